Background: an optimization exercise with open tools, aiming at small area. Do not read the settings as production practice.
RTL that was checked went through simulation tests only; none was proved equivalent to the original.
The runs stand in the order in which they began. Some may have run side by side, so a run need not build on the results above it, and the first need not be the original design.
The series may have gaps, and a smaller design here may also do less where the tests do not look.
Function not checked in run 11: the RTL went through the layout flow alone.
Power figures rest on the tool's default switching activity, not on a simulated workload.

===== flow/design.v =====
module Segway(clk,RST_n,LED,INERT_SS_n,INERT_MOSI,
              INERT_SCLK,INERT_MISO,A2D_SS_n,A2D_MOSI,A2D_SCLK,
			  A2D_MISO,PWM_rev_rght,PWM_frwrd_rght,PWM_rev_lft,
			  PWM_frwrd_lft,piezo_n,piezo,INT,RX);
  input clk,RST_n;
  input INERT_MISO;						 
  input A2D_MISO;						 
  input INT;							 
  input RX;								 
  output [7:0] LED;						 
  output A2D_SS_n, INERT_SS_n;			 
  output A2D_MOSI, INERT_MOSI;			 
  output A2D_SCLK, INERT_SCLK;			 
  output PWM_rev_rght, PWM_frwrd_rght;   
  output PWM_rev_lft, PWM_frwrd_lft;	 
  output piezo_n,piezo;					 
  localparam fast_sim = 1;				 
  localparam BATT_LOW_THRESH = 12'h800;  
  wire rst_n;                            
  wire [11:0] lft_ld, rght_ld, batt;
  wire vld;								 
  wire [15:0] ptch;						 
  wire pwr_up;
  wire [11:0] ld_cell_diff;
  wire en_steer;
  wire rider_off;
  wire lft_rev, rght_rev;
  wire [10:0] lft_spd, rght_spd;
  wire ovr_spd;
  wire batt_low;
  assign LED = 8'h00;				 
  assign batt_low = batt < BATT_LOW_THRESH;  
  Auth_blk Auth_block(.clk(clk), .rst_n(rst_n), .rider_off(rider_off), .pwr_up(pwr_up), .RX(RX));
  inert_intf Inertial_Interface(.clk(clk), .rst_n(rst_n), .vld(vld), .ptch(ptch), .SS_n(INERT_SS_n), 
								.SCLK(INERT_SCLK), .MOSI(INERT_MOSI), .MISO(INERT_MISO), .INT(INT));
  balance_cntrl  #(.fast_sim(fast_sim)) balance_control(.clk(clk), .rst_n(rst_n), .vld(vld), .ptch(ptch), .ld_cell_diff(ld_cell_diff),
							   .lft_spd(lft_spd), .lft_rev(lft_rev), .rght_spd(rght_spd), .rght_rev(rght_rev),
							   .rider_off(rider_off), .en_steer(en_steer), .pwr_up(pwr_up), .ovr_spd(ovr_spd));
  steer_en  #(.fast_sim(fast_sim)) steer_enable(.clk(clk), .rst_n(rst_n), .lft_ld(lft_ld), .rght_ld(rght_ld), .ld_cell_diff(ld_cell_diff),
						.en_steer(en_steer), .rider_off(rider_off));
  mtr_drv motor_drive(.clk(clk), .rst_n(rst_n), .PWM_rev_lft(PWM_rev_lft), .PWM_rev_rght(PWM_rev_rght), .PWM_frwrd_rght(PWM_frwrd_rght),
					  .PWM_frwrd_lft(PWM_frwrd_lft), .lft_spd(lft_spd), .lft_rev(lft_rev), .rght_spd(rght_spd), .rght_rev(rght_rev));
  A2D_Intf A2D_interface(.clk(clk), .rst_n(rst_n), .nxt(vld), .lft_ld(lft_ld), .rght_ld(rght_ld),
						.batt(batt), .SS_n_A2D(A2D_SS_n), . SCLK_A2D(A2D_SCLK), .MOSI_A2D(A2D_MOSI),
						.MISO_A2D(A2D_MISO));
  piezo #(.fast_sim(fast_sim)) pepperoni_piezo(.clk(clk), .rst_n(rst_n), .piezo(piezo), .piezo_n(piezo_n), .batt_low(batt_low), 
						.ovr_spd(ovr_spd), .norm_mode(en_steer));
  rst_synch iRST(.clk(clk),.RST_n(RST_n),.rst_n(rst_n));
endmodule
module Auth_blk(clk, rst_n, rider_off, pwr_up, RX);
	input clk, rst_n;
	input logic RX, rider_off;
	output logic pwr_up;
	logic [7:0] rx_data;
	logic clr_rx_rdy, rx_rdy;
	localparam go = 8'h67; 				 
	localparam stop = 8'h73; 			 
	UART_rcv receiver(.clk(clk), .rst_n(rst_n), .RX(RX), .clr_rdy(clr_rx_rdy), .rdy(rx_rdy), .rx_data(rx_data));
	typedef enum reg [1:0] {OFF, PWR1, PWR2} state_t;
	state_t state, nxt_state;
	always_ff @(posedge clk, negedge rst_n) begin
		if(!rst_n) state <= OFF;
		else state <= nxt_state;
	end
	always_comb begin
		nxt_state = OFF;
		pwr_up = 0; clr_rx_rdy = 0; 									 
		case (state)
			OFF: begin 										 
				if ((rx_data == go) && (rx_rdy)) begin
					clr_rx_rdy = 1;								 
					nxt_state =  PWR1;																					
				end
			end
			PWR1: begin
				pwr_up = 1; 											 
				if((rx_data == stop) && (rx_rdy)) begin			 
						clr_rx_rdy = 1;	
						nxt_state = PWR2;						 
				end
				else nxt_state = PWR1;								 
			end
			default: begin
				pwr_up = 1;									 
				if ((rx_data == go) && (rx_rdy)) begin
					clr_rx_rdy = 1;
					nxt_state = PWR1;
				end
				else if (rider_off) nxt_state = OFF;
				else nxt_state = PWR2;
			end
		endcase
	end
endmodule
module UART_rcv(clk,rst_n,RX,rdy,rx_data,clr_rdy);
input clk,rst_n;			 
input RX;					 
input clr_rdy;			 
output rdy;				 
output [7:0] rx_data;		 
typedef enum reg {IDLE, RX_STATE} state_t;
state_t state, nxt_state;
reg [8:0] shift_reg;		 
reg [3:0] bit_cnt;			 
reg [11:0] baud_cnt;			 
reg rdy;					 
reg rx_ff1, rx_ff2;			 
logic start, set_rdy, receiving;		 
wire shift;
always_ff @(posedge clk or negedge rst_n)
  if (!rst_n)
    state <= IDLE;
  else
    state <= nxt_state;
always_ff @(posedge clk or negedge rst_n)
  if (!rst_n)
    bit_cnt <= 4'b0000;
  else if (start)
    bit_cnt <= 4'b0000;
  else if (shift)
    bit_cnt <= bit_cnt+1;
always_ff @(posedge clk or negedge rst_n)
  if (!rst_n)
    baud_cnt <= 1302;			 
  else if (start)
    baud_cnt <= 1302;			 
  else if (shift)
    baud_cnt <= 2604;			 
  else if (receiving)
    baud_cnt <= baud_cnt-1;		 
always_ff @(posedge clk)
  if (shift)
    shift_reg <= {rx_ff2,shift_reg[8:1]};    
always @(posedge clk or negedge rst_n)
  if (!rst_n)
    rdy <= 1'b0;
  else if (start || clr_rdy)
    rdy <= 1'b0;			 
  else if (set_rdy)
    rdy <= 1'b1;
always_ff @(posedge clk or negedge rst_n)
  if (!rst_n)
    begin
      rx_ff1 <= 1'b1;			 
      rx_ff2 <= 1'b1;
    end
  else
    begin
      rx_ff1 <= RX;
      rx_ff2 <= rx_ff1;
    end
always_comb
  begin
    start         = 0;
    set_rdy    = 0;
    receiving     = 0;
    nxt_state     = IDLE;	 
    case (state)
      IDLE : begin
        if (!rx_ff2)		 
          begin
            nxt_state = RX_STATE;
            start = 1;
          end
        else nxt_state = IDLE;
      end
      default : begin		 
        if (bit_cnt==4'b1010)
          begin
            set_rdy = 1;
            nxt_state = IDLE;
          end
        else
          nxt_state = RX_STATE;
        receiving = 1;
      end
    endcase
  end
assign shift = ~|baud_cnt; 						 
assign rx_data = shift_reg[7:0];				 
endmodule
module SPI_mstr16(done, rd_data, SS_n, SCLK, MOSI, MISO, wrt, clk, rst_n, cmd);
	input clk, rst_n; 							 
	input wrt;								 
	input MISO;								 
	input [15:0] cmd; 							 
	output logic [15:0] rd_data;						 
	output logic SS_n; 							 
	output logic SCLK;						   	 
	output logic MOSI,  done;						 
	logic rst_cnt;								 
	logic init;									 
	logic set_done;								 
	reg [4:0] sclk_div;							 
	logic smpl; 				 				 
	logic shft; 								 
	reg MISO_smpl;								 
	reg [15:0] shft_reg; 							 
	reg [4:0] shft_cnt; 							 
	assign SCLK = sclk_div[4]; 						 
	assign rd_data = shft_reg;						 
	assign MOSI = shft_reg[15]; 						 
	always @(posedge clk) begin
		if (rst_cnt) sclk_div <= 5'b10111;
		else sclk_div <= sclk_div  + 1;
	end
	always @(posedge clk) begin
		if (rst_cnt)  shft_cnt <= 0;				
		else if (shft) shft_cnt <= shft_cnt  + 1;
	end
	always @(posedge clk) begin
		if (smpl) MISO_smpl <= MISO;
	end
	always @(posedge clk) begin
		if (init) shft_reg <= cmd; 				 
		else if (shft) shft_reg <= {shft_reg[14:0], MISO_smpl};  
	end
	always @(posedge clk, negedge rst_n) begin
		if (!rst_n) done <= 0;										
		else if (init) done <= 0;						 
		else if (set_done) done <= 1; 							
	end
	always @(posedge clk, negedge rst_n) begin
		if (!rst_n) SS_n <= 1;										
		else if (init) SS_n <= 0;						 
		else if (set_done) SS_n <= 1; 							
	end
	typedef enum reg[1:0] {IDLE, SAMPLE_WAIT, SHIFT_WAIT, FINAL} state_t;
	state_t state, nxt_state;
	always_ff @(posedge clk, negedge rst_n) begin
		if (!rst_n) state <= IDLE;
		else state <= nxt_state;
	end
	always_comb begin
		nxt_state = IDLE;
		rst_cnt = 0; 
		set_done = 0;								 
		init = 0;
		smpl = 0;
		shft = 0;
		case (state)
			IDLE: begin
				rst_cnt = 1; 						 
				if (wrt) begin
					init = 1;					 
					nxt_state = SAMPLE_WAIT;
				end
			end
			SAMPLE_WAIT: begin 						 
				if (&sclk_div[3:0]) begin 				 
					smpl = 1;					 
					if (&shft_cnt[3:0]) begin 			 
						nxt_state = FINAL;															
					end
					else nxt_state = SHIFT_WAIT;			 
				end 
				else nxt_state = SAMPLE_WAIT;				 
			end
			SHIFT_WAIT: begin						 
				if(&sclk_div) begin					 
					shft = 1;					 
					nxt_state = SAMPLE_WAIT;
				end
				 else begin
					nxt_state = SHIFT_WAIT;
				end
			end 
			FINAL: begin
				if (&sclk_div) begin 					 
					nxt_state = IDLE;
					rst_cnt = 1;					 
					set_done = 1;					 
					shft = 1;
				end
				else begin
					nxt_state = FINAL;
				end
			end
		default: nxt_state = IDLE;
		endcase
	end
endmodule
module inertial_integrator(clk,rst_n,vld,ptch_rt,AZ,ptch);
	localparam PTCH_RT_OFFSET = 16'h03C2;
	localparam AZ_OFFSET = 16'hFE80;
	localparam FUDGE_FACTOR = $signed(12'h147);			 
	input clk,rst_n;
	input vld;											 
	input signed [15:0] ptch_rt; 						 
	input signed [15:0] AZ;								 
	output signed [15:0]ptch;							 
	logic signed [26:0]ptch_int;						 
	logic signed [26:0]fusion_ptch_offset;
	logic signed [15:0]ptch_rt_comp,AZ_comp;
	logic signed [25:0]ptch_acc_product;
	logic signed [15:0]ptch_acc;
  assign AZ_comp = AZ - AZ_OFFSET;		
  assign ptch_acc_product = AZ_comp * FUDGE_FACTOR; 						 
  assign ptch_acc = {{3{ptch_acc_product[25]}},ptch_acc_product[25:13]};  	 
  assign ptch = ptch_int[26:11];									 
  assign fusion_ptch_offset = (ptch_acc > ptch) ? 1024 : -1024;		 
  assign ptch_rt_comp = ptch_rt - PTCH_RT_OFFSET;					 
  always_ff @(posedge clk,negedge rst_n) begin
    if (!rst_n)
      ptch_int <= 0;
    else if (vld)
      ptch_int <= ptch_int - {{11{ptch_rt_comp[15]}},ptch_rt_comp} + fusion_ptch_offset;
  end
endmodule
module inert_intf(clk, rst_n,  vld, ptch, SS_n, SCLK, MOSI, MISO, INT);
	input clk, rst_n; 							 
	input  INT;									 
	output logic vld;							 
	output [15:0] ptch;							 
	input MISO;
	output SS_n, SCLK, MOSI; 
	logic [15:0] cmd;
	logic [15:0] rd_data;
	logic wrt, done;
	logic C_P_L, C_P_H, C_AZ_L, C_AZ_H; 		 
	logic [7:0] pitch_L, pitch_H, AZL, AZH; 		 
	logic INT_meta1, INT_meta2;					 
	logic [15:0] timer;
	SPI_mstr16 spi(.wrt(wrt), .cmd(cmd), .MISO(MISO), .clk(clk), .rst_n(rst_n),
			.done(done), .rd_data(rd_data), .SS_n(SS_n), .SCLK(SCLK), .MOSI(MOSI));
	inertial_integrator intgr(.clk(clk),.rst_n(rst_n), .vld(vld),
			.ptch_rt({pitch_H, pitch_L}), .AZ({AZH, AZL}), .ptch(ptch));
	always_ff @(posedge clk, negedge rst_n) begin
		if (!rst_n) pitch_L<=0;
		else if (C_P_L) pitch_L <= rd_data [7:0];
	end	
	always_ff @(posedge clk, negedge rst_n) begin
    	if (!rst_n) pitch_H<=0;
		else if (C_P_H) pitch_H <= rd_data [7:0];
	end	
	always_ff @(posedge clk, negedge rst_n) begin
		if (!rst_n) AZL<=0;
		else if (C_AZ_L) AZL <= rd_data [7:0];
	end	
	always_ff @(posedge clk, negedge rst_n) begin
		if (!rst_n) AZH<=0;
		else if (C_AZ_H) AZH <= rd_data [7:0];
	end
	always_ff @(posedge clk, negedge rst_n) begin
		if (!rst_n) begin
			INT_meta1 <= 0;
			INT_meta2 <= 0;
		end 
		else begin
			INT_meta1 <= INT;
			INT_meta2 <= INT_meta1;
		end 
	end
	always_ff @(posedge clk, negedge rst_n) begin
		if (!rst_n) timer <= 0;
		else timer <= timer + 1;
	end
	typedef enum logic [3:0] {INIT1, INIT2, INIT3, INIT4,
							WAIT, READ1, READ2, READ3, READ4, ASRT_VLD} state_t;
	state_t state, nxt_state;
	always_ff @(posedge clk, negedge rst_n) begin
		if (!rst_n) state <= INIT1;
		else state <= nxt_state;
	end
	always_comb begin
		nxt_state = INIT1;			
		cmd = 0;
		wrt = 0;
		C_P_H = 0;
		C_P_L = 0;
		C_AZ_H = 0;
		C_AZ_L = 0;
		vld = 0;
		case (state)
		  INIT1: begin
			cmd = 16'h0D02;
			if (&timer) begin
				nxt_state = INIT2;
				wrt = 1;
			end 
			else nxt_state = INIT1;
		  end
		  INIT2: begin
			cmd = 16'h1053;
			if (done) begin
				nxt_state = INIT3;
				wrt = 1;
			end 
			else nxt_state = INIT2;
		  end
		  INIT3: begin
			cmd = 16'h1150;
			if (done) begin
				nxt_state = INIT4;
				wrt = 1;
			end 
			else nxt_state = INIT3;
		  end
		  INIT4: begin
			cmd = 16'h1460;
			if (done) begin
				nxt_state = WAIT;
				wrt = 1;
			end 
			else nxt_state = INIT4;
		  end
		  WAIT: begin
                        cmd = 16'hA200;
			if (INT_meta2) begin
				nxt_state = READ1;
				wrt = 1;
			end 
			else nxt_state = WAIT;
		  end
		  READ1: begin
			cmd = 16'hA300;
			if (done) begin
				nxt_state = READ2;
				wrt = 1;
				C_P_L = 1;						 
			end
			else nxt_state = READ1;
		  end
		  READ2: begin
			cmd = 16'hAC00;
			if (done) begin
				nxt_state = READ3;
				wrt = 1;
				C_P_H = 1;
			end
			else nxt_state = READ2;
		  end
		  READ3: begin
			cmd = 16'hAD00;
			if (done) begin
				nxt_state = READ4;
				wrt = 1;
				C_AZ_L = 1;
			end 
			else nxt_state = READ3;
		  end
		  READ4: begin
			if (done) begin
				nxt_state = ASRT_VLD;
				wrt = 1;
				C_AZ_H = 1;
			end 
			else nxt_state = READ4;
		  end
		  default: begin
                     vld = 1;
                     nxt_state = WAIT;
                  end
		endcase
	end
endmodule
module balance_cntrl(clk,rst_n,vld,ptch,ld_cell_diff,lft_spd,lft_rev,
                     rght_spd,rght_rev,rider_off, en_steer, pwr_up, ovr_spd);
	parameter fast_sim = 0; 					 
  localparam most_neg10b = 10'h200; 			 
  localparam most_pos10b = 10'h1FF; 			 
  localparam most_neg7b  =  7'h40;			 
  localparam most_pos7b  =  7'h3F;			 
  localparam most_pos11b_unsigned = 11'h7FF; 		 
  localparam warningSpeed = 11'h600;			 
  input clk,rst_n;
  input vld;						 
  input signed [15:0] ptch;			 
  input signed [11:0] ld_cell_diff;	 
  input rider_off;					 
  input en_steer;
  input pwr_up;						 
  output reg [10:0] lft_spd;			 
  output lft_rev;					 
  output reg [10:0] rght_spd;			 
  output rght_rev;					 
  output ovr_spd;					 
  reg signed [17:0] integrator;
  reg [9:0] ptch_err_sat_Stored1;  
  reg [9:0] prev_ptch_err ;
  wire signed [9:0]  ptch_err_sat;
  wire signed [15:0] PID_cntrl;
  wire signed [15:0] lft_torque;
  wire signed [15:0] steerEN_lft_torque;
  wire signed [15:0] rght_torque;
  wire signed [15:0] steerEN_rght_torque;
  wire signed [15:0] lft_torque_SignMult;
  wire signed [15:0] rght_torque_SignMult;
  wire signed [15:0] lft_torque_plusMinus_MinDuty;
  wire signed [15:0] rght_torque_plusMinus_MinDuty;
  wire signed [15:0] lft_shaped_int;
  logic signed [15:0] lft_shaped;
  wire signed [15:0] rght_shaped_int;
  logic signed [15:0] rght_shaped;
  wire [15:0] abs_lft_torque;
  wire [15:0] abs_rght_torque;
  wire [15:0] abs_lft_shaped;
  wire [15:0] abs_rght_shaped;
  logic signed [14:0] ptch_P_term;
  wire signed [17:0] nxt_integrator ; 
  wire neg_overflow;
  wire pos_overflow;
  wire overflow;
  logic signed [12:0] ptch_D_term;
  wire signed [9:0] ptch_D_diff;  
  wire signed [6:0] ptch_D_diff_sat;
  localparam P_COEFF = 5'h0E;
  localparam D_COEFF = 6'h14;			 
  localparam LOW_TORQUE_BAND = 8'h46;	 
  localparam GAIN_MULTIPLIER = 6'h0F;	 
  localparam MIN_DUTY = 15'h03D4;		 
  assign ptch_err_sat = (ptch[15]) ?  
						(&ptch[15:9] ? ptch[9:0] 	 : most_neg10b) :  
						(|ptch[15:9] ? most_pos10b   : ptch[9:0]);  
  always_ff @(posedge clk, negedge rst_n) begin
    if(!rst_n) ptch_P_term <= 0;
    else ptch_P_term <= ($signed(P_COEFF)) * (ptch_err_sat);
  end
  assign nxt_integrator = integrator + {{8{ptch_err_sat[9]}}, ptch_err_sat};
  assign neg_overflow = (integrator[17] & ptch_err_sat[9])   ?   (~nxt_integrator[17]): 1'b0;  
  assign pos_overflow = (!integrator[17] & !ptch_err_sat[9]) ?   nxt_integrator[17]   : 1'b0;  
  assign overflow = (neg_overflow | pos_overflow);
  always @(posedge clk, negedge rst_n) begin
	if(!rst_n) 
		integrator <= 0;
	else if (~pwr_up)
		integrator <= 0;
	else if (rider_off) 
		integrator <= 0;
	else if ((!overflow) & vld)  
		integrator <= nxt_integrator;
  end
  always @(posedge clk, negedge rst_n) begin
	if (!rst_n) begin
		ptch_err_sat_Stored1 <= 0;
		prev_ptch_err <= 0;
	end
	else if (vld) begin
		ptch_err_sat_Stored1 <= ptch_err_sat;
		prev_ptch_err <= ptch_err_sat_Stored1;
	end
  end
  assign ptch_D_diff = ptch_err_sat - prev_ptch_err;
  assign ptch_D_diff_sat = (ptch_D_diff[9]) ?  
						   (&ptch_D_diff[9:6] ? ptch_D_diff[6:0] : most_neg7b) :  
						   (|ptch_D_diff[9:6] ? most_pos7b : ptch_D_diff[6:0]);  
  always_ff @(posedge clk, negedge rst_n) begin
    if(!rst_n) ptch_D_term <= 0;
    else ptch_D_term <= ($signed(D_COEFF)) * ptch_D_diff_sat;  
  end
	assign PID_cntrl = $signed({ptch_P_term[14], ptch_P_term} + {{3{ptch_D_term[12]}}, ptch_D_term} + (fast_sim ? integrator[17:2] : {{4{integrator[17]}}, integrator[17:6]} )); 
	assign steerEN_lft_torque = PID_cntrl[15] ? (PID_cntrl+ {{7{ld_cell_diff[11]}}, ld_cell_diff[11:3]}) : (PID_cntrl - {{7{ld_cell_diff[11]}}, ld_cell_diff[11:3]});
	assign steerEN_rght_torque = PID_cntrl[15] ? ( PID_cntrl - {{7{ld_cell_diff[11]}}, ld_cell_diff[11:3]}) : (PID_cntrl + {{7{ld_cell_diff[11]}}, ld_cell_diff[11:3]}) ;
	assign lft_torque = (en_steer) ? steerEN_lft_torque : PID_cntrl;
	assign rght_torque = (en_steer) ? steerEN_rght_torque : PID_cntrl;
  wire [10:0] lft_spd_test;
  wire [10:0] rght_spd_test;
  assign lft_torque_plusMinus_MinDuty = (lft_torque[15]) ? (lft_torque - MIN_DUTY) : (lft_torque + MIN_DUTY);  
  assign lft_torque_SignMult = ($signed(GAIN_MULTIPLIER)) * lft_torque;
  assign abs_lft_torque = lft_torque[15] ? -lft_torque : lft_torque;  
  assign lft_shaped_int  = (abs_lft_torque >= LOW_TORQUE_BAND) ? lft_torque_plusMinus_MinDuty : lft_torque_SignMult;
  assign lft_rev = lft_shaped[15];  
  assign abs_lft_shaped = lft_shaped[15] ? -lft_shaped : lft_shaped;
  assign lft_spd = pwr_up ? ((|abs_lft_shaped[15:11]) ? most_pos11b_unsigned : abs_lft_shaped[10:0]) : 11'h000;  
  always_ff @(posedge clk, negedge rst_n) begin
     if(!rst_n) lft_shaped <=0;
     else lft_shaped <= lft_shaped_int;
  end
  assign rght_torque_plusMinus_MinDuty = (rght_torque[15]) ? (rght_torque - MIN_DUTY) : (rght_torque + MIN_DUTY);  
  assign rght_torque_SignMult = ($signed(GAIN_MULTIPLIER)) * rght_torque;
  assign abs_rght_torque = rght_torque[15] ? -rght_torque : rght_torque;  
  assign rght_shaped_int = (abs_rght_torque >= LOW_TORQUE_BAND) ? rght_torque_plusMinus_MinDuty : rght_torque_SignMult;
  assign rght_rev = rght_shaped[15];  
  assign abs_rght_shaped = rght_shaped[15] ? -rght_shaped : rght_shaped;
  assign rght_spd = pwr_up ? ((|abs_rght_shaped[15:11]) ? most_pos11b_unsigned : abs_rght_shaped[10:0]) : 11'h000;  
  always_ff @(posedge clk, negedge rst_n) begin
     if(!rst_n) rght_shaped <=0;
     else rght_shaped <= rght_shaped_int;
  end
  assign ovr_spd = ((lft_spd > warningSpeed) || ( rght_spd > warningSpeed));
endmodule 
module steer_en(clk,rst_n,lft_ld,rght_ld,ld_cell_diff,en_steer,rider_off);
  localparam MIN_RIDER_WEIGHT = 12'h200;	 
  parameter fast_sim = 0; 					 
  input clk;								 
  input rst_n;								 
  input signed [11:0]lft_ld,rght_ld;
  output signed [11:0]ld_cell_diff;
  output logic en_steer;					 
  output wire rider_off;					 
  logic [25:0] waitTimer;					 
  logic tmr_full;							 
  logic clr_tmr;							 
  logic [11:0] ld_cell_diff_abs;
  logic signed [11:0] ld_cell_sum;
  logic sum_gt_min;							 
  logic diff_gt_fourth;						 
  logic diff_gt_15_16;						 
  assign ld_cell_diff = lft_ld - rght_ld;
  assign ld_cell_sum = lft_ld + rght_ld;
  assign sum_gt_min = ld_cell_sum >=  MIN_RIDER_WEIGHT;
  assign ld_cell_diff_abs = !ld_cell_diff[11] ? ld_cell_diff : -ld_cell_diff;
  assign diff_gt_fourth = ld_cell_diff_abs > {{2{ld_cell_sum[11]}},ld_cell_sum[11:2]};
  assign diff_gt_15_16 = ld_cell_diff_abs > (($signed(15))*({{4{ld_cell_sum[11]}},ld_cell_sum[11:4]}));  
  always_ff @(posedge clk,negedge rst_n) begin
    if (!rst_n) waitTimer <= 0;
	else if (clr_tmr) waitTimer <= 0;
	else waitTimer <= waitTimer + 1;
  end
  assign tmr_full = fast_sim ? (&waitTimer[14:0]) : (&waitTimer);
  typedef enum reg[1:0] {IDLE, WAIT, STEER_EN} state_t;  
  state_t state, nxt_state;		 
  always_ff @(posedge clk, negedge rst_n) begin
	if(!rst_n)
		state <= IDLE;
	else
		state <= nxt_state;
  end
  assign rider_off = (!sum_gt_min);
  always_comb  begin
	nxt_state = IDLE;  
	clr_tmr = 0;	 
	en_steer = 0;	 
	case (state)
		IDLE: begin
			if (sum_gt_min) begin                
				nxt_state = WAIT;
				clr_tmr = 1;
			end
		end
		WAIT: begin
			if (~sum_gt_min) nxt_state = IDLE;   
			else if (diff_gt_fourth) begin
				nxt_state = WAIT;				 
				clr_tmr = 1;					 
			end
			else if ( tmr_full) begin
				nxt_state = STEER_EN;
				en_steer = 1;
			end
			else nxt_state = WAIT; 				 
		end
		default: begin
			if (~sum_gt_min) nxt_state = IDLE;
			else if (diff_gt_15_16) begin 		 
				nxt_state = WAIT;
				clr_tmr = 1;
			end
			else begin							 
				nxt_state = STEER_EN;
				en_steer = 1;
			end
		end
	endcase
	end
endmodule
module PWM11 (PWM_sig, clk, rst_n, duty);
	input clk, rst_n; 		 
	input [10:0] duty; 		 
	output logic PWM_sig; 	 
	logic [10:0] count;	     
	always_ff @(posedge clk, negedge rst_n) begin
		if (!rst_n)
			count <= 11'h000;
		else 
			count <= count + 1;
	end
	always_ff @(posedge clk, negedge rst_n) begin
		if (!rst_n) 				 
			PWM_sig <= 1'b0;
		else if (count >= duty) 	 
			PWM_sig <= 1'b0;
		else if (count == 11'h0000)
			PWM_sig <= 1'b1;
	end
endmodule
module mtr_drv (PWM_rev_lft, PWM_frwrd_lft, PWM_rev_rght, PWM_frwrd_rght,
				clk, rst_n, lft_spd, lft_rev, rght_spd, rght_rev);
	output logic PWM_rev_lft, PWM_frwrd_lft, PWM_rev_rght, PWM_frwrd_rght;
	input clk, rst_n;
	input logic lft_rev, rght_rev;
	input [10:0] rght_spd, lft_spd;  
	wire lftMotor, rghtMotor;
	PWM11 lftPWM(.PWM_sig(lftMotor), .clk(clk), .rst_n(rst_n), .duty(lft_spd));
	assign PWM_rev_lft = lftMotor & lft_rev;
	assign PWM_frwrd_lft = lftMotor & ~lft_rev;
	PWM11 rghtPWM(.PWM_sig(rghtMotor), .clk(clk), .rst_n(rst_n), .duty(rght_spd));
	assign PWM_rev_rght = rghtMotor & rght_rev;
	assign PWM_frwrd_rght = rghtMotor & ~rght_rev;
endmodule
module A2D_Intf(clk,rst_n, nxt, lft_ld, rght_ld, batt, SS_n_A2D, SCLK_A2D, MOSI_A2D, MISO_A2D);
	localparam CHAN0 = 3'b000;
	localparam CHAN4 = 3'b100;
	localparam CHAN5 = 3'b101;
	input clk, rst_n; 				 
	output logic [11:0] lft_ld;    	 
	output logic [11:0] rght_ld;     
	output logic [11:0] batt;    	 
	input nxt;						 
	input logic MISO_A2D; 				 
	output logic SS_n_A2D;				 
	output logic SCLK_A2D;				 
	output logic MOSI_A2D;				 
	logic [15:0] rd_data;			 
	logic [15:0] cmd;				 
	logic wrt;						 
	logic done;						 
	logic en_0, en_4, en_5; 		 
	logic [2:0] channel ;			 
	logic [1:0] round_robin_cnt ;	 
	logic update;					 
	assign cmd = {2'b00, channel[2:0], 11'h000}; 		 
	assign en_0 = (update) && (channel == 3'b000);		 
	assign en_4 = (update) && (channel == 3'b100);
	assign en_5 = (update) && (channel == 3'b101);
	SPI_mstr16 SPI_Interface(.clk(clk), .rst_n(rst_n), .rd_data(rd_data), .SS_n(SS_n_A2D), .SCLK(SCLK_A2D), 
							 .MOSI(MOSI_A2D), .MISO(MISO_A2D), .wrt(wrt), .cmd(cmd), .done(done));
		always_comb begin
			case (round_robin_cnt) 
				2'b00 : channel = CHAN0;
				2'b01 : channel = CHAN4;
				2'b10 : channel = CHAN5;
				default : channel = CHAN0;
			endcase
		end
	 always_ff @(posedge clk, negedge rst_n) begin
		 if (!rst_n) round_robin_cnt <= 0;
		 else if(update) begin
		 	if(round_robin_cnt == 2'b10) round_robin_cnt <= 2'b00;
		   	else round_robin_cnt <= round_robin_cnt + 1;
		 end
		end
		always_ff @(posedge clk, negedge rst_n) begin
			if (!rst_n) lft_ld <= 0;
			else if (en_0) lft_ld <= rd_data[11:0];	
		end
		always_ff @(posedge clk, negedge rst_n) begin
			if (!rst_n) rght_ld <= 0;
			else if (en_4) rght_ld <= rd_data[11:0];	
		end
		always_ff @(posedge clk, negedge rst_n) begin
			if (!rst_n) batt <= 0;
			else if (en_5) batt <= rd_data[11:0];	
		end
	typedef enum reg [1:0]{IDLE,SPI_1,WAIT,SPI_2} state_t;
	state_t state,nxt_state;
	always_ff @(posedge clk,negedge rst_n) begin
		if (!rst_n) state <= IDLE;
		else state <= nxt_state;
	end
	always_comb begin
		nxt_state = IDLE;
		wrt = 0;							 
		update = 0;							 
		case(state)
			IDLE: begin				 		 
				if (nxt) begin
					wrt = 1;
					nxt_state = SPI_1;
				end
			end
			SPI_1: begin					 
				if (done) nxt_state = WAIT;
				else nxt_state = SPI_1;
			end
			WAIT: begin						 
				wrt = 1;
				nxt_state = SPI_2;
			end
			default: begin					 
				if (done) begin
					update = 1;
				end
				else nxt_state = SPI_2;
			end
		endcase
	end
endmodule
module piezo(clk, rst_n, norm_mode, ovr_spd, batt_low, piezo, piezo_n);
	input clk,rst_n;
	input norm_mode,ovr_spd,batt_low;
	output piezo,piezo_n;
	parameter fast_sim = 0;	 
	localparam SH = fast_sim ? 8 : 0;
	reg [25:0]timer;
	wire norm_mode_wave,ovr_spd_wave,batt_low_wave;
	wire norm_tone_dur,warn_tone1_dur,warn_tone2_dur; 
	always_ff @(posedge clk,negedge rst_n)
	  if (!rst_n) timer <= 0;
	  else timer <= timer + 1;
	assign norm_mode_wave = timer[16-SH];	 
	assign ovr_spd_wave = timer[14-SH];	 
	assign batt_low_wave = timer[15-SH];	 
	assign norm_tone_dur = &timer[25-SH:24-SH];	 
	assign warn_tone1_dur = timer[24-SH];	 
	assign warn_tone2_dur = timer[23-SH];	 
	assign piezo = (ovr_spd & batt_low) ? (ovr_spd_wave & warn_tone2_dur):
		       ovr_spd	 ? (ovr_spd_wave & warn_tone1_dur)  :
		       batt_low	 ? (batt_low_wave & norm_tone_dur) :
		       norm_mode ? (norm_mode_wave & norm_tone_dur):
		       0;
	assign piezo_n = ~piezo;
endmodule
module rst_synch(RST_n, clk, rst_n);
	input RST_n, clk;
	output  rst_n;
	reg reg1, rst_n;
	always @(negedge clk, negedge RST_n) begin
		if (!RST_n) begin
			reg1 <= 0;
			rst_n <= 0;
		end
		else begin
			reg1 <= 1'b1;  
			rst_n <= reg1;
		end
	end
endmodule

===== flow/run.sh =====
#!/bin/bash
# synth_recipe.tcl (not shown) runs the flow's synth.tcl, then flattens the netlist and writes it again
# the make line also repeats each setting of config.mk as NAME=value (left out here)
make -C /OpenROAD-flow-scripts/flow DESIGN_CONFIG=/design/flow/config.mk WORK_HOME=/design/flow/orfs CLKGATE_MAP_FILE= SYNTH_SCRIPT=/design/flow/synth_recipe.tcl finish

===== flow/config.mk =====
export PLATFORM = sky130hd
export DESIGN_NAME = Segway
export DESIGN_NICKNAME = Segway
export VERILOG_FILES = /design/flow/design.v
export SDC_FILE = /design/flow/constraint.sdc
export NUM_CORES = 4
export LEC_CHECK = 0
export CAP_MARGIN = 20
export CORE_MARGIN = 2
export CORE_UTILIZATION = 40
export PLACE_DENSITY = 0.6
export SLEW_MARGIN = 20

===== flow/constraint.sdc =====
create_clock -name core_clock -period 20.0 [get_ports {clk}]
set_input_delay 4.0000 -clock core_clock [delete_from_list [all_inputs] [get_ports {clk}]]
set_output_delay 4.0000 -clock core_clock [all_outputs]
set_load 0.01 [all_outputs]

==> results of run 1 <==
-- cell type report --
cell class / count / area [um2] / area share, %
clock inverter: 23 / 349 / 0.976
multi-input combinational: 2735 / 21900 / 61.4
timing repair buffer: 36 / 325 / 0.910
tap: 1070 / 1340 / 3.74
sequential: 356 / 8910 / 24.9
inverter: 449 / 1690 / 4.71
clock buffer: 56 / 1210 / 3.37
-- final timing paths --
kind                                     startpoint                                   end  slack (ps)  depth (start not counted)
max in group core_clock    A2D_interface.rght_ld[0]                                 piezo        6920                         31
min reg2reg                               iRST.reg1                            iRST.rst_n         290                          0
max reg2reg                A2D_interface.rght_ld[0]        balance_control.lft_shaped[15]        7780                         52
min in group asynchronous                iRST.rst_n  A2D_interface.SPI_Interface.state[1]       10500                          1
min                                       iRST.reg1                            iRST.rst_n         290                          0
max                                           RST_n                             iRST.reg1        6390                          1
-- power breakdown --
group	internal [uW]	leakage, uW	total (uW)	switching (uW)
clock	510	0.000748	848	337
sequential	744	0.00453	758	14.1
combinational	17.1	0.0130	44.8	27.7
total	1270	0.0182	1650	379
-- cell families (layout without fill, tap and decap cells) --
group / after synthesis / in the layout
simple gates: 946 / 946
compound gates: 711 / 711
fa+ha+maj: 581 / 581
buf+inv: 533 / 564
flops: 356 / 356
other cells: 2 / 9
mux: 138 / 138
xor+xnor: 350 / 350
-- metrics by stage --
stage | total power [uW] | instance area (um2) | std cells | hold slack, ps | util (%)
floorplan | 805 | 32900 | 3624 | 292 | -
CTS | 1680 | 35800 | 4725 | 299 | 43.8
global placement | 816 | 34200 | 4646 | 303 | 41.8
global route | 1720 | 35800 | 4725 | 308 | 43.8
detailed placement | 818 | 34200 | 4646 | 302 | 41.8
finish | 1650 | 35800 | 4725 | 294 | 43.8
-- metal layers --
layer	vias to the layer above	track usage [%]
met4	0	4.57
met2	283	28.5
met1	11400	20.4
li1	12400	-
met3	93	1.97
met5	-	0
-- cells in the final DEF, fill, tap and decap left out, types with 11 or more instances in the layout --
| cell type | n |
|---|---|
| xor2_1 | 138 |
| o21ai_1 | 12 |
| a31oi_1 | 26 |
| fa_1 | 129 |
| clkdlybuf4s50_1 | 17 |
| nand2_1 | 299 |
| ha_1 | 451 |
| dfxtp_1 | 31 |
| and2_1 | 21 |
| mux2_2 | 61 |
| clkbuf_16 | 44 |
| or2_2 | 11 |
| buf_4 | 18 |
| nand2b_1 | 46 |
| o21bai_1 | 27 |
| dfrtp_1 | 284 |
| nand3_1 | 89 |
| nor2b_1 | 50 |
| nor2_1 | 217 |
| nor4_1 | 15 |
| a21o_1 | 56 |
| nor3_1 | 59 |
| o21ai_0 | 187 |
| edfxtp_1 | 30 |
| and3_1 | 35 |
| mux2i_1 | 69 |
| a21oi_1 | 205 |
| xnor2_1 | 209 |
| o31ai_1 | 25 |
| nand4_1 | 34 |
| or3_1 | 23 |
| inv_1 | 443 |
| o21a_1 | 25 |
| a211oi_1 | 18 |
==> reports/summary.txt, run 1 <==
IO buf count: 17
top cell type's share of synthesized area: 21.6%
FF+latch count, synth: 356
Pwr Density: 46.2 mW/mm2
count of pins over their slew limit: 0
total setup buffers inserted after CTS: 0
mux cell area share after synthesis: 4.48%
CP delay by family, top: buffers and inverters
Worst VDD drop: 0.0559 mV
syn avg cell area: 9.09 um2
critical-path maximum fanout: 2
largest net degree at the start of global routing: 167
H-tree depth: 2
post-DR vias/cell: 5.11
simple-gate area share of the yosys netlist: 13.8%
run status: no timing/DRC/antenna violations
Post-CTS Hold Buffers: 0
post_cts resized: 0
worst slack, placed: 5780 ps
Critical Path AT: 4490 ps
max layer used: met4
setup violators final: 0
vias in the first global route: 24,100
number of synthesized flops with an enable pin: 30
first-pass GRT wire length: 115,000 um
grt ovf: 0
Final Hold Fails: 0
WL met2: 32,500 um
largest family of logic cells by synthesized area: adder cells
# rows: 105
Leak: 0.0182 uW
layout overhead on the synthesized area: 8.77%
Buf/Inv on CP: 1
CTS tree: built
nets: 4,207
distinct cell type count after synthesis: 104
CTS Buf Count: 43
compound-cell area share of the yosys netlist: 13.7%
clock skew: 19.0 ps
WL/cell: 14.2 um
cells along the critical path: clkdlybuf4s50_1
relative slew slack: 27.8%
post-detail-place hpwl: 52,300 um
yosys warns: 13
register area share after synthesis: 27.1%
Gate Count Post-Synth: 3,617
Die ar.: 0.0845 mm2
DRC: 0
number of I/O pins: 26
critical path launch point type: input port
initial core utilization: 40.2%
maximum root-to-sink buffer count: 3
post-synthesis adder-cell area fraction: 25.0%
initial antenna violation count: 0
Sink Count: 356
synth top area cells: dfrtp_1 (22%), ha_1 (17%), fa_1 (7.9%), xnor2_1 (5.6%), inv_1 (5.1%)
ANT cells: 0
Yosys top cell by area: dfrtp_1
Setup CP Type: input port to async pin
actual slew at the worst max-slew pin: 1070 ps
TNS Setup: 0 ps
Fillers: 8,126
Synth Flop Type: dfrtp_1
Final ANT Viol Nets: 0
Critical Path Max Stage Delay: 490 ps
layout cell share with drive strength beyond 1: 5.96%
Mapped Area: 0.0329 mm2
Regs by FF count: Inertial_Interface.intgr.ptch_int x27, balance_control.integrator x18, pepperoni_piezo.timer x18
CP endpoint kind: async pin
Die W: 291 um
Metal-1 WL: 31,000 um
Clock transition at path regs: 50 ps
largest register by flop count: Inertial_Interface.intgr.ptch_int
Root Buffer: clkbuf_16
slowest CP cell: clkdlybuf4s50_1
RSZ-0062 raised after global routing: false
Largest register FFs: 27
Iter 0 DRT Violations: 965
most frequent cells after synthesis: ha_1 (451), inv_1 (443), nand2_1 (300)
DRT Pass-1 Iters: 5
XOR/XNOR share of the synthesized area: 9.41%
top-count cell post-synth: ha_1
All-Layer GR Usage: 16.0%
Critical Path RT: 10,880 ps
Max Cap Viol: 0
Final WS setup: 6390 ps
WL met3: 1800 um
core area: 0.0817 mm2
via count: 24,200
Post-synth ARST share: 82.9%
worst hold path class: flop to flop
Die Y: 291 um
worst-skew pair later-pin latency: 600 ps
final weighted congestion in routability-driven placement: 0.887
overall routed net length: 66,900 um
==> run 2, diff against run 1 <==
==> flow/design.v (replaced) <==
module Segway(clk,RST_n,LED,INERT_SS_n,INERT_MOSI,
              INERT_SCLK,INERT_MISO,A2D_SS_n,A2D_MOSI,A2D_SCLK,
              A2D_MISO,PWM_rev_rght,PWM_frwrd_rght,PWM_rev_lft,
              PWM_frwrd_lft,piezo_n,piezo,INT,RX);
  input clk,RST_n;
  input INERT_MISO;                      
  input A2D_MISO;                        
  input INT;                             
  input RX;                              
  output [7:0] LED;
  output A2D_SS_n, INERT_SS_n;
  output A2D_MOSI, INERT_MOSI;
  output A2D_SCLK, INERT_SCLK;
  output PWM_rev_rght, PWM_frwrd_rght;
  output PWM_rev_lft, PWM_frwrd_lft;
  output piezo_n,piezo;
  wire rst_n;
  wire [11:0] lft_ld, rght_ld;
  wire batt_low;
  wire vld, upd;
  wire [15:0] ptch;
  wire pwr_up;
  wire [11:0] ld_cell_diff;
  wire en_steer, rider_off;
  wire lft_rev, rght_rev;
  wire [10:0] lft_spd, rght_spd;
  wire ovr_spd;
  assign LED = 8'h00;
  reg [17:0] tmr;
  always @(posedge clk, negedge rst_n)
    if (!rst_n) tmr <= 18'h00000;
    else tmr <= tmr + 1'b1;
  Auth_blk Auth_block(.clk(clk), .rst_n(rst_n), .rider_off(rider_off), .pwr_up(pwr_up), .RX(RX));
  inert_intf Inertial_Interface(.clk(clk), .rst_n(rst_n), .tmr_full(&tmr[15:0]), .vld(vld), .upd(upd),
                                .ptch(ptch), .SS_n(INERT_SS_n), .SCLK(INERT_SCLK), .MOSI(INERT_MOSI),
                                .MISO(INERT_MISO), .INT(INT));
  balance_cntrl balance_control(.clk(clk), .rst_n(rst_n), .vld(vld), .upd(upd), .ptch(ptch),
                                .ld_cell_diff(ld_cell_diff), .lft_spd(lft_spd), .lft_rev(lft_rev),
                                .rght_spd(rght_spd), .rght_rev(rght_rev), .rider_off(rider_off),
                                .en_steer(en_steer), .pwr_up(pwr_up), .ovr_spd(ovr_spd));
  steer_en steer_enable(.clk(clk), .rst_n(rst_n), .lft_ld(lft_ld), .rght_ld(rght_ld),
                        .ld_cell_diff(ld_cell_diff), .en_steer(en_steer), .rider_off(rider_off));
  mtr_drv motor_drive(.clk(clk), .rst_n(rst_n), .cnt(tmr[10:0]),
                      .PWM_rev_lft(PWM_rev_lft), .PWM_frwrd_lft(PWM_frwrd_lft),
                      .PWM_rev_rght(PWM_rev_rght), .PWM_frwrd_rght(PWM_frwrd_rght),
                      .lft_spd(lft_spd), .lft_rev(lft_rev), .rght_spd(rght_spd), .rght_rev(rght_rev));
  A2D_Intf A2D_interface(.clk(clk), .rst_n(rst_n), .nxt(vld), .lft_ld(lft_ld), .rght_ld(rght_ld),
                         .batt_low(batt_low), .SS_n_A2D(A2D_SS_n), .SCLK_A2D(A2D_SCLK),
                         .MOSI_A2D(A2D_MOSI), .MISO_A2D(A2D_MISO));
  piezo pepperoni_piezo(.tmr(tmr), .norm_mode(en_steer), .ovr_spd(ovr_spd), .batt_low(batt_low),
                        .piezo(piezo), .piezo_n(piezo_n));
  rst_synch iRST(.clk(clk), .RST_n(RST_n), .rst_n(rst_n));
endmodule
module Auth_blk(clk, rst_n, rider_off, pwr_up, RX);
	input clk, rst_n;
	input RX, rider_off;
	output pwr_up;
	localparam [1:0] OFF = 2'd0, PWR1 = 2'd1, PWR2 = 2'd2;
	reg [1:0] state, nxt_state;
	reg clr_rx_rdy;
	wire rx_rdy, is_g, is_s;
	UART_rcv receiver(.clk(clk), .rst_n(rst_n), .RX(RX), .clr_rdy(clr_rx_rdy), .rdy(rx_rdy),
	                  .is_g(is_g), .is_s(is_s));
	wire go = rx_rdy & is_g;
	wire stop = rx_rdy & is_s;
	assign pwr_up = (state != OFF);
	always @(posedge clk, negedge rst_n)
		if (!rst_n) state <= OFF;
		else state <= nxt_state;
	always @* begin
		nxt_state = OFF;
		clr_rx_rdy = 1'b0;
		case (state)
			OFF: if (go) begin clr_rx_rdy = 1'b1; nxt_state = PWR1; end
			PWR1: if (stop) begin clr_rx_rdy = 1'b1; nxt_state = PWR2; end
			      else nxt_state = PWR1;
			default: if (go) begin clr_rx_rdy = 1'b1; nxt_state = PWR1; end
			         else if (rider_off) nxt_state = OFF;
			         else nxt_state = PWR2;
		endcase
	end
endmodule
module UART_rcv(clk, rst_n, RX, rdy, is_g, is_s, clr_rdy);
	input clk, rst_n;
	input RX;
	input clr_rdy;
	output reg rdy;
	output reg is_g, is_s;
	localparam [7:0] G = 8'h67, S = 8'h73;
	reg state;                   
	reg [3:0] bit_cnt;
	reg [11:0] baud_cnt;
	reg rx_ff1, rx_ff2;
	wire shift = ~|baud_cnt;
	wire start = ~state & ~rx_ff2;
	wire set_rdy = state & (bit_cnt == 4'd10);
	always @(posedge clk, negedge rst_n)
		if (!rst_n) state <= 1'b0;
		else if (start) state <= 1'b1;
		else if (set_rdy) state <= 1'b0;
	always @(posedge clk, negedge rst_n)
		if (!rst_n) bit_cnt <= 4'd0;
		else if (start) bit_cnt <= 4'd0;
		else if (shift) bit_cnt <= bit_cnt + 1'b1;
	always @(posedge clk, negedge rst_n)
		if (!rst_n) baud_cnt <= 12'd1302;
		else if (start) baud_cnt <= 12'd1302;
		else if (shift) baud_cnt <= 12'd2604;
		else if (state) baud_cnt <= baud_cnt - 1'b1;
	wire [2:0] bi = bit_cnt[2:0] - 3'd1;
	wire data_bit = shift & (bit_cnt >= 4'd1) & (bit_cnt <= 4'd8);
	always @(posedge clk)
		if (start) begin
			is_g <= 1'b1;
			is_s <= 1'b1;
		end else if (data_bit) begin
			is_g <= is_g & (rx_ff2 == G[bi]);
			is_s <= is_s & (rx_ff2 == S[bi]);
		end
	always @(posedge clk, negedge rst_n)
		if (!rst_n) rdy <= 1'b0;
		else if (start | clr_rdy) rdy <= 1'b0;
		else if (set_rdy) rdy <= 1'b1;
	always @(posedge clk, negedge rst_n)
		if (!rst_n) begin
			rx_ff1 <= 1'b1;
			rx_ff2 <= 1'b1;
		end else begin
			rx_ff1 <= RX;
			rx_ff2 <= rx_ff1;
		end
endmodule
module SPI_mstr16(clk, rst_n, wrt, SS_n, SCLK, done, smpl, k);
	input clk, rst_n;
	input wrt;
	output SS_n, SCLK;
	output reg done;
	output smpl;
	output [3:0] k;
	localparam [9:0] IDLE_D = 10'b11111_10111;
	reg busy;
	reg [9:0] d;
	wire last = (d == 10'b01111_11111);
	assign smpl = busy & (d[9] ? (d[4:0] == 5'b11111)
	                           : ((d[4:0] == 5'b01111) & (|d[8:5])));
	assign k = d[9] ? 4'h0 : d[8:5];
	assign SCLK = d[4];
	assign SS_n = ~busy;
	always @(posedge clk)
		if (busy & ~last) d <= d + 1'b1;
		else d <= IDLE_D;
	always @(posedge clk, negedge rst_n)
		if (!rst_n) busy <= 1'b0;
		else if (busy) busy <= ~last;
		else busy <= wrt;
	always @(posedge clk, negedge rst_n)
		if (!rst_n) done <= 1'b0;
		else if (~busy & wrt) done <= 1'b0;
		else if (busy & last) done <= 1'b1;
endmodule
module inertial_integrator(clk, rst_n, upd, ptch_rt, AZ, ptch);
	input clk, rst_n;
	input upd;
	input signed [15:0] ptch_rt;
	input signed [15:0] AZ;
	output signed [15:0] ptch;
	reg signed [26:0] ptch_int;
	wire signed [15:0] AZ_comp = AZ + 16'sh0180;                  
	wire signed [25:0] prod = AZ_comp * $signed(11'sh147);
	wire signed [12:0] ptch_acc = prod[25:13];
	wire fus = ptch_acc > ptch;
	wire signed [15:0] ptch_rt_comp = ptch_rt - 16'sh03C2;
	assign ptch = ptch_int[26:11];
	always @(posedge clk, negedge rst_n)
		if (!rst_n) ptch_int <= 27'sd0;
		else if (upd) ptch_int <= ptch_int - {{11{ptch_rt_comp[15]}}, ptch_rt_comp} +
		                          (fus ? 27'sd1024 : -27'sd1024);
endmodule
module inert_intf(clk, rst_n, tmr_full, vld, upd, ptch, SS_n, SCLK, MOSI, MISO, INT);
	input clk, rst_n;
	input tmr_full;              
	input INT;
	input MISO;
	output vld;                  
	output upd;                  
	output [15:0] ptch;
	output SS_n, SCLK, MOSI;
	localparam [3:0] INIT1 = 4'd0, INIT2 = 4'd1, INIT3 = 4'd2, INIT4 = 4'd3,
	                 WAIT  = 4'd4, READ1 = 4'd5, READ2 = 4'd6, READ3 = 4'd7,
	                 READ4 = 4'd8, ASRT_VLD = 4'd9, VLD2 = 4'd10;
	reg [3:0] state, nxt_state;
	reg wrt;
	reg INT_meta1, INT_meta2;
	reg [3:0] ic;                
	reg [31:0] chain;
	reg [15:0] cmd;
	wire done, smpl;
	wire [3:0] k;
	SPI_mstr16 spi(.clk(clk), .rst_n(rst_n), .wrt(wrt), .SS_n(SS_n), .SCLK(SCLK),
	               .done(done), .smpl(smpl), .k(k));
	inertial_integrator intgr(.clk(clk), .rst_n(rst_n), .upd(upd),
	                          .ptch_rt({chain[23:16], chain[31:24]}),
	                          .AZ({chain[7:0], chain[15:8]}), .ptch(ptch));
	always @(posedge clk, negedge rst_n)
		if (!rst_n) begin
			INT_meta1 <= 1'b0;
			INT_meta2 <= 1'b0;
		end else begin
			INT_meta1 <= INT;
			INT_meta2 <= INT_meta1;
		end
	always @(posedge clk)
		if (smpl & k[3]) chain <= {chain[30:0], MISO};
	always @(posedge clk)
		if (SS_n & wrt) ic <= state;
	always @* begin
		case (ic)
			INIT1: cmd = 16'h0D02;
			INIT2: cmd = 16'h1053;
			INIT3: cmd = 16'h1150;
			INIT4: cmd = 16'h1460;
			WAIT, VLD2: cmd = 16'hA200;
			READ1: cmd = 16'hA300;
			READ2: cmd = 16'hAC00;
			READ3: cmd = 16'hAD00;
			default: cmd = 16'h0000;
		endcase
	end
	assign MOSI = cmd[~k];
	always @(posedge clk, negedge rst_n)
		if (!rst_n) state <= INIT1;
		else state <= nxt_state;
	assign vld = (state == ASRT_VLD);
	assign upd = (state == VLD2);
	always @* begin
		nxt_state = state;
		wrt = 1'b0;
		case (state)
			INIT1: if (tmr_full) begin nxt_state = INIT2; wrt = 1'b1; end
			INIT2: if (done) begin nxt_state = INIT3; wrt = 1'b1; end
			INIT3: if (done) begin nxt_state = INIT4; wrt = 1'b1; end
			INIT4: if (done) begin nxt_state = WAIT; wrt = 1'b1; end
			WAIT, VLD2: begin
				nxt_state = WAIT;
				if (INT_meta2) begin nxt_state = READ1; wrt = 1'b1; end
			end
			READ1: if (done) begin nxt_state = READ2; wrt = 1'b1; end
			READ2: if (done) begin nxt_state = READ3; wrt = 1'b1; end
			READ3: if (done) begin nxt_state = READ4; wrt = 1'b1; end
			READ4: if (done) begin nxt_state = ASRT_VLD; wrt = 1'b1; end
			ASRT_VLD: nxt_state = VLD2;
			default: nxt_state = WAIT;
		endcase
	end
endmodule
module balance_cntrl(clk, rst_n, vld, upd, ptch, ld_cell_diff, lft_spd, lft_rev,
                     rght_spd, rght_rev, rider_off, en_steer, pwr_up, ovr_spd);
	input clk, rst_n;
	input vld;                        
	input upd;                        
	input [15:0] ptch;
	input [11:0] ld_cell_diff;
	input rider_off, en_steer, pwr_up;
	output [10:0] lft_spd, rght_spd;
	output lft_rev, rght_rev;
	output ovr_spd;
	reg signed [17:0] integrator;
	reg [9:0] err1, err2;             
	reg [10:0] lft_mag, rght_mag;
	reg lft_sgn, rght_sgn;
	wire [9:0] err = ptch[15] ? (&ptch[14:9] ? ptch[9:0] : 10'h200)
	                          : (|ptch[14:9] ? 10'h1FF : ptch[9:0]);
	wire [17:0] nxt_integrator = integrator + {{8{err[9]}}, err};
	wire overflow = (integrator[17] == err[9]) & (nxt_integrator[17] != err[9]);
	always @(posedge clk, negedge rst_n)
		if (!rst_n) integrator <= 18'h00000;
		else if (~pwr_up | rider_off) integrator <= 18'h00000;
		else if (vld & ~overflow) integrator <= nxt_integrator;
	always @(posedge clk, negedge rst_n)
		if (!rst_n) begin
			err1 <= 10'h000;
			err2 <= 10'h000;
		end else if (upd) begin
			err1 <= err;
			err2 <= err1;
		end
	wire [9:0] d_diff = err - err2;
	wire [6:0] d_sat = d_diff[9] ? (&d_diff[8:6] ? d_diff[6:0] : 7'h40)
	                             : (|d_diff[8:6] ? 7'h3F : d_diff[6:0]);
	wire [15:0] P = {{6{err[9]}}, err} * 16'd14;
	wire [15:0] D = {{9{d_sat[6]}}, d_sat} * 16'd20;
	wire [15:0] PID = P + D + integrator[17:2];
	wire [15:0] ldd = {{7{ld_cell_diff[11]}}, ld_cell_diff[11:3]};
	wire [15:0] stv = en_steer ? (PID[15] ? ldd : -ldd) : 16'h0000;
	wire [15:0] lft_torque = PID + stv;
	wire [15:0] rght_torque = PID - stv;
	wire [10:0] lft_mag_n, rght_mag_n;
	wire lft_sgn_n, rght_sgn_n;
	shape shl(.t(lft_torque), .mag(lft_mag_n), .sgn(lft_sgn_n));
	shape shr(.t(rght_torque), .mag(rght_mag_n), .sgn(rght_sgn_n));
	always @(posedge clk, negedge rst_n)
		if (!rst_n) begin
			lft_mag <= 11'h000;
			lft_sgn <= 1'b0;
			rght_mag <= 11'h000;
			rght_sgn <= 1'b0;
		end else begin
			lft_mag <= lft_mag_n;
			lft_sgn <= lft_sgn_n;
			rght_mag <= rght_mag_n;
			rght_sgn <= rght_sgn_n;
		end
	assign lft_rev = lft_sgn;
	assign rght_rev = rght_sgn;
	assign lft_spd = pwr_up ? lft_mag : 11'h000;
	assign rght_spd = pwr_up ? rght_mag : 11'h000;
	assign ovr_spd = (lft_spd[10] & lft_spd[9] & |lft_spd[8:0]) |
	                 (rght_spd[10] & rght_spd[9] & |rght_spd[8:0]);
endmodule
module shape(t, mag, sgn);
	input [15:0] t;
	output [10:0] mag;
	output sgn;
	wire neg = t[15];
	wire [14:0] u = t[14:0] ^ {15{neg}};      
	wire sml = neg ? (u < 15'd69) : (u < 15'd70);
	wire big = neg ? (u >= 15'd1067) : (u >= 15'd1068);
	wire wrap = (u >= 15'd31788);              
	wire [6:0] a7 = u[6:0] + neg;              
	wire [10:0] m_small = {a7, 4'b0000} - {4'b0000, a7};
	wire [10:0] m_band = u[10:0] + 11'd980 + neg;
	assign mag = sml ? m_small : (big ? 11'h7FF : m_band);
	assign sgn = neg ^ (~sml & wrap);
endmodule
module steer_en(clk, rst_n, lft_ld, rght_ld, ld_cell_diff, en_steer, rider_off);
	input clk, rst_n;
	input [11:0] lft_ld, rght_ld;
	output [11:0] ld_cell_diff;
	output reg en_steer;
	output rider_off;
	localparam [1:0] IDLE = 2'd0, WAIT = 2'd1, STEER_EN = 2'd2;
	reg [1:0] state, nxt_state;
	reg [14:0] waitTimer;        
	reg clr_tmr;
	wire [11:0] sum = lft_ld + rght_ld;
	assign ld_cell_diff = lft_ld - rght_ld;
	wire [11:0] diff_abs = ld_cell_diff[11] ? -ld_cell_diff : ld_cell_diff;
	wire sum_gt_min = sum[11] | sum[10] | sum[9];
	assign rider_off = ~sum_gt_min;
	wire diff_gt_fourth = ~sum[11] & (diff_abs > {3'b000, sum[10:2]});
	wire [10:0] sum15 = {sum[10:4], 4'b0000} - {4'b0000, sum[10:4]};
	wire diff_gt_15_16 = ~sum[11] & (diff_abs > {1'b0, sum15});
	wire tmr_full = &waitTimer;
	always @(posedge clk)
		if (clr_tmr) waitTimer <= 15'h0000;
		else waitTimer <= waitTimer + 1'b1;
	always @(posedge clk, negedge rst_n)
		if (!rst_n) state <= IDLE;
		else state <= nxt_state;
	always @* begin
		nxt_state = IDLE;
		clr_tmr = 1'b0;
		en_steer = 1'b0;
		case (state)
			IDLE: if (sum_gt_min) begin nxt_state = WAIT; clr_tmr = 1'b1; end
			WAIT: begin
				if (~sum_gt_min) nxt_state = IDLE;
				else if (diff_gt_fourth) begin nxt_state = WAIT; clr_tmr = 1'b1; end
				else if (tmr_full) begin nxt_state = STEER_EN; en_steer = 1'b1; end
				else nxt_state = WAIT;
			end
			default: begin
				if (~sum_gt_min) nxt_state = IDLE;
				else if (diff_gt_15_16) begin nxt_state = WAIT; clr_tmr = 1'b1; end
				else begin nxt_state = STEER_EN; en_steer = 1'b1; end
			end
		endcase
	end
endmodule
module PWM11(PWM_sig, clk, rst_n, cnt, duty);
	input clk, rst_n;
	input [10:0] cnt;
	input [10:0] duty;
	output reg PWM_sig;
	always @(posedge clk, negedge rst_n)
		if (!rst_n)
			PWM_sig <= 1'b0;
		else if (cnt >= duty)
			PWM_sig <= 1'b0;
		else if (cnt == 11'h000)
			PWM_sig <= 1'b1;
endmodule
module mtr_drv(PWM_rev_lft, PWM_frwrd_lft, PWM_rev_rght, PWM_frwrd_rght,
               clk, rst_n, cnt, lft_spd, lft_rev, rght_spd, rght_rev);
	output PWM_rev_lft, PWM_frwrd_lft, PWM_rev_rght, PWM_frwrd_rght;
	input clk, rst_n;
	input [10:0] cnt;
	input lft_rev, rght_rev;
	input [10:0] lft_spd, rght_spd;
	wire lftMotor, rghtMotor;
	PWM11 lftPWM(.PWM_sig(lftMotor), .clk(clk), .rst_n(rst_n), .cnt(cnt), .duty(lft_spd));
	PWM11 rghtPWM(.PWM_sig(rghtMotor), .clk(clk), .rst_n(rst_n), .cnt(cnt), .duty(rght_spd));
	assign PWM_rev_lft    = lftMotor & lft_rev;
	assign PWM_frwrd_lft  = lftMotor & ~lft_rev;
	assign PWM_rev_rght   = rghtMotor & rght_rev;
	assign PWM_frwrd_rght = rghtMotor & ~rght_rev;
endmodule
module A2D_Intf(clk, rst_n, nxt, lft_ld, rght_ld, batt_low, SS_n_A2D, SCLK_A2D, MOSI_A2D, MISO_A2D);
	input clk, rst_n;
	input nxt;
	output reg [11:0] lft_ld, rght_ld;
	output batt_low;
	input MISO_A2D;
	output SS_n_A2D, SCLK_A2D, MOSI_A2D;
	localparam [1:0] IDLE = 2'd0, SPI_1 = 2'd1, WAIT = 2'd2, SPI_2 = 2'd3;
	reg [1:0] state, nxt_state;
	reg [1:0] rr;
	reg wrt, update;
	reg [11:0] rx;
	reg batt11;
	wire done, smpl;
	wire [3:0] k;
	SPI_mstr16 spi(.clk(clk), .rst_n(rst_n), .wrt(wrt), .SS_n(SS_n_A2D), .SCLK(SCLK_A2D),
	               .done(done), .smpl(smpl), .k(k));
	assign MOSI_A2D = ((k == 4'd2) & (rr != 2'd0)) | ((k == 4'd4) & (rr == 2'd2));
	always @(posedge clk)
		if (smpl) rx <= {rx[10:0], MISO_A2D};
	always @(posedge clk, negedge rst_n)
		if (!rst_n) rr <= 2'd0;
		else if (update) rr <= rr[1] ? 2'd0 : rr + 1'b1;
	always @(posedge clk, negedge rst_n)
		if (!rst_n) lft_ld <= 12'h000;
		else if (update & (rr == 2'd0)) lft_ld <= rx;
	always @(posedge clk, negedge rst_n)
		if (!rst_n) rght_ld <= 12'h000;
		else if (update & (rr == 2'd1)) rght_ld <= rx;
	always @(posedge clk, negedge rst_n)
		if (!rst_n) batt11 <= 1'b0;
		else if (update & (rr == 2'd2)) batt11 <= rx[11];
	assign batt_low = ~batt11;
	always @(posedge clk, negedge rst_n)
		if (!rst_n) state <= IDLE;
		else state <= nxt_state;
	always @* begin
		nxt_state = IDLE;
		wrt = 1'b0;
		update = 1'b0;
		case (state)
			IDLE: if (nxt) begin wrt = 1'b1; nxt_state = SPI_1; end
			SPI_1: nxt_state = done ? WAIT : SPI_1;
			WAIT: begin wrt = 1'b1; nxt_state = SPI_2; end
			default: if (done) update = 1'b1; else nxt_state = SPI_2;
		endcase
	end
endmodule
module piezo(tmr, norm_mode, ovr_spd, batt_low, piezo, piezo_n);
	input [17:0] tmr;
	input norm_mode, ovr_spd, batt_low;
	output piezo, piezo_n;
	wire norm_tone_dur = tmr[17] & tmr[16];
	assign piezo = ovr_spd ? (tmr[6] & (batt_low ? tmr[15] : tmr[16])) :
	               batt_low ? (tmr[7] & norm_tone_dur) :
	               norm_mode & tmr[8] & norm_tone_dur;
	assign piezo_n = ~piezo;
endmodule
module rst_synch(RST_n, clk, rst_n);
	input RST_n, clk;
	output rst_n;
	reg reg1, rst_n;
	always @(negedge clk, negedge RST_n) begin
		if (!RST_n) begin
			reg1 <= 0;
			rst_n <= 0;
		end
		else begin
			reg1 <= 1'b1;
			rst_n <= reg1;
		end
	end
endmodule
==> reports/summary.txt, run 2 <==
most frequent cells in the layout: ha_1 (325), inv_1 (317), nor2_1 (242), nand2_1 (220), xnor2_1 (207)
Die ar.: 0.0665 mm2
actual slew at the worst max-slew pin: 1040 ps
Largest register FFs: 32
number of I/O pins: 26
Net Sw Frac: 22.5%
initial core utilization: 40.2%
CTS Buf Count: 34
Peak Freq: 67.5 MHz
Worst Hold Path Cells: 0
Clock transition at path regs: 50 ps
sequential share of power: 45.6%
CP endpoint kind: flop
Max Cap Viol: 0
relative slew slack: 30.5%
TNS Setup: 0 ps
WL/cell: 15.8 um
worst-skew pair later-pin latency: 550 ps
Post-synth ARST share: 64.7%
Hold Startpoint: iRST.reg1
post-DR vias/cell: 5.39
clock share of power: 50.4%
Yosys top cell by area: dfrtp_1
Worst R2R Start: Inertial_Interface.intgr.ptch_int[23]
# rows: 93
register area share after synthesis: 26.2%
Critical Path RT: 20,420 ps
RSZ-0062 raised after global routing: false
most common cell after layout, fill and taps aside: ha_1
RR Endpoint: balance_control.rght_mag[9]
cells on worst reg2reg path: 58
Worst R2R Setup Slack: 5190 ps
Regs by FF count: Inertial_Interface.chain x32, Inertial_Interface.intgr.ptch_int x27
Post-CTS Hold Buffers: 0
Critical Path Max Stage Delay: 770 ps
count of pins over their slew limit: 0
All-Layer GR Usage: 18.0%
core area: 0.0641 mm2
top-count cell post-synth: ha_1
Mapped Area: 0.0258 mm2
Fillers: 6,191
first-pass GRT wire length: 101,000 um
fin crit period: 14,810 ps
synth top area cells: dfrtp_1 (16%), ha_1 (16%), xnor2_1 (7.0%), fa_1 (6.5%), edfxtp_1 (5.6%)
Iter 0 DRT Violations: 1,476
largest net degree at the start of global routing: 173
syn avg cell area: 8.72 um2
critical-path maximum fanout: 13
maximum root-to-sink buffer count: 3
Sink Count: 269
slowest CP cell: o31ai_1
grt ovf: 0
vias in the first global route: 20,400
most frequent cell on the critical path: ha_1
Root Buffer: clkbuf_16
internal power: 993 uW
Final Hold Fails: 0
final weighted congestion in routability-driven placement: 0.935
overall routed net length: 60,500 um
largest register by flop count: Inertial_Interface.chain
setup violators final: 0
yosys warns: 11
layout overhead on the synthesized area: 8.71%
fin crit share: 74.1%
hold worst-path end: iRST.rst_n
Gate Count Post-Synth: 2,954
DRT Pass-1 Iters: 5
DRC: 0
H-tree depth: 2
number of synthesized flops with an enable pin: 48
Leak: 0.0125 uW
worst hold path class: flop to flop
nets: 3,358
Die W: 258 um
Die Y: 258 um
switching power: 288 uW
Finished Cell Area: 0.0280 mm2
critical path launch point type: flop
Worst VDD drop: 0.0455 mV
combinational share of power: 4.0%
post-detail-place hpwl: 47,600 um
initial antenna violation count: 0
CTS tree: built
FF+latch count, synth: 269
IO buf count: 17
clock skew: 13.4 ps
Pwr Density: 45.7 mW/mm2
Critical Path AT: 15,230 ps
Setup CP Type: flop to flop
layout cell share with drive strength beyond 1: 5.80%
via count: 20,600
top cell type's share of synthesized area: 16.0%
Synth Flop Type: dfrtp_1
run status: no timing/DRC/antenna violations
dpl cell area: 0.0268 mm2
most frequent cells after synthesis: ha_1 (325), inv_1 (317), nor2_1 (244)
post_cts resized: 0
distinct cell type count after synthesis: 104
total setup buffers inserted after CTS: 0
Final ANT Viol Nets: 0
-- run 2: cell count changes after synthesis, sizes merged, moves of 18 or more --
| cell | change |
|---|---|
| nor2 | +24 |
| nand2 | -81 |
| dfrtp | -119 |
| mux2i | -38 |
| mux2 | -37 |
| fa | -45 |
| ha | -126 |
| xor2 | -60 |
| a21oi | -31 |
| edfxtp | +18 |
| inv | -128 |
| o21ai | -27 |
| nand3 | -25 |
-- run 2: final cells by class --
type	count	area, um2	area share, %
multi-input cells	2283	17500	62.5
flip-flops and latches	269	6750	24.1
inverters	321	1200	4.30
well taps	855	1070	3.82
clock buffers	49	987	3.52
repair buffers	34	315	1.13
clock inverters	12	195	0.697
diodes	1	2.50	0.00893
-- run 2: worst max path at each step --
stage / end / cells after the start / from
4_1_cts: balance_control.rght_mag[9] / 58 / Inertial_Interface.intgr.ptch_int[23]
2_1_floorplan: A2D_interface.batt11 / 0 / iRST.rst_n
6_report: balance_control.rght_mag[9] / 58 / Inertial_Interface.intgr.ptch_int[23]
3_3_place_gp: balance_control.rght_mag[9] / 58 / Inertial_Interface.intgr.ptch_int[21]
3_5_place_dp: balance_control.rght_mag[9] / 58 / Inertial_Interface.intgr.ptch_int[22]
5_1_grt: balance_control.rght_mag[9] / 58 / Inertial_Interface.intgr.ptch_int[21]
-- run 2: worst max-delay path: cells and delay by family, from the launching register on --
kind | cells | cell delay, ps
simple gates | 21 | 3430
xor+xnor | 6 | 1820
mux | 2 | 490
fa+ha+maj | 10 | 3520
compound gates | 13 | 4030
buf+inv | 6 | 990
flops | 1 | 390
-- run 2: through the flow --
stage | util (%) | std cells | total power [uW] | hold slack, ps | worst slack, ps
floorplan | - | 2961 | 635 | 292 | 4730
global placement | 41.8 | 3761 | 643 | 305 | 5760
detailed placement | 41.8 | 3761 | 646 | 304 | 5320
CTS | 43.7 | 3822 | 1300 | 320 | 5260
global route | 43.7 | 3823 | 1330 | 331 | 3730
finish | 43.7 | 3824 | 1280 | 314 | 5190
-- run 2: power by group through the flow --
stage / Sequential [uW] / Clock [uW] / Combinational, uW
floorplan: 596 / 0 / 38.7
global placement: 594 / 0 / 49.8
detailed placement: 594 / 0 / 51.7
CTS: 584 / 666 / 52.0
global route: 586 / 689 / 57.2
finish: 584 / 646 / 51.1
-- run 2: layer usage --
layer | track usage, % | wire, um | vias up
met2 | 31.0 | 28800 | 384
met3 | 1.92 | 2000 | 89
met4 | 5.35 | 1470 | 0
met5 | 0 | 0 | -
li1 | - | - | 10200
met1 | 23.9 | 28200 | 9936
-- run 2: logic make-up after synthesis --
family | after synthesis | share of synthesized area [%]
AO/OA/AOI/OAI | 661 | 16.5
multiplexers | 65 | 2.77
flip-flops | 269 | 26.2
XOR/XNOR | 291 | 10.2
buffers and inverters | 409 | 6.15
adder cells (fa/ha/maj) | 411 | 22.4
other | 2 | 0.0291
AND/OR/NAND/NOR | 846 | 15.8
==> run 3, diff against run 2 <==
--- a/flow/design.v
+++ b/flow/design.v
@@ -51,6 +51,32 @@
                         .piezo(piezo), .piezo_n(piezo_n));
   rst_synch iRST(.clk(clk), .RST_n(RST_n), .rst_n(rst_n));
 endmodule
+module rca #(parameter W = 8) (a, b, ci, s, co);
+  input [W-1:0] a, b;
+  input ci;
+  output [W-1:0] s;
+  output co;
+  wire [W:0] c;
+  assign c[0] = ci;
+  genvar i;
+  generate for (i = 0; i < W; i = i + 1) begin : g
+    assign s[i] = a[i] ^ b[i] ^ c[i];
+    assign c[i+1] = (a[i] & b[i]) | (c[i] & (a[i] ^ b[i]));
+  end endgenerate
+  assign co = c[W];
+endmodule
+module cch #(parameter W = 8) (a, b, ci, co);
+  input [W-1:0] a, b;
+  input ci;
+  output co;
+  wire [W:0] c;
+  assign c[0] = ci;
+  genvar i;
+  generate for (i = 0; i < W; i = i + 1) begin : g
+    assign c[i+1] = (a[i] & b[i]) | (c[i] & (a[i] | b[i]));
+  end endgenerate
+  assign co = c[W];
+endmodule
 module Auth_blk(clk, rst_n, rider_off, pwr_up, RX);
 	input clk, rst_n;
 	input RX, rider_off;
@@ -161,20 +187,39 @@
 module inertial_integrator(clk, rst_n, upd, ptch_rt, AZ, ptch);
 	input clk, rst_n;
 	input upd;
-	input signed [15:0] ptch_rt;
-	input signed [15:0] AZ;
-	output signed [15:0] ptch;
-	reg signed [26:0] ptch_int;
-	wire signed [15:0] AZ_comp = AZ + 16'sh0180;                  
-	wire signed [25:0] prod = AZ_comp * $signed(11'sh147);
-	wire signed [12:0] ptch_acc = prod[25:13];
-	wire fus = ptch_acc > ptch;
-	wire signed [15:0] ptch_rt_comp = ptch_rt - 16'sh03C2;
+	input [15:0] ptch_rt;
+	input [15:0] AZ;
+	output [15:0] ptch;
+	reg [26:0] ptch_int;
 	assign ptch = ptch_int[26:11];
+	wire [8:0] ah; wire x0;
+	rca #(9) u0(.a(AZ[15:7]), .b(9'h003), .ci(1'b0), .s(ah), .co(x0));
+	wire [15:0] a = {ah, AZ[6:0]};
+	wire [16:0] f5h; wire f5c;
+	rca #(17) u1(.a({{3{a[15]}}, a[15:2]}), .b({a[15], a}), .ci(1'b0), .s(f5h), .co(f5c));
+	wire [18:0] f5 = {f5h, a[1:0]};
+	wire [18:0] a19 = {{3{a[15]}}, a};
+	wire [18:0] f7; wire x2;
+	rca #(19) u2(.a({a, 3'b000}), .b(~a19), .ci(1'b1), .s(f7), .co(x2));
+	wire [19:0] mh_a = {f5[18], f5};                  
+	wire [19:0] mh_b = {{7{f7[18]}}, f7[18:6]};
+	wire c13;
+	cch #(7) u3(.a(mh_a[6:0]), .b(mh_b[6:0]), .ci(1'b0), .co(c13));
+	wire [12:0] acc; wire x3;
+	rca #(13) u4(.a(mh_a[19:7]), .b(mh_b[19:7]), .ci(c13), .s(acc), .co(x3));
+	wire [15:0] nptch = ~ptch;
+	wire cf;
+	cch #(16) u5(.a({{3{acc[12]}}, acc}), .b(nptch), .ci(1'b0), .co(cf));
+	wire fus = ~(acc[12] ^ nptch[15] ^ cf);
+	wire [15:0] rc; wire x5;
+	rca #(16) u6(.a(ptch_rt), .b(16'hFC3E), .ci(1'b0), .s(rc), .co(x5));
+	wire [26:0] n; wire x6;
+	rca #(27) u7(.a(ptch_int), .b(~{{11{rc[15]}}, rc}), .ci(1'b1), .s(n), .co(x6));
+	wire [16:0] nh; wire x7;
+	rca #(17) u8(.a(n[26:10]), .b({17{~fus}}), .ci(fus), .s(nh), .co(x7));
 	always @(posedge clk, negedge rst_n)
-		if (!rst_n) ptch_int <= 27'sd0;
-		else if (upd) ptch_int <= ptch_int - {{11{ptch_rt_comp[15]}}, ptch_rt_comp} +
-		                          (fus ? 27'sd1024 : -27'sd1024);
+		if (!rst_n) ptch_int <= 27'd0;
+		else if (upd) ptch_int <= {nh, n[9:0]};
 endmodule
 module inert_intf(clk, rst_n, tmr_full, vld, upd, ptch, SS_n, SCLK, MOSI, MISO, INT);
 	input clk, rst_n;
@@ -264,13 +309,15 @@
 	output [10:0] lft_spd, rght_spd;
 	output lft_rev, rght_rev;
 	output ovr_spd;
-	reg signed [17:0] integrator;
+	reg [17:0] integrator;
 	reg [9:0] err1, err2;             
 	reg [10:0] lft_mag, rght_mag;
 	reg lft_sgn, rght_sgn;
 	wire [9:0] err = ptch[15] ? (&ptch[14:9] ? ptch[9:0] : 10'h200)
 	                          : (|ptch[14:9] ? 10'h1FF : ptch[9:0]);
-	wire [17:0] nxt_integrator = integrator + {{8{err[9]}}, err};
+	wire [17:0] nxt_integrator;
+	wire ci0;
+	rca #(18) a_int(.a(integrator), .b({{8{err[9]}}, err}), .ci(1'b0), .s(nxt_integrator), .co(ci0));
 	wire overflow = (integrator[17] == err[9]) & (nxt_integrator[17] != err[9]);
 	always @(posedge clk, negedge rst_n)
 		if (!rst_n) integrator <= 18'h00000;
@@ -284,20 +331,10 @@
 			err1 <= err;
 			err2 <= err1;
 		end
-	wire [9:0] d_diff = err - err2;
-	wire [6:0] d_sat = d_diff[9] ? (&d_diff[8:6] ? d_diff[6:0] : 7'h40)
-	                             : (|d_diff[8:6] ? 7'h3F : d_diff[6:0]);
-	wire [15:0] P = {{6{err[9]}}, err} * 16'd14;
-	wire [15:0] D = {{9{d_sat[6]}}, d_sat} * 16'd20;
-	wire [15:0] PID = P + D + integrator[17:2];
-	wire [15:0] ldd = {{7{ld_cell_diff[11]}}, ld_cell_diff[11:3]};
-	wire [15:0] stv = en_steer ? (PID[15] ? ldd : -ldd) : 16'h0000;
-	wire [15:0] lft_torque = PID + stv;
-	wire [15:0] rght_torque = PID - stv;
 	wire [10:0] lft_mag_n, rght_mag_n;
 	wire lft_sgn_n, rght_sgn_n;
-	shape shl(.t(lft_torque), .mag(lft_mag_n), .sgn(lft_sgn_n));
-	shape shr(.t(rght_torque), .mag(rght_mag_n), .sgn(rght_sgn_n));
+	bal_dp dp(.err(err), .err2(err2), .ih(integrator[17:2]), .ld_cell_diff(ld_cell_diff), .en_steer(en_steer),
+	          .lft_mag(lft_mag_n), .lft_sgn(lft_sgn_n), .rght_mag(rght_mag_n), .rght_sgn(rght_sgn_n));
 	always @(posedge clk, negedge rst_n)
 		if (!rst_n) begin
 			lft_mag <= 11'h000;
@@ -317,18 +354,65 @@
 	assign ovr_spd = (lft_spd[10] & lft_spd[9] & |lft_spd[8:0]) |
 	                 (rght_spd[10] & rght_spd[9] & |rght_spd[8:0]);
 endmodule
+module bal_dp(err, err2, ih, ld_cell_diff, en_steer, lft_mag, lft_sgn, rght_mag, rght_sgn);
+	input [9:0] err, err2;
+	input [15:0] ih;                  
+	input [11:0] ld_cell_diff;
+	input en_steer;
+	output [10:0] lft_mag, rght_mag;
+	output lft_sgn, rght_sgn;
+	wire [9:0] d_diff;
+	wire ci1;
+	rca #(10) a_dd(.a(err), .b(~err2), .ci(1'b1), .s(d_diff), .co(ci1));
+	wire [6:0] q = d_diff[9] ? (&d_diff[8:6] ? d_diff[6:0] : 7'h40)
+	                         : (|d_diff[8:6] ? 7'h3F : d_diff[6:0]);
+	wire [12:0] e13 = {{3{err[9]}}, err};
+	wire [12:0] e7;                   
+	wire ci2;
+	rca #(13) a_e7(.a({err, 3'b000}), .b(~e13), .ci(1'b1), .s(e7), .co(ci2));
+	wire [7:0] q5h;                   
+	wire ci3;
+	rca #(8) a_q5(.a({q[6], q}), .b({{3{q[6]}}, q[6:2]}), .ci(1'b0), .s(q5h), .co(ci3));
+	wire [9:0] q5 = {q5h, q[1:0]};
+	wire [12:0] xh;                   
+	wire ci4;
+	rca #(13) a_x(.a({e7[12], e7[12:1]}), .b({{3{q5[9]}}, q5}), .ci(1'b0), .s(xh), .co(ci4));
+	wire [13:0] x = {xh, e7[0]};
+	wire [14:0] pid_h;
+	wire ci5;
+	rca #(15) a_pid(.a({x[13], x}), .b(ih[15:1]), .ci(1'b0), .s(pid_h), .co(ci5));
+	wire [15:0] PID = {pid_h, ih[0]};
+	wire [15:0] ldd = {{7{ld_cell_diff[11]}}, ld_cell_diff[11:3]} & {16{en_steer}};
+	wire inv_l = en_steer & ~PID[15];
+	wire inv_r = en_steer & PID[15];
+	wire [15:0] lft_torque, rght_torque;
+	wire ci6, ci7;
+	rca #(16) a_l(.a(PID), .b(ldd ^ {16{inv_l}}), .ci(inv_l), .s(lft_torque), .co(ci6));
+	rca #(16) a_r(.a(PID), .b(ldd ^ {16{inv_r}}), .ci(inv_r), .s(rght_torque), .co(ci7));
+	shape shl(.t(lft_torque), .mag(lft_mag), .sgn(lft_sgn));
+	shape shr(.t(rght_torque), .mag(rght_mag), .sgn(rght_sgn));
+endmodule
 module shape(t, mag, sgn);
 	input [15:0] t;
 	output [10:0] mag;
 	output sgn;
 	wire neg = t[15];
 	wire [14:0] u = t[14:0] ^ {15{neg}};      
-	wire sml = neg ? (u < 15'd69) : (u < 15'd70);
-	wire big = neg ? (u >= 15'd1067) : (u >= 15'd1068);
+	wire [10:0] m_band;
+	wire cb;
+	rca #(11) a_b(.a(u[10:0]), .b(11'd980), .ci(neg), .s(m_band), .co(cb));
+	wire big = cb | (|u[14:11]);
+	wire sml = ~(|u[14:7]) & (neg ? (u[6:0] < 7'd69) : (u[6:0] < 7'd70));
 	wire wrap = (u >= 15'd31788);              
-	wire [6:0] a7 = u[6:0] + neg;              
-	wire [10:0] m_small = {a7, 4'b0000} - {4'b0000, a7};
-	wire [10:0] m_band = u[10:0] + 11'd980 + neg;
+	wire [6:0] a7;                             
+	wire ca;
+	rca #(7) a_a(.a(u[6:0]), .b(7'd0), .ci(neg), .s(a7), .co(ca));
+	wire [6:0] m_sh;                           
+	wire [3:0] m_sl = 4'd0 - a7[3:0];
+	wire bsl = |a7[3:0];                       
+	wire cs;
+	rca #(7) a_s(.a(a7), .b(~{4'b0000, a7[6:4]}), .ci(~bsl), .s(m_sh), .co(cs));
+	wire [10:0] m_small = {m_sh, m_sl};
 	assign mag = sml ? m_small : (big ? 11'h7FF : m_band);
 	assign sgn = neg ^ (~sml & wrap);
 endmodule
==> reports/summary.txt, run 3 <==
actual slew at the worst max-slew pin: 1040 ps
most frequent cell on the critical path: fa_1
slowest CP cell: fa_1
final weighted congestion in routability-driven placement: 0.828
hold worst-path end: iRST.rst_n
critical path launch point type: flop
grt ovf: 0
hold_ws: 301 ps
nets: 2,363
All-Layer GR Usage: 15.4%
Setup CP Type: flop to flop
Die Y: 229 um
CP endpoint kind: flop
Leak: 0.0101 uW
worst hold path class: flop to flop
TNS Setup: 0 ps
Final ANT Viol Nets: 0
critical-path maximum fanout: 15
Peak Freq: 52.6 MHz
Clock transition at path regs: 50 ps
fin crit period: 19,000 ps
DRC: 0
maximum root-to-sink buffer count: 3
layout overhead on the synthesized area: 10.7%
RR Endpoint: balance_control.rght_mag[10]
FF+latch count, synth: 269
ANT cells: 0
initial antenna violation count: 0
largest register by flop count: Inertial_Interface.chain
Largest register FFs: 32
top-count cell post-synth: inv_1
setup violators final: 0
layout cell share with drive strength beyond 1: 7.46%
Gate Count Post-Synth: 2,003
number of synthesized flops with an enable pin: 48
core area: 0.0500 mm2
Critical Path RT: 20,420 ps
relative slew slack: 30.5%
worst slack, placed: -125 ps
Iter 0 DRT Violations: 637
Mapped Area: 0.0202 mm2
Die ar.: 0.0523 mm2
Critical Path AT: 19,430 ps
count of pins over their slew limit: 0
overall routed net length: 39,000 um
CTS tree: built
Fillers: 4,719
Tot Pwr: 1240 uW
crit path from: Inertial_Interface.intgr.ptch_int[26]
synth top area cells: dfrtp_1 (20%), fa_1 (17%), ha_1 (9.8%), edfxtp_1 (7.1%), inv_1 (5.0%)
number of I/O pins: 26
Final Hold Fails: 0
most frequent cells in the layout: inv_1 (270), nand2_1 (197), fa_1 (174), dfrtp_1 (165), ha_1 (158)
Post-synth ARST share: 64.7%
clock skew: 33.8 ps
CTS Buf Count: 34
final core utilization: 44.8%
Regs by FF count: Inertial_Interface.chain x32, Inertial_Interface.intgr.ptch_int x27
distinct cell type count after synthesis: 93
via count: 13,500
Post-CTS Hold Buffers: 0
IO buf count: 17
Synth Flop Type: dfrtp_1
# rows: 82
most frequent cells after synthesis: inv_1 (271), nand2_1 (197), fa_1 (175)
Worst R2R Setup Slack: 1000 ps
initial core utilization: 40.4%
Die W: 229 um
first-pass GRT wire length: 67,800 um
register area share after synthesis: 33.4%
Hold Startpoint: iRST.reg1
vias in the first global route: 14,000
largest net degree at the start of global routing: 166
Sink Count: 269
post-DR vias/cell: 4.98
Worst Hold Path Cells: 0
fin crit share: 95.0%
Pwr Density: 55.6 mW/mm2
H-tree depth: 2
post-detail-place hpwl: 29,400 um
most common cell after layout, fill and taps aside: inv_1
top cell type's share of synthesized area: 20.4%
syn avg cell area: 10.1 um2
WL/cell: 14.3 um
worst-skew pair later-pin latency: 560 ps
cells on worst reg2reg path: 72
Critical Path Max Stage Delay: 470 ps
Final WS setup: 996 ps
run status: no timing/DRC/antenna violations
yosys warns: 11
Worst VDD drop: 0.0631 mV
Worst R2R Start: Inertial_Interface.intgr.ptch_int[26]
Root Buffer: clkbuf_16
DRT Pass-1 Iters: 6
Yosys top cell by area: dfrtp_1
Max Cap Viol: 0
## run 3: cell count changes in the layout (fill, tap and decap cells not counted), moves of 36 or more
cell | previous run | this run
ha_1 | 325 | 158
xnor2_1 | 207 | 86
nor2_1 | 242 | 123
a21oi_1 | 176 | 79
fa_1 | 84 | 174
o21ai_0 | 173 | 85
inv_1 | 317 | 270
nor3_1 | 63 | 27
## run 3: worst max path at each step
stage,to
after detailed placement,balance_control.lft_mag[9]
after floorplan,balance_control.lft_mag[10]
after global placement,balance_control.rght_mag[2]
after global routing,balance_control.rght_mag[10]
final,balance_control.rght_mag[10]
after CTS,balance_control.lft_mag[7]
## run 3: kinds of logic after synthesis
group | after synthesis | synth area share [%]
simple gates | 552 | 13.1
fa+ha+maj | 343 | 27.6
buf+inv | 335 | 6.60
compound gates | 300 | 9.46
flops | 269 | 33.4
xor+xnor | 139 | 6.31
mux | 63 | 3.51
other cells | 2 | 0.0372
## run 3: cell type report
class                           instances  area (um2)  share of cell area [%]
Tap cell                              672         841                    3.76
Inverter                              272        1020                    4.56
Clock inverter                         10         128                   0.571
Timing Repair Buffer                   41         363                    1.62
Sequential cell                       269        6750                    30.2
Clock buffer                           52         980                    4.38
Multi-Input combinational cell       1406       12300                    55.0
## run 3: routing by layer
metal  GRT usage (%)  share of wire, %  vias up
met5               0                 0        -
met4            4.04               1.6        0
met3            2.51               2.6       45
met2            26.3                49      131
met1            20.4                47     6694
li1                -                 -     6676
## run 3: critical path, delay by kind of cell (launching register included)
| kind | cells | cell delay (ps) |
|---|---|---|
| simple gates | 4 | 410 |
| flops | 1 | 420 |
| buf+inv | 14 | 1570 |
| xor+xnor | 8 | 1650 |
| compound gates | 4 | 630 |
| fa+ha+maj | 42 | 14210 |
## run 3: report_power, final
group          internal (uW)  switching (uW)  leakage [uW]
Clock                    357             250      0.000540
Sequential               571            13.2       0.00298
Combinational           22.1            29.9       0.00663
Total                    951             293        0.0101
## run 3: repair_timing
item,CTS,global route
setup buffers,0,11
gates resized for setup,1,13
pin swaps,0,5
gates cloned,0,0
endpoints found under the setup margin,17,22
## run 3: metrics by stage
step / area [um2] / cells
floorplan: 20200 / 2010
global placement: 21100 / 2649
detailed placement: 21100 / 2649
CTS: 22200 / 2711
global route: 22400 / 2722
finish: 22400 / 2722
==> run 4, diff against run 3 <==
--- a/flow/design.v
+++ b/flow/design.v
@@ -124,17 +124,15 @@
 		if (!rst_n) state <= 1'b0;
 		else if (start) state <= 1'b1;
 		else if (set_rdy) state <= 1'b0;
-	always @(posedge clk, negedge rst_n)
-		if (!rst_n) bit_cnt <= 4'd0;
-		else if (start) bit_cnt <= 4'd0;
+	always @(posedge clk)
+		if (~state) bit_cnt <= 4'd0;
 		else if (shift) bit_cnt <= bit_cnt + 1'b1;
-	always @(posedge clk, negedge rst_n)
-		if (!rst_n) baud_cnt <= 12'd1302;
-		else if (start) baud_cnt <= 12'd1302;
+	always @(posedge clk)
+		if (~state) baud_cnt <= 12'd1302;        
 		else if (shift) baud_cnt <= 12'd2604;
-		else if (state) baud_cnt <= baud_cnt - 1'b1;
+		else baud_cnt <= baud_cnt - 1'b1;
 	wire [2:0] bi = bit_cnt[2:0] - 3'd1;
-	wire data_bit = shift & (bit_cnt >= 4'd1) & (bit_cnt <= 4'd8);
+	wire data_bit = state & shift & (bit_cnt >= 4'd1) & (bit_cnt <= 4'd8);
 	always @(posedge clk)
 		if (start) begin
 			is_g <= 1'b1;
@@ -246,14 +244,10 @@
 	inertial_integrator intgr(.clk(clk), .rst_n(rst_n), .upd(upd),
 	                          .ptch_rt({chain[23:16], chain[31:24]}),
 	                          .AZ({chain[7:0], chain[15:8]}), .ptch(ptch));
-	always @(posedge clk, negedge rst_n)
-		if (!rst_n) begin
-			INT_meta1 <= 1'b0;
-			INT_meta2 <= 1'b0;
-		end else begin
-			INT_meta1 <= INT;
-			INT_meta2 <= INT_meta1;
-		end
+	always @(posedge clk) begin
+		INT_meta1 <= INT;
+		INT_meta2 <= INT_meta1;
+	end
 	always @(posedge clk)
 		if (smpl & k[3]) chain <= {chain[30:0], MISO};
 	always @(posedge clk)
@@ -319,9 +313,8 @@
 	wire ci0;
 	rca #(18) a_int(.a(integrator), .b({{8{err[9]}}, err}), .ci(1'b0), .s(nxt_integrator), .co(ci0));
 	wire overflow = (integrator[17] == err[9]) & (nxt_integrator[17] != err[9]);
-	always @(posedge clk, negedge rst_n)
-		if (!rst_n) integrator <= 18'h00000;
-		else if (~pwr_up | rider_off) integrator <= 18'h00000;
+	always @(posedge clk)
+		if (~pwr_up | rider_off) integrator <= 18'h00000;
 		else if (vld & ~overflow) integrator <= nxt_integrator;
 	always @(posedge clk, negedge rst_n)
 		if (!rst_n) begin
@@ -335,18 +328,12 @@
 	wire lft_sgn_n, rght_sgn_n;
 	bal_dp dp(.err(err), .err2(err2), .ih(integrator[17:2]), .ld_cell_diff(ld_cell_diff), .en_steer(en_steer),
 	          .lft_mag(lft_mag_n), .lft_sgn(lft_sgn_n), .rght_mag(rght_mag_n), .rght_sgn(rght_sgn_n));
-	always @(posedge clk, negedge rst_n)
-		if (!rst_n) begin
-			lft_mag <= 11'h000;
-			lft_sgn <= 1'b0;
-			rght_mag <= 11'h000;
-			rght_sgn <= 1'b0;
-		end else begin
-			lft_mag <= lft_mag_n;
-			lft_sgn <= lft_sgn_n;
-			rght_mag <= rght_mag_n;
-			rght_sgn <= rght_sgn_n;
-		end
+	always @(posedge clk) begin
+		lft_mag <= lft_mag_n;
+		lft_sgn <= lft_sgn_n;
+		rght_mag <= rght_mag_n;
+		rght_sgn <= rght_sgn_n;
+	end
 	assign lft_rev = lft_sgn;
 	assign rght_rev = rght_sgn;
 	assign lft_spd = pwr_up ? lft_mag : 11'h000;
@@ -426,14 +413,25 @@
 	reg [1:0] state, nxt_state;
 	reg [14:0] waitTimer;        
 	reg clr_tmr;
-	wire [11:0] sum = lft_ld + rght_ld;
-	assign ld_cell_diff = lft_ld - rght_ld;
-	wire [11:0] diff_abs = ld_cell_diff[11] ? -ld_cell_diff : ld_cell_diff;
+	wire [11:0] sum;
+	wire c0, c1;
+	rca #(12) a_s(.a(lft_ld), .b(rght_ld), .ci(1'b0), .s(sum), .co(c0));
+	rca #(12) a_d(.a(lft_ld), .b(~rght_ld), .ci(1'b1), .s(ld_cell_diff), .co(c1));
+	wire neg = ld_cell_diff[11];
+	wire [11:0] u = ld_cell_diff ^ {12{neg}};
 	wire sum_gt_min = sum[11] | sum[10] | sum[9];
 	assign rider_off = ~sum_gt_min;
-	wire diff_gt_fourth = ~sum[11] & (diff_abs > {3'b000, sum[10:2]});
-	wire [10:0] sum15 = {sum[10:4], 4'b0000} - {4'b0000, sum[10:4]};
-	wire diff_gt_15_16 = ~sum[11] & (diff_abs > {1'b0, sum15});
+	wire gt4;
+	cch #(12) c_4(.a(u), .b({3'b111, ~sum[10:2]}), .ci(neg), .co(gt4));
+	wire diff_gt_fourth = ~sum[11] & gt4;
+	wire [6:0] s4 = sum[10:4];
+	wire [3:0] m_l = 4'd0 - s4[3:0];
+	wire [6:0] m_h;
+	wire c2;
+	rca #(7) a_m(.a(s4), .b(~{4'b0000, s4[6:4]}), .ci(~|s4[3:0]), .s(m_h), .co(c2));
+	wire gt15;
+	cch #(12) c_15(.a(u), .b(~{1'b0, m_h, m_l}), .ci(neg), .co(gt15));
+	wire diff_gt_15_16 = ~sum[11] & gt15;
 	wire tmr_full = &waitTimer;
 	always @(posedge clk)
 		if (clr_tmr) waitTimer <= 15'h0000;
@@ -466,10 +464,8 @@
 	input [10:0] cnt;
 	input [10:0] duty;
 	output reg PWM_sig;
-	always @(posedge clk, negedge rst_n)
-		if (!rst_n)
-			PWM_sig <= 1'b0;
-		else if (cnt >= duty)
+	always @(posedge clk)
+		if (cnt >= duty)
 			PWM_sig <= 1'b0;
 		else if (cnt == 11'h000)
 			PWM_sig <= 1'b1;
==> reports/summary.txt, run 4 <==
run status: no timing/DRC/antenna violations
Net Sw Frac: 21.7%
Pwr Density: 55.8 mW/mm2
non-filler instance count after layout: 2,528
most frequent cell on the critical path: fa_1
All-Layer GR Usage: 15.1%
Setup CP Type: flop to flop
Die W: 222 um
internal power: 923 uW
yosys warns: 11
IO buf count: 17
DRT Pass-1 Iters: 5
Metal-1 WL: 16,300 um
Clock transition at path regs: 60 ps
most frequent cells in the layout: inv_1 (291), fa_1 (193), nand2_1 (168), ha_1 (118), dfxtp_1 (109)
# rows: 80
Iter 0 DRT Violations: 723
nets: 2,210
multi-input logic area: 0.0115 mm2
Synth Flop Type: dfxtp_1
combinational share of power: 2.6%
Root Buffer: clkbuf_16
CTS Buf Count: 30
synth top area cells: fa_1 (21%), dfrtp_1 (14%), dfxtp_1 (11%), ha_1 (7.7%), edfxtp_1 (7.6%)
clock skew: 13.8 ps
number of I/O pins: 26
most frequent cells after synthesis: inv_1 (293), fa_1 (196), nand2_1 (168)
worst hold path class: flop to flop
Hold Startpoint: iRST.reg1
Leak: 0.00907 uW
relative slew slack: 43.7%
Max Cap Viol: 0
grt ovf: 0
post-DR vias/cell: 4.97
Die Y: 222 um
first-pass GRT wire length: 62,800 um
WL met3: 956 um
fin crit period: 19,030 ps
Worst VDD drop: 0.0626 mV
Reg area: 0.00643 mm2
Gate Count Post-Synth: 1,865
WL met2: 18,300 um
Die ar.: 0.0495 mm2
ANT cells: 0
slowest CP cell: fa_1
top cell type's share of synthesized area: 20.6%
Critical Path Max Stage Delay: 480 ps
clock share of power: 48.5%
most common cell after layout, fill and taps aside: inv_1
CTS tree: built
Critical Path AT: 19,460 ps
Fillers: 4,434
setup violators final: 0
worst-skew pair later-pin latency: 570 ps
WL/cell: 14.4 um
Final ANT Viol Nets: 0
worst slack, placed: 102 ps
Post-synth ARST share: 41.6%
count of pins over their slew limit: 0
Worst R2R Start: Inertial_Interface.intgr.ptch_int[25]
sequential share of power: 48.9%
vias in the first global route: 13,000
Peak Freq: 52.5 MHz
TNS Setup: 0 ps
Sink Count: 269
CP endpoint kind: flop
Final WS setup: 967 ps
FF+latch count, synth: 269
layout cell share with drive strength beyond 1: 7.95%
critical path launch point type: flop
final weighted congestion in routability-driven placement: 0.827
register area share after synthesis: 33.7%
layout overhead on the synthesized area: 10.7%
distinct cell type count after synthesis: 93
overall routed net length: 36,400 um
initial antenna violation count: 0
core area: 0.0474 mm2
maximum root-to-sink buffer count: 3
fin crit share: 95.2%
number of synthesized flops with an enable pin: 48
Placed Instances: 2,468
Largest register FFs: 32
Regs by FF count: Inertial_Interface.chain x32, Inertial_Interface.intgr.ptch_int x27
switching power: 255 uW
H-tree depth: 1
final core utilization: 44.5%
Final Hold Fails: 0
DRC: 0
largest register by flop count: Inertial_Interface.chain
critical-path maximum fanout: 7
largest net degree at the start of global routing: 58
top-count cell post-synth: inv_1
post-detail-place hpwl: 27,700 um
via count: 12,600
Critical Path RT: 20,430 ps
max layer used: met4
initial core utilization: 40.2%
Mapped Area: 0.0191 mm2
actual slew at the worst max-slew pin: 841 ps
syn avg cell area: 10.2 um2
Yosys top cell by area: fa_1
crit path from: Inertial_Interface.intgr.ptch_int[25]
==> run 4: cell types whose count changed after synthesis, moves of 8 or more <==
cell / change
fa_1: +21
nand2_1: -29
mux2i_1: -19
a21o_1: -10
a21oi_1: -19
a211oi_1: +9
dfrtp_1: -57
nor2_1: -23
ha_1: -40
inv_1: +22
dfxtp_1: +62
xor2_1: -10
nor2b_1: -9
maj3_1: +8
==> run 4: cell type report <==
cell class	count	share of cell area, %
multi-input combinational	1257	54.2
sequential	269	30.4
inverter	293	5.21
clock buffer	43	4.32
tap	615	3.64
timing repair buffer	39	1.59
clock inverter	12	0.580
==> run 4: routing by layer <==
metal	vias up	track usage, %
met2	144	27.3
li1	6155	-
met1	6212	19.5
met5	-	0
met4	0	3.25
met3	44	1.89
==> run 4: path summary, 6_finish.rpt <==
kind,end,slack [ps],cells after the start
setup / recovery,balance_control.lft_mag[10],970,73
hold / removal,iRST.rst_n,300,0
setup reg to reg,balance_control.lft_mag[10],970,73
hold reg to reg,iRST.rst_n,300,0
max in group asynchronous,iRST.rst_n,6340,1
min in group asynchronous,Inertial_Interface.spi.busy,10440,1
==> run 4: kinds of logic (layout without fill, tap and decap cells) <==
family	after synthesis	in the layout	share of synthesized area [%]
multiplexers	34	34	1.95
adder cells (fa/ha/maj)	332	332	29.2
flip-flops	269	269	33.7
other	2	9	0.0394
AND/OR/NAND/NOR	493	494	12.6
XOR/XNOR	130	130	6.65
AO/OA/AOI/OAI	258	258	8.67
buffers and inverters	347	387	7.17
==> run 4: what timing repair did <==
action | 4_1_cts | 5_1_grt
setup buffers | 0 | 3
resized for setup | 0 | 20
hold buffers | 0 | 0
setup endpoints to repair | 0 | 22
==> run 4: metrics by stage <==
| stage | area, um2 | hold WS [ps] | total power, uW |
|---|---|---|---|
| final | 21100 | 296 | 1180 |
| after floorplan | 19100 | 292 | 611 |
| after detailed placement | 20000 | 298 | 619 |
| after CTS | 21000 | 298 | 1200 |
| after global routing | 21100 | 301 | 1230 |
| after global placement | 20000 | 295 | 617 |
==> run 4: worst max-delay path, delay by kind of cell, from the launching register on <==
| kind | cells | cell delay [ps] |
|---|---|---|
| AO/OA/AOI/OAI | 4 | 900 |
| AND/OR/NAND/NOR | 5 | 580 |
| buffers and inverters | 12 | 1090 |
| flip-flops | 1 | 400 |
| XOR/XNOR | 7 | 1120 |
| adder cells (fa/ha/maj) | 45 | 14780 |
==> run 4: power by group through the flow <==
stage,clock network (uW),logic (uW),registers (uW)
floorplan,0,23.1,588
global placement,0,30.4,587
detailed placement,0,31.7,587
CTS,592,31.8,576
global route,613,36.4,579
finish,571,30.9,577
==> run 5, diff against run 4 <==
--- a/flow/config.mk
+++ b/flow/config.mk
@@ -8,5 +8,8 @@
 export CAP_MARGIN = 20
 export CORE_MARGIN = 2
 export CORE_UTILIZATION = 40
+export CTS_BUF_LIST = sky130_fd_sc_hd__clkbuf_8
+export CTS_CLUSTER_DIAMETER = 60
+export CTS_CLUSTER_SIZE = 20
 export PLACE_DENSITY = 0.6
 export SLEW_MARGIN = 20
==> reports/summary.txt, run 5 <==
worst-skew pair later-pin latency: 640 ps
ANT cells: 0
slowest CP cell: fa_1
post-detail-place hpwl: 27,700 um
layout cell share with drive strength beyond 1: 8.06%
actual slew at the worst max-slew pin: 1020 ps
largest register by flop count: Inertial_Interface.chain
All-Layer GR Usage: 15.0%
Yosys top cell by area: fa_1
overall routed net length: 36,200 um
post-DR vias/cell: 4.96
cells on worst reg2reg path: 73
WL/cell: 14.3 um
critical path launch point type: flop
Worst R2R Setup Slack: 960 ps
Gate Count Post-Synth: 1,865
final core utilization: 43.9%
final weighted congestion in routability-driven placement: 0.827
TNS Setup: 0 ps
critical-path maximum fanout: 7
CTS tree: built
relative slew slack: 31.7%
H-tree depth: 1
Largest register FFs: 32
largest net degree at the start of global routing: 58
maximum root-to-sink buffer count: 3
Max Cap Viol: 0
most frequent cell on the critical path: fa_1
syn avg cell area: 10.2 um2
Setup CP Type: flop to flop
setup violators final: 0
fin crit share: 95.2%
yosys warns: 11
Worst R2R Start: Inertial_Interface.intgr.ptch_int[25]
worst hold path class: flop to flop
Die Y: 222 um
Post-synth ARST share: 41.6%
number of I/O pins: 26
top cell type's share of synthesized area: 20.6%
most frequent cells after synthesis: inv_1 (293), fa_1 (196), nand2_1 (168)
count of pins over their slew limit: 0
grt ovf: 0
CP endpoint kind: flop
Sink Count: 269
IO buf count: 17
stages on the worst setup path: 73
top-count cell post-synth: inv_1
synth top area cells: fa_1 (21%), dfrtp_1 (14%), dfxtp_1 (11%), ha_1 (7.7%), edfxtp_1 (7.6%)
Root Buffer: clkbuf_8
Finished Cell Area: 0.0208 mm2
distinct cell type count after synthesis: 93
Worst VDD drop: 0.0551 mV
run status: no timing/DRC/antenna violations
most common cell after layout, fill and taps aside: inv_1
Fillers: 4,448
dpl cell area: 0.0200 mm2
register area share after synthesis: 33.7%
Peak Freq: 52.5 MHz
FF+latch count, synth: 269
most frequent cells in the layout: inv_1 (292), fa_1 (193), nand2_1 (168), ha_1 (118), dfxtp_1 (109)
Worst Setup EP: balance_control.lft_mag[10]
nets: 2,208
Final Hold Fails: 0
initial antenna violation count: 0
clock skew: 56.1 ps
via count: 12,500
DRC: 0
layout overhead on the synthesized area: 9.19%
Final ANT Viol Nets: 0
Mapped Area: 0.0191 mm2
fin crit period: 19,040 ps
Worst Hold Path Cells: 0
Regs by FF count: Inertial_Interface.chain x32, Inertial_Interface.intgr.ptch_int x27
Leak: 0.00892 uW
Iter 0 DRT Violations: 770
Die ar.: 0.0495 mm2
Critical Path RT: 20,490 ps
CTS Buf Count: 28
RR Endpoint: balance_control.lft_mag[10]
Pwr Density: 50.0 mW/mm2
Critical Path AT: 19,520 ps
Critical Path Max Stage Delay: 480 ps
Clock transition at path regs: 100 ps
Synth Flop Type: dfxtp_1
first-pass GRT wire length: 62,400 um
vias in the first global route: 12,900
CP delay by family, top: adder cells
initial core utilization: 40.2%
crit path from: Inertial_Interface.intgr.ptch_int[25]
number of synthesized flops with an enable pin: 48
Die W: 222 um
Buf/Inv on CP: 12
DRT Pass-1 Iters: 5
core area: 0.0474 mm2
# rows: 80
-- run 5: where the power goes --
group / total (uW) / switching (uW) / internal [uW]
clock: 436 / 250 / 187
combinational: 30.8 / 15.8 / 15.0
sequential: 576 / 11.0 / 565
total: 1040 / 276 / 766
-- run 5: cell type report --
| type | count | area [um2] | share of cell area (%) |
|---|---|---|---|
| sequential | 269 | 6430 | 30.9 |
| clock buffer | 29 | 399 | 1.92 |
| tap | 615 | 769 | 3.69 |
| inverter | 293 | 1100 | 5.28 |
| clock inverter | 23 | 333 | 1.60 |
| multi-input combinational | 1257 | 11500 | 55.1 |
| timing repair buffer | 39 | 335 | 1.61 |
-- run 5: cells by family after synthesis --
logic type	Yosys count	share of synthesized area, %
simple gates	493	12.6
buf+inv	347	7.17
fa+ha+maj	332	29.2
flops	269	33.7
compound gates	258	8.67
xor+xnor	130	6.65
mux	34	1.95
other cells	2	0.0394
-- run 5: how the worst min path moves through the flow --
| stage | from | endpoint | slack [ps] |
|---|---|---|---|
| 2_1_floorplan | iRST.reg1 | iRST.rst_n | 290 |
| 5_1_grt | iRST.reg1 | iRST.rst_n | 300 |
| 3_5_place_dp | iRST.reg1 | iRST.rst_n | 300 |
| 3_3_place_gp | iRST.reg1 | iRST.rst_n | 300 |
| 6_report | iRST.reg1 | iRST.rst_n | 300 |
| 4_1_cts | iRST.reg1 | iRST.rst_n | 300 |
-- run 5: per-layer routing --
metal / global-route usage (%) / wire [um] / vias up
li1: - / - / 6150
met1: 19.4 / 16300 / 6213
met2: 26.9 / 18100 / 121
met3: 1.98 / 877 / 51
met4: 3.44 / 869 / 0
met5: 0 / 0 / -
-- run 5: through the flow --
step           worst slack [ps]  total power, uW  hold slack, ps  cells
6_report                    962             1040             297   2525
3_5_place_dp                102              619             298   2468
2_1_floorplan               240              611             292   1872
3_3_place_gp                510              617             295   2468
5_1_grt                   -31.3             1090             303   2525
4_1_cts                    59.5             1060             300   2520
-- run 5: what timing repair did --
item                       4_1_cts  5_1_grt
setup endpoints to repair        0       22
hold buffers                     0        0
setup buffers                    0        4
gates resized for setup          0       21
==> run 6, diff against run 5 <==
--- a/flow/design.v
+++ b/flow/design.v
@@ -128,9 +128,9 @@
 		if (~state) bit_cnt <= 4'd0;
 		else if (shift) bit_cnt <= bit_cnt + 1'b1;
 	always @(posedge clk)
-		if (~state) baud_cnt <= 12'd1302;        
-		else if (shift) baud_cnt <= 12'd2604;
-		else baud_cnt <= baud_cnt - 1'b1;
+		if (~state) baud_cnt <= 12'h69E;
+		else if (shift) baud_cnt <= 12'hEFE;
+		else baud_cnt <= {baud_cnt[10:0], ~(baud_cnt[11] ^ baud_cnt[5] ^ baud_cnt[3] ^ baud_cnt[0])};
 	wire [2:0] bi = bit_cnt[2:0] - 3'd1;
 	wire data_bit = state & shift & (bit_cnt >= 4'd1) & (bit_cnt <= 4'd8);
 	always @(posedge clk)
@@ -158,7 +158,7 @@
 	input clk, rst_n;
 	input wrt;
 	output SS_n, SCLK;
-	output reg done;
+	output done;
 	output smpl;
 	output [3:0] k;
 	localparam [9:0] IDLE_D = 10'b11111_10111;
@@ -177,10 +177,7 @@
 		if (!rst_n) busy <= 1'b0;
 		else if (busy) busy <= ~last;
 		else busy <= wrt;
-	always @(posedge clk, negedge rst_n)
-		if (!rst_n) done <= 1'b0;
-		else if (~busy & wrt) done <= 1'b0;
-		else if (busy & last) done <= 1'b1;
+	assign done = ~busy;
 endmodule
 module inertial_integrator(clk, rst_n, upd, ptch_rt, AZ, ptch);
 	input clk, rst_n;
@@ -411,7 +408,7 @@
 	output rider_off;
 	localparam [1:0] IDLE = 2'd0, WAIT = 2'd1, STEER_EN = 2'd2;
 	reg [1:0] state, nxt_state;
-	reg [14:0] waitTimer;        
+	reg [15:0] waitTimer;
 	reg clr_tmr;
 	wire [11:0] sum;
 	wire c0, c1;
@@ -432,10 +429,10 @@
 	wire gt15;
 	cch #(12) c_15(.a(u), .b(~{1'b0, m_h, m_l}), .ci(neg), .co(gt15));
 	wire diff_gt_15_16 = ~sum[11] & gt15;
-	wire tmr_full = &waitTimer;
+	wire tmr_full = (waitTimer == 16'hD577);
 	always @(posedge clk)
-		if (clr_tmr) waitTimer <= 15'h0000;
-		else waitTimer <= waitTimer + 1'b1;
+		if (clr_tmr) waitTimer <= 16'h0000;
+		else waitTimer <= {waitTimer[14:0], ~(waitTimer[15] ^ waitTimer[14] ^ waitTimer[12] ^ waitTimer[3])};
 	always @(posedge clk, negedge rst_n)
 		if (!rst_n) state <= IDLE;
 		else state <= nxt_state;
==> reports/summary.txt, run 6 <==
maximum root-to-sink buffer count: 3
nets: 2,138
final weighted congestion in routability-driven placement: 0.836
Final ANT Viol Nets: 0
setup violators final: 0
combinational share of power: 2.8%
DRC: 0
Iter 0 DRT Violations: 474
initial antenna violation count: 0
yosys warns: 11
fin crit share: 95.6%
All-Layer GR Usage: 15.0%
clock share of power: 42.0%
Die ar.: 0.0480 mm2
IO buf count: 17
layout cell share with drive strength beyond 1: 7.39%
initial core utilization: 40.6%
hold_ws: 300 ps
WL met3: 815 um
H-tree depth: 1
CTS tree: built
via count: 11,900
grt ovf: 0
Regs by FF count: Inertial_Interface.chain x32, Inertial_Interface.intgr.ptch_int x27
Largest register FFs: 32
most common cell after layout, fill and taps aside: inv_1
Critical Path RT: 20,480 ps
Peak Freq: 52.3 MHz
synth top area cells: fa_1 (21%), dfrtp_1 (14%), dfxtp_1 (12%), ha_1 (7.9%), edfxtp_1 (7.8%)
top-count cell post-synth: inv_1
run status: no timing/DRC/antenna violations
Metal-1 WL: 16,200 um
count of pins over their slew limit: 0
worst-skew pair later-pin latency: 610 ps
layout overhead on the synthesized area: 9.77%
most frequent cells in the layout: inv_1 (289), fa_1 (192), nand2_1 (159), ha_1 (117), dfxtp_1 (110)
slowest CP cell: o41ai_4
CTS Buf Count: 28
Max Cap Viol: 0
Mapped Area: 0.0185 mm2
Setup CP Type: flop to flop
Synth Flop Type: dfxtp_1
stages on the worst setup path: 72
WL/cell: 14.1 um
CP endpoint kind: flop
dpl cell area: 0.0194 mm2
Tot Pwr: 1040 uW
sequential share of power: 55.2%
internal power: 783 uW
most frequent cells after synthesis: inv_1 (287), fa_1 (196), nand2_1 (159)
largest net degree at the start of global routing: 69
vias in the first global route: 12,300
clock skew: 53.1 ps
Final Hold Fails: 0
max layer used: met4
critical path launch point type: flop
Critical Path Max Stage Delay: 480 ps
Root Buffer: clkbuf_8
Buf/Inv on CP: 10
Leak: 0.00891 uW
fin crit period: 19,130 ps
Post-synth ARST share: 41.0%
Post-CTS Hold Buffers: 0
Worst VDD drop: 0.0399 mV
Die W: 219 um
Placed Instances: 2,383
Worst R2R Setup Slack: 870 ps
DRT Pass-1 Iters: 5
cells on worst reg2reg path: 72
FF+latch count, synth: 268
number of I/O pins: 26
Yosys top cell by area: fa_1
core area: 0.0456 mm2
relative slew slack: 35.3%
actual slew at the worst max-slew pin: 965 ps
most frequent cell on the critical path: fa_1
Sink Count: 268
Worst Hold Path Cells: 0
ANT cells: 0
switching power: 253 uW
worst hold path class: flop to flop
distinct cell type count after synthesis: 79
worst slack, placed: -87.3 ps
Critical Path AT: 19,610 ps
CP delay by family, top: adder cells
top cell type's share of synthesized area: 21.2%
number of synthesized flops with an enable pin: 48
Clock transition at path regs: 90 ps
# rows: 78
WL met2: 16,800 um
Net Sw Frac: 24.4%
first-pass GRT wire length: 59,400 um
Finished Cell Area: 0.0203 mm2
post-detail-place hpwl: 26,700 um
Final WS setup: 871 ps
non-filler instance count after layout: 2,441
Pwr Density: 51.0 mW/mm2
largest register by flop count: Inertial_Interface.chain
post-DR vias/cell: 4.86
overall routed net length: 34,500 um
Die Y: 219 um
syn avg cell area: 10.3 um2
register area share after synthesis: 34.6%
Gate Count Post-Synth: 1,794
critical-path maximum fanout: 7
## run 6: kinds of logic after synthesis
family          count (synthesis)  synth area share [%]
flops                         268                  34.6
compound gates                257                  8.96
xor+xnor                      113                  5.59
other cells                     2                0.0406
mux                            33                  1.98
fa+ha+maj                     323                  29.6
simple gates                  452                  12.0
buf+inv                       346                  7.22
## run 6: worst register-to-register path: cells and delay by family, from the launching register on
| kind | cells | cell delay, ps |
|---|---|---|
| compound gates | 5 | 950 |
| flops | 1 | 430 |
| xor+xnor | 8 | 1540 |
| buf+inv | 10 | 860 |
| fa+ha+maj | 45 | 14790 |
| simple gates | 4 | 470 |
## run 6: cell type report
class | instances | area, um2
clock buffer | 29 | 399
clock inverter | 23 | 320
fill | 4279 | 25300
inverter | 287 | 1080
multi-input combinational | 1187 | 11000
sequential | 268 | 6400
tap | 600 | 751
timing repair buffer | 47 | 399
## run 6: stage by stage
step,utilization (%),setup TNS (ps)
6_report,44.6,0
5_1_grt,44.6,-107
4_1_cts,44.2,0
3_5_place_dp,42.6,-155
3_3_place_gp,42.6,0
2_1_floorplan,-,0
## run 6: final timing paths
check                                                    to                                  start
worst max-delay path            balance_control.lft_mag[10]  Inertial_Interface.intgr.ptch_int[24]
worst min-delay path                             iRST.rst_n                              iRST.reg1
worst max register to register  balance_control.lft_mag[10]  Inertial_Interface.intgr.ptch_int[24]
worst min register to register                   iRST.rst_n                              iRST.reg1
max in group asynchronous                         iRST.reg1                                  RST_n
min in group asynchronous               A2D_interface.rr[1]                             iRST.rst_n
## run 6: repair_timing
action,CTS,global route
endpoints found under the hold margin,0,0
pin swaps,0,8
buffers inserted,0,6
gates resized for setup,2,21
setup endpoints to repair,2,22
## run 6: metal layers
| metal | up-vias | track usage, % |
|---|---|---|
| li1 | 5918 | - |
| met2 | 82 | 25.8 |
| met5 | - | 0 |
| met4 | 0 | 3.78 |
| met3 | 36 | 1.97 |
| met1 | 5822 | 19.9 |
## run 6: power by group through the flow
stage	clock (uW)	sequential (uW)	combinational [uW]
after global routing	476	575	32.8
after global placement	0	585	28.0
after floorplan	0	585	21.5
after detailed placement	0	584	29.4
after CTS	456	573	29.6
final	435	573	28.6
==> run 7, diff against run 6 <==
--- a/flow/config.mk
+++ b/flow/config.mk
@@ -8,8 +8,8 @@
 export CAP_MARGIN = 20
 export CORE_MARGIN = 2
 export CORE_UTILIZATION = 40
-export CTS_BUF_LIST = sky130_fd_sc_hd__clkbuf_8
-export CTS_CLUSTER_DIAMETER = 60
-export CTS_CLUSTER_SIZE = 20
+export CTS_BUF_LIST = sky130_fd_sc_hd__clkbuf_4
+export CTS_CLUSTER_DIAMETER = 40
+export CTS_CLUSTER_SIZE = 10
 export PLACE_DENSITY = 0.6
 export SLEW_MARGIN = 20
==> reports/summary.txt, run 7 <==
grt ovf: 0
cells on worst reg2reg path: 72
actual slew at the worst max-slew pin: 975 ps
setup violators final: 0
layout overhead on the synthesized area: 10.4%
Yosys top cell by area: fa_1
relative slew slack: 34.6%
Synth Flop Type: dfxtp_1
Max Cap Viol: 0
run status: no timing/DRC/antenna violations
# rows: 78
CTS Buf Count: 47
WL/cell: 14.1 um
count of pins over their slew limit: 0
fin crit period: 19,140 ps
CP endpoint kind: flop
Post-CTS Hold Buffers: 0
Root Buffer: clkbuf_4
FF+latch count, synth: 268
distinct cell type count after synthesis: 79
first-pass GRT wire length: 60,200 um
Worst R2R Start: Inertial_Interface.intgr.ptch_int[23]
Clock transition at path regs: 90 ps
CTS tree: built
maximum root-to-sink buffer count: 3
most frequent cells after synthesis: inv_1 (287), fa_1 (196), nand2_1 (159)
initial core utilization: 40.6%
Mapped Area: 0.0185 mm2
vias in the first global route: 12,600
Critical Path Max Stage Delay: 500 ps
Iter 0 DRT Violations: 471
via count: 12,000
number of synthesized flops with an enable pin: 48
worst-skew pair later-pin latency: 770 ps
H-tree depth: 2
Sink Count: 268
hold worst-path end: iRST.rst_n
DRT Pass-1 Iters: 5
fin crit share: 95.7%
Setup CP Type: flop to flop
syn avg cell area: 10.3 um2
largest net degree at the start of global routing: 69
Gate Count Post-Synth: 1,794
Final Hold Fails: 0
final weighted congestion in routability-driven placement: 0.836
Final ANT Viol Nets: 0
Tot Pwr: 1080 uW
clock share of power: 44.5%
most frequent cell on the critical path: fa_1
synth top area cells: fa_1 (21%), dfrtp_1 (14%), dfxtp_1 (12%), ha_1 (7.9%), edfxtp_1 (7.8%)
most common cell after layout, fill and taps aside: inv_1
TNS Setup: 0 ps
Worst R2R Setup Slack: 860 ps
combinational share of power: 2.6%
nets: 2,157
Post-synth ARST share: 41.0%
layout cell share with drive strength beyond 1: 9.22%
register area share after synthesis: 34.6%
crit path from: Inertial_Interface.intgr.ptch_int[23]
yosys warns: 11
final core utilization: 44.8%
slowest CP cell: o41ai_4
Die ar.: 0.0480 mm2
Worst Hold Path Cells: 0
top cell type's share of synthesized area: 21.2%
number of I/O pins: 26
Worst VDD drop: 0.0320 mV
All-Layer GR Usage: 15.3%
most frequent cells in the layout: inv_1 (286), fa_1 (187), nand2_1 (159), ha_1 (117), dfxtp_1 (110)
RR Endpoint: balance_control.lft_mag[10]
Die W: 219 um
internal power: 833 uW
DRC: 0
Net Sw Frac: 23.2%
Largest register FFs: 32
Fillers: 4,282
IO buf count: 17
switching power: 251 uW
hold_ws: 300 ps
Leak: 0.00899 uW
Regs by FF count: Inertial_Interface.chain x32, Inertial_Interface.intgr.ptch_int x27
largest register by flop count: Inertial_Interface.chain
critical path launch point type: flop
post-detail-place hpwl: 26,700 um
critical-path maximum fanout: 7
Pwr Density: 53.1 mW/mm2
Peak Freq: 52.2 MHz
overall routed net length: 34,900 um
core area: 0.0456 mm2
initial antenna violation count: 1
Die Y: 219 um
post-DR vias/cell: 4.86
sequential share of power: 52.8%
worst hold path class: flop to flop
Critical Path AT: 19,770 ps
clock skew: 90.6 ps
top-count cell post-synth: inv_1
Critical Path RT: 20,630 ps
Hold Startpoint: iRST.reg1
run 7: cell counts after synthesis:
No cell type changed its count.
run 7: power by group through the flow:
stage	Sequential (uW)	Clock (uW)	Combinational [uW]
final	573	483	28.6
after global placement	585	0	28.0
after global routing	575	524	32.9
after CTS	573	504	29.6
after detailed placement	584	0	29.4
after floorplan	585	0	21.5
run 7: critical path, delay by kind of cell (launching register included):
family	cells	cell delay, ps
adders and majority gates	45	14760
xor gates and xnor gates	8	1520
AOI/OAI and AO/OA	5	960
buffers and inverters	10	890
and+or+nand+nor	4	450
DFF	1	430
run 7: kinds of logic after synthesis:
family          count (synthesis)  synth area share, %
fa+ha+maj                     323                 29.6
compound gates                257                 8.96
other cells                     2               0.0406
flops                         268                 34.6
xor+xnor                      113                 5.59
buf+inv                       346                 7.22
mux                            33                 1.98
simple gates                  452                 12.0
run 7: worst max path at each step:
stage / slack (ps) / depth (start not counted) / end
floorplan: 250 / 75 / balance_control.lft_mag[10]
global placement: 290 / 73 / balance_control.lft_mag[10]
detailed placement: -90 / 73 / balance_control.lft_mag[10]
CTS: 120 / 74 / balance_control.rght_mag[10]
global route: -40 / 74 / balance_control.lft_mag[10]
finish: 860 / 72 / balance_control.lft_mag[10]
run 7: cell type report:
| type | instances | area, um2 | area share (%) |
|---|---|---|---|
| Multi-Input combinational cell | 1187 | 11000 | 53.8 |
| Sequential cell | 268 | 6400 | 31.3 |
| Inverter | 287 | 1080 | 5.27 |
| Tap cell | 600 | 751 | 3.67 |
| Clock inverter | 33 | 410 | 2.01 |
| Clock buffer | 54 | 405 | 1.98 |
| Timing Repair Buffer | 47 | 399 | 1.95 |
| Antenna cell | 1 | 2.50 | 0.0122 |
run 7: per-stage QoR:
stage | setup slack [ps] | instance area [um2] | instances
final | 859 | 20400 | 2477
after global placement | 288 | 19400 | 2383
after detailed placement | -87.3 | 19400 | 2383
after global routing | -40.7 | 20400 | 2477
after CTS | 119 | 20300 | 2470
after floorplan | 252 | 18500 | 1801
run 7: repair_timing:
item	in CTS	in global routing
buffers inserted	0	6
pin swaps	0	8
setup endpoints to repair	2	22
gates resized for setup	3	26
run 7: per-layer routing:
layer	track usage [%]	up-vias	part of all wire, %
met4	5.07	0	2.1
met3	2.49	54	2.7
met2	26.4	111	49
met1	19.7	5880	46
met5	0	-	0
li1	-	5990	-
==> run 8, diff against run 7 <==
--- a/flow/design.v
+++ b/flow/design.v
@@ -226,12 +226,12 @@
 	output [15:0] ptch;
 	output SS_n, SCLK, MOSI;
 	localparam [3:0] INIT1 = 4'd0, INIT2 = 4'd1, INIT3 = 4'd2, INIT4 = 4'd3,
-	                 WAIT  = 4'd4, READ1 = 4'd5, READ2 = 4'd6, READ3 = 4'd7,
-	                 READ4 = 4'd8, ASRT_VLD = 4'd9, VLD2 = 4'd10;
+	                 WAIT_A = 4'd4, WAIT_B = 4'd5, VLD2 = 4'd6, ASRT_VLD = 4'd7,
+	                 READ1_A = 4'd8, READ1_B = 4'd9, READ1_C = 4'd10, READ2 = 4'd11,
+	                 READ3 = 4'd12, READ4 = 4'd13;
 	reg [3:0] state, nxt_state;
 	reg wrt;
 	reg INT_meta1, INT_meta2;
-	reg [3:0] ic;                
 	reg [31:0] chain;
 	reg [15:0] cmd;
 	wire done, smpl;
@@ -247,18 +247,16 @@
 	end
 	always @(posedge clk)
 		if (smpl & k[3]) chain <= {chain[30:0], MISO};
-	always @(posedge clk)
-		if (SS_n & wrt) ic <= state;
 	always @* begin
-		case (ic)
-			INIT1: cmd = 16'h0D02;
-			INIT2: cmd = 16'h1053;
-			INIT3: cmd = 16'h1150;
-			INIT4: cmd = 16'h1460;
-			WAIT, VLD2: cmd = 16'hA200;
-			READ1: cmd = 16'hA300;
-			READ2: cmd = 16'hAC00;
-			READ3: cmd = 16'hAD00;
+		case (state)
+			INIT2: cmd = 16'h0D02;
+			INIT3: cmd = 16'h1053;
+			INIT4: cmd = 16'h1150;
+			WAIT_A, READ1_B: cmd = 16'h1460;
+			READ1_A: cmd = 16'hA200;
+			READ2: cmd = 16'hA300;
+			READ3: cmd = 16'hAC00;
+			READ4: cmd = 16'hAD00;
 			default: cmd = 16'h0000;
 		endcase
 	end
@@ -275,17 +273,18 @@
 			INIT1: if (tmr_full) begin nxt_state = INIT2; wrt = 1'b1; end
 			INIT2: if (done) begin nxt_state = INIT3; wrt = 1'b1; end
 			INIT3: if (done) begin nxt_state = INIT4; wrt = 1'b1; end
-			INIT4: if (done) begin nxt_state = WAIT; wrt = 1'b1; end
-			WAIT, VLD2: begin
-				nxt_state = WAIT;
-				if (INT_meta2) begin nxt_state = READ1; wrt = 1'b1; end
+			INIT4: if (done) begin nxt_state = WAIT_A; wrt = 1'b1; end
+			WAIT_A: if (INT_meta2) begin nxt_state = done ? READ1_A : READ1_B; wrt = 1'b1; end
+			WAIT_B, VLD2: begin
+				nxt_state = WAIT_B;
+				if (INT_meta2) begin nxt_state = done ? READ1_A : READ1_C; wrt = 1'b1; end
 			end
-			READ1: if (done) begin nxt_state = READ2; wrt = 1'b1; end
+			READ1_A, READ1_B, READ1_C: if (done) begin nxt_state = READ2; wrt = 1'b1; end
 			READ2: if (done) begin nxt_state = READ3; wrt = 1'b1; end
 			READ3: if (done) begin nxt_state = READ4; wrt = 1'b1; end
 			READ4: if (done) begin nxt_state = ASRT_VLD; wrt = 1'b1; end
 			ASRT_VLD: nxt_state = VLD2;
-			default: nxt_state = WAIT;
+			default: nxt_state = WAIT_B;
 		endcase
 	end
 endmodule
--- a/flow/config.mk
+++ b/flow/config.mk
@@ -8,8 +8,8 @@
 export CAP_MARGIN = 20
 export CORE_MARGIN = 2
 export CORE_UTILIZATION = 40
-export CTS_BUF_LIST = sky130_fd_sc_hd__clkbuf_4
-export CTS_CLUSTER_DIAMETER = 40
-export CTS_CLUSTER_SIZE = 10
+export CTS_BUF_LIST = sky130_fd_sc_hd__clkbuf_8
+export CTS_CLUSTER_DIAMETER = 60
+export CTS_CLUSTER_SIZE = 20
 export PLACE_DENSITY = 0.6
 export SLEW_MARGIN = 20
==> reports/summary.txt, run 8 <==
setup violators final: 0
hold_ws: 298 ps
Post-CTS Hold Buffers: 0
Die ar.: 0.0479 mm2
final core utilization: 44.5%
CP endpoint kind: flop
CTS tree: built
most frequent cells in the layout: inv_1 (272), fa_1 (179), ha_1 (116), nand2_1 (115), dfrtp_1 (104)
WL/cell: 14.2 um
Critical Path RT: 20,520 ps
fin crit period: 19,130 ps
via count: 11,900
DRC: 0
largest register by flop count: Inertial_Interface.chain
IO buf count: 17
Leak: 0.00884 uW
slowest CP cell: fa_1
CP delay by family, top: adder cells
Reg area: 0.00608 mm2
Pwr Density: 48.2 mW/mm2
Sink Count: 254
top-count cell post-synth: inv_1
overall routed net length: 34,300 um
Worst VDD drop: 0.0516 mV
worst-skew pair later-pin latency: 640 ps
Iter 0 DRT Violations: 597
multi-input logic area: 0.0113 mm2
Critical Path Max Stage Delay: 500 ps
DRT Pass-1 Iters: 5
Fillers: 4,387
most frequent cells after synthesis: inv_1 (276), fa_1 (196), ha_1 (118)
Critical Path AT: 19,640 ps
layout overhead on the synthesized area: 9.64%
register area share after synthesis: 32.9%
initial core utilization: 40.6%
FF+latch count, synth: 254
most frequent cell on the critical path: fa_1
yosys warns: 11
most common cell after layout, fill and taps aside: inv_1
critical path launch point type: flop
Die W: 219 um
core area: 0.0455 mm2
# rows: 78
vias in the first global route: 12,400
relative slew slack: 36.1%
Final Hold Fails: 0
final weighted congestion in routability-driven placement: 0.846
Synth Flop Type: dfrtp_1
Largest register FFs: 32
CTS Buf Count: 27
Regs by FF count: Inertial_Interface.chain x32, Inertial_Interface.intgr.ptch_int x27
Yosys top cell by area: fa_1
Root Buffer: clkbuf_8
syn avg cell area: 10.5 um2
largest net degree at the start of global routing: 59
All-Layer GR Usage: 15.1%
critical-path maximum fanout: 4
fin crit share: 95.6%
nets: 2,116
post-DR vias/cell: 4.94
first-pass GRT wire length: 60,100 um
ANT cells: 0
TNS Setup: 0 ps
layout cell share with drive strength beyond 1: 10.9%
Mapped Area: 0.0185 mm2
Finished Cell Area: 0.0202 mm2
initial antenna violation count: 1
number of I/O pins: 26
Final ANT Viol Nets: 0
Setup CP Type: flop to flop
actual slew at the worst max-slew pin: 956 ps
count of pins over their slew limit: 0
Final WS setup: 875 ps
post-detail-place hpwl: 26,400 um
Max Cap Viol: 0
maximum root-to-sink buffer count: 3
distinct cell type count after synthesis: 81
grt ovf: 0
H-tree depth: 1
run status: no timing/DRC/antenna violations
Peak Freq: 52.3 MHz
number of synthesized flops with an enable pin: 44
dpl cell area: 0.0193 mm2
Clock transition at path regs: 100 ps
Gate Count Post-Synth: 1,765
Buf/Inv on CP: 11
Post-synth ARST share: 43.3%
worst hold path class: flop to flop
synth top area cells: fa_1 (21%), dfrtp_1 (14%), dfxtp_1 (11%), ha_1 (8.0%), edfxtp_1 (7.2%)
worst slack, placed: 44.1 ps
Die Y: 219 um
top cell type's share of synthesized area: 21.3%
clock skew: 60.7 ps
[run 8: cells by family after synthesis]
family	Yosys count	share of synthesized area [%]
xor+xnor	112	5.65
other cells	2	0.0407
simple gates	419	11.1
mux	72	4.27
compound gates	250	9.12
buf+inv	333	7.10
flops	254	32.9
fa+ha+maj	323	29.7
[run 8: worst reg2reg max path, delay by kind of cell, from the launching register on]
kind / cells / cell delay (ps)
flops: 1 / 420
xor+xnor: 7 / 1430
simple gates: 6 / 1130
fa+ha+maj: 45 / 14240
buf+inv: 11 / 890
mux: 1 / 160
compound gates: 5 / 750
[run 8: layout make-up]
class                   instances  area share (%)
clock buffers                  29            1.97
clock inverters                21            1.21
inverters                     276            5.12
multi-input cells            1185            55.8
flip-flops and latches        254            30.1
well taps                     600            3.71
repair buffers                 52            2.18
[run 8: timing repair]
action / in CTS / in global routing
endpoints found under the setup margin: 1 / 22
buffers inserted: 1 / 15
gates resized for setup: 0 / 44
pin swaps: 1 / 14
[run 8: worst paths after layout]
kind | startpoint | endpoint | slack [ps] | depth (start not counted)
min | iRST.reg1 | iRST.rst_n | 300 | 0
max in group asynchronous | RST_n | iRST.rst_n | 6400 | 1
min in group asynchronous | iRST.rst_n | Inertial_Interface.state[0] | 10380 | 1
max | Inertial_Interface.intgr.ptch_int[24] | balance_control.lft_mag[10] | 870 | 75
max reg2reg | Inertial_Interface.intgr.ptch_int[24] | balance_control.lft_mag[10] | 870 | 75
min reg2reg | iRST.reg1 | iRST.rst_n | 300 | 0
[run 8: metal layers]
metal	GRT usage [%]	part of all wire (%)	vias to the layer above
met5	0	0.041	-
met4	3.83	2.3	2
met3	2.33	3.0	57
met2	25.3	47	125
met1	20.5	48	5882
li1	-	-	5868
[run 8: per-stage QoR]
stage | std cells | total power, uW
floorplan | 1772 | 578
global placement | 2351 | 584
detailed placement | 2351 | 586
CTS | 2402 | 993
global route | 2417 | 1020
finish | 2417 | 975
[run 8: power by group]
| part | total (uW) | switching, uW | internal, uW |
|---|---|---|---|
| logic | 29.6 | 14.7 | 14.9 |
| clock network | 401 | 224 | 176 |
| registers | 545 | 8.86 | 536 |
| total | 975 | 248 | 727 |
==> run 9, diff against run 8 <==
==> flow/flow/run.sh (new file) <==
#!/bin/bash
# Standard flow, but clock tree synthesis without dummy loads.
set -e
bash standard.sh "CTS_ARGS=-sink_clustering_enable -repair_clock_nets -buf_list sky130_fd_sc_hd__clkbuf_8 -sink_clustering_size 20 -sink_clustering_max_diameter 60 -dont_use_dummy_load" finish > standard.log 2>&1
==> flow/standard.sh (new file) <==
#!/bin/bash
# synth_recipe.tcl (not shown) runs the flow's synth.tcl, then flattens the netlist and writes it again
# the make line also repeats each setting of config.mk as NAME=value (left out here)
make -C /OpenROAD-flow-scripts/flow DESIGN_CONFIG=/design/flow/config.mk WORK_HOME=/design/flow/orfs CLKGATE_MAP_FILE= SYNTH_SCRIPT=/design/flow/synth_recipe.tcl "${@:-finish}"
removed: flow/run.sh
==> reports/summary.txt, run 9 <==
most frequent cells in the layout: inv_1 (269), fa_1 (179), ha_1 (116), nand2_1 (115), dfrtp_1 (103)
number of I/O pins: 26
Hold Startpoint: iRST.reg1
Die ar.: 0.0479 mm2
Largest register FFs: 32
actual slew at the worst max-slew pin: 946 ps
CP endpoint kind: flop
maximum root-to-sink buffer count: 3
Die W: 219 um
clock skew: 111 ps
critical path launch point type: flop
largest register by flop count: Inertial_Interface.chain
layout cell share with drive strength beyond 1: 9.93%
Fillers: 4,400
most common cell after layout, fill and taps aside: inv_1
Die Y: 219 um
Final ANT Viol Nets: 0
worst hold path class: flop to flop
fin crit share: 95.6%
RR Endpoint: balance_control.lft_mag[10]
Buf/Inv on CP: 11
WL/cell: 14.2 um
largest net degree at the start of global routing: 59
Critical Path AT: 19,580 ps
final core utilization: 43.9%
Yosys top cell by area: fa_1
initial antenna violation count: 1
synth top area cells: fa_1 (21%), dfrtp_1 (14%), dfxtp_1 (11%), ha_1 (8.0%), edfxtp_1 (7.2%)
H-tree depth: 1
post-DR vias/cell: 4.96
top cell type's share of synthesized area: 21.3%
compound-cell area share of the yosys netlist: 9.12%
most frequent cell on the critical path: fa_1
core area: 0.0455 mm2
Root Buffer: clkbuf_8
fin crit period: 19,120 ps
critical-path maximum fanout: 4
CP delay by family, top: adder cells
DRT Pass-1 Iters: 4
mux cell area share after synthesis: 4.27%
Post-synth ARST share: 43.3%
most frequent cells after synthesis: inv_1 (276), fa_1 (196), ha_1 (118)
All-Layer GR Usage: 15.0%
final weighted congestion in routability-driven placement: 0.846
via count: 11,900
Mapped Area: 0.0185 mm2
overall routed net length: 34,000 um
Worst Hold Path Cells: 0
Setup CP Type: flop to flop
run status: no timing/DRC/antenna violations
simple-gate area share of the yosys netlist: 11.1%
number of synthesized flops with an enable pin: 44
largest family of logic cells by synthesized area: adder cells
slowest CP cell: fa_1
Leak: 0.00868 uW
Worst VDD drop: 0.0434 mV
Critical Path RT: 20,460 ps
Iter 0 DRT Violations: 559
# rows: 78
Worst R2R Setup Slack: 880 ps
XOR/XNOR share of the synthesized area: 5.65%
Final WS setup: 882 ps
hold_ws: 298 ps
vias in the first global route: 12,400
ANT cells: 0
yosys warns: 11
Gate Count Post-Synth: 1,765
worst slack, placed: 44.1 ps
initial core utilization: 40.6%
register area share after synthesis: 32.9%
nets: 2,114
setup violators final: 0
Regs by FF count: Inertial_Interface.chain x32, Inertial_Interface.intgr.ptch_int x27
post-detail-place hpwl: 26,400 um
count of pins over their slew limit: 0
grt ovf: 0
FF+latch count, synth: 254
Peak Freq: 52.3 MHz
distinct cell type count after synthesis: 81
CTS Buf Count: 27
post-synthesis adder-cell area fraction: 29.7%
Final Hold Fails: 0
Synth Flop Type: dfrtp_1
layout overhead on the synthesized area: 8.16%
IO buf count: 17
DRC: 0
first-pass GRT wire length: 59,700 um
dpl cell area: 0.0193 mm2
Worst R2R Start: Inertial_Interface.intgr.ptch_int[23]
Max Cap Viol: 0
top-count cell post-synth: inv_1
relative slew slack: 36.8%
Clock transition at path regs: 70 ps
syn avg cell area: 10.5 um2
cells on worst reg2reg path: 75
hold worst-path end: iRST.rst_n
worst-skew pair later-pin latency: 650 ps
Critical Path Max Stage Delay: 500 ps
CTS tree: built
Finished Cell Area: 0.0200 mm2
Pwr Density: 43.4 mW/mm2
Sink Count: 254
run 9: stage by stage:
stage,power (uW),cells,setup TNS [ps]
5_1_grt,909,2392,-104
4_1_cts,886,2379,0
3_5_place_dp,586,2351,0
6_report,867,2392,0
3_3_place_gp,584,2351,0
2_1_floorplan,578,1772,0
run 9: what timing repair did:
item,CTS,global route
setup buffers,1,13
setup endpoints to repair,1,22
pin swaps,1,13
hold buffers,0,0
resized for setup,1,48
run 9: kinds of logic (layout without fill, tap and decap cells):
family	after synthesis	after routing
AND/OR/NAND/NOR	419	419
other	2	9
flip-flops	254	254
buffers and inverters	333	353
AO/OA/AOI/OAI	250	250
adder cells (fa/ha/maj)	323	323
multiplexers	72	72
XOR/XNOR	112	112
run 9: how the worst max path moves through the flow:
stage | startpoint | to | slack [ps] | depth (start not counted)
final | Inertial_Interface.intgr.ptch_int[23] | balance_control.lft_mag[10] | 880 | 75
after global routing | Inertial_Interface.intgr.ptch_int[23] | balance_control.lft_mag[10] | -70 | 78
after CTS | Inertial_Interface.intgr.ptch_int[24] | balance_control.lft_mag[10] | 30 | 73
after detailed placement | Inertial_Interface.intgr.ptch_int[21] | balance_control.lft_mag[10] | 40 | 73
after global placement | Inertial_Interface.intgr.ptch_int[22] | balance_control.lft_mag[10] | 470 | 73
after floorplan | Inertial_Interface.intgr.ptch_int[25] | balance_control.lft_mag[10] | 9 | 75
run 9: layout make-up:
cell class                 instances  area [um2]  share of cell area (%)
multi-input combinational       1185       11300                    56.6
clock buffer                      27         372                    1.86
timing repair buffer              50         429                    2.15
inverter                         276        1040                    5.19
tap                              600         751                    3.76
sequential                       254        6080                    30.5
run 9: routing by layer:
metal / track usage, % / part of all wire [%] / up-vias
met2: 25.2 / 47 / 118
li1: - / - / 5837
met4: 3.76 / 2.1 / 2
met3: 2.30 / 3.3 / 51
met1: 20.4 / 47 / 5853
met5: 0 / 0.041 / -
run 9: power by group:
group / switching [uW] / total, uW / leakage, uW / internal [uW]
registers: 8.75 / 545 / 0.00271 / 536
clock network: 173 / 293 / 0.000194 / 119
logic: 14.5 / 29.4 / 0.00578 / 14.9
total: 197 / 867 / 0.00868 / 670
==> run 10, diff against run 9 <==
==> flow/flow/run.sh (replaced) <==
#!/bin/bash
# Layout flow: the standard synthesis, a re-mapping of its combinational logic
# (same flip-flops), then the standard flow with clock tree synthesis without
# dummy loads. Each tool writes its output to a log here.
set -euo pipefail
LIB=$FLOW_HOME/platforms/$FLOW_PLATFORM/lib/sky130_fd_sc_hd__tt_025C_1v80.lib
RES=orfs/results/$FLOW_PLATFORM/Segway/base

# 1. standard synthesis
bash standard.sh synth > synth_std.log 2>&1
cp $RES/1_2_yosys.v netlist_std.v

# 2. choose full adders to implement inverted, then re-map the other logic
python3 flow/genmodels.py $LIB models.v > genmodels.log 2>&1
python3 flow/flip.py netlist_std.v flipped.v > flip.log 2>&1
DONTUSE=$(sed -n '/DONT_USE_CELLS += /,/^$/p' $FLOW_HOME/platforms/$FLOW_PLATFORM/config.mk | tr ' \\' '\n\n' | grep '^sky130' | sed 's/^/-dont_use /' | tr '\n' ' ')
sed -e "s|@LIB@|$LIB|g" -e "s|@DONTUSE@|$DONTUSE|" -e "s|@OUT@|netlist_post.v|" flow/post.ys.in > post.ys
yosys -s post.ys > post.log 2>&1
cp netlist_post.v $RES/1_2_yosys.v

# 3. the netlist database again from the new netlist, then the rest of the flow
bash standard.sh synth > synth_odb.log 2>&1
bash standard.sh "CTS_ARGS=-sink_clustering_enable -repair_clock_nets -buf_list sky130_fd_sc_hd__clkbuf_8 -sink_clustering_size 20 -sink_clustering_max_diameter 60 -dont_use_dummy_load" finish > finish.log 2>&1
==> flow/flow/area.abc (new file) <==
strash
dc2
dch -f
amap
==> flow/flow/flip.py (new file) <==
#!/usr/bin/env python3
# Choose full-adder cells to implement in inverted polarity, FA(~a,~b,~c) = ~FA(a,b,c),
# so that fewer inverters sit between adders, flip-flops and ports, and rewrite the
# netlist with explicit inversions (assign) around the flipped adders for ABC to absorb.
import re, sys, random, math, collections
src = open(sys.argv[1]).read()
OUTP = {'X', 'Y', 'Q', 'Q_N', 'SUM', 'COUT'}
cellre = re.compile(r'(\n\s*)(sky130_fd_sc_hd__\w+)\s+(\S+)\s*\((.*?)\);', re.S)
pinre = re.compile(r'\.(\w+)\(([^()]*)\)')
inst = {}
for m in cellre.finditer(src):
    t, n, body = m.group(2), m.group(3), m.group(4)
    inst[n] = (t, dict((p, v.strip()) for p, v in pinre.findall(body)))
def isinv(t): return re.search(r'__inv_\d', t) is not None
def isfa(t): return re.search(r'__fa_\d', t) is not None
def isbox(t): return re.search(r'__(fa|ha|df|edf|dfrtn)', t) is not None
drv = {}
for n, (t, p) in inst.items():
    for pin, net in p.items():
        if pin in OUTP: drv[net] = (n, pin)
def base(net):
    inv = False
    while net in drv and isinv(inst[drv[net][0]][0]):
        net = inst[drv[net][0]][1]['A']; inv = not inv
    return net, inv
# box input consumers of each base net
cons = collections.defaultdict(list)
for n, (t, p) in inst.items():
    if not isbox(t): continue
    for pin, net in p.items():
        if pin in OUTP or pin in ('CLK', 'CLK_N', 'RESET_B', 'SET_B'): continue
        b, i = base(net)
        cons[b].append((n, pin, i))
fas = sorted(n for n, (t, p) in inst.items() if isfa(t))
flip = {n: 0 for n in fas}
# nets touched by each FA (its inputs' bases and its outputs)
touch = collections.defaultdict(set)
for b, cl in cons.items():
    for (n, pin, i) in cl:
        if n in flip: touch[n].add(b)
    if b in drv and drv[b][0] in flip: touch[drv[b][0]].add(b)
def netcost(b):
    pol = 1 if (b in drv and drv[b][0] in flip and flip[drv[b][0]]) else 0
    need = set()
    for (n, pin, i) in cons[b]:
        w = int(i) ^ (flip[n] if n in flip else 0)
        need.add(w ^ pol)
    return 1 if 1 in need else 0
def delta(n):
    before = sum(netcost(b) for b in touch[n])
    flip[n] ^= 1
    after = sum(netcost(b) for b in touch[n])
    flip[n] ^= 1
    return after - before
total = sum(netcost(b) for b in cons)
random.seed(12345)
cur = total; best = total; bestflip = dict(flip); T = 1.5
for it in range(60000):
    n = fas[random.randrange(len(fas))]
    d = delta(n)
    if d <= 0 or random.random() < math.exp(-d / T):
        flip[n] ^= 1; cur += d
        if cur < best: best = cur; bestflip = dict(flip)
    T = max(0.02, T * 0.9999)
flip = bestflip
sys.stderr.write('box-input inversions: %d -> %d, flipped %d of %d adders\n' % (total, best, sum(flip.values()), len(fas)))
# rewrite
newwires = []; assigns = []
def repl(m):
    lead, t, n, body = m.group(1), m.group(2), m.group(3), m.group(4)
    if n not in flip or not flip[n]: return m.group(0)
    key = re.sub(r'\W', '_', n)
    def pr(pm):
        pin, net = pm.group(1), pm.group(2).strip()
        w = 'flp_%s_%s' % (key, pin)
        newwires.append(w)
        if pin in ('A', 'B', 'CIN'): assigns.append('  assign %s = ~%s ;' % (w, net))
        else: assigns.append('  assign %s = ~%s ;' % (net, w))
        return '.%s(%s)' % (pin, w)
    return '%s%s %s (%s);' % (lead, t, n, pinre.sub(pr, body))
out = cellre.sub(repl, src)
i = out.index(');', out.index('module ')) + 2
out = out[:i] + '\n' + ''.join('  wire %s;\n' % w for w in newwires) + out[i:]
j = out.rindex('endmodule')
out = out[:j] + '\n'.join(assigns) + '\n' + out[j:]
open(sys.argv[2], 'w').write(out)
==> flow/flow/genmodels.py (new file) <==
# Generate Verilog models of the combinational single-output cells of a liberty file
import re,sys
lib=open(sys.argv[1]).read()
skip=re.compile(r'__(fa|ha|fah|fahcin|fahcon|df|edf|sdf|sedf|dl|sdl|conb|ebuf|einv|bufbuf|lpflow|sdlclk|dlclk|dlrtp|dlxt|dlxb|tap|fill|decap|diode|probe|lpflow|macro|clkdlybuf|dlygate|dlymetal)')
out=[]
for m in re.finditer(r'\n\s*cell\s*\(\s*"?(sky130_fd_sc_hd__\w+)"?\s*\)\s*\{', lib):
    name=m.group(1)
    if skip.search(name): continue
    # find the cell body: up to next "\n    cell (" 
    start=m.end(); nxt=lib.find('\n    cell (', start)
    body=lib[start:nxt if nxt>0 else len(lib)]
    pins=re.findall(r'\n\s*pin\s*\(\s*"?(\w+)"?\s*\)\s*\{(.*?)\n\s{8}\}', body, re.S)
    ins=[]; outs=[]
    for pn,pb in pins:
        d=re.search(r'direction\s*:\s*"?(\w+)"?',pb)
        if not d: continue
        if d.group(1)=='input': ins.append(pn)
        elif d.group(1)=='output':
            f=re.search(r'function\s*:\s*"([^"]*)"',pb)
            outs.append((pn,f.group(1) if f else None))
    if len(outs)!=1 or outs[0][1] is None or not ins: continue
    fn=outs[0][1].replace('!','~')
    fn=re.sub(r'\)\s*\(', ') & (', fn)
    out.append('module %s(%s);\n  input %s;\n  output %s;\n  assign %s = %s;\nendmodule\n' % (name, ', '.join(ins+[outs[0][0]]), ', '.join(ins), outs[0][0], outs[0][0], fn))
open(sys.argv[2],'w').write('\n'.join(out))
print(len(out),'models')
==> flow/flow/post.ys.in (new file) <==
# Re-map the combinational logic of the standard synthesis netlist.
# Flip-flops, full and half adders stay as they are (blackboxes); every other
# cell is replaced by its function and mapped again by ABC for area.
read_liberty -lib @LIB@
read_verilog -sv flipped.v
hierarchy -top Segway
techmap -map models.v
techmap
opt -fast -purge
abc -script flow/area.abc -liberty @LIB@ @DONTUSE@
opt_clean -purge
hilomap -singleton -hicell sky130_fd_sc_hd__conb_1 HI -locell sky130_fd_sc_hd__conb_1 LO
insbuf -buf sky130_fd_sc_hd__buf_4 A X
splitnets
opt_clean -purge
tee -o post_stat.txt stat -liberty @LIB@
write_verilog -noattr -nohex -nodec @OUT@
==> reports/summary.txt, run 10 <==
overall routed net length: 35,300 um
Die ar.: 0.0445 mm2
Reg area: 0.00608 mm2
fin crit share: 97.2%
post-detail-place hpwl: 27,600 um
worst-skew pair later-pin latency: 650 ps
Critical Path AT: 19,900 ps
WL/cell: 15.0 um
first-pass GRT wire length: 61,700 um
actual slew at the worst max-slew pin: 1090 ps
dpl cell area: 0.0186 mm2
number of I/O pins: 26
Die W: 211 um
most frequent cell on the critical path: fa_2
Mapped Area: 0.0171 mm2
Sink Count: 254
Worst VDD drop: 0.0457 mV
Setup CP Type: flop to flop
initial core utilization: 40.6%
Fillers: 3,961
yosys warns: 11
Peak Freq: 51.5 MHz
Final ANT Viol Nets: 0
Largest register FFs: 32
most frequent cells in the layout: clkinv_1 (275), nor2_1 (163), fa_1 (134), nand2_1 (131), ha_1 (114)
Finished Cell Area: 0.0193 mm2
grt ovf: 0
core area: 0.0421 mm2
RSZ-0062 raised after global routing: true
DRC: 0
DRT Pass-1 Iters: 5
Tot Pwr: 873 uW
initial antenna violation count: 0
clock skew: 127 ps
ANT cells: 0
IO buf count: 17
post-DR vias/cell: 5.16
Regs by FF count: Inertial_Interface.chain x32, Inertial_Interface.intgr.ptch_int x27
largest net degree at the start of global routing: 63
All-Layer GR Usage: 16.8%
H-tree depth: 1
Max Cap Viol: 0
CTS Buf Count: 28
critical path launch point type: flop
largest register by flop count: Inertial_Interface.chain
slowest CP cell: fa_2
hold_ws: 302 ps
Iter 0 DRT Violations: 511
CTS tree: built
CP endpoint kind: flop
relative slew slack: 26.9%
# rows: 75
Critical Path RT: 20,460 ps
Critical Path Max Stage Delay: 540 ps
critical-path maximum fanout: 5
syn avg cell area: 10.1 um2
nets: 2,139
Clock transition at path regs: 80 ps
maximum root-to-sink buffer count: 3
Gate Count Post-Synth: 1,702
worst hold path class: flop to flop
Pwr Density: 45.3 mW/mm2
multi-input logic area: 0.0104 mm2
count of pins over their slew limit: 0
worst slack, placed: -328 ps
run status: no timing/DRC/antenna violations
Final WS setup: 566 ps
setup violators final: 0
Die Y: 211 um
fin crit period: 19,430 ps
Root Buffer: clkbuf_8
via count: 12,200
final core utilization: 45.7%
layout overhead on the synthesized area: 12.6%
layout cell share with drive strength beyond 1: 11.2%
vias in the first global route: 12,600
Final Hold Fails: 0
Leak: 0.00750 uW
most common cell after layout, fill and taps aside: clkinv_1
final weighted congestion in routability-driven placement: 0.875
==> run 10: cell type report <==
cell class,instances,area share [%]
clock buffer,28,2.00
inverter,282,5.57
multi-input combinational,1166,53.8
sequential,254,31.5
tap,539,3.50
timing repair buffer,87,3.61
==> run 10: power by group <==
group,leakage [uW],switching [uW],internal [uW]
Sequential,0.00264,5.82,536
Clock,0.000201,173,123
Combinational,0.00466,20.4,14.0
==> run 10: through the flow <==
step	instances	TNS, ps
6_report	2356	0
3_3_place_gp	2321	-76.9
5_1_grt	2356	-628
2_1_floorplan	1709	-46.9
3_5_place_dp	2321	-1840
4_1_cts	2352	0
==> run 10: path summary, 6_finish.rpt <==
| check | start | end | slack [ps] | cells past startpoint |
|---|---|---|---|---|
| setup / recovery | Inertial_Interface.intgr.ptch_int[24] | balance_control.rght_mag[10] | 570 | 70 |
| hold / removal | iRST.reg1 | iRST.rst_n | 300 | 0 |
| setup reg to reg | Inertial_Interface.intgr.ptch_int[24] | balance_control.rght_mag[10] | 570 | 70 |
| hold reg to reg | iRST.reg1 | iRST.rst_n | 300 | 0 |
| max in group asynchronous | RST_n | iRST.rst_n | 6370 | 1 |
| min in group asynchronous | iRST.rst_n | Inertial_Interface.state[3] | 10320 | 1 |
==> run 10: repair_timing <==
item / in CTS / in global routing
gates resized for setup: 15 / 45
buffers inserted: 2 / 4
setup endpoints to repair: 20 / 22
pin swaps: 13 / 18
gates cloned: 1 / 0
hold buffers: 0 / 0
==> run 10: worst max-delay path: cells and delay by family (launching register included) <==
family / cells / cell delay (ps)
adders and majority gates: 45 / 15500
and+or+nand+nor: 7 / 810
buffers and inverters: 5 / 540
DFF: 1 / 370
AOI/OAI and AO/OA: 13 / 2060
==> run 10: routing by layer <==
layer / vias up / share of wire, % / global-route usage [%]
li1: 6050 / - / -
met4: 0 / 2.2 / 3.72
met1: 5897 / 48 / 23.2
met3: 51 / 2.7 / 2.14
met5: - / 0 / 0
met2: 169 / 47 / 28.3
==> run 11, diff against run 10 <==
--- a/flow/design.v
+++ b/flow/design.v
@@ -366,14 +366,16 @@
 	rca #(15) a_pid(.a({x[13], x}), .b(ih[15:1]), .ci(1'b0), .s(pid_h), .co(ci5));
 	wire [15:0] PID = {pid_h, ih[0]};
 	wire [15:0] ldd = {{7{ld_cell_diff[11]}}, ld_cell_diff[11:3]} & {16{en_steer}};
-	wire inv_l = en_steer & ~PID[15];
-	wire inv_r = en_steer & PID[15];
-	wire [15:0] lft_torque, rght_torque;
+	wire [15:0] pid_p, pid_m;         
 	wire ci6, ci7;
-	rca #(16) a_l(.a(PID), .b(ldd ^ {16{inv_l}}), .ci(inv_l), .s(lft_torque), .co(ci6));
-	rca #(16) a_r(.a(PID), .b(ldd ^ {16{inv_r}}), .ci(inv_r), .s(rght_torque), .co(ci7));
-	shape shl(.t(lft_torque), .mag(lft_mag), .sgn(lft_sgn));
-	shape shr(.t(rght_torque), .mag(rght_mag), .sgn(rght_sgn));
+	rca #(16) a_p(.a(PID), .b(ldd), .ci(1'b0), .s(pid_p), .co(ci6));
+	rca #(16) a_m(.a(PID), .b(~ldd), .ci(1'b1), .s(pid_m), .co(ci7));
+	wire [10:0] mag_p, mag_m;
+	wire sgn_p, sgn_m;
+	shape shp(.t(pid_p), .mag(mag_p), .sgn(sgn_p));
+	shape shm(.t(pid_m), .mag(mag_m), .sgn(sgn_m));
+	assign {lft_mag, lft_sgn} = PID[15] ? {mag_p, sgn_p} : {mag_m, sgn_m};
+	assign {rght_mag, rght_sgn} = PID[15] ? {mag_m, sgn_m} : {mag_p, sgn_p};
 endmodule
 module shape(t, mag, sgn);
 	input [15:0] t;
==> reports/summary.txt, run 11 <==
ANT cells: 0
Critical Path Max Stage Delay: 490 ps
Leak: 0.00718 uW
DRT Pass-1 Iters: 5
largest register by flop count: Inertial_Interface.chain
most frequent cell on the critical path: fa_1
Iter 0 DRT Violations: 612
Critical Path RT: 20,450 ps
initial antenna violation count: 0
Gate Count Post-Synth: 1,750
Largest register FFs: 32
Buf/Inv on CP: 9
worst hold path class: flop to flop
overall routed net length: 36,500 um
Reg area: 0.00608 mm2
fin crit share: 93.9%
vias in the first global route: 12,600
critical path launch point type: flop
critical-path maximum fanout: 14
initial core utilization: 40.4%
Die Y: 213 um
Pwr Density: 46.0 mW/mm2
first-pass GRT wire length: 62,800 um
core area: 0.0431 mm2
maximum root-to-sink buffer count: 3
worst-skew pair later-pin latency: 600 ps
most common cell after layout, fill and taps aside: clkinv_1
CTS tree: built
slowest CP cell: fa_1
Critical Path AT: 19,230 ps
Root Buffer: clkbuf_8
run status: no timing/DRC/antenna violations
CP delay by family, top: adder cells
clock skew: 62.7 ps
Die W: 213 um
WL/cell: 15.3 um
Clock transition at path regs: 70 ps
Sink Count: 254
yosys warns: 11
Max Cap Viol: 0
number of I/O pins: 26
H-tree depth: 1
TNS Setup: 0 ps
post-detail-place hpwl: 28,900 um
CTS Buf Count: 27
DRC: 0
final weighted congestion in routability-driven placement: 0.877
Regs by FF count: Inertial_Interface.chain x32, Inertial_Interface.intgr.ptch_int x27
syn avg cell area: 9.95 um2
Worst VDD drop: 0.0342 mV
All-Layer GR Usage: 17.0%
fin crit period: 18,780 ps
Worst R2R Setup Slack: 1220 ps
# rows: 76
grt ovf: 0
CP endpoint kind: flop
multi-input logic area: 0.0102 mm2
post-DR vias/cell: 5.14
actual slew at the worst max-slew pin: 1040 ps
count of pins over their slew limit: 0
relative slew slack: 30.2%
layout overhead on the synthesized area: 7.91%
largest net degree at the start of global routing: 69
Mapped Area: 0.0174 mm2
Peak Freq: 53.2 MHz
most frequent cells in the layout: clkinv_1 (289), fa_1 (196), nor2_1 (191), ha_1 (121), o21ai_0 (113)
setup violators final: 0
RSZ-0062 raised after global routing: false
final core utilization: 43.6%
IO buf count: 17
layout cell share with drive strength beyond 1: 2.71%
Die ar.: 0.0452 mm2
Final Hold Fails: 0
Final ANT Viol Nets: 0
via count: 12,300
nets: 2,135
Setup CP Type: flop to flop
Fillers: 4,151
[run 11: cell type report]
type | count | area share [%]
Timing Repair Buffer | 34 | 1.58
Clock buffer | 27 | 1.98
Sequential cell | 254 | 32.3
Multi-Input combinational cell | 1205 | 54.4
Tap cell | 585 | 3.89
Inverter | 290 | 5.81
[run 11: timing repair]
action / 4_1_cts / 5_1_grt
hold buffers: 0 / 0
gates resized for setup: 0 / 2
setup endpoints to repair: 0 / 7
setup buffers: 0 / 0
[run 11: metal layers]
| metal | track usage (%) | vias up | wire (um) |
|---|---|---|---|
| li1 | - | 6126 | - |
| met1 | 22.9 | 5964 | 17000 |
| met2 | 29.3 | 184 | 17700 |
| met3 | 2.24 | 43 | 1140 |
| met4 | 3.71 | 0 | 692 |
| met5 | 0 | - | 0 |
[run 11: per-stage QoR]
stage                     hold WS [ps]  cell area (um2)  power (uW)  setup slack, ps  cells
after floorplan                    292            17400         580              230   1757
after global placement             303            18400         587             1350   2368
after detailed placement           312            18400         588             1140   2368
after CTS                          312            18800         883             1050   2395
after global routing               322            18800         906             52.1   2395
final                              311            18800         865             1220   2395
[run 11: worst paths after layout]
| kind | startpoint | endpoint | cells after the start |
|---|---|---|---|
| max | A2D_interface.lft_ld[0] | balance_control.rght_mag[9] | 66 |
| min | iRST.reg1 | iRST.rst_n | 0 |
| max reg2reg | A2D_interface.lft_ld[0] | balance_control.rght_mag[9] | 66 |
| min reg2reg | iRST.reg1 | iRST.rst_n | 0 |
| max in group asynchronous | RST_n | iRST.rst_n | 1 |
| min in group asynchronous | iRST.rst_n | Inertial_Interface.intgr.ptch_int[21] | 1 |
[run 11: power by group]
group	switching [uW]	internal, uW
Combinational	19.5	13.7
Clock	169	119
Sequential	7.84	536
==> run 12, diff against run 11 <==
--- a/flow/design.v
+++ b/flow/design.v
@@ -40,7 +40,7 @@
                                 .en_steer(en_steer), .pwr_up(pwr_up), .ovr_spd(ovr_spd));
   steer_en steer_enable(.clk(clk), .rst_n(rst_n), .lft_ld(lft_ld), .rght_ld(rght_ld),
                         .ld_cell_diff(ld_cell_diff), .en_steer(en_steer), .rider_off(rider_off));
-  mtr_drv motor_drive(.clk(clk), .rst_n(rst_n), .cnt(tmr[10:0]),
+  mtr_drv motor_drive(.clk(clk), .rst_n(rst_n), .en(pwr_up), .cnt(tmr[10:0]),
                       .PWM_rev_lft(PWM_rev_lft), .PWM_frwrd_lft(PWM_frwrd_lft),
                       .PWM_rev_rght(PWM_rev_rght), .PWM_frwrd_rght(PWM_frwrd_rght),
                       .lft_spd(lft_spd), .lft_rev(lft_rev), .rght_spd(rght_spd), .rght_rev(rght_rev));
@@ -332,10 +332,10 @@
 	end
 	assign lft_rev = lft_sgn;
 	assign rght_rev = rght_sgn;
-	assign lft_spd = pwr_up ? lft_mag : 11'h000;
-	assign rght_spd = pwr_up ? rght_mag : 11'h000;
-	assign ovr_spd = (lft_spd[10] & lft_spd[9] & |lft_spd[8:0]) |
-	                 (rght_spd[10] & rght_spd[9] & |rght_spd[8:0]);
+	assign lft_spd = lft_mag;
+	assign rght_spd = rght_mag;
+	assign ovr_spd = pwr_up & ((lft_mag[10] & lft_mag[9] & |lft_mag[8:0]) |
+	                           (rght_mag[10] & rght_mag[9] & |rght_mag[8:0]));
 endmodule
 module bal_dp(err, err2, ih, ld_cell_diff, en_steer, lft_mag, lft_sgn, rght_mag, rght_sgn);
 	input [9:0] err, err2;
@@ -382,13 +382,17 @@
 	output [10:0] mag;
 	output sgn;
 	wire neg = t[15];
-	wire [14:0] u = t[14:0] ^ {15{neg}};      
+	wire [10:0] u = t[10:0] ^ {11{neg}};      
+	wire hz7 = neg ? &t[14:7] : ~|t[14:7];
+	wire hz10 = neg ? &t[14:10] : ~|t[14:10];
+	wire hz11 = neg ? &t[14:11] : ~|t[14:11];
+	wire ho10 = neg ? ~|t[14:10] : &t[14:10];   
 	wire [10:0] m_band;
 	wire cb;
-	rca #(11) a_b(.a(u[10:0]), .b(11'd980), .ci(neg), .s(m_band), .co(cb));
-	wire big = cb | (|u[14:11]);
-	wire sml = ~(|u[14:7]) & (neg ? (u[6:0] < 7'd69) : (u[6:0] < 7'd70));
-	wire wrap = (u >= 15'd31788);              
+	rca #(11) a_b(.a(u), .b(11'd980), .ci(neg), .s(m_band), .co(cb));
+	wire big = cb | ~hz11;
+	wire sml = hz7 & (neg ? (u[6:0] < 7'd69) : (u[6:0] < 7'd70));
+	wire wrap = ho10 & (u[9:0] >= 10'h02C);    
 	wire [6:0] a7;                             
 	wire ca;
 	rca #(7) a_a(.a(u[6:0]), .b(7'd0), .ci(neg), .s(a7), .co(ca));
@@ -457,27 +461,29 @@
 		endcase
 	end
 endmodule
-module PWM11(PWM_sig, clk, rst_n, cnt, duty);
+module PWM11(PWM_sig, clk, rst_n, en, cnt, duty);
 	input clk, rst_n;
+	input en;
 	input [10:0] cnt;
 	input [10:0] duty;
 	output reg PWM_sig;
 	always @(posedge clk)
-		if (cnt >= duty)
+		if (~en | (cnt >= duty))
 			PWM_sig <= 1'b0;
 		else if (cnt == 11'h000)
 			PWM_sig <= 1'b1;
 endmodule
 module mtr_drv(PWM_rev_lft, PWM_frwrd_lft, PWM_rev_rght, PWM_frwrd_rght,
-               clk, rst_n, cnt, lft_spd, lft_rev, rght_spd, rght_rev);
+               clk, rst_n, en, cnt, lft_spd, lft_rev, rght_spd, rght_rev);
 	output PWM_rev_lft, PWM_frwrd_lft, PWM_rev_rght, PWM_frwrd_rght;
 	input clk, rst_n;
+	input en;                        
 	input [10:0] cnt;
 	input lft_rev, rght_rev;
 	input [10:0] lft_spd, rght_spd;
 	wire lftMotor, rghtMotor;
-	PWM11 lftPWM(.PWM_sig(lftMotor), .clk(clk), .rst_n(rst_n), .cnt(cnt), .duty(lft_spd));
-	PWM11 rghtPWM(.PWM_sig(rghtMotor), .clk(clk), .rst_n(rst_n), .cnt(cnt), .duty(rght_spd));
+	PWM11 lftPWM(.PWM_sig(lftMotor), .clk(clk), .rst_n(rst_n), .en(en), .cnt(cnt), .duty(lft_spd));
+	PWM11 rghtPWM(.PWM_sig(rghtMotor), .clk(clk), .rst_n(rst_n), .en(en), .cnt(cnt), .duty(rght_spd));
 	assign PWM_rev_lft    = lftMotor & lft_rev;
 	assign PWM_frwrd_lft  = lftMotor & ~lft_rev;
 	assign PWM_rev_rght   = rghtMotor & rght_rev;
==> flow/flow/area.abc (replaced) <==
strash
dc2
&get -n
&dch -f
&nf -p -a -R 2000 -C 32
&put
==> reports/summary.txt, run 12 <==
run status: no timing/DRC/antenna violations
Die W: 211 um
Die ar.: 0.0445 mm2
critical-path maximum fanout: 10
DRC: 0
count of pins over their slew limit: 0
yosys warns: 11
final weighted congestion in routability-driven placement: 0.870
clock skew: 83.5 ps
fin crit period: 18,630 ps
hold worst-path end: iRST.rst_n
Final ANT Viol Nets: 0
Clock transition at path regs: 70 ps
layout overhead on the synthesized area: 8.08%
via count: 11,000
most frequent cell on the critical path: fa_1
crit path from: A2D_interface.lft_ld[0]
maximum root-to-sink buffer count: 3
actual slew at the worst max-slew pin: 938 ps
clock share of power: 33.6%
TNS Setup: 0 ps
grt ovf: 0
relative slew slack: 37.3%
initial antenna violation count: 0
CTS tree: built
Die Y: 211 um
Post-CTS Hold Buffers: 0
CP delay by family, top: adder cells
Critical Path AT: 19,050 ps
number of I/O pins: 26
Peak Freq: 53.7 MHz
Worst VDD drop: 0.0410 mV
most frequent cells in the layout: fa_1 (196), clkinv_1 (159), ha_1 (121), nor2_1 (111), dfrtp_1 (106)
Pwr Density: 46.5 mW/mm2
Root Buffer: clkbuf_8
Buf/Inv on CP: 10
Reg area: 0.00608 mm2
Setup CP Type: flop to flop
overall routed net length: 31,300 um
CP endpoint kind: flop
post-detail-place hpwl: 24,800 um
Sink Count: 254
first-pass GRT wire length: 55,100 um
syn avg cell area: 11.2 um2
ANT cells: 0
Max Cap Viol: 0
All-Layer GR Usage: 14.9%
vias in the first global route: 11,400
DRT Pass-1 Iters: 5
cells on worst reg2reg path: 66
IO buf count: 17
Iter 0 DRT Violations: 540
worst-skew pair later-pin latency: 610 ps
Largest register FFs: 32
Leak: 0.00787 uW
RR Endpoint: balance_control.rght_mag[7]
sequential share of power: 63.2%
fin crit share: 93.2%
most common cell after layout, fill and taps aside: fa_1
post-DR vias/cell: 5.14
Worst R2R Start: A2D_interface.lft_ld[0]
largest register by flop count: Inertial_Interface.chain
largest net degree at the start of global routing: 62
RSZ-0062 raised after global routing: false
H-tree depth: 1
Gate Count Post-Synth: 1,537
final core utilization: 44.0%
WL/cell: 14.7 um
Final Hold Fails: 0
Regs by FF count: Inertial_Interface.chain x32, Inertial_Interface.intgr.ptch_int x27
Mapped Area: 0.0171 mm2
multi-input logic area: 0.0105 mm2
switching power: 192 uW
Fillers: 3,942
Critical Path Max Stage Delay: 510 ps
core area: 0.0421 mm2
initial core utilization: 40.7%
combinational share of power: 3.2%
# rows: 75
Worst R2R Setup Slack: 1370 ps
nets: 1,922
worst hold path class: flop to flop
layout cell share with drive strength beyond 1: 3.44%
Critical Path RT: 20,420 ps
Hold Startpoint: iRST.reg1
CTS Buf Count: 27
slowest CP cell: xor2_1
internal power: 669 uW
Worst Hold Path Cells: 0
critical path launch point type: flop
setup violators final: 0
Net Sw Frac: 22.3%
[run 12: power by group through the flow]
stage | clock network (uW) | registers (uW) | logic [uW]
floorplan | 0 | 556 | 20.7
global placement | 0 | 555 | 26.8
detailed placement | 0 | 555 | 28.5
CTS | 304 | 545 | 28.3
global route | 322 | 546 | 31.6
finish | 289 | 545 | 27.3
[run 12: cell type report]
| type | count | share of cell area (%) |
|---|---|---|
| Clock buffer | 27 | 2.01 |
| Inverter | 159 | 3.22 |
| Multi-Input combinational cell | 1123 | 56.7 |
| Sequential cell | 254 | 32.8 |
| Tap cell | 539 | 3.64 |
| Timing Repair Buffer | 34 | 1.65 |
[run 12: how the worst max path moves through the flow]
stage	endpoint	cells after the start
3_5_place_dp	balance_control.rght_mag[7]	66
5_1_grt	balance_control.rght_mag[7]	66
4_1_cts	balance_control.rght_mag[7]	66
3_3_place_gp	balance_control.rght_mag[7]	65
2_1_floorplan	balance_control.rght_mag[10]	50
6_report	balance_control.rght_mag[7]	66
[run 12: stage by stage]
step,hold slack [ps],worst slack (ps),area [um2],power [uW],std cells
after floorplan,292,1330,17200,577,1544
after global placement,294,1310,18100,582,2106
after detailed placement,297,1150,18100,584,2108
after CTS,291,1090,18500,877,2135
after global routing,299,359,18500,900,2136
final,286,1370,18500,861,2136
[run 12: metal layers]
metal	routed length, um	track usage, %
met1	14900	20.8
met2	14700	24.4
met4	702	3.72
met3	1030	2.10
met5	0	0
[run 12: repair_timing]
action | CTS | global route
gates resized for setup | 0 | 1
buffers inserted | 0 | 0
setup endpoints to repair | 0 | 2
==> run 13, diff against run 12 <==
--- a/flow/config.mk
+++ b/flow/config.mk
@@ -7,9 +7,9 @@
 export LEC_CHECK = 0
 export CAP_MARGIN = 20
 export CORE_MARGIN = 2
-export CORE_UTILIZATION = 40
+export CORE_UTILIZATION = 60
 export CTS_BUF_LIST = sky130_fd_sc_hd__clkbuf_8
 export CTS_CLUSTER_DIAMETER = 60
 export CTS_CLUSTER_SIZE = 20
-export PLACE_DENSITY = 0.6
+export PLACE_DENSITY = 0.75
 export SLEW_MARGIN = 20
==> reports/summary.txt, run 13 <==
run status: no timing/DRC/antenna violations
All-Layer GR Usage: 21.5%
Reg area: 0.00608 mm2
critical path launch point type: flop
yosys warns: 11
critical-path maximum fanout: 16
layout cell share with drive strength beyond 1: 3.21%
Peak Freq: 53.2 MHz
WL/cell: 15.6 um
Fillers: 2,167
final weighted congestion in routability-driven placement: 0.894
clock skew: 89.9 ps
largest register by flop count: Inertial_Interface.chain
Largest register FFs: 32
overall routed net length: 30,700 um
H-tree depth: 1
Final ANT Viol Nets: 0
Die Y: 173 um
fin crit period: 18,780 ps
Clock transition at path regs: 110 ps
worst slack, placed: 770 ps
Die W: 173 um
Root Buffer: clkbuf_8
DRT Pass-1 Iters: 7
Final Hold Fails: 0
most frequent cells in the layout: fa_1 (196), clkinv_1 (159), ha_1 (121), nor2_1 (110), dfrtp_1 (106)
CP delay by family, top: adder cells
post-detail-place hpwl: 24,200 um
Critical Path RT: 20,440 ps
Gate Count Post-Synth: 1,537
actual slew at the worst max-slew pin: 990 ps
final core utilization: 65.4%
number of I/O pins: 26
Worst Hold Path Cells: 0
Regs by FF count: Inertial_Interface.chain x32, Inertial_Interface.intgr.ptch_int x27
setup violators final: 0
layout overhead on the synthesized area: 6.67%
grt ovf: 0
core area: 0.0279 mm2
# rows: 61
initial antenna violation count: 0
Mapped Area: 0.0171 mm2
Finished Cell Area: 0.0183 mm2
CTS Buf Count: 25
dpl cell area: 0.0179 mm2
via count: 11,100
initial core utilization: 61.3%
slowest CP cell: xor2_2
Max Cap Viol: 0
Setup CP Type: flop to flop
Critical Path AT: 19,230 ps
multi-input logic area: 0.0105 mm2
CTS tree: built
Worst VDD drop: 0.0513 mV
Iter 0 DRT Violations: 739
post-DR vias/cell: 5.64
nets: 1,915
count of pins over their slew limit: 0
worst-skew pair later-pin latency: 590 ps
vias in the first global route: 11,400
Leak: 0.00783 uW
most frequent cell on the critical path: fa_1
Die ar.: 0.0299 mm2
Pwr Density: 46.5 mW/mm2
cells on worst reg2reg path: 65
CP endpoint kind: flop
ANT cells: 0
Buf/Inv on CP: 9
worst hold path class: flop to flop
fin crit share: 93.9%
relative slew slack: 33.8%
largest net degree at the start of global routing: 62
stages on the worst setup path: 65
first-pass GRT wire length: 53,900 um
Critical Path Max Stage Delay: 630 ps
Sink Count: 254
TNS Setup: 0 ps
maximum root-to-sink buffer count: 3
Final WS setup: 1220 ps
DRC: 0
RSZ-0062 raised after global routing: false
most common cell after layout, fill and taps aside: fa_1
syn avg cell area: 11.2 um2
total setup buffers inserted after CTS: 0
IO buf count: 17
## run 13: worst register-to-register path: cells and delay by family (launching register included)
kind	cells	cell delay (ps)
mux	1	320
flops	1	360
buf+inv	9	940
simple gates	5	1160
compound gates	10	1890
fa+ha+maj	37	12490
xor+xnor	3	1490
## run 13: path summary, 6_finish.rpt
| path | from | to | slack [ps] |
|---|---|---|---|
| min in group asynchronous | iRST.rst_n | A2D_interface.spi.busy | 10420 |
| setup / recovery | A2D_interface.lft_ld[0] | balance_control.rght_mag[7] | 1220 |
| hold reg to reg | iRST.reg1 | iRST.rst_n | 300 |
| setup reg to reg | A2D_interface.lft_ld[0] | balance_control.rght_mag[7] | 1220 |
| max in group asynchronous | RST_n | iRST.rst_n | 6360 |
| hold / removal | iRST.reg1 | iRST.rst_n | 300 |
## run 13: final cells by class
cell class	instances	area share, %
sequential	254	33.2
tap	378	2.59
inverter	159	3.26
multi-input combinational	1123	57.6
timing repair buffer	29	1.46
clock buffer	25	1.88
## run 13: stage by stage
stage               hold slack (ps)  power [uW]  std cells
detailed placement              297         584       1942
CTS                             298         862       1967
floorplan                       292         577       1544
global route                    305         883       1968
global placement                293         582       1942
finish                          299         850       1968
## run 13: per-layer routing
metal	part of all wire [%]	global-route usage, %	wire length (um)	up-vias
met3	3.4	2.66	1060	51
met4	2.6	5.76	814	0
met2	48	36.4	14800	192
li1	-	-	-	5345
met5	0	0	0	-
met1	46	29.7	14000	5510
## run 13: power by group
part	internal (uW)	leakage, uW	total [uW]	switching [uW]
clock network	111	0.000180	278	167
registers	536	0.00272	544	8.68
logic	14.1	0.00494	27.3	13.2
## run 13: timing repair
item | CTS | global route
setup endpoints to repair | 0 | 14
gates resized for setup | 0 | 1
hold buffers | 0 | 0
==> run 14, diff against run 13 <==
==> flow/config.mk (replaced) <==
export PLATFORM = sky130hd
export DESIGN_NAME = Segway
export DESIGN_NICKNAME = Segway
export VERILOG_FILES = /design/flow/design.v
export SDC_FILE = /design/flow/constraint.sdc
export NUM_CORES = 4
export LEC_CHECK = 0
export CAP_MARGIN = 0
export CORE_MARGIN = 2
export CORE_UTILIZATION = 40
export CTS_BUF_LIST = sky130_fd_sc_hd__clkbuf_8
export CTS_CLUSTER_DIAMETER = 60
export CTS_CLUSTER_SIZE = 20
export PLACE_DENSITY = 0.6
export SLEW_MARGIN = 0
==> reports/summary.txt, run 14 <==
nets: 1,919
critical-path maximum fanout: 16
Final ANT Viol Nets: 0
CP delay by family, top: adder cells
Root Buffer: clkbuf_8
layout cell share with drive strength beyond 1: 3.26%
initial antenna violation count: 0
Die Y: 211 um
relative slew slack: 20.8%
total setup buffers inserted after CTS: 0
Tot Pwr: 862 uW
initial core utilization: 40.7%
Regs by FF count: Inertial_Interface.chain x32, Inertial_Interface.intgr.ptch_int x27
worst hold path class: flop to flop
Gate Count Post-Synth: 1,537
core area: 0.0421 mm2
CP endpoint kind: flop
Critical Path RT: 20,420 ps
Max Cap Viol: 0
IO buf count: 17
max layer used: met4
Iter 0 DRT Violations: 588
final core utilization: 43.9%
Final Hold Fails: 0
layout overhead on the synthesized area: 7.89%
first-pass GRT wire length: 55,100 um
# rows: 75
Sink Count: 254
H-tree depth: 1
Peak Freq: 54.1 MHz
fin crit share: 92.4%
grt ovf: 0
clock skew: 107 ps
slowest CP cell: xor2_2
final weighted congestion in routability-driven placement: 0.870
setup violators final: 0
largest net degree at the start of global routing: 62
run status: no timing/DRC/antenna violations
WL/cell: 14.7 um
post-detail-place hpwl: 24,700 um
overall routed net length: 31,400 um
Largest register FFs: 32
fin crit period: 18,480 ps
ANT cells: 0
Worst VDD drop: 0.0412 mV
actual slew at the worst max-slew pin: 1180 ps
Mapped Area: 0.0171 mm2
vias in the first global route: 11,300
via count: 11,000
TNS Setup: 0 ps
number of I/O pins: 26
WL met3: 993 um
switching power: 193 uW
dpl cell area: 0.0181 mm2
most common cell after layout, fill and taps aside: fa_1
post-DR vias/cell: 5.14
Net Sw Frac: 22.4%
largest register by flop count: Inertial_Interface.chain
CTS tree: built
Critical Path Max Stage Delay: 660 ps
Setup CP Type: flop to flop
sequential share of power: 63.1%
WL met2: 14,600 um
Die W: 211 um
Clock transition at path regs: 60 ps
Metal-1 WL: 15,100 um
maximum root-to-sink buffer count: 3
count of pins over their slew limit: 0
hold_ws: 285 ps
Buf/Inv on CP: 9
yosys warns: 11
most frequent cell on the critical path: fa_1
DRC: 0
Critical Path AT: 18,900 ps
Finished Cell Area: 0.0185 mm2
CTS Buf Count: 27
critical path launch point type: flop
Leak: 0.00785 uW
syn avg cell area: 11.2 um2
Fillers: 3,959
Pwr Density: 46.6 mW/mm2
DRT Pass-1 Iters: 5
combinational share of power: 3.1%
clock share of power: 33.7%
worst-skew pair later-pin latency: 640 ps
most frequent cells in the layout: fa_1 (196), clkinv_1 (159), ha_1 (121), nor2_1 (111), dfrtp_1 (106)
internal power: 669 uW
Die ar.: 0.0445 mm2
RSZ-0062 raised after global routing: false
All-Layer GR Usage: 14.9%
==> run 14: what timing repair did <==
item                                    CTS  global route
endpoints found under the setup margin    0            19
resized for setup                         0             2
hold buffers                              0             0
==> run 14: path summary, 6_finish.rpt <==
kind,start,to,slack (ps),depth (start not counted)
setup / recovery,A2D_interface.lft_ld[0],balance_control.rght_mag[7],1520,65
max in group asynchronous,RST_n,iRST.reg1,6360,1
hold / removal,iRST.reg1,iRST.rst_n,280,0
min in group asynchronous,iRST.rst_n,A2D_interface.rr[0],10390,1
setup reg to reg,A2D_interface.lft_ld[0],balance_control.rght_mag[7],1520,65
hold reg to reg,iRST.reg1,iRST.rst_n,280,0
==> run 14: layout make-up <==
type	instances	area (um2)	area share, %
multi-input cells	1123	10500	56.8
clock buffers	27	372	2.01
well taps	539	674	3.65
inverters	159	597	3.23
flip-flops and latches	254	6080	32.9
repair buffers	31	275	1.49
==> run 14: power groups by stage <==
stage / logic (uW) / clock network (uW) / registers [uW]
finish: 27.1 / 291 / 544
global route: 30.9 / 325 / 546
CTS: 28.0 / 307 / 544
detailed placement: 27.9 / 0 / 555
global placement: 26.8 / 0 / 555
floorplan: 20.7 / 0 / 556
==> run 14: layer usage <==
layer	up-vias	track usage [%]
li1	5359	-
met1	5413	20.8
met2	147	24.4
met3	53	2.08
met4	0	4.01
met5	-	0
==> run 14: worst register-to-register path: cells and delay by family, from the launching register on <==
family	cells	cell delay (ps)
adders and majority gates	37	12490
AOI/OAI and AO/OA	10	1810
xor gates and xnor gates	3	1500
and+or+nand+nor	5	1060
buffers and inverters	9	920
DFF	1	350
muxes	1	310
==> run 14: metrics by stage <==
step	setup slack, ps	std cells
finish	1520	2133
floorplan	1330	1544
global route	379	2133
detailed placement	842	2106
CTS	841	2133
global placement	1310	2106
==> run 15, diff against run 14 <==
--- a/flow/flow/run.sh
+++ b/flow/flow/run.sh
@@ -20,4 +20,4 @@
 
 # 3. the netlist database again from the new netlist, then the rest of the flow
 bash standard.sh synth > synth_odb.log 2>&1
-bash standard.sh "CTS_ARGS=-sink_clustering_enable -repair_clock_nets -buf_list sky130_fd_sc_hd__clkbuf_8 -sink_clustering_size 20 -sink_clustering_max_diameter 60 -dont_use_dummy_load" finish > finish.log 2>&1
+bash standard.sh "CTS_ARGS=-sink_clustering_enable -repair_clock_nets -buf_list sky130_fd_sc_hd__clkbuf_4 -sink_clustering_size 12 -sink_clustering_max_diameter 40 -dont_use_dummy_load" finish > finish.log 2>&1
==> flow/config.mk (replaced) <==
export PLATFORM = sky130hd
export DESIGN_NAME = Segway
export DESIGN_NICKNAME = Segway
export VERILOG_FILES = /design/flow/design.v
export SDC_FILE = /design/flow/constraint.sdc
export NUM_CORES = 4
export LEC_CHECK = 0
export CAP_MARGIN = 20
export CORE_MARGIN = 2
export CORE_UTILIZATION = 60
export CTS_BUF_LIST = sky130_fd_sc_hd__clkbuf_8
export CTS_CLUSTER_DIAMETER = 60
export CTS_CLUSTER_SIZE = 20
export PLACE_DENSITY = 0.75
export SLEW_MARGIN = 20
==> reports/summary.txt, run 15 <==
run status: no timing/DRC/antenna violations
Buf/Inv on CP: 9
Die ar.: 0.0299 mm2
Final ANT Viol Nets: 0
first-pass GRT wire length: 53,600 um
Worst VDD drop: 0.0397 mV
largest net degree at the start of global routing: 62
RR Endpoint: balance_control.rght_mag[7]
actual slew at the worst max-slew pin: 977 ps
Pwr Density: 45.6 mW/mm2
Final Hold Fails: 0
worst slack, placed: 770 ps
via count: 11,100
post-detail-place hpwl: 24,200 um
relative slew slack: 34.7%
H-tree depth: 2
clock skew: 100 ps
Critical Path RT: 20,470 ps
fin crit period: 18,770 ps
CP endpoint kind: flop
initial core utilization: 61.3%
count of pins over their slew limit: 0
worst hold path class: flop to flop
Mapped Area: 0.0171 mm2
Root Buffer: clkbuf_4
All-Layer GR Usage: 21.4%
sequential share of power: 65.5%
number of I/O pins: 26
Worst Setup EP: balance_control.rght_mag[7]
slowest CP cell: xor2_2
TNS Setup: 0 ps
setup violators final: 0
Peak Freq: 53.3 MHz
CTS tree: built
grt ovf: 0
initial antenna violation count: 1
Net Sw Frac: 22.6%
vias in the first global route: 11,500
final weighted congestion in routability-driven placement: 0.894
syn avg cell area: 11.2 um2
Die W: 173 um
Worst R2R Start: A2D_interface.lft_ld[0]
yosys warns: 11
Leak: 0.00784 uW
Worst R2R Setup Slack: 1230 ps
DRC: 0
nets: 1,931
Final WS setup: 1230 ps
layout cell share with drive strength beyond 1: 4.17%
overall routed net length: 30,600 um
maximum root-to-sink buffer count: 3
DRT Pass-1 Iters: 5
IO buf count: 17
largest register by flop count: Inertial_Interface.chain
most frequent cells in the layout: fa_1 (196), clkinv_1 (159), ha_1 (121), nor2_1 (110), dfrtp_1 (106)
most common cell after layout, fill and taps aside: fa_1
most frequent cell on the critical path: fa_1
Critical Path Max Stage Delay: 630 ps
Setup CP Type: flop to flop
layout overhead on the synthesized area: 6.48%
# rows: 61
crit path from: A2D_interface.lft_ld[0]
Sink Count: 254
cells on worst reg2reg path: 65
Largest register FFs: 32
internal power: 644 uW
critical-path maximum fanout: 16
Regs by FF count: Inertial_Interface.chain x32, Inertial_Interface.intgr.ptch_int x27
WL/cell: 15.4 um
CTS Buf Count: 41
combinational share of power: 3.3%
RSZ-0062 raised after global routing: false
post-DR vias/cell: 5.61
Die Y: 173 um
Gate Count Post-Synth: 1,537
fin crit share: 93.9%
critical path launch point type: flop
stages on the worst setup path: 65
core area: 0.0279 mm2
Critical Path AT: 19,240 ps
Max Cap Viol: 0
CP delay by family, top: adder cells
worst-skew pair later-pin latency: 680 ps
clock share of power: 31.2%
switching power: 188 uW
Clock transition at path regs: 110 ps
Iter 0 DRT Violations: 628
==> run 15: cell types whose count changed in the layout (fill, tap and decap cells not counted), sizes merged <==
cell,delta
clkbuf,+14
buf,-2
diode,+1
==> run 15: layout make-up <==
| cell class | instances | area, um2 |
|---|---|---|
| Multi-Input combinational cell | 1123 | 10500 |
| Clock buffer | 41 | 308 |
| Tap cell | 378 | 473 |
| Inverter | 159 | 597 |
| Sequential cell | 254 | 6080 |
| Antenna cell | 1 | 2.50 |
| Timing Repair Buffer | 29 | 268 |
| Fill cell | 2195 | 9690 |
==> run 15: per-layer routing <==
layer	vias to the layer above	track usage, %	wire length (um)
met1	5502	29.2	14000
li1	5389	-	-
met5	-	0	0
met4	0	5.58	631
met2	200	36.1	14800
met3	46	3.45	1210
==> run 15: worst reg2reg max path, delay by kind of cell, from the launching register on <==
kind | cells | cell delay, ps
DFF | 1 | 370
adders and majority gates | 37 | 12490
muxes | 1 | 320
xor gates and xnor gates | 3 | 1490
buffers and inverters | 9 | 940
and+or+nand+nor | 5 | 1120
AOI/OAI and AO/OA | 10 | 1870
==> run 15: what timing repair did <==
action	4_1_cts	5_1_grt
buffers inserted	0	0
hold buffers	0	0
resized for setup	0	1
hold endpoints to repair	0	0
setup endpoints to repair	0	14
==> run 15: worst min path at each step <==
stage,start,end,slack [ps],cells after the start
detailed placement,iRST.reg1,iRST.rst_n,300,0
CTS,iRST.reg1,iRST.rst_n,300,0
global route,iRST.reg1,iRST.rst_n,300,0
global placement,iRST.reg1,iRST.rst_n,290,0
floorplan,iRST.reg1,iRST.rst_n,290,0
finish,iRST.reg1,iRST.rst_n,300,0
==> run 15: power groups by stage <==
stage / Sequential [uW] / Clock, uW / Combinational, uW
final: 544 / 260 / 27.2
after global routing: 547 / 291 / 30.8
after detailed placement: 556 / 0 / 28.3
after floorplan: 556 / 0 / 20.7
after global placement: 555 / 0 / 26.6
after CTS: 545 / 272 / 28.1
==> run 15: through the flow <==
step | area (um2) | hold WS [ps] | util [%] | power [uW] | std cells
floorplan | 17200 | 292 | - | 577 | 1544
global placement | 17900 | 293 | 64.0 | 582 | 1942
detailed placement | 17900 | 297 | 64.0 | 584 | 1942
CTS | 18200 | 297 | 65.1 | 845 | 1983
global route | 18200 | 304 | 65.3 | 869 | 1985
finish | 18200 | 300 | 65.3 | 831 | 1985
==> run 16, diff against run 15 <==
--- a/flow/flow/run.sh
+++ b/flow/flow/run.sh
@@ -20,4 +20,4 @@
 
 # 3. the netlist database again from the new netlist, then the rest of the flow
 bash standard.sh synth > synth_odb.log 2>&1
-bash standard.sh "CTS_ARGS=-sink_clustering_enable -repair_clock_nets -buf_list sky130_fd_sc_hd__clkbuf_4 -sink_clustering_size 12 -sink_clustering_max_diameter 40 -dont_use_dummy_load" finish > finish.log 2>&1
+bash standard.sh "CTS_ARGS=-sink_clustering_enable -repair_clock_nets -buf_list sky130_fd_sc_hd__clkbuf_16 -sink_clustering_size 30 -sink_clustering_max_diameter 80 -dont_use_dummy_load" finish > finish.log 2>&1
--- a/flow/config.mk
+++ b/flow/config.mk
@@ -7,9 +7,9 @@
 export LEC_CHECK = 0
 export CAP_MARGIN = 20
 export CORE_MARGIN = 2
-export CORE_UTILIZATION = 60
+export CORE_UTILIZATION = 40
 export CTS_BUF_LIST = sky130_fd_sc_hd__clkbuf_8
 export CTS_CLUSTER_DIAMETER = 60
 export CTS_CLUSTER_SIZE = 20
-export PLACE_DENSITY = 0.75
+export PLACE_DENSITY = 0.6
 export SLEW_MARGIN = 20
==> reports/summary.txt, run 16 <==
Critical Path Max Stage Delay: 680 ps
M1 GR Usage: 21.1%
post_cts resized: 0
yosys warns: 11
vias in the first global route: 11,300
H-tree depth: 1
largest net degree at the start of global routing: 62
internal power: 701 uW
Largest register FFs: 32
Max Cap Viol: 0
layout cell share with drive strength beyond 1: 2.77%
Mapped Area: 0.0171 mm2
GRT busiest layer: met2
CP endpoint kind: flop
Critical Path RT: 20,380 ps
sequential share of power: 61.0%
grt ovf: 0
GR met2 Demand/Resource: 24.3%
nets: 1,912
Die ar.: 0.0445 mm2
CTS Buf Count: 17
first-pass GRT wire length: 55,100 um
CP delay by family, top: adder cells
Critical Path AT: 19,310 ps
critical path launch point type: flop
most common cell after layout, fill and taps aside: fa_1
count of pins over their slew limit: 0
Regs by FF count: Inertial_Interface.chain x32, Inertial_Interface.intgr.ptch_int x27
Sink Count: 254
Final Hold Fails: 0
overall routed net length: 31,300 um
# rows: 75
Net Sw Frac: 21.4%
relative slew slack: 37.6%
critical-path maximum fanout: 10
Tot Pwr: 892 uW
layout overhead on the synthesized area: 8.35%
initial core utilization: 40.7%
clock skew: 76.0 ps
Fillers: 3,916
IO buf count: 17
fin crit share: 94.7%
most frequent cells in the layout: fa_1 (196), clkinv_1 (159), ha_1 (121), nor2_1 (111), dfrtp_1 (106)
worst hold path class: flop to flop
fin crit period: 18,930 ps
DRC: 0
largest register by flop count: Inertial_Interface.chain
initial antenna violation count: 0
post-detail-place hpwl: 24,800 um
Pwr Density: 48.0 mW/mm2
Post-CTS Hold Buffers: 0
number of I/O pins: 26
Die W: 211 um
Worst VDD drop: 0.0460 mV
setup violators final: 0
via count: 10,900
DRT Pass-1 Iters: 5
Leak: 0.00788 uW
syn avg cell area: 11.2 um2
ANT cells: 0
Peak Freq: 52.8 MHz
CTS tree: built
Setup CP Type: flop to flop
slowest CP cell: xnor2_1
clock share of power: 35.9%
Die Y: 211 um
final core utilization: 44.1%
RSZ-0062 raised after global routing: false
post-DR vias/cell: 5.15
total setup buffers inserted after CTS: 0
Final ANT Viol Nets: 0
maximum root-to-sink buffer count: 3
met3 Track Usage GR: 1.84%
Gate Count Post-Synth: 1,537
run status: no timing/DRC/antenna violations
WL/cell: 14.7 um
worst-skew pair later-pin latency: 540 ps
Iter 0 DRT Violations: 536
Clock transition at path regs: 70 ps
most frequent cell on the critical path: fa_1
combinational share of power: 3.1%
switching power: 191 uW
Root Buffer: clkbuf_16
actual slew at the worst max-slew pin: 933 ps
All-Layer GR Usage: 14.9%
TNS Setup: 0 ps
core area: 0.0421 mm2
Buf/Inv on CP: 10
final weighted congestion in routability-driven placement: 0.870
[run 16: layer usage]
| metal | routed length, um | up-vias | share of wire (%) |
|---|---|---|---|
| met2 | 14600 | 160 | 47 |
| li1 | - | 5344 | - |
| met5 | 0 | - | 0 |
| met3 | 973 | 39 | 3.1 |
| met4 | 724 | 0 | 2.3 |
| met1 | 15000 | 5405 | 48 |
[run 16: final timing paths]
kind,slack [ps],cells after the start,end,from
setup / recovery,1070,66,balance_control.rght_mag[7],A2D_interface.lft_ld[0]
hold / removal,300,0,iRST.rst_n,iRST.reg1
setup reg to reg,1070,66,balance_control.rght_mag[7],A2D_interface.lft_ld[0]
hold reg to reg,300,0,iRST.rst_n,iRST.reg1
max in group asynchronous,6310,1,iRST.rst_n,RST_n
min in group asynchronous,10410,1,A2D_interface.spi.busy,iRST.rst_n
[run 16: layout make-up]
| class | count | area [um2] | share of cell area (%) |
|---|---|---|---|
| clock buffer | 17 | 425 | 2.29 |
| inverter | 159 | 597 | 3.21 |
| multi-input combinational | 1123 | 10500 | 56.5 |
| sequential | 254 | 6080 | 32.7 |
| tap | 539 | 674 | 3.63 |
| timing repair buffer | 34 | 305 | 1.64 |
[run 16: stage by stage]
| stage | setup WS, ps | instance area, um2 | cells | hold WS (ps) |
|---|---|---|---|---|
| floorplan | 1330 | 17200 | 1544 | 292 |
| global placement | 1310 | 18100 | 2106 | 294 |
| CTS | 1150 | 18500 | 2125 | 297 |
| detailed placement | 1150 | 18100 | 2108 | 297 |
| finish | 1070 | 18600 | 2126 | 297 |
| global route | 48.3 | 18600 | 2126 | 303 |
[run 16: power by group through the flow]
| stage | logic (uW) | clock network (uW) | registers (uW) |
|---|---|---|---|
| after global routing | 31.5 | 353 | 546 |
| after CTS | 28.3 | 337 | 545 |
| after detailed placement | 28.5 | 0 | 555 |
| after global placement | 26.8 | 0 | 555 |
| after floorplan | 20.7 | 0 | 556 |
| final | 27.5 | 320 | 545 |
==> run 17, diff against run 16 <==
--- a/flow/flow/run.sh
+++ b/flow/flow/run.sh
@@ -20,4 +20,4 @@
 
 # 3. the netlist database again from the new netlist, then the rest of the flow
 bash standard.sh synth > synth_odb.log 2>&1
-bash standard.sh "CTS_ARGS=-sink_clustering_enable -repair_clock_nets -buf_list sky130_fd_sc_hd__clkbuf_16 -sink_clustering_size 30 -sink_clustering_max_diameter 80 -dont_use_dummy_load" finish > finish.log 2>&1
+bash standard.sh "CTS_ARGS=-sink_clustering_enable -repair_clock_nets -buf_list {sky130_fd_sc_hd__clkbuf_4 sky130_fd_sc_hd__clkbuf_8 sky130_fd_sc_hd__clkbuf_16} -sink_clustering_size 20 -sink_clustering_max_diameter 60 -dont_use_dummy_load" finish > finish.log 2>&1
==> reports/summary.txt, run 17 <==
run status: no timing/DRC/antenna violations
critical-path maximum fanout: 10
H-tree depth: 1
final weighted congestion in routability-driven placement: 0.870
post-detail-place hpwl: 24,800 um
nets: 1,922
Max Cap Viol: 0
RSZ-0062 raised after global routing: false
multi-input logic area: 0.0105 mm2
actual slew at the worst max-slew pin: 951 ps
DRC: 0
Gate Count Post-Synth: 1,537
total setup buffers inserted after CTS: 0
ANT cells: 0
Fillers: 3,897
initial core utilization: 40.7%
syn avg cell area: 11.2 um2
CP endpoint kind: flop
post-DR vias/cell: 5.16
largest register by flop count: Inertial_Interface.chain
Worst VDD drop: 0.0602 mV
DRT Pass-1 Iters: 4
CTS Buf Count: 27
slowest CP cell: xor2_1
Peak Freq: 53.6 MHz
layout overhead on the synthesized area: 9.86%
vias in the first global route: 11,400
Reg area: 0.00608 mm2
via count: 11,000
Die Y: 211 um
count of pins over their slew limit: 0
Net Sw Frac: 21.1%
Largest register FFs: 32
clock share of power: 42.4%
internal power: 785 uW
number of I/O pins: 26
Die W: 211 um
CTS tree: built
# rows: 75
Tot Pwr: 995 uW
switching power: 210 uW
Critical Path Max Stage Delay: 500 ps
worst hold path class: flop to flop
fin crit share: 93.2%
Setup CP Type: flop to flop
Final Hold Fails: 0
maximum root-to-sink buffer count: 3
layout cell share with drive strength beyond 1: 3.44%
largest net degree at the start of global routing: 62
first-pass GRT wire length: 55,400 um
Clock transition at path regs: 60 ps
IO buf count: 17
non-filler instance count after layout: 2,136
most frequent cells in the layout: fa_1 (196), clkinv_1 (159), ha_1 (121), nor2_1 (111), dfrtp_1 (106)
TNS Setup: 0 ps
All-Layer GR Usage: 15.0%
worst-skew pair later-pin latency: 570 ps
grt ovf: 0
Final ANT Viol Nets: 0
hold_ws: 292 ps
Pwr Density: 52.9 mW/mm2
WL/cell: 14.8 um
yosys warns: 11
Post-CTS Hold Buffers: 0
Critical Path AT: 19,020 ps
Regs by FF count: Inertial_Interface.chain x32, Inertial_Interface.intgr.ptch_int x27
Leak: 0.00801 uW
Mapped Area: 0.0171 mm2
sequential share of power: 54.8%
most frequent cell on the critical path: fa_1
Placed Instances: 2,108
Iter 0 DRT Violations: 555
fin crit period: 18,640 ps
Sink Count: 254
clock skew: 77.1 ps
critical path launch point type: flop
setup violators final: 0
initial antenna violation count: 0
combinational share of power: 2.8%
overall routed net length: 31,600 um
Root Buffer: clkbuf_16
relative slew slack: 36.4%
Critical Path RT: 20,380 ps
Die ar.: 0.0445 mm2
core area: 0.0421 mm2
most common cell after layout, fill and taps aside: fa_1
[run 17: metal layers]
layer  track usage, %  up-vias  share of wire, %
met2             24.6      155                47
li1                 -     5369                 -
met1             20.9     5451                47
met5                0        -                 0
met3             2.04       46               3.1
met4             3.84        0               2.3
[run 17: path summary, 6_finish.rpt]
check | start | end | slack (ps) | depth (start not counted)
setup / recovery | A2D_interface.lft_ld[0] | balance_control.rght_mag[7] | 1360 | 66
hold reg to reg | iRST.reg1 | iRST.rst_n | 290 | 0
min in group asynchronous | iRST.rst_n | A2D_interface.state[1] | 10440 | 1
hold / removal | iRST.reg1 | iRST.rst_n | 290 | 0
setup reg to reg | A2D_interface.lft_ld[0] | balance_control.rght_mag[7] | 1360 | 66
max in group asynchronous | RST_n | iRST.reg1 | 6350 | 1
[run 17: repair_timing]
action | 4_1_cts | 5_1_grt
hold endpoints to repair | 0 | 0
endpoints found under the setup margin | 0 | 1
gates resized for setup | 0 | 1
[run 17: layout make-up]
class / count / area share [%]
multi-input combinational: 1123 / 55.8
sequential: 254 / 32.3
clock buffer: 27 / 3.59
tap: 539 / 3.58
inverter: 159 / 3.17
timing repair buffer: 34 / 1.62
[run 17: worst max-delay path, delay by kind of cell (launching register included)]
kind,cells,cell delay (ps)
xor+xnor,3,1290
mux,1,310
compound gates,10,1890
simple gates,5,1010
fa+ha+maj,37,12490
flops,1,350
buf+inv,10,1190
[run 17: stage by stage]
step           area (um2)  util (%)  setup slack, ps
4_1_cts             18800      44.6             1100
3_5_place_dp        18100      43.0             1150
3_3_place_gp        18100      43.0             1310
2_1_floorplan       17200         -             1330
6_report            18800      44.7             1360
5_1_grt             18800      44.7              367
[run 17: power groups by stage]
stage	sequential, uW	combinational (uW)	clock, uW
after CTS	545	28.3	437
after global placement	555	26.8	0
after global routing	547	31.5	455
final	545	27.5	422
after detailed placement	555	28.5	0
after floorplan	556	20.7	0
==> run 18, diff against run 17 <==
--- a/flow/flow/run.sh
+++ b/flow/flow/run.sh
@@ -20,4 +20,4 @@
 
 # 3. the netlist database again from the new netlist, then the rest of the flow
 bash standard.sh synth > synth_odb.log 2>&1
-bash standard.sh "CTS_ARGS=-sink_clustering_enable -repair_clock_nets -buf_list {sky130_fd_sc_hd__clkbuf_4 sky130_fd_sc_hd__clkbuf_8 sky130_fd_sc_hd__clkbuf_16} -sink_clustering_size 20 -sink_clustering_max_diameter 60 -dont_use_dummy_load" finish > finish.log 2>&1
+bash standard.sh "CTS_ARGS=-sink_clustering_enable -repair_clock_nets -buf_list sky130_fd_sc_hd__clkbuf_8 -sink_clustering_size 20 -sink_clustering_max_diameter 60 -dont_use_dummy_load" finish > finish.log 2>&1
==> flow/flow/area.abc (replaced) <==
strash
dc2
dch -f
amap
--- a/flow/flow/flip.py
+++ b/flow/flow/flip.py
@@ -13,7 +13,7 @@
     inst[n] = (t, dict((p, v.strip()) for p, v in pinre.findall(body)))
 def isinv(t): return re.search(r'__inv_\d', t) is not None
 def isfa(t): return re.search(r'__fa_\d', t) is not None
-def isbox(t): return re.search(r'__(fa|ha|df|edf|dfrtn)', t) is not None
+def isbox(t): return re.search(r"__(fa|df|edf|dfrtn)", t) is not None
 drv = {}
 for n, (t, p) in inst.items():
     for pin, net in p.items():
==> flow/flow/genmodels.py (replaced) <==
# Generate Verilog models of the combinational single-output cells of a liberty file
import re,sys
lib=open(sys.argv[1]).read()
skip=re.compile(r'__(fa|fah|fahcin|fahcon|df|edf|sdf|sedf|dl|sdl|conb|ebuf|einv|bufbuf|lpflow|sdlclk|dlclk|dlrtp|dlxt|dlxb|tap|fill|decap|diode|probe|lpflow|macro|clkdlybuf|dlygate|dlymetal)')
out=[]
for m in re.finditer(r'\n\s*cell\s*\(\s*"?(sky130_fd_sc_hd__\w+)"?\s*\)\s*\{', lib):
    name=m.group(1)
    if skip.search(name): continue
    # find the cell body: up to next "\n    cell (" 
    start=m.end(); nxt=lib.find('\n    cell (', start)
    body=lib[start:nxt if nxt>0 else len(lib)]
    pins=re.findall(r'\n\s*pin\s*\(\s*"?(\w+)"?\s*\)\s*\{(.*?)\n\s{8}\}', body, re.S)
    ins=[]; outs=[]
    for pn,pb in pins:
        d=re.search(r'direction\s*:\s*"?(\w+)"?',pb)
        if not d: continue
        if d.group(1)=='input': ins.append(pn)
        elif d.group(1)=='output':
            f=re.search(r'function\s*:\s*"([^"]*)"',pb)
            outs.append((pn,f.group(1) if f else None))
    if any(f is None for _, f in outs) or not outs or not ins: continue
    body=''
    for on, f in outs:
        fn=re.sub(r'\)\s*\(', ') & (', f.replace('!','~'))
        body+='  assign %s = %s;\n' % (on, fn)
    names=[o for o, _ in outs]
    out.append('module %s(%s);\n  input %s;\n  output %s;\n%sendmodule\n' % (name, ', '.join(ins+names), ', '.join(ins), ', '.join(names), body))
open(sys.argv[2],'w').write('\n'.join(out))
print(len(out),'models')
==> reports/summary.txt, run 18 <==
WL/cell: 14.5 um
CP endpoint kind: flop
core area: 0.0395 mm2
clock skew: 120 ps
most common cell after layout, fill and taps aside: clkinv_1
Buf/Inv on CP: 9
Iter 0 DRT Violations: 610
stages on the worst setup path: 63
layout cell share with drive strength beyond 1: 2.90%
actual slew at the worst max-slew pin: 973 ps
syn avg cell area: 9.59 um2
most frequent cell on the critical path: fa_1
maximum root-to-sink buffer count: 3
Regs by FF count: Inertial_Interface.chain x32, Inertial_Interface.intgr.ptch_int x27
Clock transition at path regs: 110 ps
total setup buffers inserted after CTS: 0
Worst R2R Setup Slack: 1510 ps
relative slew slack: 34.8%
ANT cells: 0
DRT Pass-1 Iters: 5
Setup CP Type: flop to flop
multi-input logic area: 0.00892 mm2
IO buf count: 17
Sink Count: 254
All-Layer GR Usage: 16.8%
post-DR vias/cell: 5.19
yosys warns: 11
Fillers: 3,820
non-filler instance count after layout: 2,247
Final Hold Fails: 0
largest net degree at the start of global routing: 57
nets: 1,926
Critical Path AT: 18,920 ps
Worst R2R Start: A2D_interface.rght_ld[0]
overall routed net length: 32,600 um
Die ar.: 0.0415 mm2
hold_ws: 303 ps
Reg area: 0.00608 mm2
Peak Freq: 54.1 MHz
largest register by flop count: Inertial_Interface.chain
Post-CTS Hold Buffers: 0
fin crit period: 18,490 ps
DRC: 0
RSZ-0062 raised after global routing: false
crit path from: A2D_interface.rght_ld[0]
Die W: 204 um
first-pass GRT wire length: 57,700 um
Max Cap Viol: 0
initial antenna violation count: 0
via count: 11,700
setup violators final: 0
Worst Setup EP: balance_control.lft_mag[2]
RR Endpoint: balance_control.lft_mag[2]
Pwr Density: 49.5 mW/mm2
Placed Instances: 2,220
Critical Path RT: 20,430 ps
Mapped Area: 0.0160 mm2
Tot Pwr: 856 uW
Worst Hold Path Cells: 0
slowest CP cell: o31ai_1
H-tree depth: 1
critical-path maximum fanout: 17
worst-skew pair later-pin latency: 640 ps
TNS Setup: 0 ps
Worst VDD drop: 0.0419 mV
critical path launch point type: flop
cells on worst reg2reg path: 63
post_cts resized: 0
CP delay by family, top: adder cells
vias in the first global route: 12,000
Critical Path Max Stage Delay: 670 ps
final core utilization: 43.7%
Leak: 0.00639 uW
Die Y: 204 um
final weighted congestion in routability-driven placement: 0.888
Final ANT Viol Nets: 0
Largest register FFs: 32
grt ovf: 0
CTS Buf Count: 27
Gate Count Post-Synth: 1,664
most frequent cells in the layout: clkinv_1 (259), nor2_1 (243), fa_1 (196), o21ai_0 (132), nand2_1 (121)
worst hold path class: flop to flop
CTS tree: built
fin crit share: 92.4%
initial core utilization: 40.4%
post-detail-place hpwl: 25,500 um
count of pins over their slew limit: 0
Root Buffer: clkbuf_8
run status: no timing/DRC/antenna violations
layout overhead on the synthesized area: 8.34%
number of I/O pins: 26
# rows: 73
run 18: stage by stage:
step           worst slack [ps]  area, um2
2_1_floorplan               964      16000
3_3_place_gp               1860      16900
3_5_place_dp               1340      16900
4_1_cts                    1230      17300
5_1_grt                     106      17300
6_report                   1510      17300
run 18: worst min-delay path by stage:
stage | startpoint | to | slack, ps
after floorplan | iRST.reg1 | iRST.rst_n | 290
after global placement | iRST.reg1 | iRST.rst_n | 300
after detailed placement | iRST.reg1 | iRST.rst_n | 310
after CTS | iRST.reg1 | iRST.rst_n | 310
after global routing | iRST.reg1 | iRST.rst_n | 320
final | iRST.reg1 | iRST.rst_n | 300
run 18: where the power goes:
part | internal, uW | switching, uW | total [uW]
clock | 119 | 169 | 289
combinational | 11.0 | 13.7 | 24.7
sequential | 536 | 7.39 | 543
run 18: per-layer routing:
metal,routed length (um),track usage [%],vias up
met5,0,0,-
met4,787,4.61,0
met3,1020,2.16,54
met2,15300,27.7,162
met1,15500,23.3,5618
li1,-,-,5825
run 18: cell type report:
class                           count  area share, %
Multi-Input combinational cell   1150           51.6
Sequential cell                   254           35.1
Inverter                          259           5.62
Tap cell                          525           3.80
Clock buffer                       27           2.15
Timing Repair Buffer               32           1.68
==> run 19, diff against run 18 <==
--- a/flow/flow/run.sh
+++ b/flow/flow/run.sh
@@ -20,4 +20,4 @@
 
 # 3. the netlist database again from the new netlist, then the rest of the flow
 bash standard.sh synth > synth_odb.log 2>&1
-bash standard.sh "CTS_ARGS=-sink_clustering_enable -repair_clock_nets -buf_list sky130_fd_sc_hd__clkbuf_8 -sink_clustering_size 20 -sink_clustering_max_diameter 60 -dont_use_dummy_load" finish > finish.log 2>&1
+bash standard.sh "CTS_ARGS=-sink_clustering_enable -repair_clock_nets -buf_list sky130_fd_sc_hd__clkbuf_4 -sink_clustering_size 12 -sink_clustering_max_diameter 40 -dont_use_dummy_load" finish > finish.log 2>&1
--- a/flow/config.mk
+++ b/flow/config.mk
@@ -7,9 +7,9 @@
 export LEC_CHECK = 0
 export CAP_MARGIN = 20
 export CORE_MARGIN = 2
-export CORE_UTILIZATION = 40
+export CORE_UTILIZATION = 60
 export CTS_BUF_LIST = sky130_fd_sc_hd__clkbuf_8
 export CTS_CLUSTER_DIAMETER = 60
 export CTS_CLUSTER_SIZE = 20
-export PLACE_DENSITY = 0.6
+export PLACE_DENSITY = 0.75
 export SLEW_MARGIN = 20
==> reports/summary.txt, run 19 <==
run status: no timing/DRC/antenna violations
grt ovf: 0
relative slew slack: 37.1%
layout cell share with drive strength beyond 1: 3.47%
Leak: 0.00636 uW
Die W: 167 um
DRT Pass-1 Iters: 5
Tot Pwr: 818 uW
clock share of power: 30.7%
RSZ-0062 raised after global routing: false
syn avg cell area: 9.59 um2
DRC: 0
Worst VDD drop: 0.0799 mV
first-pass GRT wire length: 56,900 um
count of pins over their slew limit: 0
Regs by FF count: Inertial_Interface.chain x32, Inertial_Interface.intgr.ptch_int x27
Pwr Density: 48.2 mW/mm2
Fillers: 2,128
largest net degree at the start of global routing: 58
sequential share of power: 66.4%
hold_ws: 308 ps
Die Y: 167 um
All-Layer GR Usage: 24.7%
post-DR vias/cell: 5.79
slowest CP cell: o31ai_1
worst hold path class: flop to flop
Critical Path Max Stage Delay: 720 ps
Gate Count Post-Synth: 1,664
yosys warns: 11
fin crit share: 90.9%
Critical Path RT: 20,480 ps
via count: 12,000
most frequent cell on the critical path: fa_1
Final ANT Viol Nets: 0
Root Buffer: clkbuf_4
Final Hold Fails: 0
WL/cell: 15.9 um
fin crit period: 18,170 ps
H-tree depth: 2
initial antenna violation count: 1
worst-skew pair later-pin latency: 660 ps
CP endpoint kind: flop
actual slew at the worst max-slew pin: 940 ps
Post-CTS Hold Buffers: 0
layout overhead on the synthesized area: 6.21%
combinational share of power: 3.0%
CTS tree: built
largest register by flop count: Inertial_Interface.chain
Iter 0 DRT Violations: 915
Sink Count: 254
number of I/O pins: 26
CTS Buf Count: 37
TNS Setup: 0 ps
Max Cap Viol: 0
Largest register FFs: 32
Critical Path AT: 18,650 ps
Peak Freq: 55.0 MHz
core area: 0.0261 mm2
vias in the first global route: 12,000
setup violators final: 0
final weighted congestion in routability-driven placement: 0.939
Die ar.: 0.0279 mm2
clock skew: 93.4 ps
IO buf count: 17
critical-path maximum fanout: 17
Clock transition at path regs: 120 ps
post-detail-place hpwl: 25,800 um
Mapped Area: 0.0160 mm2
# rows: 59
most common cell after layout, fill and taps aside: clkinv_1
critical path launch point type: flop
most frequent cells in the layout: clkinv_1 (258), nor2_1 (243), fa_1 (196), o21ai_0 (132), nand2_1 (121)
Setup CP Type: flop to flop
initial core utilization: 61.3%
switching power: 186 uW
overall routed net length: 32,800 um
maximum root-to-sink buffer count: 3
internal power: 632 uW
nets: 1,935
Net Sw Frac: 22.8%
==> run 19: changes by cell type in the layout (fill, tap and decap cells not counted) <==
cell / before / now
clkinvlp_4: 0 / 1
clkbuf_4: 0 / 37
clkbuf_8: 27 / 0
buf_8: 1 / 0
clkinv_1: 259 / 258
diode_2: 0 / 1
==> run 19: critical path, delay by kind of cell, from the launching register on <==
family | cells | cell delay (ps)
flops | 1 | 420
compound gates | 17 | 3990
fa+ha+maj | 24 | 10240
buf+inv | 10 | 1860
simple gates | 13 | 1490
==> run 19: area by class of cell <==
type / count / area (um2) / share of cell area, %
timing repair buffer: 31 / 275 / 1.62
inverter: 259 / 976 / 5.76
antenna: 1 / 2.50 / 0.0148
tap: 335 / 419 / 2.47
sequential: 254 / 6080 / 35.9
multi-input combinational: 1150 / 8920 / 52.6
clock buffer: 37 / 278 / 1.64
==> run 19: power by group through the flow <==
stage          clock [uW]  sequential (uW)  combinational, uW
2_1_floorplan           0              555               18.3
3_3_place_gp            0              553               24.2
3_5_place_dp            0              554               24.9
4_1_cts               261              543               25.2
5_1_grt               278              545               28.8
6_report              251              543               24.5
==> run 19: metal layers <==
layer	global-route usage [%]	vias to the layer above	routed length [um]
met3	3.78	64	1420
met5	0	-	0
li1	-	5854	-
met2	40.9	253	15900
met4	7.46	0	905
met1	34.2	5793	14600
==> run 19: what timing repair did <==
action,4_1_cts,5_1_grt
buffers inserted,0,0
gates resized for setup,0,2
endpoints found under the setup margin,0,14
==> run 19: path summary, 6_finish.rpt <==
path                                     startpoint                               endpoint  slack, ps  depth (start not counted)
setup / recovery           A2D_interface.rght_ld[0]            balance_control.rght_mag[3]       1830                         64
hold / removal                            iRST.reg1                             iRST.rst_n        310                          0
setup reg to reg           A2D_interface.rght_ld[0]            balance_control.rght_mag[3]       1830                         64
hold reg to reg                           iRST.reg1                             iRST.rst_n        310                          0
max in group asynchronous                     RST_n                              iRST.reg1       6390                          1
min in group asynchronous                iRST.rst_n  Inertial_Interface.intgr.ptch_int[20]      10070                          0
==> run 19: through the flow <==
step / setup slack (ps) / utilization (%) / instance area [um2] / instances
2_1_floorplan: 964 / - / 16000 / 1671
3_3_place_gp: 2090 / 64.0 / 16700 / 2029
3_5_place_dp: 1550 / 64.0 / 16700 / 2029
4_1_cts: 1470 / 65.0 / 16900 / 2066
5_1_grt: 258 / 65.1 / 17000 / 2067
6_report: 1830 / 65.1 / 17000 / 2067
==> run 20, diff against run 19 <==
--- a/flow/design.v
+++ b/flow/design.v
@@ -208,13 +208,13 @@
 	wire fus = ~(acc[12] ^ nptch[15] ^ cf);
 	wire [15:0] rc; wire x5;
 	rca #(16) u6(.a(ptch_rt), .b(16'hFC3E), .ci(1'b0), .s(rc), .co(x5));
-	wire [26:0] n; wire x6;
-	rca #(27) u7(.a(ptch_int), .b(~{{11{rc[15]}}, rc}), .ci(1'b1), .s(n), .co(x6));
-	wire [16:0] nh; wire x7;
-	rca #(17) u8(.a(n[26:10]), .b({17{~fus}}), .ci(fus), .s(nh), .co(x7));
+	wire [6:0] xh; wire x6;
+	rca #(7) u7(.a({rc[15], rc[15:10]}), .b({{6{fus}}, 1'b1}), .ci(1'b0), .s(xh), .co(x6));
+	wire [26:0] n; wire x7;
+	rca #(27) u8(.a(ptch_int), .b(~{{10{xh[6]}}, xh, rc[9:0]}), .ci(1'b1), .s(n), .co(x7));
 	always @(posedge clk, negedge rst_n)
 		if (!rst_n) ptch_int <= 27'd0;
-		else if (upd) ptch_int <= {nh, n[9:0]};
+		else if (upd) ptch_int <= n;
 endmodule
 module inert_intf(clk, rst_n, tmr_full, vld, upd, ptch, SS_n, SCLK, MOSI, MISO, INT);
 	input clk, rst_n;
@@ -349,18 +349,16 @@
 	rca #(10) a_dd(.a(err), .b(~err2), .ci(1'b1), .s(d_diff), .co(ci1));
 	wire [6:0] q = d_diff[9] ? (&d_diff[8:6] ? d_diff[6:0] : 7'h40)
 	                         : (|d_diff[8:6] ? 7'h3F : d_diff[6:0]);
-	wire [12:0] e13 = {{3{err[9]}}, err};
-	wire [12:0] e7;                   
+	wire [10:0] eq_s;                 
 	wire ci2;
-	rca #(13) a_e7(.a({err, 3'b000}), .b(~e13), .ci(1'b1), .s(e7), .co(ci2));
-	wire [7:0] q5h;                   
+	rca #(11) a_s(.a({err[9], err}), .b({{4{q[6]}}, q}), .ci(1'b0), .s(eq_s), .co(ci2));
+	wire [10:0] eq_v;                 
 	wire ci3;
-	rca #(8) a_q5(.a({q[6], q}), .b({{3{q[6]}}, q[6:2]}), .ci(1'b0), .s(q5h), .co(ci3));
-	wire [9:0] q5 = {q5h, q[1:0]};
-	wire [12:0] xh;                   
+	rca #(11) a_v(.a({{3{q[6]}}, q, 1'b0}), .b(~{err[9], err}), .ci(1'b1), .s(eq_v), .co(ci3));
+	wire [10:0] xh;                   
 	wire ci4;
-	rca #(13) a_x(.a({e7[12], e7[12:1]}), .b({{3{q5[9]}}, q5}), .ci(1'b0), .s(xh), .co(ci4));
-	wire [13:0] x = {xh, e7[0]};
+	rca #(11) a_x(.a(eq_s), .b({{3{eq_v[10]}}, eq_v[10:3]}), .ci(1'b0), .s(xh), .co(ci4));
+	wire [13:0] x = {xh, eq_v[2:0]};
 	wire [14:0] pid_h;
 	wire ci5;
 	rca #(15) a_pid(.a({x[13], x}), .b(ih[15:1]), .ci(1'b0), .s(pid_h), .co(ci5));
==> flow/flow/run.sh (replaced) <==
#!/bin/bash
# Layout flow: the standard synthesis, a re-mapping of its combinational logic
# (same flip-flops), then the standard flow with clock tree synthesis without
# dummy loads. Each tool writes its output to a log here.
set -euo pipefail
LIB=$FLOW_HOME/platforms/$FLOW_PLATFORM/lib/sky130_fd_sc_hd__tt_025C_1v80.lib
RES=orfs/results/$FLOW_PLATFORM/Segway/base

# 1. standard synthesis
bash standard.sh synth > synth_std.log 2>&1
cp $RES/1_2_yosys.v netlist_std.v

# 2. choose full adders to implement inverted, then re-map the other logic
python3 flow/genmodels.py $LIB models.v > genmodels.log 2>&1
DONTUSE=$(sed -n '/DONT_USE_CELLS += /,/^$/p' $FLOW_HOME/platforms/$FLOW_PLATFORM/config.mk | tr ' \\' '\n\n' | grep '^sky130' | sed 's/^/-dont_use /' | tr '\n' ' ')
# a few adder polarity choices (annealing seeds) and ABC scripts; keep the smallest netlist
best=""; best_area=""
for seed in 1 2 3; do
  python3 flow/flip.py netlist_std.v flipped_$seed.v $seed > flip_$seed.log 2>&1
  for scr in a b c d; do
    tag=${seed}_$scr
    sed -e "s|@LIB@|$LIB|g" -e "s|@DONTUSE@|$DONTUSE|" -e "s|@IN@|flipped_$seed.v|" -e "s|@ABC@|flow/area_$scr.abc|" \
        -e "s|@OUT@|post_$tag.v|" -e "s|@STAT@|post_stat_$tag.txt|" flow/post.ys.in > post_$tag.ys
    yosys -s post_$tag.ys > post_$tag.log 2>&1
    area=$(awk '/Chip area for module/ {print $NF}' post_stat_$tag.txt)
    echo "$tag $area" >> post_areas.txt
    if [[ -z "$best_area" ]] || awk -v a="$area" -v b="$best_area" 'BEGIN {exit !(a < b)}'; then
      best=$tag; best_area=$area
    fi
  done
done
echo "best $best $best_area" >> post_areas.txt
cp post_$best.v netlist_post.v
cp netlist_post.v $RES/1_2_yosys.v

# 3. the netlist database again from the new netlist, then the rest of the flow
bash standard.sh synth > synth_odb.log 2>&1
bash standard.sh "CTS_ARGS=-sink_clustering_enable -repair_clock_nets -buf_list sky130_fd_sc_hd__clkbuf_8 -sink_clustering_size 20 -sink_clustering_max_diameter 60 -dont_use_dummy_load" finish > finish.log 2>&1
==> flow/flow/area_a.abc (new file) <==
strash
dc2
dch -f
amap
==> flow/flow/area_b.abc (new file) <==
strash
dch -f
amap
strash
dch -f
amap
==> flow/flow/area_c.abc (new file) <==
strash
ifraig
dc2
dch -f
amap -m
==> flow/flow/area_d.abc (new file) <==
strash
dch -f
amap
--- a/flow/flow/flip.py
+++ b/flow/flow/flip.py
@@ -53,7 +53,7 @@
     flip[n] ^= 1
     return after - before
 total = sum(netcost(b) for b in cons)
-random.seed(12345)
+random.seed(int(sys.argv[3]) if len(sys.argv) > 3 else 12345)
 cur = total; best = total; bestflip = dict(flip); T = 1.5
 for it in range(60000):
     n = fas[random.randrange(len(fas))]
==> flow/flow/post.ys.in (replaced) <==
# Re-map the combinational logic of the standard synthesis netlist.
# Flip-flops and full adders stay as they are (blackboxes); every other
# cell is replaced by its function and mapped again by ABC for area.
read_liberty -lib @LIB@
read_verilog -sv @IN@
hierarchy -top Segway
techmap -map models.v
techmap
opt -fast -purge
abc -script @ABC@ -liberty @LIB@ @DONTUSE@
opt_clean -purge
hilomap -singleton -hicell sky130_fd_sc_hd__conb_1 HI -locell sky130_fd_sc_hd__conb_1 LO
insbuf -buf sky130_fd_sc_hd__buf_4 A X
splitnets
opt_clean -purge
tee -o @STAT@ stat -liberty @LIB@
write_verilog -noattr -nohex -nodec @OUT@
--- a/flow/config.mk
+++ b/flow/config.mk
@@ -7,9 +7,9 @@
 export LEC_CHECK = 0
 export CAP_MARGIN = 20
 export CORE_MARGIN = 2
-export CORE_UTILIZATION = 60
+export CORE_UTILIZATION = 40
 export CTS_BUF_LIST = sky130_fd_sc_hd__clkbuf_8
 export CTS_CLUSTER_DIAMETER = 60
 export CTS_CLUSTER_SIZE = 20
-export PLACE_DENSITY = 0.75
+export PLACE_DENSITY = 0.6
 export SLEW_MARGIN = 20
removed: flow/flow/area.abc
==> reports/summary.txt, run 20 <==
fin crit period: 18,300 ps
core area: 0.0389 mm2
overall routed net length: 32,200 um
Die W: 203 um
vias in the first global route: 11,700
Final Hold Fails: 0
largest register by flop count: Inertial_Interface.chain
Die ar.: 0.0413 mm2
layout overhead on the synthesized area: 8.21%
nets: 1,931
run status: no timing/DRC/antenna violations
Fillers: 3,776
yosys warns: 11
Largest register FFs: 32
most common cell after layout, fill and taps aside: clkinv_1
layout cell share with drive strength beyond 1: 2.94%
final weighted congestion in routability-driven placement: 0.852
Max Cap Viol: 0
Mapped Area: 0.0159 mm2
slowest CP cell: fa_1
setup violators final: 0
maximum root-to-sink buffer count: 3
critical-path maximum fanout: 29
grt ovf: 0
Iter 0 DRT Violations: 606
Sink Count: 254
most frequent cells in the layout: clkinv_1 (267), nor2_1 (241), fa_1 (188), o21ai_0 (140), nand2_1 (133)
relative slew slack: 34.0%
total setup buffers inserted after CTS: 0
non-filler instance count after layout: 2,253
largest net degree at the start of global routing: 67
ANT cells: 0
Final ANT Viol Nets: 0
clock skew: 86.6 ps
Critical Path Max Stage Delay: 520 ps
Regs by FF count: Inertial_Interface.chain x32, Inertial_Interface.intgr.ptch_int x27
count of pins over their slew limit: 0
CTS tree: built
via count: 11,600
Worst VDD drop: 0.0351 mV
syn avg cell area: 9.47 um2
Leak: 0.00642 uW
All-Layer GR Usage: 16.4%
worst slack, placed: 949 ps
DRC: 0
DRT Pass-1 Iters: 7
actual slew at the worst max-slew pin: 983 ps
fin crit share: 91.5%
hold_ws: 301 ps
number of I/O pins: 26
IO buf count: 17
TNS Setup: 0 ps
post-DR vias/cell: 5.17
first-pass GRT wire length: 56,200 um
Placed Instances: 2,226
# rows: 72
Critical Path RT: 20,490 ps
most frequent cell on the critical path: fa_1
CP endpoint kind: flop
CTS Buf Count: 27
Clock transition at path regs: 110 ps
critical path launch point type: flop
initial antenna violation count: 0
Gate Count Post-Synth: 1,676
Final WS setup: 1700 ps
Die Y: 203 um
RSZ-0062 raised after global routing: false
final core utilization: 44.1%
worst hold path class: flop to flop
initial core utilization: 40.8%
Critical Path AT: 18,790 ps
Pwr Density: 50.0 mW/mm2
Setup CP Type: flop to flop
H-tree depth: 1
worst-skew pair later-pin latency: 610 ps
post-detail-place hpwl: 25,100 um
Root Buffer: clkbuf_8
Peak Freq: 54.7 MHz
WL/cell: 14.3 um
## run 20: worst paths after layout
path / to / slack, ps / start / cells past startpoint
max: balance_control.lft_mag[10] / 1700 / Inertial_Interface.intgr.ptch_int[25] / 61
min: iRST.rst_n / 300 / iRST.reg1 / 0
max reg2reg: balance_control.lft_mag[10] / 1700 / Inertial_Interface.intgr.ptch_int[25] / 61
min reg2reg: iRST.rst_n / 300 / iRST.reg1 / 0
max in group asynchronous: iRST.rst_n / 6330 / RST_n / 1
min in group asynchronous: tmr[0] / 10340 / iRST.rst_n / 1
## run 20: area by class of cell
| class | instances | area, um2 | area share, % |
|---|---|---|---|
| clock buffer | 27 | 372 | 2.16 |
| inverter | 267 | 1000 | 5.84 |
| multi-input combinational | 1153 | 8770 | 51.1 |
| sequential | 254 | 6080 | 35.4 |
| tap | 518 | 648 | 3.77 |
| timing repair buffer | 34 | 298 | 1.73 |
## run 20: timing repair
item | 4_1_cts | 5_1_grt
hold buffers | 0 | 0
endpoints found under the hold margin | 0 | 0
endpoints found under the setup margin | 0 | 22
resized for setup | 0 | 2
## run 20: worst max-delay path: cells and delay by family, from the launching register on
family	cells	cell delay (ps)
flops	1	400
fa+ha+maj	26	11090
simple gates	12	1720
compound gates	14	3180
buf+inv	9	1840
## run 20: power by group
| group | switching [uW] | internal, uW | leakage (uW) |
|---|---|---|---|
| sequential | 6.03 | 536 | 0.00264 |
| clock | 169 | 119 | 0.000194 |
| combinational | 17.8 | 11.2 | 0.00359 |
| total | 193 | 667 | 0.00642 |
## run 20: routing by layer
layer | up-vias | GRT usage (%) | part of all wire [%]
met1 | 5589 | 22.1 | 47
met4 | 0 | 5.03 | 2.9
met3 | 46 | 2.14 | 2.9
met5 | - | 0 | 0
li1 | 5848 | - | -
met2 | 160 | 27.5 | 47
## run 20: per-stage QoR
stage	power [uW]	instance area, um2
2_1_floorplan	575	15900
3_3_place_gp	582	16800
3_5_place_dp	582	16800
4_1_cts	877	17200
5_1_grt	901	17200
6_report	859	17200
==> run 21, diff against run 20 <==
--- a/flow/config.mk
+++ b/flow/config.mk
@@ -7,9 +7,9 @@
 export LEC_CHECK = 0
 export CAP_MARGIN = 20
 export CORE_MARGIN = 2
-export CORE_UTILIZATION = 40
+export CORE_UTILIZATION = 60
 export CTS_BUF_LIST = sky130_fd_sc_hd__clkbuf_8
 export CTS_CLUSTER_DIAMETER = 60
 export CTS_CLUSTER_SIZE = 20
-export PLACE_DENSITY = 0.6
+export PLACE_DENSITY = 0.75
 export SLEW_MARGIN = 20
==> reports/summary.txt, run 21 <==
All-Layer GR Usage: 23.8%
multi-input logic area: 0.00878 mm2
critical path launch point type: flop
Critical Path RT: 20,470 ps
CTS tree: built
Pwr Density: 49.4 mW/mm2
most common cell after layout, fill and taps aside: clkinv_1
nets: 1,927
final core utilization: 65.0%
Iter 0 DRT Violations: 735
Die Y: 167 um
most frequent cells in the layout: clkinv_1 (267), nor2_1 (241), fa_1 (188), o21ai_0 (141), nand2_1 (133)
actual slew at the worst max-slew pin: 993 ps
CTS Buf Count: 23
CP endpoint kind: flop
RSZ-0062 raised after global routing: false
Setup CP Type: flop to flop
post-DR vias/cell: 5.71
most frequent cell on the critical path: fa_1
via count: 11,800
IO buf count: 17
layout cell share with drive strength beyond 1: 2.66%
Final ANT Viol Nets: 0
H-tree depth: 1
DRC: 0
number of I/O pins: 26
count of pins over their slew limit: 0
Die ar.: 0.0278 mm2
M1 GR Usage: 32.7%
layout overhead on the synthesized area: 6.42%
grt ovf: 0
WL/cell: 15.2 um
Largest register FFs: 32
Root Buffer: clkbuf_8
CP delay by family, top: adder cells
largest register by flop count: Inertial_Interface.chain
met3 Track Usage GR: 2.28%
worst-skew pair later-pin latency: 570 ps
GR met2 Demand/Resource: 40.9%
Max Cap Viol: 0
Final Hold Fails: 0
Critical Path Max Stage Delay: 660 ps
non-filler instance count after layout: 2,066
vias in the first global route: 11,900
hold_ws: 302 ps
initial core utilization: 61.1%
fin crit period: 18,520 ps
relative slew slack: 33.3%
run status: no timing/DRC/antenna violations
Die W: 167 um
Worst VDD drop: 0.0642 mV
Mapped Area: 0.0159 mm2
GRT busiest layer: met2
TNS Setup: 0 ps
ANT cells: 0
Critical Path AT: 18,990 ps
initial antenna violation count: 0
final weighted congestion in routability-driven placement: 0.918
Buf/Inv on CP: 10
maximum root-to-sink buffer count: 3
DRT Pass-1 Iters: 6
fin crit share: 92.6%
largest net degree at the start of global routing: 62
Post-CTS Hold Buffers: 0
setup violators final: 0
Placed Instances: 2,043
slowest CP cell: a2111oi_1
post-detail-place hpwl: 24,600 um
syn avg cell area: 9.47 um2
Gate Count Post-Synth: 1,676
# rows: 59
Peak Freq: 54.0 MHz
worst hold path class: flop to flop
critical-path maximum fanout: 18
Sink Count: 254
core area: 0.0260 mm2
first-pass GRT wire length: 55,400 um
yosys warns: 11
Tot Pwr: 834 uW
Fillers: 2,167
overall routed net length: 31,400 um
Reg area: 0.00608 mm2
Regs by FF count: Inertial_Interface.chain x32, Inertial_Interface.intgr.ptch_int x27
Clock transition at path regs: 90 ps
Leak: 0.00639 uW
clock skew: 62.0 ps
[run 21: report_power, final]
part	leakage [uW]	switching, uW	total [uW]	internal [uW]
logic	0.00359	17.7	29.0	11.3
clock network	0.000165	161	263	102
registers	0.00264	6.07	542	536
[run 21: per-layer routing]
layer,vias to the layer above,part of all wire [%]
met4,0,2.9
met2,240,49
met3,64,3.6
li1,5838,-
met5,-,0
met1,5662,45
[run 21: worst reg2reg max path, delay by kind of cell, from the launching register on]
family          cells  cell delay, ps
simple gates       12            1550
fa+ha+maj          24           10260
buf+inv            10            2060
flops               1             400
compound gates     16            4170
[run 21: worst paths after layout]
check	startpoint	to	slack, ps	depth (start not counted)
max reg2reg	A2D_interface.rght_ld[0]	balance_control.rght_mag[1]	1480	62
max	A2D_interface.rght_ld[0]	balance_control.rght_mag[1]	1480	62
min	iRST.reg1	iRST.rst_n	300	0
min in group asynchronous	iRST.rst_n	Inertial_Interface.intgr.ptch_int[4]	10380	1
min reg2reg	iRST.reg1	iRST.rst_n	300	0
max in group asynchronous	RST_n	iRST.rst_n	6340	1
[run 21: repair_timing]
action                                  CTS  global route
endpoints found under the setup margin    0            14
resized for setup                         0             1
buffers inserted                          0             0
[run 21: stage by stage]
stage / setup slack [ps] / cell area [um2]
after floorplan: 977 / 15900
after detailed placement: 1080 / 16600
after CTS: 1040 / 16900
after global placement: 567 / 16600
final: 1480 / 16900
after global routing: 217 / 16900
[run 21: cell type report]
cell class                 count  area share [%]
timing repair buffer          34            1.74
sequential                   254            36.0
clock buffer                  23            1.87
tap                          335            2.48
multi-input combinational   1153            52.0
inverter                     267            5.93
==> run 22, diff against run 21 <==
--- a/flow/flow/run.sh
+++ b/flow/flow/run.sh
@@ -35,4 +35,4 @@
 
 # 3. the netlist database again from the new netlist, then the rest of the flow
 bash standard.sh synth > synth_odb.log 2>&1
-bash standard.sh "CTS_ARGS=-sink_clustering_enable -repair_clock_nets -buf_list sky130_fd_sc_hd__clkbuf_8 -sink_clustering_size 20 -sink_clustering_max_diameter 60 -dont_use_dummy_load" finish > finish.log 2>&1
+bash standard.sh "CTS_ARGS=-sink_clustering_enable -repair_clock_nets -buf_list sky130_fd_sc_hd__clkbuf_8 -sink_clustering_size 25 -sink_clustering_max_diameter 50 -dont_use_dummy_load" finish > finish.log 2>&1
==> reports/summary.txt, run 22 <==
Worst R2R Setup Slack: 1530 ps
Post-CTS Hold Buffers: 0
post-DR vias/cell: 5.70
initial antenna violation count: 0
critical-path maximum fanout: 18
Final ANT Viol Nets: 0
most frequent cell on the critical path: fa_1
WL/cell: 15.3 um
worst hold path class: flop to flop
Sink Count: 254
post-detail-place hpwl: 24,600 um
Worst VDD drop: 0.0612 mV
syn avg cell area: 9.47 um2
largest net degree at the start of global routing: 62
fin crit share: 92.3%
initial core utilization: 61.1%
Largest register FFs: 32
Die ar.: 0.0278 mm2
most frequent cells in the layout: clkinv_1 (267), nor2_1 (241), fa_1 (188), o21ai_0 (141), nand2_1 (133)
most common cell after layout, fill and taps aside: clkinv_1
worst-skew pair later-pin latency: 600 ps
DRC: 0
CTS tree: built
grt ovf: 0
TNS Setup: 0 ps
All-Layer GR Usage: 24.0%
Mapped Area: 0.0159 mm2
maximum root-to-sink buffer count: 3
CTS Buf Count: 25
largest register by flop count: Inertial_Interface.chain
yosys warns: 11
Pwr Density: 50.0 mW/mm2
nets: 1,929
Root Buffer: clkbuf_8
Tot Pwr: 845 uW
Critical Path Max Stage Delay: 640 ps
final weighted congestion in routability-driven placement: 0.918
layout cell share with drive strength beyond 1: 2.77%
Final Hold Fails: 0
post_cts resized: 0
first-pass GRT wire length: 55,800 um
H-tree depth: 1
layout overhead on the synthesized area: 6.59%
ANT cells: 0
Setup CP Type: flop to flop
Die W: 167 um
Max Cap Viol: 0
total setup buffers inserted after CTS: 0
number of I/O pins: 26
slowest CP cell: a2111oi_1
Clock transition at path regs: 90 ps
Iter 0 DRT Violations: 665
# rows: 59
setup violators final: 0
Die Y: 167 um
Regs by FF count: Inertial_Interface.chain x32, Inertial_Interface.intgr.ptch_int x27
relative slew slack: 31.8%
critical path launch point type: flop
via count: 11,800
overall routed net length: 31,600 um
CP endpoint kind: flop
vias in the first global route: 11,900
core area: 0.0260 mm2
Critical Path AT: 18,930 ps
IO buf count: 17
Gate Count Post-Synth: 1,676
clock skew: 103 ps
actual slew at the worst max-slew pin: 1020 ps
DRT Pass-1 Iters: 6
Leak: 0.00641 uW
RSZ-0062 raised after global routing: false
Critical Path RT: 20,460 ps
run status: no timing/DRC/antenna violations
Peak Freq: 54.1 MHz
count of pins over their slew limit: 0
fin crit period: 18,470 ps
==> run 22: worst max-delay path: cells and delay by family, from the launching register on <==
kind / cells / cell delay, ps
AOI/OAI and AO/OA: 16 / 4130
and+or+nand+nor: 12 / 1550
buffers and inverters: 10 / 2040
adders and majority gates: 24 / 10250
DFF: 1 / 400
==> run 22: where the power goes <==
part / total, uW / switching (uW) / internal, uW
Combinational: 29.0 / 17.8 / 11.3
Sequential: 542 / 6.06 / 536
Clock: 274 / 163 / 111
Total: 845 / 187 / 658
==> run 22: cell type report <==
cell class,instances,area [um2]
fillers,2166,9070
multi-input cells,1153,8780
flip-flops and latches,254,6080
inverters,267,1000
well taps,335,419
clock buffers,25,344
repair buffers,34,294
==> run 22: path summary, 6_finish.rpt <==
check,startpoint,to,depth (start not counted)
max,A2D_interface.rght_ld[0],balance_control.rght_mag[1],62
min,iRST.reg1,iRST.rst_n,0
max reg2reg,A2D_interface.rght_ld[0],balance_control.rght_mag[1],62
min reg2reg,iRST.reg1,iRST.rst_n,0
max in group asynchronous,RST_n,iRST.rst_n,1
min in group asynchronous,iRST.rst_n,Inertial_Interface.intgr.ptch_int[1],1
==> run 22: layer usage <==
layer	track usage, %	up-vias	wire length [um]
li1	-	5837	-
met1	32.7	5653	14000
met2	41.3	242	15500
met3	2.69	65	1200
met4	6.93	0	897
met5	0	-	0
==> run 22: stage by stage <==
step / util (%) / setup slack [ps] / area [um2] / hold WS [ps] / cells
final: 65.1 / 1530 / 16900 / 301 / 2068
after global routing: 65.1 / 126 / 16900 / 324 / 2068
after CTS: 65.1 / 1040 / 16900 / 306 / 2068
after detailed placement: 63.7 / 1080 / 16600 / 306 / 2043
after global placement: 63.7 / 567 / 16600 / 298 / 2042
after floorplan: - / 977 / 15900 / 292 / 1683
==> run 23, diff against run 22 <==
--- a/flow/flow/run.sh
+++ b/flow/flow/run.sh
@@ -35,4 +35,4 @@
 
 # 3. the netlist database again from the new netlist, then the rest of the flow
 bash standard.sh synth > synth_odb.log 2>&1
-bash standard.sh "CTS_ARGS=-sink_clustering_enable -repair_clock_nets -buf_list sky130_fd_sc_hd__clkbuf_8 -sink_clustering_size 25 -sink_clustering_max_diameter 50 -dont_use_dummy_load" finish > finish.log 2>&1
+bash standard.sh "CTS_ARGS=-sink_clustering_enable -repair_clock_nets -buf_list sky130_fd_sc_hd__clkbuf_4 -sink_clustering_size 10 -sink_clustering_max_diameter 30 -dont_use_dummy_load" finish > finish.log 2>&1
==> reports/summary.txt, run 23 <==
initial core utilization: 61.1%
largest net degree at the start of global routing: 62
Die ar.: 0.0278 mm2
vias in the first global route: 12,200
via count: 12,000
actual slew at the worst max-slew pin: 1040 ps
critical-path maximum fanout: 18
CTS tree: built
layout overhead on the synthesized area: 6.90%
final weighted congestion in routability-driven placement: 0.918
relative slew slack: 30.4%
overall routed net length: 31,800 um
Iter 0 DRT Violations: 689
core area: 0.0260 mm2
Mapped Area: 0.0159 mm2
Worst Hold Path Cells: 0
Critical Path AT: 19,080 ps
post-detail-place hpwl: 24,600 um
Final WS setup: 1490 ps
critical path launch point type: flop
fin crit period: 18,510 ps
WL/cell: 15.2 um
nets: 1,956
H-tree depth: 2
Die Y: 167 um
# rows: 59
worst hold path class: flop to flop
Final ANT Viol Nets: 0
Tot Pwr: 862 uW
count of pins over their slew limit: 0
Pwr Density: 50.8 mW/mm2
final core utilization: 65.3%
Root Buffer: clkbuf_4
Regs by FF count: Inertial_Interface.chain x32, Inertial_Interface.intgr.ptch_int x27
first-pass GRT wire length: 56,200 um
Max Cap Viol: 0
clock skew: 87.2 ps
cells on worst reg2reg path: 62
most common cell after layout, fill and taps aside: clkinv_1
Largest register FFs: 32
most frequent cells in the layout: clkinv_1 (267), nor2_1 (241), fa_1 (188), o21ai_0 (141), nand2_1 (133)
initial antenna violation count: 3
slowest CP cell: a2111oi_1
Die W: 167 um
Final Hold Fails: 0
layout cell share with drive strength beyond 1: 4.26%
total setup buffers inserted after CTS: 0
Gate Count Post-Synth: 1,676
Critical Path Max Stage Delay: 660 ps
worst-skew pair later-pin latency: 690 ps
post-DR vias/cell: 5.71
Peak Freq: 54.0 MHz
non-filler instance count after layout: 2,096
Worst R2R Setup Slack: 1490 ps
Placed Instances: 2,043
Sink Count: 254
fin crit share: 92.5%
CP endpoint kind: flop
Critical Path RT: 20,570 ps
Setup CP Type: flop to flop
DRC: 0
number of I/O pins: 26
IO buf count: 17
Clock transition at path regs: 100 ps
yosys warns: 11
syn avg cell area: 9.47 um2
worst slack, placed: 1080 ps
run status: no timing/DRC/antenna violations
maximum root-to-sink buffer count: 3
CTS Buf Count: 52
RSZ-0062 raised after global routing: false
Leak: 0.00647 uW
DRT Pass-1 Iters: 5
most frequent cell on the critical path: fa_1
largest register by flop count: Inertial_Interface.chain
TNS Setup: 0 ps
setup violators final: 0
Worst VDD drop: 0.0638 mV
All-Layer GR Usage: 24.2%
grt ovf: 0
## run 23: area by class of cell
| class | count | area (um2) |
|---|---|---|
| inverter | 267 | 1000 |
| sequential | 254 | 6080 |
| multi-input combinational | 1153 | 8780 |
| clock buffer | 52 | 390 |
| timing repair buffer | 34 | 294 |
| antenna | 1 | 2.50 |
| fill | 2194 | 9020 |
| tap | 335 | 419 |
## run 23: repair_timing
action | in CTS | in global routing
hold buffers | 0 | 0
resized for setup | 0 | 1
endpoints found under the setup margin | 0 | 14
## run 23: power by group
group	total (uW)	switching, uW	internal [uW]
clock network	291	173	118
logic	29.1	17.8	11.3
registers	542	6.07	536
## run 23: through the flow
stage	hold slack, ps	cell area, um2
final	302	17000
after detailed placement	306	16600
after global placement	298	16600
after global routing	322	17000
after CTS	307	17000
after floorplan	292	15900
## run 23: layer usage
metal / routed length (um) / vias to the layer above / GRT usage (%) / share of wire (%)
li1: - / 5918 / - / -
met2: 15500 / 259 / 41.1 / 49
met3: 1420 / 63 / 3.85 / 4.5
met4: 818 / 2 / 7.61 / 2.6
met1: 14100 / 5728 / 32.5 / 44
met5: 13 / - / 0 / 0.041
## run 23: final timing paths
kind / startpoint / to
min reg2reg: iRST.reg1 / iRST.rst_n
max reg2reg: A2D_interface.rght_ld[0] / balance_control.rght_mag[1]
max in group asynchronous: RST_n / iRST.rst_n
max: A2D_interface.rght_ld[0] / balance_control.rght_mag[1]
min: iRST.reg1 / iRST.rst_n
min in group asynchronous: iRST.rst_n / Inertial_Interface.intgr.ptch_int[3]
## run 23: worst max-delay path: cells and delay by family, from the launching register on
family	cells	cell delay (ps)
compound gates	16	4140
fa+ha+maj	24	10280
buf+inv	10	2050
flops	1	400
simple gates	12	1560
==> run 24, diff against run 23 <==
--- a/flow/flow/run.sh
+++ b/flow/flow/run.sh
@@ -17,7 +17,7 @@
 best=""; best_area=""
 for seed in 1 2 3; do
   python3 flow/flip.py netlist_std.v flipped_$seed.v $seed > flip_$seed.log 2>&1
-  for scr in a b c d; do
+  for scr in a b c d e f; do
     tag=${seed}_$scr
     sed -e "s|@LIB@|$LIB|g" -e "s|@DONTUSE@|$DONTUSE|" -e "s|@IN@|flipped_$seed.v|" -e "s|@ABC@|flow/area_$scr.abc|" \
         -e "s|@OUT@|post_$tag.v|" -e "s|@STAT@|post_stat_$tag.txt|" flow/post.ys.in > post_$tag.ys
@@ -35,4 +35,4 @@
 
 # 3. the netlist database again from the new netlist, then the rest of the flow
 bash standard.sh synth > synth_odb.log 2>&1
-bash standard.sh "CTS_ARGS=-sink_clustering_enable -repair_clock_nets -buf_list sky130_fd_sc_hd__clkbuf_4 -sink_clustering_size 10 -sink_clustering_max_diameter 30 -dont_use_dummy_load" finish > finish.log 2>&1
+bash standard.sh "CTS_ARGS=-sink_clustering_enable -repair_clock_nets -buf_list sky130_fd_sc_hd__clkbuf_8 -sink_clustering_size 20 -sink_clustering_max_diameter 60 -dont_use_dummy_load" finish > finish.log 2>&1
==> flow/flow/area_e.abc (new file) <==
strash
dc2
dch -f
amap
strash
dc2
dch -f
amap
strash
dc2
dch -f
amap
==> flow/flow/area_f.abc (new file) <==
strash
dc2
dc2
dch -f
amap
strash
dc2
dc2
dch -f
amap
strash
dc2
dc2
dch -f
amap
==> reports/summary.txt, run 24 <==
ANT cells: 0
Critical Path Max Stage Delay: 710 ps
Fillers: 2,115
final weighted congestion in routability-driven placement: 0.893
relative slew slack: 30.1%
layout overhead on the synthesized area: 6.59%
Final Hold Fails: 0
actual slew at the worst max-slew pin: 1040 ps
most common cell after layout, fill and taps aside: clkinv_1
RR Endpoint: balance_control.rght_mag[4]
vias in the first global route: 11,700
WL/cell: 15.2 um
Die Y: 166 um
grt ovf: 0
CP endpoint kind: flop
multi-input logic area: 0.00881 mm2
overall routed net length: 31,100 um
slowest CP cell: a221oi_1
crit path from: A2D_interface.rght_ld[0]
via count: 11,600
Final ANT Viol Nets: 0
Regs by FF count: Inertial_Interface.chain x32, Inertial_Interface.intgr.ptch_int x27
largest register by flop count: Inertial_Interface.chain
critical-path maximum fanout: 18
RSZ-0062 raised after global routing: false
maximum root-to-sink buffer count: 3
DRT Pass-1 Iters: 5
Peak Freq: 54.8 MHz
nets: 1,903
post-detail-place hpwl: 24,000 um
total setup buffers inserted after CTS: 0
Sink Count: 254
Setup CP Type: flop to flop
worst slack, placed: 1420 ps
stages on the worst setup path: 62
Critical Path AT: 18,790 ps
Leak: 0.00642 uW
fin crit period: 18,260 ps
most frequent cell on the critical path: fa_1
Final WS setup: 1740 ps
run status: no timing/DRC/antenna violations
fin crit share: 91.3%
Reg area: 0.00608 mm2
DRC: 0
CTS tree: built
yosys warns: 11
Worst Setup EP: balance_control.rght_mag[4]
first-pass GRT wire length: 54,800 um
worst hold path class: flop to flop
initial antenna violation count: 0
hold_ws: 307 ps
non-filler instance count after layout: 2,042
Max Cap Viol: 0
number of I/O pins: 26
Critical Path RT: 20,530 ps
setup violators final: 0
critical path launch point type: flop
Worst R2R Setup Slack: 1740 ps
Root Buffer: clkbuf_8
Buf/Inv on CP: 11
Post-CTS Hold Buffers: 0
post_cts resized: 0
Die W: 166 um
post-DR vias/cell: 5.69
syn avg cell area: 9.59 um2
Die ar.: 0.0277 mm2
All-Layer GR Usage: 23.5%
Clock transition at path regs: 120 ps
Iter 0 DRT Violations: 731
H-tree depth: 1
cells on worst reg2reg path: 62
Worst VDD drop: 0.0629 mV
WL met2: 15,000 um
max layer used: met4
layout cell share with drive strength beyond 1: 2.81%
Mapped Area: 0.0158 mm2
most frequent cells in the layout: clkinv_1 (252), nor2_1 (246), fa_1 (188), nand2_1 (121), o21ai_0 (114)
Gate Count Post-Synth: 1,652
Placed Instances: 2,017
CTS Buf Count: 25
core area: 0.0260 mm2
# rows: 59
worst-skew pair later-pin latency: 600 ps
count of pins over their slew limit: 0
largest net degree at the start of global routing: 67
TNS Setup: 0 ps
initial core utilization: 61.0%
clock skew: 85.0 ps
WL met3: 1130 um
Largest register FFs: 32
IO buf count: 17
final core utilization: 65.0%
Pwr Density: 50.2 mW/mm2
Worst R2R Start: A2D_interface.rght_ld[0]
CP delay by family, top: adder cells
Metal-1 WL: 14,200 um
run 24: final cells by class:
cell class,count,area share (%)
sequential,254,36.0
tap,335,2.48
clock buffer,25,2.04
inverter,252,5.60
multi-input combinational,1144,52.2
timing repair buffer,32,1.67
run 24: how the worst min path moves through the flow:
stage,start,endpoint,slack (ps),cells after the start
4_1_cts,iRST.reg1,iRST.rst_n,310,0
2_1_floorplan,iRST.reg1,iRST.rst_n,290,0
3_5_place_dp,iRST.reg1,iRST.rst_n,310,0
5_1_grt,iRST.reg1,iRST.rst_n,320,0
3_3_place_gp,iRST.reg1,iRST.rst_n,300,0
6_report,iRST.reg1,iRST.rst_n,310,0
run 24: power breakdown:
part	switching (uW)	total [uW]	internal [uW]
Sequential	5.71	542	536
Combinational	16.9	27.6	10.6
Clock	168	279	111
run 24: per-layer routing:
| metal | vias to the layer above | track usage [%] |
|---|---|---|
| met5 | - | 0 |
| met4 | 0 | 5.70 |
| met3 | 50 | 2.50 |
| met2 | 199 | 39.7 |
| met1 | 5607 | 33.1 |
| li1 | 5764 | - |
run 24: per-stage QoR:
step | area, um2 | power [uW]
2_1_floorplan | 15900 | 574
3_3_place_gp | 16500 | 579
3_5_place_dp | 16500 | 580
4_1_cts | 16900 | 857
5_1_grt | 16900 | 883
6_report | 16900 | 848
run 24: worst register-to-register path, delay by kind of cell (launching register included):
family | cells | cell delay [ps]
flops | 1 | 410
simple gates | 10 | 1430
compound gates | 17 | 3990
fa+ha+maj | 24 | 10210
buf+inv | 11 | 2170
==> run 25, diff against run 24 <==
--- a/flow/flow/run.sh
+++ b/flow/flow/run.sh
@@ -35,4 +35,4 @@
 
 # 3. the netlist database again from the new netlist, then the rest of the flow
 bash standard.sh synth > synth_odb.log 2>&1
-bash standard.sh "CTS_ARGS=-sink_clustering_enable -repair_clock_nets -buf_list sky130_fd_sc_hd__clkbuf_8 -sink_clustering_size 20 -sink_clustering_max_diameter 60 -dont_use_dummy_load" finish > finish.log 2>&1
+bash standard.sh "CTS_ARGS=-sink_clustering_enable -repair_clock_nets -buf_list sky130_fd_sc_hd__clkbuf_8 -sink_clustering_size 16 -sink_clustering_max_diameter 120 -dont_use_dummy_load" finish > finish.log 2>&1
==> reports/summary.txt, run 25 <==
run status: no timing/DRC/antenna violations
initial core utilization: 61.0%
layout cell share with drive strength beyond 1: 2.47%
IO buf count: 17
Placed Instances: 2,017
largest net degree at the start of global routing: 67
cells on worst reg2reg path: 57
Fillers: 2,119
Worst Hold Path Cells: 0
core area: 0.0260 mm2
final weighted congestion in routability-driven placement: 0.893
H-tree depth: 1
Sink Count: 254
All-Layer GR Usage: 23.5%
overall routed net length: 31,100 um
Final ANT Viol Nets: 0
Final Hold Fails: 0
count of pins over their slew limit: 0
syn avg cell area: 9.59 um2
Root Buffer: clkbuf_8
clock skew: 37.7 ps
dpl cell area: 0.0165 mm2
number of I/O pins: 26
WL/cell: 15.3 um
fin crit period: 18,380 ps
non-filler instance count after layout: 2,036
Die W: 166 um
maximum root-to-sink buffer count: 3
most common cell after layout, fill and taps aside: clkinv_1
GR met2 Demand/Resource: 39.6%
vias in the first global route: 11,700
Max Cap Viol: 0
Peak Freq: 54.4 MHz
DRC: 0
relative slew slack: 30.1%
critical-path maximum fanout: 29
Finished Cell Area: 0.0168 mm2
most frequent cells in the layout: clkinv_1 (252), nor2_1 (246), fa_1 (188), nand2_1 (121), o21ai_0 (114)
setup violators final: 0
initial antenna violation count: 0
met3 Track Usage GR: 2.38%
CTS tree: built
TNS Setup: 0 ps
fin crit share: 91.9%
CTS Buf Count: 19
Tot Pwr: 817 uW
M1 GR Usage: 33.3%
Mapped Area: 0.0158 mm2
worst-skew pair later-pin latency: 550 ps
post_cts resized: 0
Die ar.: 0.0277 mm2
Critical Path Max Stage Delay: 720 ps
CP endpoint kind: flop
Critical Path AT: 18,810 ps
Die Y: 166 um
worst hold path class: flop to flop
Clock transition at path regs: 120 ps
Setup CP Type: flop to flop
DRT Pass-1 Iters: 5
Iter 0 DRT Violations: 699
# rows: 59
Largest register FFs: 32
ANT cells: 0
Leak: 0.00638 uW
GRT busiest layer: met2
Critical Path RT: 20,430 ps
post-detail-place hpwl: 24,000 um
actual slew at the worst max-slew pin: 1040 ps
Worst VDD drop: 0.0686 mV
slowest CP cell: o41ai_2
critical path launch point type: flop
yosys warns: 11
most frequent cell on the critical path: fa_1
first-pass GRT wire length: 54,800 um
post-DR vias/cell: 5.73
RSZ-0062 raised after global routing: false
nets: 1,897
Pwr Density: 48.6 mW/mm2
Post-CTS Hold Buffers: 0
layout overhead on the synthesized area: 6.07%
largest register by flop count: Inertial_Interface.chain
Gate Count Post-Synth: 1,652
grt ovf: 0
via count: 11,700
Regs by FF count: Inertial_Interface.chain x32, Inertial_Interface.intgr.ptch_int x27
total setup buffers inserted after CTS: 0
## run 25: area by class of cell
type,instances,area (um2),area share [%]
timing repair buffer,32,283,1.68
tap,335,419,2.49
inverter,252,946,5.63
multi-input combinational,1144,8810,52.5
clock buffer,19,262,1.56
sequential,254,6080,36.2
## run 25: path summary, 6_finish.rpt
kind                                                  startpoint                               endpoint  slack, ps
max                        Inertial_Interface.intgr.ptch_int[20]             balance_control.lft_mag[9]       1620
max reg2reg                Inertial_Interface.intgr.ptch_int[20]             balance_control.lft_mag[9]       1620
min                                                    iRST.reg1                             iRST.rst_n        310
min reg2reg                                            iRST.reg1                             iRST.rst_n        310
min in group asynchronous                             iRST.rst_n  Inertial_Interface.intgr.ptch_int[22]      10350
max in group asynchronous                                  RST_n                              iRST.reg1       6330
## run 25: metal layers
metal | vias to the layer above | share of wire (%)
met5 | - | 0
met4 | 0 | 2.8
met3 | 52 | 3.6
met2 | 223 | 48
met1 | 5640 | 45
li1 | 5753 | -
## run 25: metrics by stage
step	utilization, %	worst slack [ps]	hold WS, ps
4_1_cts	64.6	1250	311
3_5_place_dp	63.6	1420	310
3_3_place_gp	63.6	1810	300
2_1_floorplan	-	1100	292
6_report	64.7	1620	307
5_1_grt	64.7	35.0	317
## run 25: critical path: cells and delay by family, from the launching register on
family,cells,cell delay (ps)
AO/OA/AOI/OAI,12,3480
adder cells (fa/ha/maj),26,11120
buffers and inverters,8,1880
flip-flops,1,440
AND/OR/NAND/NOR,11,1340
## run 25: where the power goes
part           switching (uW)  total (uW)  internal [uW]
clock network             163         248           85.8
logic                    17.0        27.7           10.6
registers                5.73         541            536
total                     185         817            632
==> run 26, diff against run 25 <==
--- a/flow/design.v
+++ b/flow/design.v
@@ -211,10 +211,10 @@
 	wire [6:0] xh; wire x6;
 	rca #(7) u7(.a({rc[15], rc[15:10]}), .b({{6{fus}}, 1'b1}), .ci(1'b0), .s(xh), .co(x6));
 	wire [26:0] n; wire x7;
-	rca #(27) u8(.a(ptch_int), .b(~{{10{xh[6]}}, xh, rc[9:0]}), .ci(1'b1), .s(n), .co(x7));
+	rca #(27) u8(.a(ptch_int), .b(~{{10{xh[6]}}, xh, rc[9:0]} & {27{upd}}), .ci(upd), .s(n), .co(x7));
 	always @(posedge clk, negedge rst_n)
 		if (!rst_n) ptch_int <= 27'd0;
-		else if (upd) ptch_int <= n;
+		else ptch_int <= n;
 endmodule
 module inert_intf(clk, rst_n, tmr_full, vld, upd, ptch, SS_n, SCLK, MOSI, MISO, INT);
 	input clk, rst_n;
==> reports/summary.txt, run 26 <==
most common cell after layout, fill and taps aside: clkinv_1
maximum root-to-sink buffer count: 3
Worst Hold Path Cells: 0
Max Cap Viol: 0
ANT cells: 0
via count: 11,600
cells on worst reg2reg path: 53
combinational share of power: 3.4%
layout cell share with drive strength beyond 1: 2.63%
Worst R2R Setup Slack: 1820 ps
TNS Setup: 0 ps
internal power: 632 uW
count of pins over their slew limit: 0
Sink Count: 254
crit path from: Inertial_Interface.intgr.ptch_int[26]
yosys warns: 11
Gate Count Post-Synth: 1,616
total setup buffers inserted after CTS: 0
first-pass GRT wire length: 53,500 um
Final Hold Fails: 0
WL/cell: 15.6 um
Leak: 0.00649 uW
Net Sw Frac: 22.5%
post-DR vias/cell: 5.78
All-Layer GR Usage: 24.3%
Worst VDD drop: 0.0504 mV
initial core utilization: 60.6%
worst hold path class: flop to flop
clock share of power: 30.2%
fin crit period: 18,180 ps
Critical Path RT: 20,400 ps
setup violators final: 0
final weighted congestion in routability-driven placement: 0.925
Hold Startpoint: iRST.reg1
Fillers: 2,102
CP endpoint kind: flop
H-tree depth: 1
grt ovf: 0
Root Buffer: clkbuf_8
slowest CP cell: dfrtp_1
Post-CTS Hold Buffers: 0
overall routed net length: 31,200 um
post_cts resized: 0
number of I/O pins: 26
Die W: 166 um
run status: no timing/DRC/antenna violations
post-detail-place hpwl: 24,400 um
Critical Path Max Stage Delay: 710 ps
Peak Freq: 55.0 MHz
hold_ws: 299 ps
CTS Buf Count: 19
Mapped Area: 0.0157 mm2
Die Y: 166 um
# rows: 59
DRT Pass-1 Iters: 5
Die ar.: 0.0274 mm2
largest net degree at the start of global routing: 72
IO buf count: 17
most frequent cell on the critical path: fa_1
worst slack, placed: 1860 ps
relative slew slack: 28.4%
Regs by FF count: Inertial_Interface.chain x32, Inertial_Interface.intgr.ptch_int x27
Critical Path AT: 18,580 ps
nets: 1,868
core area: 0.0258 mm2
layout overhead on the synthesized area: 6.29%
worst-skew pair later-pin latency: 560 ps
Setup CP Type: flop to flop
vias in the first global route: 11,500
DRC: 0
RSZ-0062 raised after global routing: false
critical-path maximum fanout: 26
Largest register FFs: 32
most frequent cells in the layout: clkinv_1 (242), nor2_1 (233), fa_1 (190), nand2_1 (129), o21ai_0 (113)
Final WS setup: 1820 ps
CTS tree: built
Worst R2R Start: Inertial_Interface.intgr.ptch_int[26]
clock skew: 54.8 ps
fin crit share: 90.9%
syn avg cell area: 9.69 um2
Final ANT Viol Nets: 0
hold worst-path end: iRST.rst_n
Iter 0 DRT Violations: 733
actual slew at the worst max-slew pin: 1060 ps
critical path launch point type: flop
Pwr Density: 49.0 mW/mm2
Clock transition at path regs: 100 ps
switching power: 184 uW
sequential share of power: 66.4%
initial antenna violation count: 0
largest register by flop count: Inertial_Interface.chain
RR Endpoint: balance_control.lft_mag[10]
## run 26: worst max-delay path by stage
| stage | cells after the start | end | slack [ps] |
|---|---|---|---|
| 2_1_floorplan | 51 | balance_control.lft_mag[10] | 1370 |
| 3_3_place_gp | 53 | balance_control.rght_mag[10] | 2310 |
| 3_5_place_dp | 53 | balance_control.rght_mag[10] | 1860 |
| 4_1_cts | 53 | balance_control.lft_mag[10] | 1790 |
| 5_1_grt | 53 | balance_control.lft_mag[10] | 430 |
| 6_report | 53 | balance_control.lft_mag[10] | 1820 |
## run 26: stage by stage
stage | area, um2 | util [%] | total power (uW) | instances
6_report | 16600 | 64.4 | 816 | 2005
5_1_grt | 16600 | 64.4 | 846 | 2005
4_1_cts | 16600 | 64.4 | 826 | 2005
3_5_place_dp | 16400 | 63.4 | 581 | 1986
3_3_place_gp | 16400 | 63.4 | 579 | 1986
2_1_floorplan | 15700 | - | 574 | 1623
## run 26: per-layer routing
layer | GRT usage [%] | vias up | routed length, um
met5 | 0 | - | 0
met4 | 6.47 | 0 | 856
met1 | 33.5 | 5688 | 14100
met2 | 41.4 | 206 | 15300
met3 | 2.55 | 58 | 999
li1 | - | 5641 | -
## run 26: power groups by stage
stage / clock, uW / sequential [uW] / combinational, uW
6_report: 246 / 542 / 27.8
5_1_grt: 270 / 543 / 33.0
4_1_cts: 256 / 542 / 28.2
3_5_place_dp: 0 / 552 / 28.3
3_3_place_gp: 0 / 552 / 26.8
2_1_floorplan: 0 / 554 / 20.1
## run 26: final cells by class
type                    count  area (um2)  area share (%)
well taps                 335         419            2.52
inverters                 242         908            5.46
flip-flops and latches    254        6080            36.5
clock buffers              19         262            1.57
multi-input cells        1119        8660            52.1
repair buffers             36         313            1.88
## run 26: worst max-delay path, delay by kind of cell, from the launching register on
| family | cells | cell delay (ps) |
|---|---|---|
| fa+ha+maj | 26 | 11070 |
| compound gates | 10 | 2830 |
| buf+inv | 6 | 1750 |
| simple gates | 11 | 1630 |
| flops | 1 | 710 |
==> run 27, diff against run 26 <==
--- a/flow/config.mk
+++ b/flow/config.mk
@@ -7,9 +7,9 @@
 export LEC_CHECK = 0
 export CAP_MARGIN = 20
 export CORE_MARGIN = 2
-export CORE_UTILIZATION = 60
+export CORE_UTILIZATION = 75
 export CTS_BUF_LIST = sky130_fd_sc_hd__clkbuf_8
-export CTS_CLUSTER_DIAMETER = 60
-export CTS_CLUSTER_SIZE = 20
-export PLACE_DENSITY = 0.75
+export CTS_CLUSTER_DIAMETER = 120
+export CTS_CLUSTER_SIZE = 16
+export PLACE_DENSITY = 0.85
 export SLEW_MARGIN = 20
==> reports/summary.txt, run 27 <==
fin crit period: 18,470 ps
Final ANT Viol Nets: 0
IO buf count: 17
Die ar.: 0.0221 mm2
core area: 0.0204 mm2
largest net degree at the start of global routing: 68
relative slew slack: 40.1%
sequential share of power: 66.4%
Worst VDD drop: 0.0676 mV
final weighted congestion in routability-driven placement: 0.918
Root Buffer: clkbuf_8
Pwr Density: 49.3 mW/mm2
cells on worst reg2reg path: 54
Die W: 149 um
Hold Startpoint: iRST.reg1
Iter 0 DRT Violations: 739
nets: 1,866
via count: 11,900
CP endpoint kind: flop
Setup CP Type: flop to flop
actual slew at the worst max-slew pin: 889 ps
worst-skew pair later-pin latency: 550 ps
first-pass GRT wire length: 56,800 um
ANT cells: 0
yosys warns: 11
Clock transition at path regs: 110 ps
Worst R2R Start: Inertial_Interface.intgr.ptch_int[25]
initial antenna violation count: 0
number of I/O pins: 26
critical-path maximum fanout: 26
Leak: 0.00649 uW
initial core utilization: 76.9%
H-tree depth: 1
slowest CP cell: o21ai_0
CP delay by family, top: adder cells
vias in the first global route: 12,300
internal power: 632 uW
Gate Count Post-Synth: 1,616
post-DR vias/cell: 6.13
WL met3: 1790 um
Critical Path RT: 20,410 ps
Metal-1 WL: 13,400 um
worst hold path class: flop to flop
combinational share of power: 3.5%
clock share of power: 30.1%
overall routed net length: 33,100 um
CTS Buf Count: 19
most common cell after layout, fill and taps aside: clkinv_1
layout cell share with drive strength beyond 1: 2.58%
Max Cap Viol: 0
Worst R2R Setup Slack: 1530 ps
WL met2: 16,700 um
most frequent cells in the layout: clkinv_1 (242), nor2_1 (233), fa_1 (190), nand2_1 (129), o21ai_0 (110)
grt ovf: 0
CTS tree: built
All-Layer GR Usage: 31.8%
TNS Setup: 0 ps
max layer used: met4
Placed Instances: 1,919
non-filler instance count after layout: 1,938
post_cts resized: 0
Mapped Area: 0.0157 mm2
hold_ws: 303 ps
total setup buffers inserted after CTS: 0
DRT Pass-1 Iters: 5
syn avg cell area: 9.69 um2
Net Sw Frac: 22.5%
critical path launch point type: flop
Final Hold Fails: 0
Critical Path Max Stage Delay: 700 ps
Largest register FFs: 32
count of pins over their slew limit: 0
Peak Freq: 54.1 MHz
setup violators final: 0
most frequent cell on the critical path: fa_1
post-detail-place hpwl: 25,700 um
maximum root-to-sink buffer count: 3
layout overhead on the synthesized area: 5.72%
WL/cell: 17.1 um
fin crit share: 92.4%
switching power: 183 uW
run status: no timing/DRC/antenna violations
Die Y: 149 um
Sink Count: 254
Worst Hold Path Cells: 0
RR Endpoint: balance_control.lft_mag[10]
Post-CTS Hold Buffers: 0
Critical Path AT: 18,880 ps
Regs by FF count: Inertial_Interface.chain x32, Inertial_Interface.intgr.ptch_int x27
# rows: 52
hold worst-path end: iRST.rst_n
Buf/Inv on CP: 6
DRC: 0
clock skew: 38.5 ps
RSZ-0062 raised after global routing: false
largest register by flop count: Inertial_Interface.chain
[run 27: cell types whose count changed in the layout (fill, tap and decap cells not counted)]
cell	before	now
o41ai_1	1	0
buf_4	19	17
o21ai_1	1	4
o21ai_0	113	110
or2_0	15	14
or2_1	0	1
o41ai_2	0	1
[run 27: layer usage]
layer | vias to the layer above | GRT usage (%)
met2 | 420 | 55.6
met5 | - | 0
met3 | 110 | 3.80
met4 | 0 | 11.3
met1 | 5717 | 41.5
li1 | 5624 | -
[run 27: worst reg2reg max path: cells and delay by family (launching register included)]
kind,cells,cell delay (ps)
compound gates,10,3010
flops,1,420
buf+inv,6,1810
simple gates,12,1800
fa+ha+maj,26,11290
[run 27: layout make-up]
type                    count  area [um2]
clock buffers              19         262
fillers                  1210        3810
inverters                 242         908
multi-input cells        1119        8670
flip-flops and latches    254        6080
well taps                 270         338
repair buffers             34         298
[run 27: worst max path at each step]
stage,cells after the start,startpoint,end,slack [ps]
finish,54,Inertial_Interface.intgr.ptch_int[25],balance_control.lft_mag[10],1530
global route,54,Inertial_Interface.intgr.ptch_int[24],balance_control.rght_mag[10],280
CTS,53,Inertial_Interface.intgr.ptch_int[26],balance_control.lft_mag[10],1440
detailed placement,53,Inertial_Interface.intgr.ptch_int[26],balance_control.rght_mag[10],1470
global placement,53,Inertial_Interface.intgr.ptch_int[26],balance_control.rght_mag[10],2380
floorplan,51,Inertial_Interface.intgr.ptch_int[26],balance_control.lft_mag[10],1370
[run 27: power groups by stage]
stage          Clock [uW]  Combinational, uW  Sequential (uW)
5_1_grt               267               34.6              543
2_1_floorplan           0               20.1              554
3_3_place_gp            0               27.0              552
4_1_cts               249               28.7              542
3_5_place_dp            0               28.9              552
6_report              246               28.2              542
[run 27: per-stage QoR]
step                      util [%]  setup slack [ps]  cell area, um2  power (uW)
after global routing          81.3               276           16600         845
final                         81.3              1530           16600         815
after CTS                     81.3              1440           16500         820
after global placement        80.0              2380           16300         579
after detailed placement      80.0              1470           16300         581
after floorplan                  -              1370           15700         574
